From an optimization exercise on the open Yosys and OpenROAD flow, aimed at small area, a short achievable clock period and few clock cycles; shortcuts taken in it are not production practice. At most, simulation tests tie the RTL to the original design; equivalence was not proved. Runs are listed by start time; runs that overlapped did not see each other's results, and the first one shown may already differ from the original design. The series may have gaps, and a smaller design here may also do less where the tests do not look. The RTL of runs 2, 3, 7 to 10, 15, 18, 19, 26 and 30 to 32 was laid out without a check of its function.

### config.mk
export PLATFORM = sky130hd
export DESIGN_NAME = fewcore
export DESIGN_NICKNAME = fewcore
export VERILOG_FILES = /design/flow/design.v
export SDC_FILE = /design/flow/constraint.sdc
export NUM_CORES = 4
export LEC_CHECK = 0
export CAP_MARGIN = 20
export CORE_MARGIN = 2
export CORE_UTILIZATION = 40
export PLACE_DENSITY = 0.6
export SLEW_MARGIN = 20
### constraint.sdc
create_clock -name core_clock -period 12.5 [get_ports {clk}]
set_input_delay 2.5000 -clock core_clock [delete_from_list [all_inputs] [get_ports {clk}]]
set_output_delay 2.5000 -clock core_clock [all_outputs]
set_load 0.01 [all_outputs]
### design.v
module forwardingBoard(lastRd,rs1,rs2,encFB_1,encFB_2);
	input [4:0] lastRd,rs1,rs2;
	output encFB_1, encFB_2;
	assign encFB_1 = (lastRd == rs1 && rs1 != 0);
	assign encFB_2 = (lastRd == rs2 && rs2 != 0);
endmodule
module control (clk, reset, lastRD, curRS1, curRS2, ALU_forwarding_RS1, ALU_forwarding_RS2);
input clk, reset;
input [4:0] lastRD, curRS1, curRS2;
output reg ALU_forwarding_RS1, ALU_forwarding_RS2;
wire i_FB_1;
wire i_FB_2;
always @(posedge clk) begin
	if (reset) begin
		ALU_forwarding_RS1 <= 1'b0;
		ALU_forwarding_RS2 <= 1'b0;
	end else begin
		ALU_forwarding_RS1 <= i_FB_1;
		ALU_forwarding_RS2 <= i_FB_2;
	end
end
forwardingBoard forwarding_board_m(
	.lastRd(lastRD),
	.rs1(curRS1),
	.rs2(curRS2),
	.encFB_1(i_FB_1),
	.encFB_2(i_FB_2)
);
endmodule
module decoder(
		input [31:0] inst,
		output reg [4:0] rs1i,
		output reg [4:0] rs2i,
		output reg [4:0] rdi,
		output reg [31:0] imm,
		output reg [11:0] code,
		output reg isLoad,
		output reg isBranch
	 );
	always @* begin
		rs2i      = 5'b1;
		rs1i      = 5'b1;
		rdi       = 5'b1;
		imm       = 32'b1;
		code      = 12'b1;
		isBranch  = 1'b0;
		isLoad    = 1'b0;
		case (inst[6:0])
			7'b0010111: begin                  
				imm          = {inst[31:12], {12{1'b0}}};
				rdi          = inst[11:7];
				rs1i         = {5{1'b0}};
				rs2i         = {5{1'b0}};
				code         = {{5{1'b0}} , inst[6:0]};
				isBranch     = 1'b0;
				isLoad       = 1'b0;
			end
			7'b0110111: begin                  
				imm          = {inst[31:12], {12{1'b0}}};
				rdi          = inst[11:7];
				rs1i         = {5{1'b0}};
				rs2i         = {5{1'b0}};
				code         = {{5{1'b0}} , inst[6:0]};
				isBranch     = 1'b0;
				isLoad       = 1'b0;
			end
			7'b1101111: begin                              
				imm          = {{11{inst[31]}},inst[31],inst[19:12],inst[20],inst[30:21],1'b0};
				rdi          = inst[11:7];
				rs1i         = {5{1'b0}};
				rs2i         = {5{1'b0}};
				code         = {{5{1'b0}} , inst[6:0]};
				isBranch     = 1'b1;
				isLoad       = 1'b0;
			end
			7'b1100111: begin                              
				if (inst[14:12] == 3'b000) begin
					imm      = {{20{inst[31]}},inst[31:20]};
					rs1i     = inst[19:15];
					rdi      = inst[11:7];
					rs2i     = {5{1'b0}};
					code     = {{2{1'b0}} ,inst[14:12] , inst[6:0]};
					isBranch = 1'b1;
					isLoad   = 1'b0;
				end
			end
			7'b1100011: begin                              
				if((inst[14] == 1'b1)||(inst[14:13] == 2'b00)) begin
					imm      = {{19{inst[31]}},inst[31],inst[7],inst[30:25],inst[11:8],1'b0};
					rdi      = {5{1'b0}};
					rs1i     = inst[19:15];
					rs2i     = inst[24:20];
					code     = {{2{1'b0}} ,inst[14:12] , inst[6:0]};
					isBranch = 1'b1;
					isLoad   = 1'b0;
				end
			end
			7'b0000011: begin                              
				if(((inst[14] == 1'b0)&&(inst[13:12] != 2'b11))||(inst[14:13] == 2'b10)) begin  
					imm      = {{20{inst[31]}},inst[31:20]};
					rs1i     = inst[19:15];
					rdi      = inst[11:7];
					rs2i     = {5{1'b0}};
					code     = {{2{1'b0}} ,inst[14:12] , inst[6:0]};
					isBranch = 1'b0;
					isLoad   = 1'b1;
				end
			end
			7'b0100011: begin                              
				if((inst[14] == 1'b0)&&(inst[13:12] != 2'b11)) begin     
					imm      = {{20{inst[31]}},inst[31:25],inst[11:7]} ;
					rs1i     = inst[19:15];
					rs2i     = inst[24:20];
					rdi      = {5{1'b0}};
					code     = {{2{1'b0}} ,inst[14:12] , inst[6:0]};
					isBranch = 1'b0;
					isLoad   = 1'b0;
				end
			end
			7'b0010011: begin  
				if (inst[13:12] != 2'b01)begin  
					rdi      = inst[11:7];
					rs1i     = inst[19:15];
					rs2i     = {5{1'b0}};
					imm      = {{20{inst[31]}},inst[31:20]};
					code     = {2'b00 ,inst[14:12] , inst[6:0]};
					isBranch = 1'b0;
					isLoad   = 1'b0;
				end else begin  
					rdi      = inst[11:7];
					rs1i     = inst[19:15];
					rs2i     = {5{1'b0}};
					imm      = {{20{inst[31]}},inst[31:20]};
					code     = {1'b0, inst[30] ,inst[14:12] , inst[6:0]};   
					isBranch = 1'b0;
					isLoad   = 1'b0;
				end
			end
			7'b0110011: begin  
				if({inst[31], inst[29:25]} == 6'b000000) begin  
					rs2i     = inst[24:20];
					rs1i     = inst[19:15];
					rdi      = inst[11:7];
					imm      = {32{1'b0}};
					code     = {inst[30],inst[25] ,inst[14:12] , inst[6:0]};
					isBranch = 1'b0;
					isLoad   = 1'b0;
				end
			end
		endcase
	end
endmodule
module alu(clk,operation,opr1,opr2,pc,alu_out,zero);
parameter XLEN = 32;
input clk;
input [11:0] operation;  
input [XLEN-1:0] opr1;
input [XLEN-1:0] opr2;
input [XLEN-1:0] pc;
output reg [XLEN-1:0] alu_out;
output reg zero;
	always @*
	 begin
		case (operation)
			12'b000000010011,12'b000000110011, 12'b000000000011,12'b000010000011,12'b000100000011,12'b001000000011,12'b001010000011,12'b000000100011,12'b000010100011,12'b000100100011: begin  
				alu_out <= opr1 + opr2;
				zero    <= 1'b0;
			end
			12'b100000110011: begin  
				alu_out <= opr1 - opr2;
				zero    <= 1'b0;
			end
			12'b001110010011,12'b001110110011: begin  
				alu_out <= opr1 & opr2;
				zero    <= 1'b0;
			end
			12'b001000010011,12'b001000110011: begin  
				alu_out <= opr1 ^ opr2;
				zero    <= 1'b0;
			end
			12'b001100010011,12'b001100110011: begin  
				alu_out <= opr1 | opr2;
				zero    <= 1'b0;
			end
			12'b000100010011,12'b000100110011: begin  
				alu_out <= $signed(opr1) < $signed(opr2);
				zero    <= 1'b0;
			end
			12'b000110010011,12'b000110110011: begin  
				alu_out <= opr1 < opr2;
				zero    <= 1'b0;
			end
			12'b000001100011: begin  
				alu_out <= 'b0;
				zero    <= opr1 == opr2;
			end
			12'b001011100011: begin  
				alu_out <= 'b0;
				zero    <= $signed(opr1) >= $signed(opr2);
			end
			12'b000011100011: begin  
				alu_out <= 'b0;
				zero    <= !(opr1 == opr2);
			end
			12'b001001100011: begin  
				alu_out <= 'b0;
				zero    <= $signed(opr1) <= $signed(opr2);
			end
			12'b001101100011: begin  
				alu_out <= 'b0;
				zero    <= opr1 <= opr2;
			end
			12'b001111100011: begin  
				alu_out <= 'b0;
				zero    <= opr1 >= opr2;
			end
			12'b001010110011,12'b001010010011: begin  
				alu_out <= opr1 >> opr2[4:0];
				zero    <= 1'b0;
			end
			12'b000010110011,12'b000010010011: begin  
				alu_out <= opr1 << opr2[4:0];
				zero    <= 1'b0;
			end
			12'b101010110011,12'b011010010011: begin  
				alu_out <= opr1 >>> opr2[4:0];
				zero    <= 1'b0;
			end
			12'b000001101111,12'b000001100111: begin  
				alu_out <= pc + 3'b100;
				zero    <= 1'b1;
			end
			12'b000000010111: begin  
				alu_out <= pc + opr2;
				zero    <= 1'b0;
			end
			12'b000000110111: begin  
				alu_out <= opr2;
				zero    <= 1'b0;
			end
			default: begin  
				alu_out <= 'b1;
				zero    <= 1'b0;
			end
		endcase
	end
endmodule
module loadUnit(operation, memData, aluResult, out);
	input [9:0] operation;
	input [31:0] memData, aluResult;
	output reg [31:0] out;
	always @* begin
		case(operation[9:0])
			10'b0000000011: out = {{24{memData[31]}}, memData[31:24]};  
			10'b0010000011: out = {{16{memData[31]}}, memData[31:16]};  
			10'b0100000011: out = memData;                              
			10'b1000000011: out = {{24{1'b0}}, memData[31:24]};         
			10'b1010000011: out = {{16{1'b0}}, memData[31:16]};         
			default:        out = aluResult;  
		endcase
	end
endmodule
module bancoRegistrador(clk,reset,rs1, rs2, data, rd, wEn, r1, r2);
	parameter XLEN=32;
	parameter AMOUNT=16;
	parameter ADDRESSLEN=5;
	input [ADDRESSLEN-1:0] rs1, rs2, rd;
	input wEn, reset;
	input [XLEN-1:0] data;
	input clk;
	output reg [XLEN-1:0] r1, r2;
	reg [XLEN-1:0] registers [AMOUNT-1:1];
	integer i;
	always @(posedge clk) begin
		if (reset) begin
			for (i = 1; i < AMOUNT; i = i + 1)
				registers[i] <= 0;
		end else if (wEn && rd[3:0] != 0) begin
			registers[rd[3:0]] <= data;
		end
	end
	always @* begin
		if (rs1 == 0)
			r1 = 'b0;
		else if (wEn && rd == rs1)
			r1 = data;
		else
			r1 = registers[rs1[3:0]];
		if (rs2 == 0)
			r2 = 'b0;
		else if (wEn && rd == rs2)
			r2 = data;
		else
			r2 = registers[rs2[3:0]];
	end
endmodule
module fetch(
	clk,
	reset,
	pcBranch,
	originPc,
	instr,
	imemAddr,
	rd,
	rs1,
	rs2,
	imm,
	code,
	isLoad,
	isBranch,
	writeEnabled,
	pcOut
);
	parameter XLEN = 32;
	input clk,reset,originPc;
	input [31:0] pcBranch;
	input [XLEN-1:0] instr;       
	output [31:0] imemAddr;       
	output [XLEN-1:0] imm;
	output reg [31:0] pcOut;      
	output [4:0] rd;
	output [11:0] code;
	output isLoad, isBranch;
	output [4:0] rs1, rs2;
	output writeEnabled;          
	reg [31:0] pc;
	reg fetched;
	decoder dec(
		.inst(instr),
		.rs1i(rs1),
		.rs2i(rs2),
		.rdi(rd),
		.imm(imm),
		.code(code),
		.isLoad(isLoad),
		.isBranch(isBranch)
	);
	assign imemAddr = originPc ? pcBranch : pc;
	assign writeEnabled = fetched & ~originPc;
	always @(posedge clk) begin
		if (reset) begin
			pc      <= 32'b0;
			pcOut   <= 32'b0;
			fetched <= 1'b0;
		end
		else begin
			pcOut   <= imemAddr;
			pc      <= imemAddr + 32'b100;
			fetched <= 1'b1;
		end
	end
endmodule
module execute(clk,operation,rs1,rs2,imm,fwd,rs1_fwd,rs2_fwd,pc,reset,isBranch,new_pc,execOut,originPc, storeData, resultALU, isStore);
parameter  XLEN = 32;
input clk;
input [11:0] operation;  
input [XLEN-1:0] rs1;
input [XLEN-1:0] rs2;
input [XLEN-1:0] imm, fwd;
input rs1_fwd;
input rs2_fwd;
input [XLEN-1:0] pc;
input reset;
input isBranch;
output reg [XLEN-1:0] new_pc;
output originPc;
output [XLEN-1:0] execOut;
output [XLEN-1:0] storeData;
output [XLEN-1:0] resultALU;
output reg isStore;
wire zero;
wire [31:0] operando1, operando2;
assign originPc = isBranch & zero;
assign operando1 = rs1_fwd ? fwd : rs1;
assign operando2 = ((operation[6:0] == 7'b0110011 || operation[6:0] == 7'b1100011)) ? (rs2_fwd ? fwd : rs2) : imm;
assign storeData = rs2_fwd ? fwd : rs2;
alu alu_m(
	.clk(clk),
	.operation(operation),
	.opr1(operando1),
	.opr2(operando2),
	.pc(pc),
	.alu_out(resultALU),
	.zero(zero)
);
wire [XLEN-1:0] new_pc_intermediario;
assign new_pc_intermediario = operando1 + imm;
always @* begin
	case(operation[9:0])
		10'b0001100111: begin  
			new_pc = {new_pc_intermediario[31:1], 1'b0};
		end
		default: begin
			new_pc = pc + imm;
		end
	endcase
end
assign execOut = resultALU;
always @* begin
	case(operation[6:0])
		7'b0100011: begin
			isStore = 1'b1;
		end
		default: begin
			isStore = 1'b0;
		end
	endcase
end
endmodule
module fewcore (clk, reset, imem_addr, imem_rdata, dmem_addr, dmem_wdata, dmem_we, dmem_rdata);
	input clk, reset;
	output [31:0] imem_addr;
	input  [31:0] imem_rdata;
	output [31:0] dmem_addr;
	output [31:0] dmem_wdata;
	output dmem_we;
	input  [31:0] dmem_rdata;
	wire [31:0] pcBranch;
	wire originPc, isLoad, isBranch;
	wire writeEnabled, isStore;
	wire [4:0] inst_rd_f, inst_rs1_f, inst_rs2_f;
	wire [31:0] inst_rs1_f_v, inst_rs2_f_v, inst_imm_f_v, current_pc_v;
	wire [11:0] dec_code;
	wire [31:0] exec_out, mem_address_e, store_data_e, wb_data;
	reg [31:0] exec_out_e;
	reg [9:0] code_e;
	reg [4:0] rd_e;
	reg banco_write_enabled;
	reg [31:0] rs1_f_v, rs2_f_v, imm_f_v, old_pc_v;
	reg [11:0] code_f;
	reg [4:0] rd_f;
	reg isLoad_f, isBranch_f, writeEnabled_f;
	wire fwd_rs1_f, fwd_rs2_f;
	bancoRegistrador bancoRegistrador_m(
		.clk(clk),
		.reset(reset),
		.rs1(inst_rs1_f),
		.rs2(inst_rs2_f),
		.data(wb_data),
		.rd(rd_e),
		.wEn(banco_write_enabled),
		.r1(inst_rs1_f_v),
		.r2(inst_rs2_f_v)
	);
	control control_m(
		.clk(clk),
		.reset(reset),
		.lastRD(writeEnabled_f ? rd_f : 5'b0),
		.curRS1(inst_rs1_f),
		.curRS2(inst_rs2_f),
		.ALU_forwarding_RS1(fwd_rs1_f),
		.ALU_forwarding_RS2(fwd_rs2_f)
	);
	fetch fetch_m(
		.clk(clk),
		.reset(reset),
		.pcBranch(pcBranch),
		.originPc(originPc),
		.instr(imem_rdata),
		.imemAddr(imem_addr),
		.rs1(inst_rs1_f),
		.rs2(inst_rs2_f),
		.rd(inst_rd_f),
		.imm(inst_imm_f_v),
		.code(dec_code),
		.isLoad(isLoad),
		.isBranch(isBranch),
		.pcOut(current_pc_v),
		.writeEnabled(writeEnabled)
	);
	always @(posedge clk) begin
		if (reset) begin
			rs1_f_v             <= 0;
			rs2_f_v             <= 0;
			rd_f                <= 0;
			imm_f_v             <= 0;
			code_f              <= 0;
			isLoad_f            <= 0;
			isBranch_f          <= 0;
			old_pc_v            <= 0;
			writeEnabled_f      <= 0;
		end else begin
			rs1_f_v             <= inst_rs1_f_v;
			rs2_f_v             <= inst_rs2_f_v;
			rd_f                <= inst_rd_f;
			imm_f_v             <= inst_imm_f_v;
			code_f              <= dec_code;
			isLoad_f            <= isLoad;
			isBranch_f          <= isBranch;
			old_pc_v            <= current_pc_v;
			writeEnabled_f      <= writeEnabled;
		end
	end
	wire originPc_e;
	execute execute_m(
		.clk(clk),
		.reset(reset),
		.operation(code_f),
		.rs1(rs1_f_v),
		.rs2(rs2_f_v),
		.imm(imm_f_v),
		.fwd(wb_data),
		.rs1_fwd(fwd_rs1_f),
		.rs2_fwd(fwd_rs2_f),
		.isBranch(isBranch_f),
		.resultALU(mem_address_e),
		.pc(old_pc_v),
		.new_pc(pcBranch),
		.execOut(exec_out),
		.originPc(originPc_e),
		.storeData(store_data_e),
		.isStore(isStore)
	);
	assign originPc = originPc_e & writeEnabled_f;
	assign dmem_addr  = mem_address_e;
	assign dmem_wdata = store_data_e;
	assign dmem_we    = writeEnabled_f & isStore & ~reset;
	always @(posedge clk) begin
		if (reset) begin
			banco_write_enabled <= 0;
			rd_e                <= 0;
			code_e              <= 0;
			exec_out_e          <= 0;
		end else begin
			banco_write_enabled <= writeEnabled_f;
			rd_e                <= rd_f;
			code_e              <= code_f[9:0];
			exec_out_e          <= exec_out;
		end
	end
	loadUnit loadUnit_m(
		.operation(code_e),
		.memData(dmem_rdata),
		.aluResult(exec_out_e),
		.out(wb_data)
	);
endmodule
### run.sh
#!/bin/bash
# synth_recipe.tcl (not shown) runs the flow's synth.tcl, then flattens the netlist and writes it again
# the make line also repeats each setting of config.mk as NAME=value (left out here)
make -C /OpenROAD-flow-scripts/flow DESIGN_CONFIG=/design/flow/config.mk WORK_HOME=/design/flow/orfs CLKGATE_MAP_FILE= SYNTH_SCRIPT=/design/flow/synth_recipe.tcl finish
==> results of run 1 <==
-- registers in the layout (all words and copies together), names as in the netlist --
signal,count
exec_out_e,32
fetch_m.pcOut,30
banco_write_enabled,1
rd_f,5
fetch_m.fetched,1
rd_e,5
control_m.ALU_forwarding_RS2,1
fetch_m.pc,32
imm_f_v,32
rs2_f_v,32
rs1_f_v,32
old_pc_v,32
isBranch_f,1
bancoRegistrador_m.registers,512
code_e,10
writeEnabled_f,1
control_m.ALU_forwarding_RS1,1
code_f,12
-- kinds of logic (layout without fill, tap and decap cells) --
family | after synthesis | count (layout) | synth area share, %
adders and majority gates | 195 | 195 | 4.67
xor gates and xnor gates | 143 | 143 | 2.37
other | 1 | 34 | 0.00710
buffers and inverters | 659 | 677 | 4.82
and+or+nand+nor | 2699 | 2699 | 22.9
AOI/OAI and AO/OA | 1373 | 1373 | 17.8
DFF | 772 | 772 | 38.9
muxes | 360 | 360 | 8.49
-- per-layer routing --
metal | GRT usage, % | routed length [um] | up-vias
li1 | - | - | 22300
met2 | 48.7 | 97900 | 3760
met4 | 19.8 | 15900 | 10
met1 | 48.2 | 97000 | 25000
met5 | 0 | 65 | -
met3 | 10.2 | 33700 | 698
-- metrics by stage --
stage               instances  hold WS [ns]  setup WS, ns  utilization, %
floorplan                6233         0.414          1.81               -
global placement         7842         0.417         0.809            43.1
detailed placement       7843         0.421         0.759            43.1
CTS                      8006         0.436         0.712            45.3
global route             8006         0.449         0.116            45.3
finish                   8008         0.433         0.299            45.3
-- area by class of cell --
class,count,area (um2)
Antenna cell,2,5.00
Clock buffer,122,2480
Clock inverter,41,473
Fill cell,12700,71800
Inverter,178,668
Multi-Input combinational cell,4802,30100
Sequential cell,772,20600
Tap cell,1755,2200
Timing Repair Buffer,336,2990
-- synthesized netlist by cell type (all sizes together), types with 118 or more instances --
cell type,n,share of area (%)
a211oi,118,1.7
a21oi,315,3.0
a31oi,139,1.6
and2,143,1.7
and3,139,1.6
clkbuf,396,2.8
dfxtp,260,9.9
edfxtp,512,29
ha,191,4.5
inv,175,1.2
mux2i,240,4.5
nand2,996,7.1
nand3,167,1.6
nor2,853,6.1
o21ai,214,2.1
-- worst min-delay path by stage --
stage,from,end
finish,fetch_m.pcOut[31],old_pc_v[31]
global route,fetch_m.pcOut[12],old_pc_v[12]
CTS,fetch_m.pcOut[27],old_pc_v[27]
detailed placement,fetch_m.pcOut[18],old_pc_v[18]
global placement,fetch_m.pcOut[30],old_pc_v[30]
floorplan,fetch_m.pcOut[10],old_pc_v[10]
-- worst max-delay path: cells and delay by family --
kind / cells / cell delay [ns]
multiplexers: 1 / 0.94
adder cells (fa/ha/maj): 1 / 0.51
AO/OA/AOI/OAI: 6 / 1.56
buffers and inverters: 6 / 1.80
AND/OR/NAND/NOR: 8 / 2.36
==> impl_results.md, run 1 <==
- First-pass GRT wire length: 345 mm
- DRC violations left: 0
- WS Path Type: primary input to output pin
- Area of the mapped netlist: 52,800 um2
- RSZ-0062 raised after global routing: false
- Max frequency: 0.0820 GHz
- Final setup fails: 0
- DIE AREA: 135,000 um2
- Initial Util: 40.2%
- CTS buffer count: 88
- H-tree depth: 3
- GRT Total Usage: 35.0%
- CP required: 10.00 ns
- Clk root buf: clkbuf_16
- Placed cell area: 56,600 um2
- Area grow syn2layout: 12.6%
- Max FO, Critical Path: 17
- Worst Reg-to-Reg Cells: 26
- Cell Rows: 133
- Fin Clk Skew: 0.0487 ns
- Final Cycle Share: 97.6%
- Setup TNS: 0 ns
- Distinct cells, synth: 107
- Share of layout cells above drive strength 1: 8.86%
- Hold WC Path Type: register to register
- Clock Latency Late Sink: 0.73 ns
- GRT overflow: 0
- Nets: 6,439
- Setup bufs post-CTS: 0
- Largest net degree at the start of global routing: 114
- Buffers added on ports: 162
- Total core area: 131,000 um2
- CP max stage cell: mux2i_1
- RR Startpoint: code_e[8]
- Max-cap violations: 0
- DR iter-0 viols: 8,430
- Hold Path Depth: 1
- Arrival time worst endpoint: 9.70 ns
- Minimum clock period: 12.20 ns
- FF-to-FF setup slack: 3.51 ns
- Crit path capture: imem_addr[12]
- Synthesized area per cell: 8.52 um2
- Post-synth ARST share: 0%
- Sink Count: 772
- Vias per Instance: 6.47
- Ys flop type: edfxtp_1
- DR pass1 iterations: 9
- Seq cells post-synth: 772
- DIE WIDTH: 367 um
- Initial antenna violation count: 10
- Slew Limit Fails: 0
- Vias in the first global route: 47,900
- Commonest non-fill, non-tap cell in the layout: nand2_1
- Post-synth EDFFs: 512
- Vias: 51,800
- Sequential share of the synthesized area: 38.9%
- Clock Tree Buf Depth: 3
- CP Launch Type: primary input
- Ys Warns: 8
- Commonest cells after routing, fill and taps aside: 967 x nand2_1, 848 x nor2_1, 512 x edfxtp_1
- Dpl hpwl: 167 mm
- Cts hold-fix bufs: 0
- I/O pins: 163
- Crit-path cells: clkdlybuf4s50_1 > nor2b_1 > o21bai_1 > and2_1 > buf_4 > nand2_1 > o21ai_2 > inv_1 > mux2i_1 > ha_1 > nor4_1 > nand4_1 > a21oi_2 > nor4_1 > or4_4 > a41o_1 > nand2_1 > buf_4 > a21oi_1 > a21oi_1 > inv_1 > clkdlybuf4s50_1
- Gp weighted congestion: 1.08
- Fin. Hold Viols: 0
- Crit path launch: dmem_rdata[31]
- Die H: 367 um
- Outcome: finished clean
- Clk slew on worst S/H paths: 0.06 ns
- Routed WL per cell: 30.5 um
- Post-Syn Instances: 6,202
- Post-cts sizing count: 0
- CTS tree: yes
- R2r endpoint: fetch_m.pc[10]
- Total Wirelength: 244 mm
- Worst rel slew slack: 14.7%
- Post-route ant nets: 0
- Crit path largest cell delay: 0.94 ns
- Critical Path End Type: output pin
- Tightest Pin Transition: 1.28 ns
- Layout Cell Area excl Fill: 59,500 um2
Testbench counts, summed over its fixed seeds: cycles 62,618.
Power of run 1 is not shown: the default activity estimate is doubtful for this run.
==> inputs of run 2 (changes only) <==
==> design.v (replaced) <==
module decoder(
	input  [31:0] inst,
	output [3:0]  rs1,
	output [3:0]  rs2,
	output [3:0]  rd,
	output [31:0] imm,
	output        uses1,      
	output        uses2,      
	output        bImm,       
	output        wr,         
	output        isLoad,
	output        isStore,
	output        isJal,
	output        isJalr,
	output        sub,        
	output        cmpUns,     
	output        rSum, rLt, rXor, rOr, rAnd, rSh, rImm, rTgt, rNpc,
	output        shLeft,
	output        cEq, cNe, cLe, cGe,
	output        ldByte, ldHalf, ldUns
);
	wire [4:0] op = inst[6:2];
	wire [2:0] f3 = inst[14:12];
	wire lui   = op == 5'b01101;
	wire auipc = op == 5'b00101;
	wire jal   = op == 5'b11011;
	wire jalr  = op == 5'b11001;
	wire br    = op == 5'b11000;
	wire ld    = op == 5'b00000;
	wire st    = op == 5'b01000;
	wire opi   = op == 5'b00100;
	wire opr   = op == 5'b01100;
	wire alu   = opi | opr;
	assign rs1 = inst[18:15];
	assign rs2 = inst[23:20];
	assign rd  = inst[10:7];
	wire [31:0] immI = {{20{inst[31]}}, inst[31:20]};
	wire [31:0] immS = {{20{inst[31]}}, inst[31:25], inst[11:7]};
	wire [31:0] immB = {{19{inst[31]}}, inst[31], inst[7], inst[30:25], inst[11:8], 1'b0};
	wire [31:0] immU = {inst[31:12], 12'b0};
	wire [31:0] immJ = {{11{inst[31]}}, inst[31], inst[19:12], inst[20], inst[30:21], 1'b0};
	assign imm = st ? immS : br ? immB : (lui | auipc) ? immU : jal ? immJ : immI;
	assign uses1   = ~(lui | auipc | jal);
	assign uses2   = opr | br | st;
	assign bImm    = opi | ld | st | jalr;
	assign wr      = alu | lui | auipc | jal | jalr | ld;
	assign isLoad  = ld;
	assign isStore = st;
	assign isJal   = jal;
	assign isJalr  = jalr;
	assign sub    = br | (alu & f3[2:1] == 2'b01) | (opr & f3 == 3'b000 & inst[30]);
	assign cmpUns = br ? f3[1] : f3[0];
	assign rSum  = (alu & f3 == 3'b000) | ld | st;
	assign rLt   = alu & f3[2:1] == 2'b01;
	assign rXor  = alu & f3 == 3'b100;
	assign rOr   = alu & f3 == 3'b110;
	assign rAnd  = alu & f3 == 3'b111;
	assign rSh   = alu & f3[1:0] == 2'b01;
	assign shLeft = ~f3[2];
	assign rImm  = lui;
	assign rTgt  = auipc;
	assign rNpc  = jal | jalr;
	assign cEq = br & f3 == 3'b000;
	assign cNe = br & f3 == 3'b001;
	assign cLe = br & f3[2] & ~f3[0];
	assign cGe = br & f3[2] &  f3[0];
	assign ldByte = f3[1:0] == 2'b00;
	assign ldHalf = f3[1:0] == 2'b01;
	assign ldUns  = f3[2];
endmodule
module alu(a, b, sub, cmpUns, shLeft, sum, lt, eq, shOut);
	input  [31:0] a, b;
	input  sub, cmpUns, shLeft;
	output [31:0] sum;
	output lt, eq;
	output [31:0] shOut;
	wire [31:0] bx = b ^ {32{sub}};
	wire [32:0] s  = {a, 1'b1} + {bx, sub};
	assign sum = s[32:1];
	wire sg = ~cmpUns;
	assign lt = {a[31] ^ sg, a[30:0]} < {b[31] ^ sg, b[30:0]};
	assign eq = a == b;
	reg [31:0] ain, rout;
	integer i;
	always @* begin
		for (i = 0; i < 32; i = i + 1) ain[i] = shLeft ? a[31 - i] : a[i];
	end
	wire [31:0] r = ain >> b[4:0];
	always @* begin
		for (i = 0; i < 32; i = i + 1) rout[i] = shLeft ? r[31 - i] : r[i];
	end
	assign shOut = rout;
endmodule
module loadUnit(ldByte, ldHalf, ldUns, memData, out);
	input ldByte, ldHalf, ldUns;
	input [31:0] memData;
	output [31:0] out;
	wire s = ~ldUns & memData[31];
	assign out[31:16] = (ldByte | ldHalf) ? {16{s}} : memData[31:16];
	assign out[15:8]  = ldByte ? {8{s}} : ldHalf ? memData[31:24] : memData[15:8];
	assign out[7:0]   = ldByte ? memData[31:24] : ldHalf ? memData[23:16] : memData[7:0];
endmodule
module bancoRegistrador(clk, reset, rs1, rs2, data, rd, wEn, r1, r2);
	input clk, reset;
	input [3:0] rs1, rs2, rd;
	input wEn;                
	input [31:0] data;
	output [31:0] r1, r2;
	reg [31:0] registers [1:15];
	reg [15:1] valid;
	integer i;
	always @(posedge clk) begin
		for (i = 1; i < 16; i = i + 1)
			if (wEn && rd == i) registers[i] <= data;
	end
	always @(posedge clk) begin
		if (reset) valid <= 15'b0;
		else if (wEn) valid[rd] <= 1'b1;
	end
	wire wt1 = wEn && rd == rs1;
	wire wt2 = wEn && rd == rs2;
	reg [31:0] a, b;
	always @* begin
		a = wt1 ? data : 32'b0;
		b = wt2 ? data : 32'b0;
		for (i = 1; i < 16; i = i + 1) begin
			if (rs1 == i && valid[i] && !(wEn && rd == i)) a = a | registers[i];
			if (rs2 == i && valid[i] && !(wEn && rd == i)) b = b | registers[i];
		end
	end
	assign r1 = a;
	assign r2 = b;
endmodule
module fewcore (clk, reset, imem_addr, imem_rdata, dmem_addr, dmem_wdata, dmem_we, dmem_rdata);
	input clk, reset;
	output [31:0] imem_addr;
	input  [31:0] imem_rdata;
	output [31:0] dmem_addr;
	output [31:0] dmem_wdata;
	output dmem_we;
	input  [31:0] dmem_rdata;
	reg  [31:0] pcF;           
	reg         fv;            
	wire        redir;
	wire [31:0] redirPc;
	wire        dHaz;
	assign imem_addr = redir ? redirPc : pcF;
	wire [31:0] pcD = pcF - 32'd4;     
	wire        refetch = fv & dHaz & ~redir;
	always @(posedge clk) begin
		if (reset) begin
			pcF <= 32'b0;
			fv  <= 1'b0;
		end else begin
			pcF <= refetch ? pcD : {imem_addr[31:2] + 30'd1, imem_addr[1:0]};
			fv  <= ~refetch;
		end
	end
	wire [3:0]  dRs1, dRs2, dRd;
	wire [31:0] dImm;
	wire dUses1, dUses2, dBImm, dWr, dLoad, dStore, dJal, dJalr, dSub, dCmpUns;
	wire dRSum, dRLt, dRXor, dROr, dRAnd, dRSh, dRImm, dRTgt, dRNpc, dShLeft;
	wire dCEq, dCNe, dCLe, dCGe, dLdByte, dLdHalf, dLdUns;
	decoder dec(
		.inst(imem_rdata), .rs1(dRs1), .rs2(dRs2), .rd(dRd), .imm(dImm),
		.uses1(dUses1), .uses2(dUses2), .bImm(dBImm), .wr(dWr),
		.isLoad(dLoad), .isStore(dStore), .isJal(dJal), .isJalr(dJalr),
		.sub(dSub), .cmpUns(dCmpUns),
		.rSum(dRSum), .rLt(dRLt), .rXor(dRXor), .rOr(dROr), .rAnd(dRAnd),
		.rSh(dRSh), .rImm(dRImm), .rTgt(dRTgt), .rNpc(dRNpc), .shLeft(dShLeft),
		.cEq(dCEq), .cNe(dCNe), .cLe(dCLe), .cGe(dCGe),
		.ldByte(dLdByte), .ldHalf(dLdHalf), .ldUns(dLdUns)
	);
	wire [31:0] dX = (dRTgt | dJal | dCEq | dCNe | dCLe | dCGe) ? pcD + dImm : dImm;
	reg  [3:0]  rdW;
	reg         wW, ldW, ldByteW, ldHalfW, ldUnsW;
	reg  [31:0] resW;
	wire [31:0] ldData, wbData;
	loadUnit lu(.ldByte(ldByteW), .ldHalf(ldHalfW), .ldUns(ldUnsW), .memData(dmem_rdata), .out(ldData));
	assign wbData = ldW ? ldData : resW;
	wire [31:0] rf1, rf2;
	bancoRegistrador rf(
		.clk(clk), .reset(reset), .rs1(dRs1), .rs2(dRs2),
		.data(wbData), .rd(rdW), .wEn(wW), .r1(rf1), .r2(rf2)
	);
	reg  [3:0] rdX;
	reg        wrX, ldX;       
	wire m1 = dRs1 == rdX && wrX;
	wire m2 = dRs2 == rdX && wrX;
	assign dHaz = ldX & ((dUses1 & m1) | (dUses2 & m2));
	reg  [31:0] aX, bX, xX, npcX;
	reg  fa, faR, fb, fbR, fi, fs, fsR;    
	reg  vX, stX, jmpX, jtX, subX, cmpUnsX, shLeftX;
	reg  rSumX, rLtX, rXorX, rOrX, rAndX, rShX, rXX, rNpcX;
	reg  cEqX, cNeX, cLeX, cGeX, ldByteX, ldHalfX, ldUnsX;
	always @(posedge clk) begin
		aX   <= rf1;
		bX   <= rf2;
		xX   <= dX;
		npcX <= pcF;
		rdX  <= dRd;
		fa <= m1;  faR <= ~m1;
		fb <= m2 & ~dBImm;  fbR <= ~m2 & ~dBImm;  fi <= dBImm;
		fs <= m2;  fsR <= ~m2;
		jtX  <= dJalr;
		subX <= dSub;  cmpUnsX <= dCmpUns;  shLeftX <= dShLeft;
		rSumX <= dRSum; rLtX <= dRLt; rXorX <= dRXor; rOrX <= dROr; rAndX <= dRAnd;
		rShX <= dRSh; rXX <= dRImm | dRTgt; rNpcX <= dRNpc;
		ldByteX <= dLdByte; ldHalfX <= dLdHalf; ldUnsX <= dLdUns;
		stX  <= dStore;
		jmpX <= dJal | dJalr;
		cEqX <= dCEq; cNeX <= dCNe; cLeX <= dCLe; cGeX <= dCGe;
		if (reset) begin
			vX <= 1'b0; wrX <= 1'b0; ldX <= 1'b0;
		end else begin
			vX   <= fv & ~redir & ~dHaz;
			wrX  <= fv & ~redir & ~dHaz & dWr & (dRd != 4'd0);
			ldX  <= fv & ~redir & ~dHaz & dLoad;
		end
	end
	wire [31:0] opA = ({32{fa}} & resW) | ({32{faR}} & aX);
	wire [31:0] opB = ({32{fb}} & resW) | ({32{fbR}} & bX) | ({32{fi}} & xX);
	wire [31:0] stData = ({32{fs}} & resW) | ({32{fsR}} & bX);
	wire [31:0] sum, shOut;
	wire lt, eq;
	alu alu_m(.a(opA), .b(opB), .sub(subX), .cmpUns(cmpUnsX), .shLeft(shLeftX),
	          .sum(sum), .lt(lt), .eq(eq), .shOut(shOut));
	wire [31:0] res = ({32{rSumX}} & sum) | {31'b0, rLtX & lt} |
	                  ({32{rXorX}} & (opA ^ opB)) | ({32{rOrX}} & (opA | opB)) |
	                  ({32{rAndX}} & (opA & opB)) | ({32{rShX}} & shOut) |
	                  ({32{rXX}} & xX) | ({32{rNpcX}} & npcX);
	wire taken = jmpX | (cEqX & eq) | (cNeX & ~eq) | (cLeX & (lt | eq)) | (cGeX & ~lt);
	assign redir   = vX & taken;
	assign redirPc = jtX ? {sum[31:1], 1'b0} : xX;
	assign dmem_addr  = sum;
	assign dmem_wdata = stData;
	assign dmem_we    = vX & stX & ~reset;
	always @(posedge clk) begin
		resW <= res;
		rdW  <= rdX;
		ldByteW <= ldByteX; ldHalfW <= ldHalfX; ldUnsW <= ldUnsX;
		if (reset) begin
			wW  <= 1'b0;
			ldW <= 1'b0;
		end else begin
			wW  <= vX & wrX;
			ldW <= ldX;
		end
	end
endmodule
--- a/config.mk
+++ b/config.mk
@@ -7,2 +7,3 @@
 export LEC_CHECK = 0
+export ABC_CLOCK_PERIOD_IN_PS = 4000
 export CAP_MARGIN = 20
==> impl_results.md, run 2 <==
- Dpl hpwl: 115 mm
- Share of layout cells above drive strength 1: 9.42%
- Sink Count: 731
- Buffers added on ports: 160
- Arrival time worst endpoint: 7.34 ns
- H-tree depth: 3
- DR iter-0 viols: 7,722
- Clk slew on worst S/H paths: 0.06 ns
- Post-cts sizing count: 0
- Largest cells by area after synthesis: edfxtp_1 36%, dfxtp_1 12%, ha_1 5.3%
- Worst rel slew slack: 10.4%
- Fill count: 9,227
- Hold WC Path Type: register to register
- CP Launch Type: register
- DIE WIDTH: 321 um
- Slew Limit Fails: 0
- RR Startpoint: fb
- Nets: 4,134
- Distinct cells, synth: 100
- Yosys top cell area share: 35.8%
- DRC violations left: 0
- Sequential share of the synthesized area: 48.2%
- Post-synth EDFFs: 480
- Cts hold-fix bufs: 0
- Clock Latency Late Sink: 0.68 ns
- Post-synth ARST share: 0%
- Minimum clock period: 9.84 ns
- CTS tree: yes
- Total core area: 100,000 um2
- Max-cap violations: 0
- Clk root buf: clkbuf_16
- Max frequency: 0.102 GHz
- Total Wirelength: 179 mm
- DR pass1 iterations: 10
- Largest net degree at the start of global routing: 58
- Initial Util: 40.3%
- Gp weighted congestion: 0.997
- Final Cycle Share: 78.7%
- First-pass GRT wire length: 248 mm
- Routed WL per cell: 34.1 um
- Area grow syn2layout: 15.0%
- Top cells by instance count after synthesis: 480 x edfxtp_1, 309 x nand2_1, 281 x a22oi_1
- Setup bufs post-CTS: 0
- Fin. Hold Viols: 0
- Seq cells post-synth: 731
- Post-route ant nets: 0
- Multi-input gate area: 19,500 um2
- Outcome: finished clean
- Synthesized area per cell: 10.6 um2
- Synth area leader: edfxtp_1
- Die H: 321 um
- Commonest non-fill, non-tap cell in the layout: edfxtp_1
- Clock Tree Buf Depth: 3
- Hold_sp: ldByteX
- Initial antenna violation count: 6
- Setup TNS: 0 ns
- Cell Rows: 116
- Max FO, Critical Path: 32
- Area of the mapped netlist: 40,300 um2
- Commonest cells after routing, fill and taps aside: 480 x edfxtp_1, 309 x nand2_1, 281 x a22oi_1
- GRT overflow: 0
- Critical Path End Type: output pin
- Most flop-heavy register: rf.registers
- Ys Warns: 4
- I/O pins: 163
- RSZ-0062 raised after global routing: false
- Vias in the first global route: 34,000
- Ys flop type: edfxtp_1
- Final setup fails: 0
- WS Path Type: register to output pin
- Most common cell in the netlist: edfxtp_1
- Reg area: 19,400 um2
- DIE AREA: 103,000 um2
- Fin Clk Skew: 0.0510 ns
- Tightest Pin Transition: 1.33 ns
- CP required: 10.00 ns
- Vias per Instance: 6.93
- Crit path launch: fi
- GRT Total Usage: 33.5%
- CTS buffer count: 81
- Post-Syn Instances: 3,813
- Vias: 36,500
- Max reg flops: 480
## run 2: stage by stage
step	worst slack, ns	hold WS [ns]	cell area, um2	cells	util [%]
floorplan	5.38	0.310	40300	3813	-
global placement	3.61	0.313	43500	5110	43.5
detailed placement	3.59	0.314	43500	5110	43.5
global route	2.48	0.332	46400	5259	46.4
CTS	2.86	0.328	46400	5259	46.4
finish	2.66	0.326	46400	5260	46.4
## run 2: worst max-delay path: stages, from the launching register on
cell             delay [ns]
dfxtp_1                0.30
buf_4                  0.37
a22oi_1                0.16
nand2_1                0.75
inv_1                  0.67
xnor2_1                0.27
ha_1                   0.45
a21oi_1                0.19
a21oi_1                0.12
a211oi_4               0.58
o211ai_2               0.30
nand3_1                0.23
a31oi_1                0.13
o41ai_1                0.32
xnor2_1                0.36
mux2i_1                0.15
o21ai_0                0.60
clkdlybuf4s50_1        0.68
## run 2: cells by family after synthesis
logic type,share of synthesized area [%]
AO/OA/AOI/OAI,22.4
adder cells (fa/ha/maj),5.39
multiplexers,3.70
XOR/XNOR,3.45
flip-flops,48.2
buffers and inverters,4.00
AND/OR/NAND/NOR,12.8
## run 2: per-layer routing
layer / up-vias / global-route usage [%] / share of wire [%]
li1: 15100 / - / -
met1: 17800 / 45.1 / 39
met2: 2969 / 48.3 / 42
met3: 554 / 11.5 / 15
met4: 8 / 15.2 / 5.1
met5: - / 0.615 / 0.050
## run 2: cell type report
cell class	count	share of cell area, %
Multi-Input combinational cell	2659	42.1
Sequential cell	731	41.9
Timing Repair Buffer	256	5.00
Clock buffer	107	4.87
Tap cell	1298	3.50
Inverter	166	1.34
Clock inverter	42	1.31
Antenna cell	1	0.00540
## run 2: worst paths after layout
| kind | endpoint | slack (ns) | depth (start not counted) |
|---|---|---|---|
| hold reg to reg | ldByteW | 0.33 | 0 |
| setup / recovery | imem_addr[31] | 2.66 | 17 |
| setup reg to reg | pcF[30] | 4.21 | 21 |
| hold / removal | ldByteW | 0.33 | 0 |
Power of run 2 is not shown: the default activity estimate is doubtful for this run.
==> inputs of run 3 (changes only) <==
==> flow/run.sh (new file) <==
#!/bin/bash
# Own flow: the standard layout (standard.sh, unchanged synthesis), with
# the ports buffered by a plain buffer cell instead of the delay cell the
# resizer picks by default, and timing repair asked to leave setup margin.
set -uo pipefail
MARGIN=${FLOW_SETUP_MARGIN:-7}
bash standard.sh "SETUP_SLACK_MARGIN=$MARGIN" \
  "BUFFER_PORTS_ARGS=-buffer_cell sky130_fd_sc_hd__buf_2" \
  finish > standard_make.log 2>&1
status=$?
cp -f orfs/logs/sky130hd/fewcore/base/*.log . 2>/dev/null || true
exit $status
==> standard.sh (new file) <==
#!/bin/bash
# synth_recipe.tcl (not shown) runs the flow's synth.tcl, then flattens the netlist and writes it again
# the make line also repeats each setting of config.mk as NAME=value (left out here)
make -C /OpenROAD-flow-scripts/flow DESIGN_CONFIG=/design/flow/config.mk WORK_HOME=/design/flow/orfs CLKGATE_MAP_FILE= SYNTH_SCRIPT=/design/flow/synth_recipe.tcl "${@:-finish}"
removed: run.sh
==> impl_results.md, run 3 <==
- WS Path Type: register to output pin
- Final setup fails: 0
- DR top layer: met5
- Largest net degree at the start of global routing: 58
- RSZ-0062 raised after global routing: true
- GRT overflow: 0
- Vias per Instance: 6.92
- Commonest non-fill, non-tap cell in the layout: edfxtp_1
- Gp weighted congestion: 1.00
- Routed WL per cell: 34.0 um
- Critical Path End Type: output pin
- Sink Count: 731
- Initial Util: 40.3%
- Post-synth EDFFs: 480
- DR pass1 iterations: 11
- Hold WC Path Type: register to register
- Post-synth ARST share: 0%
- Vias: 38,300
- Seq cells post-synth: 731
- DRC violations left: 0
- CP Buf/Inv Count: 7
- Tightest Pin Transition: 1.23 ns
- Clock Latency Late Sink: 0.68 ns
- Nets: 4,414
- CTS buffer count: 80
- Crit-path cells: buf_8 > a222oi_1 > inv_1 > ha_4 > nor4_4 > nand4_1 > buf_6 > or3_4 > nor2_4 > mux2_4 > a311oi_4 > a21o_4 > buf_12 > buf_16 > o21ai_2 > buf_4 > buf_2
- Synthesized area per cell: 10.6 um2
- CP required: 10.00 ns
- Arrival time worst endpoint: 4.85 ns
- I/O pins: 163
- DIE WIDTH: 321 um
- Synth area leader: edfxtp_1
- Post-Layout Cell Count: 5,539
- Setup TNS: 0 ns
- Distinct cells, synth: 100
- CP top delay family: buffers and inverters
- Dpl hpwl: 115 mm
- First-pass GRT wire length: 255 mm
- Max-cap violations: 0
- CP Launch Type: register
- Final Cycle Share: 58.8%
- DR iter-0 viols: 7,759
- Max FO, Critical Path: 6
- Total core area: 100,000 um2
- Met1 WL: 69.1 mm
- Clk root buf: clkbuf_16
- CTS tree: yes
- Clock Tree Buf Depth: 3
- Max reg flops: 480
- Largest cells by area after synthesis: edfxtp_1 36%, dfxtp_1 12%, ha_1 5.3%
- Buffers added on ports: 160
- Initial antenna violation count: 7
- Fin Clk Skew: 0.0437 ns
- Sequential share of the synthesized area: 48.2%
- DIE AREA: 103,000 um2
- Top cells by instance count after synthesis: 480 x edfxtp_1, 309 x nand2_1, 281 x a22oi_1
- Vias in the first global route: 34,900
- Max frequency: 0.136 GHz
- Ys Warns: 4
- Share of layout cells above drive strength 1: 25.7%
- Met2 Wirelength: 77.4 mm
- CP max stage cell: dfxtp_4
- Ys flop type: edfxtp_1
- Commonest cells after routing, fill and taps aside: 480 x edfxtp_1, 301 x buf_4, 278 x a22oi_1
- Post-route ant nets: 0
- Minimum clock period: 7.35 ns
- Yosys top cell area share: 35.8%
- Crit path largest cell delay: 0.41 ns
- Cell Rows: 116
- Die H: 321 um
- Worst rel slew slack: 17.7%
- Most flop-heavy register: rf.registers
- H-tree depth: 3
- Cts hold-fix bufs: 0
- Placed Instances: 5,110
- Area of the mapped netlist: 40,300 um2
- Most common cell in the netlist: edfxtp_1
- Fin. Hold Viols: 0
- Met3 WL post-DR: 30.7 mm
- Slew Limit Fails: 0
- Total Wirelength: 188 mm
- GRT Total Usage: 34.3%
- Clk slew on worst S/H paths: 0.06 ns
- Outcome: finished clean
- Post-Syn Instances: 3,813
- Area grow syn2layout: 26.0%
run 3: cell count changes in the layout (fill, tap and decap cells not counted), sizes merged, moves of 2 or more:
cell,before,now
buf,97,521
clkdlybuf4s50,159,0
clkbuf,107,122
bufbuf,0,4
bufinv,10,6
inv,169,165
nand2,309,311
run 3: per-layer routing:
layer  track usage, %  vias up
li1                 -    15700
met1             45.4    18600
met2             48.6     3301
met3             14.0      653
met4             15.8       18
met5            0.898        -
run 3: metrics by stage:
step	setup WS, ns	hold WS, ns	instance area [um2]	utilization, %
5_1_grt	5.09	0.338	50800	50.8
4_1_cts	5.22	0.331	48100	48.1
3_5_place_dp	4.18	0.318	43200	43.2
6_report	5.15	0.327	50800	50.8
3_3_place_gp	4.23	0.311	43200	43.2
2_1_floorplan	6.15	0.310	41100	-
run 3: cells by family (layout without fill, tap and decap cells):
family          Yosys count  after routing  share of synthesized area [%]
flops                   731            731                           48.2
mux                     107            107                           3.70
simple gates           1039           1042                           12.8
other cells               0              1                              0
xor+xnor                155            155                           3.45
compound gates         1185           1185                           22.4
buf+inv                 423            847                           4.00
fa+ha+maj               173            173                           5.39
run 3: repair_timing:
action                     CTS  global route
setup buffers              106           156
pin swaps                   86           144
gates resized for setup    220           278
cloned                      14             5
setup endpoints to repair  112            92
run 3: final timing paths:
path / start / to / slack (ns) / cells after the start
setup reg to reg: fb / pcF[24] / 6.38 / 24
setup / recovery: fb / imem_addr[31] / 5.15 / 17
hold / removal: ldUnsX / ldUnsW / 0.33 / 0
hold reg to reg: ldUnsX / ldUnsW / 0.33 / 0
run 3: worst reg2reg max path, stage by stage (launching register included):
cell and delay, ns:
dfxtp_4 0.41, buf_8 0.17, a222oi_1 0.41, inv_1 0.14, ha_4 0.27, nor4_4 0.38
nand4_1 0.19, buf_6 0.18, or3_4 0.35, nor2_4 0.13, mux2_4 0.33, a311oi_4 0.31
a21o_4 0.26, buf_12 0.14, buf_16 0.16, nand2_4 0.07, o21ai_4 0.08, buf_6 0.13
ha_4 0.15, nand4_1 0.12, buf_6 0.20, or3_4 0.36, a221o_1 0.48, or3_1 0.38
a311oi_1 0.25
run 3: area by class of cell:
class | count | area (um2)
fill | 8750 | 49200
multi-input combinational | 2662 | 21700
sequential | 731 | 19400
timing repair buffer | 532 | 4570
clock buffer | 115 | 2230
tap | 1298 | 1620
inverter | 166 | 699
clock inverter | 32 | 462
timing repair inverter | 2 | 13.8
antenna | 1 | 2.50
Power of run 3 is not shown: the default activity estimate is doubtful for this run.
==> inputs of run 4 (changes only) <==
--- a/design.v
+++ b/design.v
@@ -50,5 +50,5 @@
 	assign isJalr  = jalr;
-	assign sub    = br | (alu & f3[2:1] == 2'b01) | (opr & f3 == 3'b000 & inst[30]);
+	assign sub    = (alu & f3[2:1] == 2'b01) | (opr & f3 == 3'b000 & inst[30]);
 	assign cmpUns = br ? f3[1] : f3[0];
-	assign rSum  = (alu & f3 == 3'b000) | ld | st;
+	assign rSum  = alu & f3 == 3'b000;
 	assign rLt   = alu & f3[2:1] == 2'b01;
@@ -70,14 +70,15 @@
 endmodule
-module alu(a, b, sub, cmpUns, shLeft, sum, lt, eq, shOut);
+module alu(a, b, sub, cmpUns, shLeft, shamt, sum, lt, shOut);
 	input  [31:0] a, b;
 	input  sub, cmpUns, shLeft;
+	input  [4:0] shamt;
 	output [31:0] sum;
-	output lt, eq;
+	output lt;
 	output [31:0] shOut;
 	wire [31:0] bx = b ^ {32{sub}};
-	wire [32:0] s  = {a, 1'b1} + {bx, sub};
+	wire [33:0] s  = {1'b0, a, 1'b1} + {1'b0, bx, sub};
 	assign sum = s[32:1];
-	wire sg = ~cmpUns;
-	assign lt = {a[31] ^ sg, a[30:0]} < {b[31] ^ sg, b[30:0]};
-	assign eq = a == b;
+	wire ltu = ~s[33];
+	wire lts = (a[31] ^ b[31]) ? a[31] : s[32];
+	assign lt = cmpUns ? ltu : lts;
 	reg [31:0] ain, rout;
@@ -87,3 +88,3 @@
 	end
-	wire [31:0] r = ain >> b[4:0];
+	wire [31:0] r = ain >> shamt;
 	always @* begin
@@ -141,9 +142,12 @@
 	input  [31:0] dmem_rdata;
+	reg  [31:0] xX;
 	reg  [31:0] pcF;           
 	reg         fv;            
-	wire        redir;
-	wire [31:0] redirPc;
+	reg         again;         
+	wire        redirJ, redirB;
+	wire [31:0] jalrPc;
 	wire        dHaz;
-	assign imem_addr = redir ? redirPc : pcF;
-	wire [31:0] pcD = pcF - 32'd4;     
+	wire [31:0] pcF4 = {pcF[31:2] + 30'd1, pcF[1:0]};
+	assign imem_addr = redirJ ? jalrPc : redirB ? xX : again ? pcF : pcF4;
+	wire        redir   = redirJ | redirB;
 	wire        refetch = fv & dHaz & ~redir;
@@ -151,7 +155,9 @@
 		if (reset) begin
-			pcF <= 32'b0;
-			fv  <= 1'b0;
+			pcF   <= 32'hfffffffc;
+			fv    <= 1'b0;
+			again <= 1'b0;
 		end else begin
-			pcF <= refetch ? pcD : {imem_addr[31:2] + 30'd1, imem_addr[1:0]};
-			fv  <= ~refetch;
+			pcF   <= refetch ? pcF : imem_addr;
+			fv    <= ~refetch;
+			again <= refetch;
 		end
@@ -173,3 +179,3 @@
 	);
-	wire [31:0] dX = (dRTgt | dJal | dCEq | dCNe | dCLe | dCGe) ? pcD + dImm : dImm;
+	wire [31:0] dX = (dRTgt | dJal | dCEq | dCNe | dCLe | dCGe) ? pcF + dImm : dImm;
 	reg  [3:0]  rdW;
@@ -190,5 +196,6 @@
 	assign dHaz = ldX & ((dUses1 & m1) | (dUses2 & m2));
-	reg  [31:0] aX, bX, xX, npcX;
+	reg  [31:0] aX, bX;
+	reg  [4:0] shX;
 	reg  fa, faR, fb, fbR, fi, fs, fsR;    
-	reg  vX, stX, jmpX, jtX, subX, cmpUnsX, shLeftX;
+	reg  vX, stX, jalX, jtX, subX, cmpUnsX, shLeftX;
 	reg  rSumX, rLtX, rXorX, rOrX, rAndX, rShX, rXX, rNpcX;
@@ -197,6 +204,6 @@
 		aX   <= rf1;
-		bX   <= rf2;
+		bX   <= (dJal | dJalr) ? pcF4 : rf2;    
 		xX   <= dX;
-		npcX <= pcF;
 		rdX  <= dRd;
+		shX  <= dBImm ? dImm[4:0] : rf2[4:0];
 		fa <= m1;  faR <= ~m1;
@@ -210,3 +217,3 @@
 		stX  <= dStore;
-		jmpX <= dJal | dJalr;
+		jalX <= dJal;
 		cEqX <= dCEq; cNeX <= dCNe; cLeX <= dCLe; cGeX <= dCGe;
@@ -221,8 +228,13 @@
 	wire [31:0] opA = ({32{fa}} & resW) | ({32{faR}} & aX);
+	wire [31:0] opR = ({32{fs}} & resW) | ({32{fsR}} & bX);      
 	wire [31:0] opB = ({32{fb}} & resW) | ({32{fbR}} & bX) | ({32{fi}} & xX);
-	wire [31:0] stData = ({32{fs}} & resW) | ({32{fsR}} & bX);
+	wire [4:0]  shamt = fb ? resW[4:0] : shX;
 	wire [31:0] sum, shOut;
-	wire lt, eq;
-	alu alu_m(.a(opA), .b(opB), .sub(subX), .cmpUns(cmpUnsX), .shLeft(shLeftX),
-	          .sum(sum), .lt(lt), .eq(eq), .shOut(shOut));
+	wire lt;
+	alu alu_m(.a(opA), .b(opB), .sub(subX), .cmpUns(cmpUnsX), .shLeft(shLeftX), .shamt(shamt),
+	          .sum(sum), .lt(lt), .shOut(shOut));
+	wire [31:0] addr = opA + xX;
+	wire sg  = ~cmpUnsX;
+	wire bLt = {opA[31] ^ sg, opA[30:0]} < {opR[31] ^ sg, opR[30:0]};
+	wire bEq = opA == opR;
 	wire [31:0] res = ({32{rSumX}} & sum) | {31'b0, rLtX & lt} |
@@ -230,8 +242,8 @@
 	                  ({32{rAndX}} & (opA & opB)) | ({32{rShX}} & shOut) |
-	                  ({32{rXX}} & xX) | ({32{rNpcX}} & npcX);
-	wire taken = jmpX | (cEqX & eq) | (cNeX & ~eq) | (cLeX & (lt | eq)) | (cGeX & ~lt);
-	assign redir   = vX & taken;
-	assign redirPc = jtX ? {sum[31:1], 1'b0} : xX;
-	assign dmem_addr  = sum;
-	assign dmem_wdata = stData;
+	                  ({32{rXX}} & xX) | ({32{rNpcX}} & bX);
+	assign redirJ = vX & jtX;
+	assign redirB = vX & (jalX | (cEqX & bEq) | (cNeX & ~bEq) | (cLeX & (bLt | bEq)) | (cGeX & ~bLt));
+	assign jalrPc = {addr[31:1], 1'b0};
+	assign dmem_addr  = addr;
+	assign dmem_wdata = opR;
 	assign dmem_we    = vX & stX & ~reset;
==> run.sh (new file) <==
#!/bin/bash
# synth_recipe.tcl (not shown) runs the flow's synth.tcl, then flattens the netlist and writes it again
# the make line also repeats each setting of config.mk as NAME=value (left out here)
make -C /OpenROAD-flow-scripts/flow DESIGN_CONFIG=/design/flow/config.mk WORK_HOME=/design/flow/orfs CLKGATE_MAP_FILE= SYNTH_SCRIPT=/design/flow/synth_recipe.tcl finish
removed: flow/run.sh
removed: standard.sh
==> impl_results.md, run 4 <==
- Outcome: finished clean
- Yosys top cell area share: 35.5%
- Clk root buf: clkbuf_16
- Post-route ant nets: 0
- Total core area: 100,000 um2
- Fill count: 9,419
- Simple-gate share of the synthesized area: 11.3%
- Tightest Pin Transition: 1.13 ns
- Max-cap violations: 0
- DIE AREA: 104,000 um2
- Commonest non-fill, non-tap cell in the layout: edfxtp_1
- Placed cell area: 44,000 um2
- WS Path Type: register to output pin
- Cts hold-fix bufs: 0
- Layout Cell Area excl Fill: 46,600 um2
- CTS buffer count: 80
- Largest net degree at the start of global routing: 50
- Final setup fails: 0
- Sink Count: 706
- Most common cell in the netlist: edfxtp_1
- Initial Util: 40.4%
- Antenna Cells: 0
- Fin Clk Skew: 0.0607 ns
- Post-synth ARST share: 0%
- Crit path largest cell delay: 0.91 ns
- Max reg flops: 480
- Largest cells by area after synthesis: edfxtp_1 35%, dfxtp_1 11%, ha_1 6.3%
- Clock Tree Buf Depth: 3
- Setup bufs post-CTS: 0
- Seq cells post-synth: 706
- Sequential share of the synthesized area: 46.6%
- DIE WIDTH: 323 um
- Distinct cells, synth: 81
- Fin. Hold Viols: 0
- Buffers added on ports: 160
- Setup TNS: 0 ns
- Vias: 37,000
- Vias per Instance: 6.84
- Post-synthesis compound-gate area fraction: 23.4%
- Crit-path cells: buf_4 > a22oi_1 > inv_1 > ha_1 > nand4_1 > or4_1 > a21o_1 > a31oi_1 > o21ai_1 > a2111o_1 > nand2_1 > nor3_1 > a211oi_1 > clkdlybuf4s50_1
- Clk slew on worst S/H paths: 0.06 ns
- Vias in the first global route: 34,700
- Max frequency: 0.0973 GHz
- Top cells by instance count after synthesis: 480 x edfxtp_1, 294 x nand2_1, 271 x nor2_1
- Post-synth EDFFs: 480
- I/O pins: 163
- DRC violations left: 0
- CP top delay family: compound AO/OA/AOI/OAI gates
- Worst rel slew slack: 24.5%
- Arrival time worst endpoint: 7.78 ns
- DR pass1 iterations: 10
- Adder-Cell Fraction of Synth Area: 6.35%
- Max FO, Critical Path: 21
- Most flop-heavy register: rf.registers
- Post-Syn Instances: 3,913
- Area of the mapped netlist: 40,600 um2
- Synth area leader: edfxtp_1
- Hold WC Path Type: register to register
- Ys flop type: edfxtp_1
- Total Wirelength: 180 mm
- CP Launch Type: register
- Routed WL per cell: 33.3 um
- CP Buf/Inv Count: 3
- CTS tree: yes
- Critical Path End Type: output pin
- Final Cycle Share: 82.2%
- Mux contribution to synthesized area: 4.15%
- DR iter-0 viols: 6,417
- Nets: 4,257
- Xor/xnor cell area share of the yosys netlist: 4.14%
- Share of layout cells above drive strength 1: 9.40%
- Dpl hpwl: 117 mm
- Clock Latency Late Sink: 0.69 ns
- RSZ-0062 raised after global routing: false
- Gp weighted congestion: 1.04
- Placed Instances: 5,261
- GRT Total Usage: 33.7%
- GRT overflow: 0
- Post-cts sizing count: 0
- Largest family of logic cells by synthesized area: compound AO/OA/AOI/OAI gates
- Synthesized area per cell: 10.4 um2
- Ys Warns: 4
- First-pass GRT wire length: 252 mm
- Hold Slack: 0.339 ns
- Slew Limit Fails: 0
- CP required: 10.00 ns
- Initial antenna violation count: 7
- H-tree depth: 3
- Die H: 323 um
- Commonest cells after routing, fill and taps aside: 480 x edfxtp_1, 294 x nand2_1, 258 x a22oi_1
- Area grow syn2layout: 14.7%
- Minimum clock period: 10.28 ns
- Post-Layout Cell Count: 5,411
- CP max stage cell: a22oi_1
- Cell Rows: 116
[run 4: cell types whose count changed after synthesis, moves of 29 or more]
cell,previous run,this run
nor2_1,229,271
and3_1,53,19
ha_1,172,203
a221oi_1,56,97
o211ai_1,16,51
a21oi_1,167,234
a22o_1,114,85
[run 4: cells by family (layout without fill, tap and decap cells)]
family          Yosys count  after routing
simple gates            972            972
compound gates         1295           1295
flops                   706            706
buf+inv                 423            564
fa+ha+maj               205            205
xor+xnor                192            192
mux                     120            120
[run 4: layer usage]
layer | global-route usage (%) | part of all wire (%)
met1 | 42.3 | 36
met2 | 50.9 | 43
met3 | 11.5 | 14
met4 | 18.4 | 6.3
met5 | 0 | 0.015
[run 4: worst reg2reg max path: stages (launching register included)]
cell,delay (ns)
dfxtp_1,0.46
buf_4,0.28
a22oi_1,0.91
inv_1,0.38
ha_1,0.42
nand4_1,0.15
or4_1,0.74
a21o_1,0.23
a31oi_1,0.56
o21ai_1,0.12
a2111o_1,0.61
o21ai_2,0.82
nand3_2,0.34
nand2b_2,0.61
inv_1,0.22
a41oi_1,0.24
[run 4: path summary, 6_finish.rpt]
kind                                       to     from  slack [ns]  depth (start not counted)
worst max-delay path            imem_addr[21]       fa        2.22                         14
worst max register to register        pcF[30]       fa        5.34                         15
worst min-delay path                  ldByteW  ldByteX        0.34                          0
worst min register to register        ldByteW  ldByteX        0.34                          0
[run 4: through the flow]
stage	util, %	setup slack, ns
floorplan	-	5.84
global placement	43.8	3.17
detailed placement	43.8	3.17
CTS	46.4	2.44
global route	46.4	2.11
finish	46.4	2.22
[run 4: area by class of cell]
| cell class | instances | area [um2] | share of cell area [%] |
|---|---|---|---|
| sequential | 706 | 18900 | 40.7 |
| inverter | 156 | 586 | 1.26 |
| tap | 1357 | 1700 | 3.64 |
| clock buffer | 116 | 2260 | 4.85 |
| timing repair buffer | 258 | 2340 | 5.02 |
| clock inverter | 34 | 379 | 0.814 |
| multi-input combinational | 2784 | 20400 | 43.8 |
Testbench counts for the RTL of run 4, summed over its fixed seeds: cycles 63,270.
Power of run 4 is not shown: the default activity estimate is doubtful for this run.
==> inputs of run 5 (changes only) <==
--- a/design.v
+++ b/design.v
@@ -1 +1,10 @@
+module forwardingBoard(a, b, f3, taken);
+	input [31:0] a, b;
+	input [2:0] f3;
+	output taken;
+	wire sg = ~f3[1];
+	wire lt = {a[31] ^ sg, a[30:0]} < {b[31] ^ sg, b[30:0]};
+	wire eq = a == b;
+	assign taken = f3[2] ? (f3[0] ? ~lt : (lt | eq)) : (f3[0] ? ~eq : eq);
+endmodule
 module decoder(
@@ -70,6 +79,5 @@
 endmodule
-module alu(a, b, sub, cmpUns, shLeft, shamt, sum, lt, shOut);
+module alu(a, b, sub, cmpUns, shLeft, sum, lt, shOut);
 	input  [31:0] a, b;
 	input  sub, cmpUns, shLeft;
-	input  [4:0] shamt;
 	output [31:0] sum;
@@ -88,3 +96,3 @@
 	end
-	wire [31:0] r = ain >> shamt;
+	wire [31:0] r = ain >> b[4:0];
 	always @* begin
@@ -142,3 +150,2 @@
 	input  [31:0] dmem_rdata;
-	reg  [31:0] xX;
 	reg  [31:0] pcF;           
@@ -146,9 +153,13 @@
 	reg         again;         
-	wire        redirJ, redirB;
-	wire [31:0] jalrPc;
+	reg  [31:0] xX;            
+	reg  [31:0] aX, bX;        
+	reg         vX, jalrX, takeX;
+	wire [31:0] pcF4 = {pcF[31:2] + 30'd1, pcF[1:0]};
+	wire [31:0] addr = aX + xX;     
+	wire        redirJ = vX & jalrX;
+	wire        redirB = vX & takeX;
+	wire        redir  = redirJ | redirB;
 	wire        dHaz;
-	wire [31:0] pcF4 = {pcF[31:2] + 30'd1, pcF[1:0]};
-	assign imem_addr = redirJ ? jalrPc : redirB ? xX : again ? pcF : pcF4;
-	wire        redir   = redirJ | redirB;
 	wire        refetch = fv & dHaz & ~redir;
+	assign imem_addr = redirJ ? {addr[31:1], 1'b0} : redirB ? xX : again ? pcF : pcF4;
 	always @(posedge clk) begin
@@ -179,3 +190,3 @@
 	);
-	wire [31:0] dX = (dRTgt | dJal | dCEq | dCNe | dCLe | dCGe) ? pcF + dImm : dImm;
+	wire dBr = dCEq | dCNe | dCLe | dCGe;
 	reg  [3:0]  rdW;
@@ -191,4 +202,5 @@
 	);
-	reg  [3:0] rdX;
-	reg        wrX, ldX;       
+	reg  [3:0]  rdX;
+	reg         wrX, ldX;      
+	wire [31:0] res;           
 	wire m1 = dRs1 == rdX && wrX;
@@ -196,18 +208,15 @@
 	assign dHaz = ldX & ((dUses1 & m1) | (dUses2 & m2));
-	reg  [31:0] aX, bX;
-	reg  [4:0] shX;
-	reg  fa, faR, fb, fbR, fi, fs, fsR;    
-	reg  vX, stX, jalX, jtX, subX, cmpUnsX, shLeftX;
+	wire [31:0] dA = m1 ? res : rf1;
+	wire [31:0] dB = m2 ? res : rf2;
+	wire dTake;
+	forwardingBoard bcmp(.a(dA), .b(dB), .f3(imem_rdata[14:12]), .taken(dTake));
+	reg  fi, stX, subX, cmpUnsX, shLeftX;
 	reg  rSumX, rLtX, rXorX, rOrX, rAndX, rShX, rXX, rNpcX;
-	reg  cEqX, cNeX, cLeX, cGeX, ldByteX, ldHalfX, ldUnsX;
-	always @(posedge clk) begin
-		aX   <= rf1;
-		bX   <= (dJal | dJalr) ? pcF4 : rf2;    
-		xX   <= dX;
+	reg  ldByteX, ldHalfX, ldUnsX;
+	always @(posedge clk) begin
+		aX   <= dA;
+		bX   <= dB;
+		xX   <= (dRTgt | dJal | dBr) ? pcF + dImm : dImm;
 		rdX  <= dRd;
-		shX  <= dBImm ? dImm[4:0] : rf2[4:0];
-		fa <= m1;  faR <= ~m1;
-		fb <= m2 & ~dBImm;  fbR <= ~m2 & ~dBImm;  fi <= dBImm;
-		fs <= m2;  fsR <= ~m2;
-		jtX  <= dJalr;
+		fi   <= dBImm;
 		subX <= dSub;  cmpUnsX <= dCmpUns;  shLeftX <= dShLeft;
@@ -216,5 +225,5 @@
 		ldByteX <= dLdByte; ldHalfX <= dLdHalf; ldUnsX <= dLdUns;
-		stX  <= dStore;
-		jalX <= dJal;
-		cEqX <= dCEq; cNeX <= dCNe; cLeX <= dCLe; cGeX <= dCGe;
+		stX   <= dStore;
+		jalrX <= dJalr;
+		takeX <= dJal | (dBr & dTake);
 		if (reset) begin
@@ -227,23 +236,13 @@
 	end
-	wire [31:0] opA = ({32{fa}} & resW) | ({32{faR}} & aX);
-	wire [31:0] opR = ({32{fs}} & resW) | ({32{fsR}} & bX);      
-	wire [31:0] opB = ({32{fb}} & resW) | ({32{fbR}} & bX) | ({32{fi}} & xX);
-	wire [4:0]  shamt = fb ? resW[4:0] : shX;
+	wire [31:0] opB = fi ? xX : bX;
 	wire [31:0] sum, shOut;
 	wire lt;
-	alu alu_m(.a(opA), .b(opB), .sub(subX), .cmpUns(cmpUnsX), .shLeft(shLeftX), .shamt(shamt),
+	alu alu_m(.a(aX), .b(opB), .sub(subX), .cmpUns(cmpUnsX), .shLeft(shLeftX),
 	          .sum(sum), .lt(lt), .shOut(shOut));
-	wire [31:0] addr = opA + xX;
-	wire sg  = ~cmpUnsX;
-	wire bLt = {opA[31] ^ sg, opA[30:0]} < {opR[31] ^ sg, opR[30:0]};
-	wire bEq = opA == opR;
-	wire [31:0] res = ({32{rSumX}} & sum) | {31'b0, rLtX & lt} |
-	                  ({32{rXorX}} & (opA ^ opB)) | ({32{rOrX}} & (opA | opB)) |
-	                  ({32{rAndX}} & (opA & opB)) | ({32{rShX}} & shOut) |
-	                  ({32{rXX}} & xX) | ({32{rNpcX}} & bX);
-	assign redirJ = vX & jtX;
-	assign redirB = vX & (jalX | (cEqX & bEq) | (cNeX & ~bEq) | (cLeX & (bLt | bEq)) | (cGeX & ~bLt));
-	assign jalrPc = {addr[31:1], 1'b0};
+	assign res = ({32{rSumX}} & sum) | {31'b0, rLtX & lt} |
+	             ({32{rXorX}} & (aX ^ opB)) | ({32{rOrX}} & (aX | opB)) |
+	             ({32{rAndX}} & (aX & opB)) | ({32{rShX}} & shOut) |
+	             ({32{rXX}} & xX) | ({32{rNpcX}} & pcF);
 	assign dmem_addr  = addr;
-	assign dmem_wdata = opR;
+	assign dmem_wdata = bX;
 	assign dmem_we    = vX & stX & ~reset;
==> flow/run.sh (new file) <==
#!/bin/bash
# Own flow: the standard layout (standard.sh, unchanged synthesis), with
# the ports buffered by a plain buffer cell instead of the delay cell the
# resizer picks by default, and timing repair asked to leave setup margin.
set -uo pipefail
MARGIN=${FLOW_SETUP_MARGIN:-7}
bash standard.sh "SETUP_SLACK_MARGIN=$MARGIN" \
  "BUFFER_PORTS_ARGS=-buffer_cell sky130_fd_sc_hd__buf_2" \
  finish > standard_make.log 2>&1
status=$?
cp -f orfs/logs/sky130hd/fewcore/base/*.log . 2>/dev/null || true
exit $status
==> standard.sh (new file) <==
#!/bin/bash
# synth_recipe.tcl (not shown) runs the flow's synth.tcl, then flattens the netlist and writes it again
# the make line also repeats each setting of config.mk as NAME=value (left out here)
make -C /OpenROAD-flow-scripts/flow DESIGN_CONFIG=/design/flow/config.mk WORK_HOME=/design/flow/orfs CLKGATE_MAP_FILE= SYNTH_SCRIPT=/design/flow/synth_recipe.tcl "${@:-finish}"
--- a/config.mk
+++ b/config.mk
@@ -7,3 +7,3 @@
 export LEC_CHECK = 0
-export ABC_CLOCK_PERIOD_IN_PS = 4000
+export ABC_AREA = 1
 export CAP_MARGIN = 20
removed: run.sh
==> impl_results.md, run 5 <==
- Outcome: finished clean
- Tightest Pin Transition: 1.10 ns
- CTS buffer count: 77
- CP required: 13.07 ns
- DR top layer: met5
- Max reg flops: 480
- Simple-gate share of the synthesized area: 18.0%
- DRC violations left: 0
- Critical Path End Type: register
- Xor/xnor cell area share of the yosys netlist: 2.66%
- Sink Count: 691
- RR Startpoint: xX[0]
- Share of layout cells above drive strength 1: 21.1%
- H-tree depth: 3
- CP Launch Type: register
- Synthesized area per cell: 8.45 um2
- Clock Latency Late Sink: 0.69 ns
- Fin. Hold Viols: 0
- Gp weighted congestion: 1.02
- Final setup fails: 0
- Arrival time worst endpoint: 6.13 ns
- Post-synth EDFFs: 480
- GRT overflow: 0
- R2r endpoint: pcF[16]
- Vias: 41,300
- Largest net degree at the start of global routing: 60
- CP top delay family: buffers and inverters
- Largest cells by area after synthesis: edfxtp_1 35%, dfxtp_1 10%, nand2_1 9.8%
- Worst rel slew slack: 26.6%
- Post-synth ARST share: 0%
- DR pass1 iterations: 7
- Synth area leader: edfxtp_1
- Max-cap violations: 0
- Seq cells post-synth: 691
- Mux contribution to synthesized area: 0.0731%
- Buffers added on ports: 160
- Vias in the first global route: 36,800
- Clk root buf: clkbuf_16
- Commonest non-fill, non-tap cell in the layout: nand2_1
- RSZ-0062 raised after global routing: true
- Pre-CTS worst setup slack: 4.71 ns
- Max FO, Critical Path: 3
- Ys Warns: 4
- Minimum clock period: 5.56 ns
- I/O pins: 163
- Initial antenna violation count: 9
- Ys flop type: edfxtp_1
- Most flop-heavy register: rf.registers
- Setup TNS: 0 ns
- Max frequency: 0.180 GHz
- Die H: 324 um
- Crit path largest cell delay: 0.38 ns
- GRT Total Usage: 34.2%
- Total Wirelength: 195 mm
- Most common cell in the netlist: nand2_1
- CP Buf/Inv Count: 29
- Vias per Instance: 6.19
- Met1 WL: 70.2 mm
- Crit path top cell by count: buf_4
- Total core area: 102,000 um2
- Routed WL per cell: 29.2 um
- DR iter-0 viols: 6,403
- Hold_sp: ldUnsX
- DIE AREA: 105,000 um2
- Post-synthesis compound-gate area fraction: 19.5%
- CTS tree: yes
- Final WS setup: 6.94 ns
- Met2 Wirelength: 84.3 mm
- Hold Path Depth: 0
- Dpl hpwl: 127 mm
- Cell Rows: 117
- Commonest cells after routing, fill and taps aside: 979 x nand2_1, 558 x inv_1, 480 x edfxtp_1
- Post-route ant nets: 0
- Sequential share of the synthesized area: 45.4%
- Adder-Cell Fraction of Synth Area: 6.25%
- Hold WC Path Type: register to register
- Clk slew on worst S/H paths: 0.06 ns
- Distinct cells, synth: 75
- Area grow syn2layout: 24.3%
- Layout Cell Area excl Fill: 51,100 um2
- Post-Syn Instances: 4,865
- Placed cell area: 43,400 um2
- DIE WIDTH: 324 um
- Worst Reg-to-Reg Cells: 38
- WHS Endpoint: ldUnsW
- Top cells by instance count after synthesis: 1,068 x nand2_1, 613 x inv_1, 480 x edfxtp_1
- Largest family of logic cells by synthesized area: compound AO/OA/AOI/OAI gates
- Yosys top cell area share: 35.1%
- Final Cycle Share: 44.4%
- Clock Tree Buf Depth: 3
- CP max stage cell: dfxtp_4
- First-pass GRT wire length: 261 mm
- Met3 WL post-DR: 24.7 mm
- Fin Clk Skew: 0.0538 ns
- Slew Limit Fails: 0
- Area of the mapped netlist: 41,100 um2
- Initial Util: 40.3%
- WS Path Type: register to register
- FF-to-FF setup slack: 6.94 ns
- Nets: 5,505
==> run 5: changes by cell type after synthesis, moves of 146 or more <==
cell / delta
a222oi_1: -153
inv_1: +458
o22ai_1: +146
a22oi_1: -222
o21ai_0: +150
nand2_1: +774
==> run 5: what timing repair did <==
item                       CTS  global route
pin swaps                   61           147
setup endpoints to repair   80            70
hold buffers                 0             0
hold endpoints to repair     0             0
gates cloned                 3            14
gates resized for setup    381           369
setup buffers               89           145
==> run 5: worst max path at each step <==
stage	start	to	slack, ns	depth (start not counted)
floorplan	imem_rdata[5]	xX[22]	7.04	28
global placement	imem_rdata[15]	takeX	4.80	23
detailed placement	imem_rdata[15]	takeX	4.71	23
CTS	dmem_rdata[31]	takeX	6.87	22
global route	imem_rdata[20]	takeX	6.83	25
finish	xX[0]	pcF[16]	6.94	38
==> run 5: logic make-up after synthesis <==
family	Yosys count
simple gates	1736
compound gates	1254
buf+inv	853
flops	691
fa+ha+maj	204
xor+xnor	124
mux	3
==> run 5: through the flow <==
| step | utilization [%] | hold slack (ns) | std cells |
|---|---|---|---|
| after floorplan | - | 0.310 | 4865 |
| after CTS | 47.3 | 0.337 | 6508 |
| after global routing | 50.1 | 0.347 | 6667 |
| after detailed placement | 42.6 | 0.319 | 6273 |
| after global placement | 42.6 | 0.316 | 6273 |
| final | 50.1 | 0.339 | 6673 |
==> run 5: final cells by class <==
cell class              count  area (um2)
clock buffers              96        2040
repair buffers            499        4320
well taps                1368        1710
multi-input cells        3321       21100
inverters                 645        2580
flip-flops and latches    691       18800
diodes                      6        15.0
fillers                  9576       50800
clock inverters            47         522
==> run 5: routing by layer <==
metal  vias up  GRT usage, %
met3       717          8.59
met5         -             0
met4        10          21.1
li1      17900             -
met2      3023          53.1
met1     19600          42.8
Testbench counts for the RTL of run 5, summed over its fixed seeds: cycles 63,270.
Power of run 5 is not shown: the default activity estimate is doubtful for this run.
==> inputs of run 6 (changes only) <==
--- a/config.mk
+++ b/config.mk
@@ -10,4 +10,4 @@
 export CORE_MARGIN = 2
-export CORE_UTILIZATION = 40
-export PLACE_DENSITY = 0.6
+export CORE_UTILIZATION = 55
+export PLACE_DENSITY = 0.7
 export SLEW_MARGIN = 20
==> impl_results.md, run 6 <==
- Post-route ant nets: 0
- Buffers added on ports: 160
- Share of layout cells above drive strength 1: 21.3%
- Cts hold-fix bufs: 0
- Minimum clock period: 5.67 ns
- First-pass GRT wire length: 258 mm
- Critical Path End Type: register
- Vias per Instance: 6.74
- Largest net degree at the start of global routing: 95
- Total Wirelength: 193 mm
- Seq cells post-synth: 691
- Fill count: 5,897
- Sink Count: 691
- Clock Tree Buf Depth: 3
- DIE AREA: 76,900 um2
- Area grow syn2layout: 22.9%
- I/O pins: 163
- Commonest non-fill, non-tap cell in the layout: nand2_1
- Total core area: 74,200 um2
- Max FO, Critical Path: 6
- Dpl hpwl: 128 mm
- Vias: 42,100
- Max-cap violations: 0
- DR pass1 iterations: 9
- Post-Syn Instances: 4,865
- GRT overflow: 0
- Post-synth EDFFs: 480
- Layout Cell Area excl Fill: 50,500 um2
- CP max stage cell: nor3_1
- Initial Util: 55.4%
- Distinct cells, synth: 75
- Gp weighted congestion: 1.08
- Most common cell in the netlist: nand2_1
- Ys flop type: edfxtp_1
- Tightest Pin Transition: 1.30 ns
- DRC violations left: 0
- Largest cells by area after synthesis: edfxtp_1 35%, dfxtp_1 10%, nand2_1 9.8%
- Crit path largest cell delay: 1.04 ns
- Crit path top cell by count: nand2_1
- Placed cell area: 42,900 um2
- Cell Rows: 100
- Commonest cells after routing, fill and taps aside: 970 x nand2_1, 551 x inv_1, 480 x edfxtp_1
- Routed WL per cell: 30.8 um
- Clk slew on worst S/H paths: 0.06 ns
- Fin Clk Skew: 0.0683 ns
- Sequential share of the synthesized area: 45.4%
- Most flop-heavy register: rf.registers
- GRT Total Usage: 46.6%
- Ys Warns: 4
- Clk root buf: clkbuf_16
- CP Launch Type: primary input
- Top cells by instance count after synthesis: 1,068 x nand2_1, 613 x inv_1, 480 x edfxtp_1
- CP required: 13.06 ns
- Slew Limit Fails: 0
- Fin. Hold Viols: 0
- RSZ-0062 raised after global routing: true
- Max reg flops: 480
- Clock Latency Late Sink: 0.67 ns
- DR iter-0 viols: 7,182
- Yosys top cell area share: 35.1%
- Final setup fails: 0
- Hold WC Path Type: register to register
- Nets: 5,488
- Arrival time worst endpoint: 6.23 ns
- Final Cycle Share: 45.3%
- CTS tree: yes
- Die H: 277 um
- Post-synth ARST share: 0%
- H-tree depth: 3
- Max frequency: 0.177 GHz
- DIE WIDTH: 277 um
- Setup TNS: 0 ns
- Vias in the first global route: 37,300
- Synth area leader: edfxtp_1
- WS Path Type: primary input to register
- Synthesized area per cell: 8.45 um2
- Crit-path cells: buf_6 > nand2_4 > nor3_1 > a32o_1 > a2111oi_2 > a41oi_2 > ha_2 > a21oi_4 > o21a_1 > o221ai_2 > a221oi_2 > buf_4 > nand2_1 > a21oi_2 > nand2_1 > nand3_2 > nand2_1
- Worst rel slew slack: 12.6%
- CTS buffer count: 75
- Area of the mapped netlist: 41,100 um2
- Initial antenna violation count: 4
- Outcome: finished clean
run 6: cell families after synthesis:
family	share of synthesized area, %
flops	45.4
xor+xnor	2.66
simple gates	18.0
buf+inv	8.10
compound gates	19.5
fa+ha+maj	6.25
mux	0.0731
run 6: repair_timing:
action,in CTS,in global routing
setup endpoints to repair,77,52
pin swaps,34,178
gates resized for setup,307,491
setup buffers,53,174
cloned,4,10
run 6: worst paths after layout:
check | cells after the start | slack, ns | start | end
max | 17 | 6.83 | imem_rdata[17] | takeX
min | 0 | 0.30 | ldUnsX | ldUnsW
max reg2reg | 27 | 7.13 | fi | takeX
min reg2reg | 0 | 0.30 | ldUnsX | ldUnsW
run 6: through the flow:
step / util (%) / instances / hold slack, ns / setup slack, ns
global route: 68.0 / 6247 / 0.318 / 6.79
CTS: 63.3 / 6062 / 0.306 / 6.84
detailed placement: 57.8 / 5868 / 0.315 / 4.19
global placement: 57.8 / 5868 / 0.315 / 4.20
finish: 68.0 / 6250 / 0.303 / 6.83
floorplan: - / 4865 / 0.310 / 7.04
run 6: critical path: cells and delay by family:
family / cells / cell delay [ns]
adders and majority gates: 1 / 0.37
buffers and inverters: 2 / 0.32
AOI/OAI and AO/OA: 8 / 1.63
and+or+nand+nor: 6 / 1.40
run 6: area by class of cell:
class	count	area, um2	share of cell area [%]
diodes	3	7.51	0.0149
flip-flops and latches	691	18800	37.3
repair buffers	484	4160	8.24
well taps	969	1210	2.40
clock buffers	106	2140	4.23
inverters	645	2610	5.18
multi-input cells	3321	21200	41.9
clock inverters	31	383	0.758
run 6: metal layers:
layer  global-route usage [%]  share of wire, %  vias up
met5                        0            0.0093        -
met4                     37.0               9.8        2
met3                     13.0                14      953
met2                     68.9                42     3582
met1                     57.5                34    19700
li1                         -                 -    17900
Power of run 6 is not shown: the default activity estimate is doubtful for this run.
==> inputs of run 7 (changes only) <==
--- a/design.v
+++ b/design.v
@@ -85,7 +85,7 @@
 	output [31:0] shOut;
-	wire [31:0] bx = b ^ {32{sub}};
-	wire [33:0] s  = {1'b0, a, 1'b1} + {1'b0, bx, sub};
+	wire [33:0] s = {1'b0, a, 1'b1} + {1'b0, b, sub};
 	assign sum = s[32:1];
+	wire b31 = b[31] ^ sub;            
 	wire ltu = ~s[33];
-	wire lts = (a[31] ^ b[31]) ? a[31] : s[32];
+	wire lts = (a[31] ^ b31) ? a[31] : s[32];
 	assign lt = cmpUns ? ltu : lts;
@@ -153,13 +153,11 @@
 	reg         again;         
-	reg  [31:0] xX;            
-	reg  [31:0] aX, bX;        
-	reg         vX, jalrX, takeX;
+	reg  [31:0] aX, oX;        
+	reg  [31:0] zX;            
+	reg         vX, takeX;
+	wire [31:0] sum;           
 	wire [31:0] pcF4 = {pcF[31:2] + 30'd1, pcF[1:0]};
-	wire [31:0] addr = aX + xX;     
-	wire        redirJ = vX & jalrX;
-	wire        redirB = vX & takeX;
-	wire        redir  = redirJ | redirB;
+	wire        redir = vX & takeX;
 	wire        dHaz;
 	wire        refetch = fv & dHaz & ~redir;
-	assign imem_addr = redirJ ? {addr[31:1], 1'b0} : redirB ? xX : again ? pcF : pcF4;
+	assign imem_addr = redir ? {sum[31:1], 1'b0} : again ? pcF : pcF4;
 	always @(posedge clk) begin
@@ -212,3 +210,3 @@
 	forwardingBoard bcmp(.a(dA), .b(dB), .f3(imem_rdata[14:12]), .taken(dTake));
-	reg  fi, stX, subX, cmpUnsX, shLeftX;
+	reg  stV, subX, cmpUnsX, shLeftX;
 	reg  rSumX, rLtX, rXorX, rOrX, rAndX, rShX, rXX, rNpcX;
@@ -216,17 +214,15 @@
 	always @(posedge clk) begin
-		aX   <= dA;
-		bX   <= dB;
-		xX   <= (dRTgt | dJal | dBr) ? pcF + dImm : dImm;
+		aX   <= (dRTgt | dJal | dBr) ? pcF : dA;
+		oX   <= ((dBImm | dRTgt | dJal | dBr | dRImm) ? dImm : dB) ^ {32{dSub}};
+		zX   <= dB;
 		rdX  <= dRd;
-		fi   <= dBImm;
 		subX <= dSub;  cmpUnsX <= dCmpUns;  shLeftX <= dShLeft;
-		rSumX <= dRSum; rLtX <= dRLt; rXorX <= dRXor; rOrX <= dROr; rAndX <= dRAnd;
-		rShX <= dRSh; rXX <= dRImm | dRTgt; rNpcX <= dRNpc;
+		rSumX <= dRSum | dRTgt; rLtX <= dRLt; rXorX <= dRXor; rOrX <= dROr; rAndX <= dRAnd;
+		rShX <= dRSh; rXX <= dRImm; rNpcX <= dRNpc;
 		ldByteX <= dLdByte; ldHalfX <= dLdHalf; ldUnsX <= dLdUns;
-		stX   <= dStore;
-		jalrX <= dJalr;
-		takeX <= dJal | (dBr & dTake);
+		takeX <= dJal | dJalr | (dBr & dTake);
 		if (reset) begin
-			vX <= 1'b0; wrX <= 1'b0; ldX <= 1'b0;
+			vX <= 1'b0; wrX <= 1'b0; ldX <= 1'b0; stV <= 1'b0;
 		end else begin
+			stV  <= fv & ~redir & ~dHaz & dStore;
 			vX   <= fv & ~redir & ~dHaz;
@@ -236,14 +232,13 @@
 	end
-	wire [31:0] opB = fi ? xX : bX;
-	wire [31:0] sum, shOut;
+	wire [31:0] shOut;
 	wire lt;
-	alu alu_m(.a(aX), .b(opB), .sub(subX), .cmpUns(cmpUnsX), .shLeft(shLeftX),
+	alu alu_m(.a(aX), .b(oX), .sub(subX), .cmpUns(cmpUnsX), .shLeft(shLeftX),
 	          .sum(sum), .lt(lt), .shOut(shOut));
 	assign res = ({32{rSumX}} & sum) | {31'b0, rLtX & lt} |
-	             ({32{rXorX}} & (aX ^ opB)) | ({32{rOrX}} & (aX | opB)) |
-	             ({32{rAndX}} & (aX & opB)) | ({32{rShX}} & shOut) |
-	             ({32{rXX}} & xX) | ({32{rNpcX}} & pcF);
-	assign dmem_addr  = addr;
-	assign dmem_wdata = bX;
-	assign dmem_we    = vX & stX & ~reset;
+	             ({32{rXorX}} & (aX ^ oX)) | ({32{rOrX}} & (aX | oX)) |
+	             ({32{rAndX}} & (aX & oX)) | ({32{rShX}} & shOut) |
+	             ({32{rXX}} & oX) | ({32{rNpcX}} & pcF);
+	assign dmem_addr  = sum;
+	assign dmem_wdata = zX;
+	assign dmem_we    = stV & ~reset;
 	always @(posedge clk) begin
==> flow/run.sh (replaced) <==
#!/bin/bash
# Own flow: the standard layout (standard.sh, unchanged synthesis) with
#  - the ports buffered by a plain buffer cell instead of the delay cell the
#    resizer picks by default,
#  - timing repair asked to leave setup margin,
#  - a clock tree of fewer, smaller buffers without dummy loads.
# make's full output goes to standard_make.log; ORFS's per-step logs stay
# under orfs/logs.
set -uo pipefail
MARGIN=7
CTS="-sink_clustering_enable -repair_clock_nets -dont_use_dummy_load -sink_clustering_size 16 -sink_clustering_max_diameter 120 -buf_list sky130_fd_sc_hd__clkbuf_16"
bash standard.sh "SETUP_SLACK_MARGIN=$MARGIN" \
  "BUFFER_PORTS_ARGS=-buffer_cell sky130_fd_sc_hd__buf_2" \
  "CTS_ARGS=$CTS" \
  finish > standard_make.log 2>&1
--- a/config.mk
+++ b/config.mk
@@ -10,4 +10,4 @@
 export CORE_MARGIN = 2
-export CORE_UTILIZATION = 55
-export PLACE_DENSITY = 0.7
+export CORE_UTILIZATION = 40
+export PLACE_DENSITY = 0.6
 export SLEW_MARGIN = 20
==> impl_results.md, run 7 <==
- Outcome: finished clean
- Fin Clk Skew: 0.0665 ns
- Worst rel slew slack: 13.4%
- Gp weighted congestion: 1.02
- Setup TNS: 0 ns
- Critical Path End Type: output pin
- Slew Limit Fails: 0
- DR pass1 iterations: 7
- Cts hold-fix bufs: 0
- Placed Instances: 5,742
- CP max stage cell: dfxtp_4
- Initial antenna violation count: 3
- CTS tree: yes
- DIE WIDTH: 312 um
- Post-synth EDFFs: 480
- Final setup fails: 0
- Pre-CTS worst setup slack: 4.91 ns
- Mux contribution to synthesized area: 0.188%
- Final Cycle Share: 45.4%
- Post-synth ARST share: 0%
- R2r endpoint: takeX
- Distinct cells, synth: 66
- Total core area: 93,700 um2
- Placed cell area: 40,000 um2
- GR peak layer: met2
- Max reg flops: 480
- Top cells by instance count after synthesis: 1,179 x nand2_1, 490 x inv_1, 480 x edfxtp_1
- FF-to-FF setup slack: 7.14 ns
- Hold_sp: ldHalfX
- Xor/xnor cell area share of the yosys netlist: 1.12%
- CP required: 10.00 ns
- Max-cap violations: 0
- Initial Util: 40.5%
- Final WS setup: 6.83 ns
- Synthesized area per cell: 8.55 um2
- Post-route ant nets: 0
- DR iter-0 viols: 5,761
- Post-Syn Instances: 4,438
- WS Path Type: register to output pin
- Total Wirelength: 183 mm
- Max FO, Critical Path: 6
- RR Startpoint: shLeftX
- Reg area: 18,700 um2
- Ys Warns: 4
- Clock Tree Buf Depth: 3
- WP depth: 16
- Vias per Instance: 6.20
- Largest family of logic cells by synthesized area: simple AND/OR/NAND/NOR gates
- Minimum clock period: 5.67 ns
- Tightest Pin Transition: 1.29 ns
- GRT overflow: 0
- CP Buf/Inv Count: 6
- Crit-path cells: buf_12 > inv_8 > buf_12 > ha_4 > nand2_4 > nor2_4 > nand2_2 > o211ai_1 > buf_4 > a21oi_4 > buf_12 > o21ai_4 > xor2_4 > nand2_1 > o21ai_2 > buf_2
- Global routing usage on met1: 45.8%
- Cell Rows: 112
- Dpl hpwl: 119 mm
- Sequential share of the synthesized area: 49.0%
- Hold Path Depth: 0
- Ys flop type: edfxtp_1
- Crit path largest cell delay: 0.36 ns
- Simple-gate share of the synthesized area: 21.5%
- Adder-Cell Fraction of Synth Area: 3.65%
- Commonest cells after routing, fill and taps aside: 1,088 x nand2_1, 480 x edfxtp_1, 451 x inv_1
- Hold WC Path Type: register to register
- Post-synthesis compound-gate area fraction: 16.4%
- Clock Latency Late Sink: 0.67 ns
- Commonest non-fill, non-tap cell in the layout: nand2_1
- Buffers added on ports: 160
- Arrival time worst endpoint: 3.17 ns
- Largest net degree at the start of global routing: 66
- Clk root buf: clkbuf_16
- Post-Layout Cell Count: 5,974
- H-tree depth: 2
- Antenna Cells: 0
- Share of layout cells above drive strength 1: 20.8%
- Area of the mapped netlist: 38,000 um2
- Most common cell in the netlist: nand2_1
- GRT Total Usage: 36.2%
- WHS Endpoint: ldHalfW
- Nets: 4,898
- M3 GR Usage: 10.0%
- I/O pins: 163
- First-pass GRT wire length: 251 mm
- Fin. Hold Viols: 0
- Seq cells post-synth: 689
- Largest cells by area after synthesis: edfxtp_1 38%, nand2_1 12%, dfxtp_1 11%
- CTS buffer count: 50
- Max frequency: 0.176 GHz
- Yosys top cell area share: 38.0%
- Crit path top cell by count: buf_12
- Synth area leader: edfxtp_1
- Die H: 312 um
- DIE AREA: 97,400 um2
- Vias in the first global route: 33,800
- RSZ-0062 raised after global routing: true
- Routed WL per cell: 30.7 um
- Most flop-heavy register: rf.registers
- Layout Cell Area excl Fill: 45,900 um2
- Area grow syn2layout: 20.8%
- Fill count: 8,845
- Vias: 37,000
- Clk slew on worst S/H paths: 0.08 ns
- DRC violations left: 0
- CP top delay family: buffers and inverters
- Sink Count: 689
- Multi-input gate area: 18,200 um2
- Worst Reg-to-Reg Cells: 29
- Met2 Use GR: 53.9%
- CP Launch Type: register
==> run 7: cell types whose count changed in the layout (fill, tap and decap cells not counted), moves of 25 or more <==
cell | before | now
dfxtp_4 | 38 | 13
xor2_1 | 92 | 20
o21ai_1 | 99 | 35
clkbuf_16 | 87 | 51
nand3_1 | 187 | 292
nand2_1 | 970 | 1088
ha_1 | 167 | 76
inv_1 | 551 | 451
nor2_1 | 210 | 177
buf_4 | 247 | 192
o21ai_0 | 248 | 142
a21oi_1 | 219 | 139
==> run 7: routing by layer <==
layer	vias up	wire length (um)
li1	16100	-
met1	17500	65800
met2	2812	76700
met3	646	24400
met4	0	16200
met5	-	0
==> run 7: cell type report <==
cell class                      count  area share, %
Clock buffer                       50           2.73
Sequential cell                   689           40.7
Timing Repair inverter              2         0.0300
Multi-Input combinational cell   2992           39.7
Timing Repair Buffer              427           8.29
Tap cell                         1254           3.42
Inverter                          560           5.08
==> run 7: kinds of logic after synthesis <==
family,count (synthesis)
buf+inv,757
compound gates,926
xor+xnor,47
fa+ha+maj,110
mux,7
flops,689
simple gates,1902
==> run 7: per-stage QoR <==
step | hold slack (ns) | utilization (%)
floorplan | 0.310 | -
global placement | 0.313 | 42.7
detailed placement | 0.317 | 42.7
CTS | 0.335 | 47.4
global route | 0.350 | 48.9
finish | 0.331 | 48.9
==> run 7: repair_timing <==
action / in CTS / in global routing
gates resized for setup: 477 / 213
pin swaps: 77 / 83
buffers inserted: 112 / 56
cloned: 13 / 1
endpoints found under the setup margin: 68 / 49
==> run 7: how the worst max path moves through the flow <==
stage                    end           start
3_3_place_gp           takeX  imem_rdata[17]
2_1_floorplan        dmem_we           reset
4_1_cts        imem_addr[18]           oX[1]
6_report       imem_addr[30]           oX[3]
3_5_place_dp           takeX  imem_rdata[17]
5_1_grt               oX[15]  imem_rdata[23]
Power of run 7 is not shown: the default activity estimate is doubtful for this run.
==> inputs of run 8 (changes only) <==
--- a/flow/run.sh
+++ b/flow/run.sh
@@ -9,3 +9,3 @@
 set -uo pipefail
-MARGIN=7
+MARGIN=6.5
 CTS="-sink_clustering_enable -repair_clock_nets -dont_use_dummy_load -sink_clustering_size 16 -sink_clustering_max_diameter 120 -buf_list sky130_fd_sc_hd__clkbuf_16"
==> impl_results.md, run 8 <==
- Met2 Use GR: 52.0%
- RSZ-0062 raised after global routing: true
- Post-synth ARST share: 0%
- DR iter-0 viols: 5,820
- Arrival time worst endpoint: 6.60 ns
- Crit path largest cell delay: 0.37 ns
- Total core area: 93,700 um2
- Multi-input gate area: 16,900 um2
- Most common cell in the netlist: nand2_1
- Global routing usage on met1: 44.5%
- Initial Util: 40.5%
- Ys flop type: edfxtp_1
- Fin Clk Skew: 0.0734 ns
- Max frequency: 0.165 GHz
- RR Startpoint: shLeftX
- Worst rel slew slack: 13.8%
- Gp weighted congestion: 1.02
- Area of the mapped netlist: 38,000 um2
- Dpl hpwl: 119 mm
- Post-route ant nets: 0
- Synthesized area per cell: 8.55 um2
- Slew Limit Fails: 0
- Post-Syn Instances: 4,438
- M3 GR Usage: 8.94%
- Area grow syn2layout: 12.1%
- Nets: 4,752
- Worst Reg-to-Reg Cells: 23
- Largest net degree at the start of global routing: 66
- Clk root buf: clkbuf_16
- Max FO, Critical Path: 15
- Clock Tree Buf Depth: 3
- Max reg flops: 480
- Hold WC Path Type: register to register
- Critical Path End Type: register
- Hold Path Depth: 0
- Vias in the first global route: 32,600
- Most flop-heavy register: rf.registers
- Ys Warns: 4
- DIE WIDTH: 312 um
- GR peak layer: met2
- Fin. Hold Viols: 0
- Commonest non-fill, non-tap cell in the layout: nand2_1
- Clk slew on worst S/H paths: 0.08 ns
- Routed WL per cell: 30.1 um
- DRC violations left: 0
- Initial antenna violation count: 2
- Final Cycle Share: 48.6%
- Share of layout cells above drive strength 1: 12.8%
- Tightest Pin Transition: 1.28 ns
- Buffers added on ports: 160
- Final setup fails: 0
- Sink Count: 689
- Fill count: 9,191
- Clock Latency Late Sink: 0.67 ns
- Minimum clock period: 6.07 ns
- Hold_sp: ldHalfX
- CP required: 13.03 ns
- Setup TNS: 0 ns
- Top cells by instance count after synthesis: 1,179 x nand2_1, 490 x inv_1, 480 x edfxtp_1
- Outcome: finished clean
- Crit path launch: imem_rdata[20]
- Cell Rows: 112
- Seq cells post-synth: 689
- Commonest cells after routing, fill and taps aside: 1,166 x nand2_1, 480 x edfxtp_1, 463 x inv_1
- CP Launch Type: primary input
- CTS buffer count: 50
- H-tree depth: 2
- DR pass1 iterations: 6
- DIE AREA: 97,400 um2
- Sequential share of the synthesized area: 49.0%
- Vias: 35,800
- Yosys top cell area share: 38.0%
- Total Wirelength: 175 mm
- Crit path top cell by count: nand2_1
- I/O pins: 163
- GRT Total Usage: 34.7%
- Largest cells by area after synthesis: edfxtp_1 38%, nand2_1 12%, dfxtp_1 11%
- CTS tree: yes
- Die H: 312 um
- Synth area leader: edfxtp_1
- WS Path Type: primary input to register
- GRT overflow: 0
- CP max stage cell: inv_6
- Max-cap violations: 0
- Post-synth EDFFs: 480
- Distinct cells, synth: 66
- First-pass GRT wire length: 241 mm
- Finished Core Util: 45.4%
- Vias per Instance: 6.14
- Reg area: 18,600 um2
==> run 8: cell types whose count changed in the layout (fill, tap and decap cells not counted), sizes merged <==
cell / before / now
buf: 415 / 278
bufbuf: 10 / 1
clkbuf: 52 / 53
clkinv: 22 / 23
clkinvlp: 8 / 7
diode: 0 / 1
inv: 532 / 531
==> run 8: cells by family (layout without fill, tap and decap cells) <==
logic type,count (synthesis),in the layout,share of synthesized area (%)
simple gates,1902,1902,21.5
fa+ha+maj,110,110,3.65
xor+xnor,47,47,1.12
other cells,0,1,0
buf+inv,757,893,8.12
compound gates,926,926,16.4
flops,689,689,49.0
mux,7,7,0.188
==> run 8: what timing repair did <==
item	in CTS	in global routing
gates resized for setup	110	117
setup endpoints to repair	60	30
gates cloned	2	3
setup buffers	12	19
hold buffers	0	0
pin swaps	9	29
==> run 8: metal layers <==
layer / share of wire (%) / vias up
met5: 0.023 / -
met4: 7.7 / 6
met3: 12 / 535
met2: 43 / 2495
met1: 38 / 17000
li1: - / 15700
==> run 8: area by class of cell <==
class                   instances  area share [%]
multi-input cells            2992            39.6
clock buffers                  50            2.94
flip-flops and latches        689            43.7
repair inverters                1          0.0118
inverters                     560            5.25
diodes                          1         0.00588
repair buffers                282            4.74
well taps                    1254            3.69
==> run 8: per-stage QoR <==
step | setup slack, ns | hold slack, ns | cell area, um2 | instances
floorplan | 7.13 | 0.310 | 38000 | 4438
global placement | 4.91 | 0.313 | 40000 | 5742
detailed placement | 4.91 | 0.317 | 40000 | 5742
CTS | 6.49 | 0.335 | 41900 | 5806
global route | 6.39 | 0.353 | 42600 | 5828
finish | 6.43 | 0.333 | 42600 | 5829
==> run 8: critical path, delay by kind of cell <==
| kind | cells | cell delay (ns) |
|---|---|---|
| and+or+nand+nor | 17 | 2.13 |
| buffers and inverters | 4 | 0.98 |
| AOI/OAI and AO/OA | 4 | 0.67 |
| adders and majority gates | 1 | 0.28 |
==> run 8: path summary, 6_finish.rpt <==
kind	slack (ns)	endpoint
worst max-delay path	6.43	takeX
worst min-delay path	0.33	ldHalfW
worst max register to register	6.71	takeX
worst min register to register	0.33	ldHalfW
Power of run 8 is not shown: the default activity estimate is doubtful for this run.
==> inputs of run 9 (changes only) <==
--- a/flow/run.sh
+++ b/flow/run.sh
@@ -9,3 +9,3 @@
 set -uo pipefail
-MARGIN=6.5
+MARGIN=6
 CTS="-sink_clustering_enable -repair_clock_nets -dont_use_dummy_load -sink_clustering_size 16 -sink_clustering_max_diameter 120 -buf_list sky130_fd_sc_hd__clkbuf_16"
==> impl_results.md, run 9 <==
- Worst Reg-to-Reg Cells: 28
- Die H: 312 um
- RR Startpoint: oX[4]
- Final setup fails: 0
- Ys Warns: 4
- Commonest cells after routing, fill and taps aside: 1,177 x nand2_1, 480 x edfxtp_1, 471 x inv_1
- Vias in the first global route: 32,400
- CP top delay family: simple AND/OR/NAND/NOR gates
- WS Path Type: primary input to register
- Routed WL per cell: 30.0 um
- Layout Cell Area excl Fill: 41,400 um2
- Max frequency: 0.152 GHz
- GRT Total Usage: 34.5%
- Seq cells post-synth: 689
- Final Cycle Share: 52.5%
- Clock Latency Late Sink: 0.67 ns
- Most common cell in the netlist: nand2_1
- Post-route ant nets: 0
- Vias: 35,600
- Crit path top cell by count: nand2_1
- Pre-CTS worst setup slack: 4.91 ns
- Post-Syn Instances: 4,438
- Placed cell area: 40,000 um2
- GRT overflow: 0
- Setup TNS: 0 ns
- GR peak layer: met2
- Critical Path End Type: register
- RSZ-0062 raised after global routing: true
- Ys flop type: edfxtp_1
- Total Wirelength: 174 mm
- Dpl hpwl: 119 mm
- Clk slew on worst S/H paths: 0.08 ns
- FF-to-FF setup slack: 6.78 ns
- H-tree depth: 2
- Most flop-heavy register: rf.registers
- DIE AREA: 97,400 um2
- Hold WC Path Type: register to register
- I/O pins: 163
- Largest net degree at the start of global routing: 66
- Fin. Hold Viols: 0
- DR pass1 iterations: 9
- R2r endpoint: takeX
- CP required: 13.03 ns
- Largest cells by area after synthesis: edfxtp_1 38%, nand2_1 12%, dfxtp_1 11%
- Max FO, Critical Path: 13
- Global routing usage on met1: 44.7%
- Finished Core Util: 44.2%
- DIE WIDTH: 312 um
- Outcome: finished clean
- Area grow syn2layout: 9.16%
- Commonest non-fill, non-tap cell in the layout: nand2_1
- Post-synth ARST share: 0%
- First-pass GRT wire length: 240 mm
- WHS Endpoint: ldUnsW
- Clk root buf: clkbuf_16
- Final WS setup: 5.94 ns
- DR iter-0 viols: 5,510
- CTS tree: yes
- Cell Rows: 112
- Gp weighted congestion: 1.02
- DRC violations left: 0
- M3 GR Usage: 8.10%
- Sink Count: 689
- Nets: 4,720
- Worst rel slew slack: 13.1%
- Synth area leader: edfxtp_1
- Sequential share of the synthesized area: 49.0%
- Total core area: 93,700 um2
- Met2 Use GR: 52.1%
- Slew Limit Fails: 0
- Synthesized area per cell: 8.55 um2
- Vias per Instance: 6.14
- Yosys top cell area share: 38.0%
- Share of layout cells above drive strength 1: 10.4%
- CP Buf/Inv Count: 6
- Hold_sp: ldUnsX
- Fin Clk Skew: 0.0688 ns
- Max-cap violations: 0
- Max reg flops: 480
- Clock Tree Buf Depth: 3
- CP Launch Type: primary input
- Hold Path Depth: 0
- Tightest Pin Transition: 1.29 ns
- Initial antenna violation count: 2
- Area of the mapped netlist: 38,000 um2
- Distinct cells, synth: 66
- CTS buffer count: 50
- CP max stage cell: nor3_1
- Minimum clock period: 6.56 ns
- Antenna Cells: 0
- Buffers added on ports: 160
- Crit path largest cell delay: 0.49 ns
- Arrival time worst endpoint: 7.09 ns
- Post-synth EDFFs: 480
- Top cells by instance count after synthesis: 1,179 x nand2_1, 490 x inv_1, 480 x edfxtp_1
- Initial Util: 40.5%
## run 9: changes by cell type in the layout (fill, tap and decap cells not counted), sizes merged
cell,before,now
diode,1,0
clkinv,23,22
bufbuf,1,0
buf,278,250
clkinvlp,7,4
inv,531,535
clkbuf,53,50
## run 9: final cells by class
class | instances | area, um2
multi-input cells | 2992 | 16400
repair buffers | 250 | 1500
well taps | 1254 | 1570
clock buffers | 50 | 1250
inverters | 560 | 2130
fillers | 9313 | 52300
repair inverters | 1 | 5.00
flip-flops and latches | 689 | 18600
## run 9: worst max-delay path by stage
stage,startpoint,end,slack (ns),cells after the start
6_report,imem_rdata[15],takeX,5.94,26
2_1_floorplan,reset,dmem_we,7.13,2
3_3_place_gp,imem_rdata[17],takeX,4.91,23
5_1_grt,imem_rdata[20],takeX,5.92,26
3_5_place_dp,imem_rdata[17],takeX,4.91,23
4_1_cts,oX[3],imem_addr[28],6.03,17
## run 9: cells by family (layout without fill, tap and decap cells)
logic type,Yosys count,after routing,synth area share (%)
AO/OA/AOI/OAI,926,926,16.4
multiplexers,7,7,0.188
AND/OR/NAND/NOR,1902,1902,21.5
adder cells (fa/ha/maj),110,110,3.65
flip-flops,689,689,49.0
XOR/XNOR,47,47,1.12
buffers and inverters,757,861,8.12
## run 9: stage by stage
step,cells,hold WS (ns)
detailed placement,5742,0.317
finish,5796,0.335
floorplan,4438,0.310
global route,5796,0.351
global placement,5742,0.313
CTS,5794,0.335
## run 9: layer usage
metal,part of all wire [%],routed length (um)
met5,0.023,40
met4,7.4,12900
met3,12,20600
met2,43,74300
met1,38,66100
## run 9: worst register-to-register path, delay by kind of cell (launching register included)
family / cells / cell delay (ns)
AO/OA/AOI/OAI: 4 / 1.12
flip-flops: 1 / 0.33
adder cells (fa/ha/maj): 2 / 0.85
XOR/XNOR: 1 / 0.74
buffers and inverters: 5 / 0.74
AND/OR/NAND/NOR: 16 / 1.83
## run 9: timing repair
action                     CTS  global route
setup endpoints to repair   44            21
setup buffers                1             2
hold buffers                 0             0
gates resized for setup      8            27
gates cloned                 1             0
Power of run 9 is not shown: the default activity estimate is doubtful for this run.
==> inputs of run 10 (changes only) <==
--- a/flow/run.sh
+++ b/flow/run.sh
@@ -9,3 +9,3 @@
 set -uo pipefail
-MARGIN=6
+MARGIN=5.5
 CTS="-sink_clustering_enable -repair_clock_nets -dont_use_dummy_load -sink_clustering_size 16 -sink_clustering_max_diameter 120 -buf_list sky130_fd_sc_hd__clkbuf_16"
==> impl_results.md, run 10 <==
- Arrival time worst endpoint: 7.51 ns
- Initial antenna violation count: 2
- Tightest Pin Transition: 1.28 ns
- Fill count: 9,315
- Synthesized area per cell: 8.55 um2
- Cell Rows: 112
- H-tree depth: 2
- Largest cells by area after synthesis: edfxtp_1 38%, nand2_1 12%, dfxtp_1 11%
- Area of the mapped netlist: 38,000 um2
- Final setup fails: 0
- Max-cap violations: 0
- Ys Warns: 4
- Routed WL per cell: 29.9 um
- Critical Path End Type: register
- Most flop-heavy register: rf.registers
- Total Wirelength: 174 mm
- Clock Latency Late Sink: 0.66 ns
- Most common cell in the netlist: nand2_1
- Worst rel slew slack: 14.1%
- Post-route ant nets: 0
- Post-synth EDFFs: 480
- Seq cells post-synth: 689
- CTS tree: yes
- First-pass GRT wire length: 240 mm
- Multi-input gate area: 16,300 um2
- Gp weighted congestion: 1.02
- Post-Syn Instances: 4,438
- DR iter-0 viols: 5,439
- Slew Limit Fails: 0
- Vias per Instance: 6.15
- CTS buffer count: 50
- Ys flop type: edfxtp_1
- Commonest cells after routing, fill and taps aside: 1,178 x nand2_1, 480 x edfxtp_1, 471 x inv_1
- Nets: 4,721
- Clk slew on worst S/H paths: 0.08 ns
- Total core area: 93,700 um2
- Top cells by instance count after synthesis: 1,179 x nand2_1, 490 x inv_1, 480 x edfxtp_1
- Initial Util: 40.5%
- Post-synth ARST share: 0%
- Dpl hpwl: 119 mm
- Vias: 35,700
- Clock Tree Buf Depth: 3
- Crit path top cell by count: nand2_1
- Synth area leader: edfxtp_1
- Commonest non-fill, non-tap cell in the layout: nand2_1
- DIE AREA: 97,400 um2
- RSZ-0062 raised after global routing: false
- DR pass1 iterations: 6
- Area grow syn2layout: 8.90%
- Share of layout cells above drive strength 1: 10.1%
- DRC violations left: 0
- DIE WIDTH: 312 um
- GRT overflow: 0
- Reg area: 18,600 um2
- Yosys top cell area share: 38.0%
- Vias in the first global route: 32,400
- Sink Count: 689
- CP required: 13.03 ns
- Largest net degree at the start of global routing: 66
- Setup TNS: 0 ns
- Buffers added on ports: 160
- CP Launch Type: primary input
- Hold WC Path Type: register to register
- Minimum clock period: 6.98 ns
- GRT Total Usage: 34.4%
- Max FO, Critical Path: 15
- Fin Clk Skew: 0.0646 ns
- WS Path Type: primary input to register
- Outcome: finished clean
- Sequential share of the synthesized area: 49.0%
- Max frequency: 0.143 GHz
- Crit path largest cell delay: 0.72 ns
- Die H: 312 um
- CP max stage cell: clkinv_1
- Clk root buf: clkbuf_16
- Distinct cells, synth: 66
- Max reg flops: 480
- I/O pins: 163
- Fin. Hold Viols: 0
- Final Cycle Share: 55.9%
## run 10: worst paths after layout
kind | startpoint | end | slack [ns] | depth (start not counted)
worst max-delay path | imem_rdata[15] | takeX | 5.52 | 26
worst min-delay path | ldUnsX | ldUnsW | 0.34 | 0
worst min register to register | ldUnsX | ldUnsW | 0.34 | 0
worst max register to register | oX[1] | takeX | 6.56 | 29
## run 10: repair_timing
item	in CTS	in global routing
resized for setup	0	2
setup buffers	0	4
hold buffers	0	0
endpoints found under the setup margin	0	17
## run 10: final cells by class
class | instances | area share [%]
clock buffers | 50 | 3.03
multi-input cells | 2992 | 39.5
flip-flops and latches | 689 | 45.0
repair inverters | 1 | 0.0121
well taps | 1254 | 3.80
inverters | 560 | 5.09
repair buffers | 251 | 3.59
diodes | 2 | 0.0121
## run 10: cells by family (layout without fill, tap and decap cells)
| logic type | count (synthesis) | count (layout) | synth area share (%) |
|---|---|---|---|
| simple gates | 1902 | 1902 | 21.5 |
| compound gates | 926 | 926 | 16.4 |
| buf+inv | 757 | 862 | 8.12 |
| flops | 689 | 689 | 49.0 |
| fa+ha+maj | 110 | 110 | 3.65 |
| xor+xnor | 47 | 47 | 1.12 |
| mux | 7 | 7 | 0.188 |
| other cells | 0 | 2 | 0 |
## run 10: through the flow
step                      utilization (%)  instance area (um2)  std cells  setup WS, ns  hold slack (ns)
final                                44.1                41300       5799          5.52            0.336
after global routing                 44.1                41300       5797          5.52            0.351
after CTS                            44.0                41300       5792          5.51            0.335
after detailed placement             42.7                40000       5742          4.91            0.317
after global placement               42.7                40000       5742          4.91            0.313
after floorplan                         -                38000       4438          7.13            0.310
## run 10: routing by layer
layer	track usage, %	part of all wire (%)
met1	44.7	38
met2	52.0	43
met5	0	0.023
met4	21.4	7.3
met3	8.06	12
## run 10: worst max-delay path, delay by kind of cell
kind / cells / cell delay (ns)
AOI/OAI and AO/OA: 8 / 1.60
and+or+nand+nor: 12 / 1.28
adders and majority gates: 1 / 0.30
buffers and inverters: 5 / 1.78
Power of run 10 is not shown: the default activity estimate is doubtful for this run.
==> inputs of run 11 (changes only) <==
--- a/design.v
+++ b/design.v
@@ -5,4 +5,18 @@
 	wire sg = ~f3[1];
-	wire lt = {a[31] ^ sg, a[30:0]} < {b[31] ^ sg, b[30:0]};
-	wire eq = a == b;
+	wire [31:0] x = {a[31] ^ sg, a[30:0]};
+	wire [31:0] y = {b[31] ^ sg, b[30:0]};
+	reg [31:0] l, e;
+	integer w, i;
+	reg lt, eq;
+	always @* begin
+		l = ~x & y;
+		e = ~(x ^ y);
+		for (w = 1; w < 32; w = w * 2)
+			for (i = 0; i < 32; i = i + 2 * w) begin
+				l[i] = l[i + w] | (e[i + w] & l[i]);
+				e[i] = e[i + w] & e[i];
+			end
+		lt = l[0];
+		eq = e[0];
+	end
 	assign taken = f3[2] ? (f3[0] ? ~lt : (lt | eq)) : (f3[0] ? ~eq : eq);
@@ -153,2 +167,3 @@
 	reg         again;         
+	reg         start;         
 	reg  [31:0] aX, oX;        
@@ -161,12 +176,13 @@
 	wire        refetch = fv & dHaz & ~redir;
-	assign imem_addr = redir ? {sum[31:1], 1'b0} : again ? pcF : pcF4;
-	always @(posedge clk) begin
+	assign imem_addr = redir ? {sum[31:1], 1'b0} : start ? 32'b0 : again ? pcF : pcF4;
+	always @(posedge clk) begin
+		pcF <= refetch ? pcF : imem_addr;
 		if (reset) begin
-			pcF   <= 32'hfffffffc;
 			fv    <= 1'b0;
 			again <= 1'b0;
+			start <= 1'b1;
 		end else begin
-			pcF   <= refetch ? pcF : imem_addr;
 			fv    <= ~refetch;
 			again <= refetch;
+			start <= 1'b0;
 		end
--- a/flow/run.sh
+++ b/flow/run.sh
@@ -9,3 +9,3 @@
 set -uo pipefail
-MARGIN=5.5
+MARGIN=7
 CTS="-sink_clustering_enable -repair_clock_nets -dont_use_dummy_load -sink_clustering_size 16 -sink_clustering_max_diameter 120 -buf_list sky130_fd_sc_hd__clkbuf_16"
==> impl_results.md, run 11 <==
- Total Wirelength: 183 mm
- Sink Count: 690
- Commonest cells after routing, fill and taps aside: 1,090 x nand2_1, 526 x inv_1, 512 x edfxtp_1
- Max-cap violations: 0
- Crit-path cells: buf_2 > o21ai_0 > a21oi_4 > a21oi_1 > nand4_1 > nand2_1 > nand2_1 > ha_1 > nand4_1 > o221ai_2 > nand2_1 > nand2_1 > nand2_1 > nand2_2 > nand2_1 > nand2_2 > nand2_2 > o21ai_4 > nand2_1 > nand2_1
- Vias: 37,500
- Post-synth ARST share: 0%
- Vias per Instance: 6.14
- Ys Warns: 5
- Synthesized area per cell: 8.41 um2
- Top cells by instance count after synthesis: 1,166 x nand2_1, 561 x inv_1, 512 x edfxtp_1
- Share of layout cells above drive strength 1: 19.2%
- Minimum clock period: 5.54 ns
- Arrival time worst endpoint: 6.08 ns
- CTS tree: yes
- Ys flop type: edfxtp_1
- DIE AREA: 98,300 um2
- CP Launch Type: primary input
- Outcome: finished clean
- Setup TNS: 0 ns
- CP Buf/Inv Count: 1
- Yosys top cell area share: 40.1%
- Clock Tree Buf Depth: 3
- Dpl hpwl: 118 mm
- Most flop-heavy register: rf.registers
- Gp weighted congestion: 1.03
- Critical Path End Type: register
- Clk slew on worst S/H paths: 0.08 ns
- I/O pins: 163
- Slew Limit Fails: 0
- GRT overflow: 0
- DRC violations left: 0
- Clock Latency Late Sink: 0.66 ns
- CP max stage cell: o21ai_0
- Fill count: 9,159
- CTS buffer count: 49
- Routed WL per cell: 30.0 um
- RSZ-0062 raised after global routing: true
- Crit path top cell by count: nand2_1
- Total core area: 95,000 um2
- Final Cycle Share: 44.4%
- Most common cell in the netlist: nand2_1
- CP top delay family: simple AND/OR/NAND/NOR gates
- First-pass GRT wire length: 248 mm
- DR iter-0 viols: 5,932
- Seq cells post-synth: 690
- Die H: 314 um
- Distinct cells, synth: 67
- Post-Syn Instances: 4,555
- Synth area leader: edfxtp_1
- Buffers added on ports: 160
- CP required: 13.04 ns
- Nets: 5,015
- Fin. Hold Viols: 0
- Largest net degree at the start of global routing: 65
- Initial Util: 40.3%
- Vias in the first global route: 33,800
- DIE WIDTH: 314 um
- Max frequency: 0.180 GHz
- Sequential share of the synthesized area: 49.4%
- Crit path largest cell delay: 0.66 ns
- Area grow syn2layout: 20.1%
- WS Path Type: primary input to register
- Final setup fails: 0
- Clk root buf: clkbuf_16
- GRT Total Usage: 35.4%
- Max reg flops: 480
- Commonest non-fill, non-tap cell in the layout: nand2_1
- Area of the mapped netlist: 38,300 um2
- Post-synth EDFFs: 512
- Post-route ant nets: 0
- Cts hold-fix bufs: 0
- DR pass1 iterations: 8
- Hold WC Path Type: register to register
- H-tree depth: 2
- Largest cells by area after synthesis: edfxtp_1 40%, nand2_1 11%, dfxtp_1 9.3%
- Tightest Pin Transition: 1.17 ns
- Worst rel slew slack: 21.2%
- Cell Rows: 113
- Fin Clk Skew: 0.0706 ns
- Initial antenna violation count: 12
- Max FO, Critical Path: 17
## run 11: changes by cell type in the layout (fill, tap and decap cells not counted), moves of 55 or more
| cell | change |
|---|---|
| buf_4 | +106 |
| nand2_1 | -88 |
| dfxtp_1 | -67 |
| inv_1 | +55 |
| o21ai_0 | -55 |
| nand3_1 | +106 |
| a221oi_1 | -57 |
## run 11: what timing repair did
| action | 4_1_cts | 5_1_grt |
|---|---|---|
| setup buffers | 55 | 121 |
| setup endpoints to repair | 63 | 35 |
| gates cloned | 10 | 10 |
| pin swaps | 40 | 91 |
| gates resized for setup | 342 | 299 |
## run 11: worst paths after layout
kind	start	end	slack, ns	cells past startpoint
setup reg to reg	ldByteW	takeX	7.65	20
setup / recovery	dmem_rdata[30]	takeX	6.96	20
hold / removal	ldByteX	ldByteW	0.33	0
hold reg to reg	ldByteX	ldByteW	0.33	0
## run 11: layout make-up
class / count / area (um2) / area share, %
Inverter: 631 / 2670 / 5.80
Sequential cell: 690 / 19000 / 41.3
Multi-Input combinational cell: 3039 / 17700 / 38.5
Antenna cell: 6 / 15.0 / 0.0326
Clock buffer: 49 / 1230 / 2.66
Tap cell: 1265 / 1580 / 3.44
Timing Repair Buffer: 425 / 3770 / 8.18
Timing Repair inverter: 3 / 28.8 / 0.0625
## run 11: per-layer routing
metal  up-vias  global-route usage [%]  part of all wire [%]
met2      2766                    55.0                    43
met5         -                       0                 0.029
met4         8                    23.1                   8.4
met3       680                    8.81                    12
li1      16300                       -                     -
met1     17800                    43.9                    36
## run 11: cells by family (layout without fill, tap and decap cells)
logic type / after synthesis / after routing / share of synthesized area (%)
AOI/OAI and AO/OA: 843 / 843 / 14.2
adders and majority gates: 110 / 110 / 3.61
buffers and inverters: 826 / 1108 / 8.58
and+or+nand+nor: 2041 / 2041 / 23.2
other: 0 / 6 / 0
DFF: 690 / 690 / 49.4
muxes: 1 / 1 / 0.0261
xor gates and xnor gates: 44 / 44 / 1.01
## run 11: stage by stage
step	utilization (%)	setup WS, ns	cell area [um2]	hold slack [ns]	std cells
final	48.5	6.96	46000	0.332	6108
after global placement	42.5	4.69	40300	0.313	5853
after global routing	48.4	6.88	46000	0.341	6102
after floorplan	-	7.02	38300	0.310	4555
after detailed placement	42.5	4.66	40300	0.322	5853
after CTS	45.9	6.84	43600	0.333	5967
Testbench counts for the RTL of run 11, summed over its fixed seeds: cycles 63,270.
Power of run 11 is not shown: the default activity estimate is doubtful for this run.
==> inputs of run 12 (changes only) <==
--- a/flow/run.sh
+++ b/flow/run.sh
@@ -9,3 +9,3 @@
 set -uo pipefail
-MARGIN=7
+MARGIN=6.5
 CTS="-sink_clustering_enable -repair_clock_nets -dont_use_dummy_load -sink_clustering_size 16 -sink_clustering_max_diameter 120 -buf_list sky130_fd_sc_hd__clkbuf_16"
==> impl_results.md, run 12 <==
- H-tree depth: 2
- Vias in the first global route: 33,400
- Hold Slack: 0.332 ns
- Fin Clk Skew: 0.0599 ns
- Post-Syn Instances: 4,555
- Ys Warns: 5
- Hold_sp: ldHalfX
- Gp weighted congestion: 1.05
- Cell Rows: 113
- Clock Tree Buf Depth: 3
- CP Launch Type: primary input
- Ys flop type: edfxtp_1
- Yosys top cell area share: 40.1%
- Nets: 4,838
- Seq cells post-synth: 690
- CP required: 13.06 ns
- Max reg flops: 480
- DR iter-0 viols: 6,188
- Tightest Pin Transition: 1.13 ns
- Final Cycle Share: 48.0%
- Clk slew on worst S/H paths: 0.07 ns
- Final setup fails: 0
- Die H: 314 um
- Max-cap violations: 0
- DIE AREA: 98,300 um2
- FF-to-FF setup slack: 7.46 ns
- Slew Limit Fails: 0
- Hold WC Path Type: register to register
- Setup TNS: 0 ns
- Commonest non-fill, non-tap cell in the layout: nand2_1
- Area grow syn2layout: 10.4%
- Most flop-heavy register: rf.registers
- Post-route ant nets: 0
- Initial antenna violation count: 8
- GRT Total Usage: 34.4%
- RR Startpoint: shLeftX
- Area of the mapped netlist: 38,300 um2
- Outcome: finished clean
- Vias per Instance: 6.09
- Top cells by instance count after synthesis: 1,166 x nand2_1, 561 x inv_1, 512 x edfxtp_1
- Max frequency: 0.167 GHz
- First-pass GRT wire length: 241 mm
- Minimum clock period: 6.00 ns
- Most common cell in the netlist: nand2_1
- Clock Latency Late Sink: 0.67 ns
- Buffers added on ports: 160
- Distinct cells, synth: 67
- Arrival time worst endpoint: 6.56 ns
- Post-synth ARST share: 0%
- Sink Count: 690
- Initial Util: 40.3%
- Finished Core Util: 44.5%
- GRT overflow: 0
- DR pass1 iterations: 8
- WS Path Type: primary input to register
- R2r endpoint: takeX
- Dpl hpwl: 117 mm
- Total core area: 95,000 um2
- Post-synth EDFFs: 512
- Synthesized area per cell: 8.41 um2
- Commonest cells after routing, fill and taps aside: 1,160 x nand2_1, 541 x inv_1, 512 x edfxtp_1
- Worst Reg-to-Reg Cells: 26
- I/O pins: 163
- Share of layout cells above drive strength 1: 10.4%
- Clk root buf: clkbuf_16
- DIE WIDTH: 314 um
- WHS Endpoint: ldHalfW
- Largest net degree at the start of global routing: 66
- Total Wirelength: 174 mm
- Synth area leader: edfxtp_1
- Sequential share of the synthesized area: 49.4%
- Worst rel slew slack: 23.7%
- Fin. Hold Viols: 0
- RSZ-0062 raised after global routing: true
- Hold Path Depth: 0
- DRC violations left: 0
- CTS tree: yes
- CTS buffer count: 49
- Max FO, Critical Path: 23
- Largest cells by area after synthesis: edfxtp_1 40%, nand2_1 11%, dfxtp_1 9.3%
- Vias: 36,100
- Routed WL per cell: 29.4 um
- Critical Path End Type: register
## run 12: cell counts after synthesis
Identical to the previous run, type by type.
## run 12: kinds of logic (layout without fill, tap and decap cells)
kind of cell    after synthesis  after routing  synth area share [%]
buf+inv                     826            931                  8.58
simple gates               2041           2041                  23.2
other cells                   0              4                     0
compound gates              843            843                  14.2
xor+xnor                     44             44                  1.01
fa+ha+maj                   110            110                  3.61
mux                           1              1                0.0261
flops                       690            690                  49.4
## run 12: critical path, stage by stage
cell      delay (ns)
buf_2           0.15
inv_1           0.13
nand2_1         0.23
nor2_1          0.12
nand3_4         0.30
clkinv_8        0.28
a22o_1          0.29
a211oi_1        0.22
nand4_1         0.41
o21ai_2         0.31
ha_1            0.30
nand2_1         0.08
o21a_1          0.13
o221ai_1        0.16
nand2_1         0.11
nand2_1         0.08
nand2_1         0.06
nand2_1         0.09
o21ai_0         0.20
nand2_1         0.10
o21ai_2         0.13
nand2_1         0.09
nand2_1         0.06
## run 12: final cells by class
cell class / count / area, um2
diodes: 4 / 10.0
clock buffers: 49 / 1230
fillers: 9417 / 52700
inverters: 631 / 2490
multi-input cells: 3039 / 16400
flip-flops and latches: 690 / 18900
well taps: 1265 / 1580
repair buffers: 250 / 1620
repair inverters: 1 / 5.00
## run 12: routing by layer
| metal | track usage (%) | part of all wire (%) | routed length, um |
|---|---|---|---|
| met5 | 0.725 | 0.074 | 129 |
| met4 | 24.0 | 8.1 | 14200 |
| met3 | 7.79 | 12 | 21400 |
| met2 | 53.0 | 43 | 75200 |
| met1 | 42.8 | 36 | 63400 |
## run 12: repair_timing
| item | in CTS | in global routing |
|---|---|---|
| gates resized for setup | 79 | 80 |
| hold endpoints to repair | 0 | 0 |
| cloned | 1 | 0 |
| pin swaps | 5 | 9 |
| setup buffers | 8 | 16 |
| hold buffers | 0 | 0 |
| setup endpoints to repair | 88 | 15 |
## run 12: how the worst max path moves through the flow
| stage | from | to | slack (ns) | cells past startpoint |
|---|---|---|---|---|
| final | imem_rdata[15] | takeX | 6.50 | 23 |
| after floorplan | reset | dmem_we | 6.83 | 3 |
| after CTS | imem_rdata[15] | takeX | 6.51 | 26 |
| after global routing | oX[2] | imem_addr[23] | 6.42 | 17 |
| after global placement | imem_rdata[15] | takeX | 4.56 | 24 |
| after detailed placement | imem_rdata[15] | takeX | 4.53 | 24 |
## run 12: per-stage QoR
stage / cell area, um2 / cells / setup WS [ns]
global placement: 40300 / 5851 / 4.56
CTS: 41900 / 5909 / 6.51
floorplan: 38300 / 4555 / 6.83
detailed placement: 40300 / 5851 / 4.53
global route: 42300 / 5925 / 6.42
finish: 42300 / 5929 / 6.50
Power of run 12 is not shown: the default activity estimate is doubtful for this run.
==> inputs of run 13 (changes only) <==
--- a/config.mk
+++ b/config.mk
@@ -10,4 +10,4 @@
 export CORE_MARGIN = 2
-export CORE_UTILIZATION = 40
-export PLACE_DENSITY = 0.6
+export CORE_UTILIZATION = 55
+export PLACE_DENSITY = 0.7
 export SLEW_MARGIN = 20
==> impl_results.md, run 13 <==
- Sequential share of the synthesized area: 49.4%
- Area of the mapped netlist: 38,300 um2
- Cell Rows: 96
- Dpl hpwl: 113 mm
- Clk root buf: clkbuf_16
- Post-synth ARST share: 0%
- Outcome: finished clean
- Finished Core Util: 61.3%
- Distinct cells, synth: 67
- WS Path Type: primary input to register
- Total core area: 68,800 um2
- Total Wirelength: 168 mm
- Most common cell in the netlist: nand2_1
- GRT overflow: 0
- Most flop-heavy register: rf.registers
- Clk slew on worst S/H paths: 0.08 ns
- Ys Warns: 5
- I/O pins: 163
- Sink Count: 690
- Buffers added on ports: 160
- Area grow syn2layout: 10.2%
- GRT Total Usage: 45.7%
- Final WS setup: 6.52 ns
- Commonest non-fill, non-tap cell in the layout: nand2_1
- Fin Clk Skew: 0.0524 ns
- CP required: 13.07 ns
- Max frequency: 0.167 GHz
- Post-Syn Instances: 4,555
- Die H: 268 um
- CTS tree: yes
- Vias: 36,700
- Initial Util: 55.7%
- Fill count: 6,025
- Synthesized area per cell: 8.41 um2
- DR pass1 iterations: 8
- Tightest Pin Transition: 1.15 ns
- Clock Latency Late Sink: 0.66 ns
- Vias per Instance: 6.56
- Worst rel slew slack: 22.6%
- Initial antenna violation count: 11
- Synth area leader: edfxtp_1
- Routed WL per cell: 30.0 um
- Ys flop type: edfxtp_1
- DR iter-0 viols: 6,478
- Minimum clock period: 5.98 ns
- Clock Tree Buf Depth: 3
- Max FO, Critical Path: 20
- Hold WC Path Type: register to register
- CTS buffer count: 49
- Top cells by instance count after synthesis: 1,166 x nand2_1, 561 x inv_1, 512 x edfxtp_1
- Fin. Hold Viols: 0
- Post-route ant nets: 0
- Final setup fails: 0
- DRC violations left: 0
- DIE AREA: 71,800 um2
- Arrival time worst endpoint: 6.55 ns
- Setup TNS: 0 ns
- Commonest cells after routing, fill and taps aside: 1,152 x nand2_1, 546 x inv_1, 512 x edfxtp_1
- First-pass GRT wire length: 233 mm
- Nets: 4,846
- H-tree depth: 2
- Yosys top cell area share: 40.1%
- Share of layout cells above drive strength 1: 10.7%
- RSZ-0062 raised after global routing: true
- Gp weighted congestion: 1.04
- Post-synth EDFFs: 512
- Max-cap violations: 0
- Vias in the first global route: 33,500
- Final Cycle Share: 47.8%
- Seq cells post-synth: 690
- Critical Path End Type: register
- Max reg flops: 480
- Largest net degree at the start of global routing: 66
- Multi-input gate area: 16,500 um2
- DIE WIDTH: 268 um
- Reg area: 18,900 um2
- Pre-CTS worst setup slack: 4.96 ns
- CP Launch Type: primary input
- Slew Limit Fails: 0
- Largest cells by area after synthesis: edfxtp_1 40%, nand2_1 11%, dfxtp_1 9.3%
-- run 13: cell counts after synthesis --
Identical to the previous run, type by type.
-- run 13: path summary, 6_finish.rpt --
check                       from      end  cells past startpoint  slack (ns)
setup / recovery  imem_rdata[17]    takeX                     25        6.52
hold / removal           ldByteX  ldByteW                      0        0.32
setup reg to reg          rdW[0]    takeX                     22        7.50
hold reg to reg          ldByteX  ldByteW                      0        0.32
-- run 13: cell type report --
class / instances / area share [%]
Antenna cell: 6 / 0.0356
Multi-Input combinational cell: 3040 / 39.1
Inverter: 631 / 5.95
Timing Repair Buffer: 257 / 4.36
Sequential cell: 690 / 44.9
Timing Repair inverter: 1 / 0.0207
Clock buffer: 49 / 2.90
Tap cell: 931 / 2.76
-- run 13: through the flow --
stage               hold WS (ns)  std cells  cell area, um2
CTS                        0.320       5577           41500
global placement           0.313       5521           39900
finish                     0.321       5605           42200
detailed placement         0.314       5521           39900
floorplan                  0.310       4555           38300
global route               0.332       5600           42200
-- run 13: layer usage --
layer	GRT usage [%]	vias up	part of all wire [%]
met1	56.2	17100	34
met4	32.7	8	8.9
li1	-	16000	-
met2	68.4	2966	42
met5	1.01	-	0.037
met3	14.1	711	14
-- run 13: what timing repair did --
| action | CTS | global route |
|---|---|---|
| pin swaps | 3 | 19 |
| hold buffers | 0 | 0 |
| setup endpoints to repair | 51 | 20 |
| gates cloned | 1 | 4 |
| gates resized for setup | 87 | 118 |
| setup buffers | 6 | 16 |
-- run 13: worst max-delay path: stages --
cell	delay (ns)
buf_2	0.18
inv_1	0.13
nand2_1	0.13
nor3_1	0.06
nand2_1	0.07
buf_4	0.43
inv_1	0.08
buf_4	0.26
nand2_1	0.09
nand3_1	0.09
nor4_1	0.24
nand4_1	0.37
o21ai_2	0.31
ha_1	0.32
nand4_1	0.13
o221ai_2	0.14
nand2_1	0.08
nand2_1	0.08
nand2_1	0.06
nand2_1	0.11
nand2_1	0.08
nand2_1	0.06
o21ai_1	0.28
nand2_1	0.12
nand2_1	0.07
-- run 13: cell families (layout without fill, tap and decap cells) --
group	after synthesis	in the layout	synth area share, %
simple gates	2041	2042	23.2
compound gates	843	843	14.2
buf+inv	826	938	8.58
flops	690	690	49.4
fa+ha+maj	110	110	3.61
xor+xnor	44	44	1.01
mux	1	1	0.0261
other cells	0	6	0
Power of run 13 is not shown: the default activity estimate is doubtful for this run.
==> inputs of run 14 (changes only) <==
--- a/flow/run.sh
+++ b/flow/run.sh
@@ -10,3 +10,3 @@
 MARGIN=6.5
-CTS="-sink_clustering_enable -repair_clock_nets -dont_use_dummy_load -sink_clustering_size 16 -sink_clustering_max_diameter 120 -buf_list sky130_fd_sc_hd__clkbuf_16"
+CTS="-sink_clustering_enable -repair_clock_nets -dont_use_dummy_load -sink_clustering_size 22 -sink_clustering_max_diameter 140 -buf_list sky130_fd_sc_hd__clkbuf_16"
 bash standard.sh "SETUP_SLACK_MARGIN=$MARGIN" \
--- a/config.mk
+++ b/config.mk
@@ -10,4 +10,4 @@
 export CORE_MARGIN = 2
-export CORE_UTILIZATION = 55
-export PLACE_DENSITY = 0.7
+export CORE_UTILIZATION = 40
+export PLACE_DENSITY = 0.6
 export SLEW_MARGIN = 20
==> impl_results.md, run 14 <==
- Outcome: finished clean
- Initial Util: 40.3%
- Critical Path End Type: register
- CP required: 13.04 ns
- Post-Layout Cell Count: 5,915
- CTS buffer count: 37
- DIE AREA: 98,300 um2
- Max reg flops: 480
- Sink Count: 690
- Final setup fails: 0
- Yosys top cell area share: 40.1%
- Synthesized area per cell: 8.41 um2
- Ys flop type: edfxtp_1
- Tightest Pin Transition: 1.10 ns
- Minimum clock period: 6.03 ns
- Post-synth ARST share: 0%
- Area of the mapped netlist: 38,300 um2
- Sequential share of the synthesized area: 49.4%
- Vias per Instance: 6.12
- Post-route ant nets: 0
- Share of layout cells above drive strength 1: 10.1%
- Clk root buf: clkbuf_16
- Synth area leader: edfxtp_1
- Post-synthesis compound-gate area fraction: 14.2%
- Placed Instances: 5,851
- Post-Syn Instances: 4,555
- Routed WL per cell: 29.4 um
- Gp weighted congestion: 1.05
- Most common cell in the netlist: nand2_1
- Initial antenna violation count: 6
- Post-synth EDFFs: 512
- Commonest cells after routing, fill and taps aside: 1,160 x nand2_1, 542 x inv_1, 512 x edfxtp_1
- DIE WIDTH: 314 um
- Max-cap violations: 0
- Setup TNS: 0 ns
- WS Path Type: primary input to register
- Dpl hpwl: 117 mm
- Final Cycle Share: 48.3%
- H-tree depth: 2
- CP top delay family: simple AND/OR/NAND/NOR gates
- DR pass1 iterations: 6
- Fin. Hold Viols: 0
- CP max stage cell: nor4_1
- Most flop-heavy register: rf.registers
- First-pass GRT wire length: 241 mm
- DR iter-0 viols: 6,060
- Max frequency: 0.166 GHz
- CP Buf/Inv Count: 3
- Seq cells post-synth: 690
- Largest cells by area after synthesis: edfxtp_1 40%, nand2_1 11%, dfxtp_1 9.3%
- RSZ-0062 raised after global routing: true
- Distinct cells, synth: 67
- Vias: 36,200
- Ys Warns: 5
- I/O pins: 163
- Top cells by instance count after synthesis: 1,166 x nand2_1, 561 x inv_1, 512 x edfxtp_1
- Crit-path cells: buf_2 > inv_1 > nand2_1 > nor2_1 > nand3_2 > clkbuf_8 > o21ai_0 > nor4_1 > nand4_1 > o21ai_1 > ha_1 > nand2_1 > o21a_1 > o221a_2 > nand2_1 > nand2_1 > nand2_1 > o21ai_0 > nand2_1 > o21ai_2 > nand2_1 > nand2_1
- Arrival time worst endpoint: 6.57 ns
- Crit path top cell by count: nand2_1
- Commonest non-fill, non-tap cell in the layout: nand2_1
- Die H: 314 um
- Clock Latency Late Sink: 0.65 ns
- Clk slew on worst S/H paths: 0.10 ns
- Total core area: 95,000 um2
- CP Launch Type: primary input
- Simple-gate share of the synthesized area: 23.2%
- Mux contribution to synthesized area: 0.0261%
- Adder-Cell Fraction of Synth Area: 3.61%
- Fin Clk Skew: 0.0715 ns
- Worst rel slew slack: 26.5%
- Fill count: 9,459
- Cell Rows: 113
- Xor/xnor cell area share of the yosys netlist: 1.01%
- Hold WC Path Type: register to register
- GRT overflow: 0
- Largest family of logic cells by synthesized area: simple AND/OR/NAND/NOR gates
- GRT Total Usage: 34.3%
- Clock Tree Buf Depth: 3
- Slew Limit Fails: 0
- Total Wirelength: 174 mm
- Crit path largest cell delay: 0.48 ns
- Vias in the first global route: 33,300
- Area grow syn2layout: 9.60%
- Nets: 4,823
- DRC violations left: 0
- Largest net degree at the start of global routing: 66
- Max FO, Critical Path: 32
- Buffers added on ports: 160
- CTS tree: yes
## run 14: cell counts after synthesis
Identical to the previous run, type by type.
## run 14: worst register-to-register path: cells and delay by family (launching register included)
| kind | cells | cell delay [ns] |
|---|---|---|
| AOI/OAI and AO/OA | 4 | 0.81 |
| adders and majority gates | 1 | 0.31 |
| buffers and inverters | 4 | 1.03 |
| DFF | 1 | 0.32 |
| and+or+nand+nor | 17 | 2.50 |
## run 14: repair_timing
action | in CTS | in global routing
hold buffers | 0 | 0
cloned | 1 | 0
resized for setup | 80 | 82
buffers inserted | 8 | 13
pin swaps | 5 | 12
endpoints found under the setup margin | 89 | 21
## run 14: through the flow
stage | hold slack [ns] | instance area, um2 | setup WS (ns) | util (%)
floorplan | 0.310 | 38300 | 6.83 | -
global placement | 0.315 | 40300 | 4.56 | 42.4
detailed placement | 0.316 | 40300 | 4.53 | 42.4
CTS | 0.338 | 41600 | 6.48 | 43.8
global route | 0.345 | 42000 | 6.42 | 44.2
finish | 0.339 | 42000 | 6.47 | 44.2
## run 14: cells by family (layout without fill, tap and decap cells)
group,Yosys count,count (layout)
adder cells (fa/ha/maj),110,110
buffers and inverters,826,916
other,0,5
AND/OR/NAND/NOR,2041,2041
AO/OA/AOI/OAI,843,843
XOR/XNOR,44,44
flip-flops,690,690
multiplexers,1,1
## run 14: cell type report
class / count / area (um2) / area share (%)
Antenna cell: 5 / 12.5 / 0.0298
Clock buffer: 37 / 926 / 2.20
Timing Repair inverter: 1 / 5.00 / 0.0119
Multi-Input combinational cell: 3039 / 16400 / 39.1
Sequential cell: 690 / 18900 / 45.1
Tap cell: 1265 / 1580 / 3.77
Timing Repair Buffer: 247 / 1610 / 3.83
Inverter: 631 / 2490 / 5.92
## run 14: path summary, 6_finish.rpt
path	slack (ns)	from	cells after the start	to
hold reg to reg	0.34	ldHalfX	0	ldHalfW
hold / removal	0.34	ldHalfX	0	ldHalfW
setup / recovery	6.47	imem_rdata[15]	22	takeX
setup reg to reg	7.49	shLeftX	26	takeX
## run 14: per-layer routing
layer  wire length, um  GRT usage (%)  up-vias
li1                  -              -    15900
met1             63800           43.0    17100
met2             75300           53.0     2614
met3             21300           7.70      537
met4             13400           23.2        2
met5                18              0        -
Power of run 14 is not shown: the default activity estimate is doubtful for this run.
==> inputs of run 15 (changes only) <==
--- a/design.v
+++ b/design.v
@@ -1,11 +1,9 @@
-module forwardingBoard(a, b, f3, taken);
+module forwardingBoard(a, b, uns, lt, eq);
 	input [31:0] a, b;
-	input [2:0] f3;
-	output taken;
-	wire sg = ~f3[1];
-	wire [31:0] x = {a[31] ^ sg, a[30:0]};
-	wire [31:0] y = {b[31] ^ sg, b[30:0]};
+	input uns;
+	output reg lt, eq;
+	wire [31:0] x = {a[31] ^ ~uns, a[30:0]};
+	wire [31:0] y = {b[31] ^ ~uns, b[30:0]};
 	reg [31:0] l, e;
 	integer w, i;
-	reg lt, eq;
 	always @* begin
@@ -21,3 +19,2 @@
 	end
-	assign taken = f3[2] ? (f3[0] ? ~lt : (lt | eq)) : (f3[0] ? ~eq : eq);
 endmodule
@@ -170,5 +167,6 @@
 	reg  [31:0] zX;            
-	reg         vX, takeX;
+	reg         vX, jmpX, ltX, eqX, cEqX, cNeX, cLeX, cGeX;
 	wire [31:0] sum;           
 	wire [31:0] pcF4 = {pcF[31:2] + 30'd1, pcF[1:0]};
+	wire        takeX = jmpX | (cEqX & eqX) | (cNeX & ~eqX) | (cLeX & (ltX | eqX)) | (cGeX & ~ltX);
 	wire        redir = vX & takeX;
@@ -224,4 +222,4 @@
 	wire [31:0] dB = m2 ? res : rf2;
-	wire dTake;
-	forwardingBoard bcmp(.a(dA), .b(dB), .f3(imem_rdata[14:12]), .taken(dTake));
+	wire dLt, dEq;
+	forwardingBoard bcmp(.a(dA), .b(dB), .uns(imem_rdata[13]), .lt(dLt), .eq(dEq));
 	reg  stV, subX, cmpUnsX, shLeftX;
@@ -238,3 +236,5 @@
 		ldByteX <= dLdByte; ldHalfX <= dLdHalf; ldUnsX <= dLdUns;
-		takeX <= dJal | dJalr | (dBr & dTake);
+		jmpX <= dJal | dJalr;
+		ltX  <= dLt;  eqX <= dEq;
+		cEqX <= dCEq; cNeX <= dCNe; cLeX <= dCLe; cGeX <= dCGe;
 		if (reset) begin
--- a/flow/run.sh
+++ b/flow/run.sh
@@ -10,3 +10,3 @@
 MARGIN=6.5
-CTS="-sink_clustering_enable -repair_clock_nets -dont_use_dummy_load -sink_clustering_size 22 -sink_clustering_max_diameter 140 -buf_list sky130_fd_sc_hd__clkbuf_16"
+CTS="-sink_clustering_enable -repair_clock_nets -dont_use_dummy_load -sink_clustering_size 16 -sink_clustering_max_diameter 120 -buf_list sky130_fd_sc_hd__clkbuf_16"
 bash standard.sh "SETUP_SLACK_MARGIN=$MARGIN" \
==> impl_results.md, run 15 <==
- Max FO, Critical Path: 20
- Hold Slack: 0.329 ns
- Nets: 4,822
- Largest net degree at the start of global routing: 65
- Yosys top cell area share: 40.1%
- Total Wirelength: 176 mm
- R2r endpoint: ltX
- Hold WC Path Type: register to register
- DIE WIDTH: 314 um
- Slew Limit Fails: 0
- Worst Reg-to-Reg Cells: 18
- I/O pins: 163
- Final WS setup: 6.37 ns
- First-pass GRT wire length: 242 mm
- Buffers added on ports: 160
- DRC violations left: 0
- Worst rel slew slack: 18.2%
- Sink Count: 695
- RSZ-0062 raised after global routing: true
- CTS tree: yes
- Fill count: 9,389
- Initial Util: 40.4%
- Final setup fails: 0
- Fin. Hold Viols: 0
- Vias: 36,200
- Top cells by instance count after synthesis: 1,155 x nand2_1, 567 x inv_1, 512 x edfxtp_1
- Distinct cells, synth: 69
- Cell Rows: 113
- Max reg flops: 480
- Arrival time worst endpoint: 6.66 ns
- CP required: 13.03 ns
- Cts hold-fix bufs: 0
- CP Launch Type: primary input
- Share of layout cells above drive strength 1: 10.0%
- Outcome: finished clean
- Ys Warns: 5
- Tightest Pin Transition: 1.23 ns
- Clock Tree Buf Depth: 3
- Synth area leader: edfxtp_1
- DR iter-0 viols: 5,870
- Vias per Instance: 6.13
- Initial antenna violation count: 8
- Seq cells post-synth: 695
- Vias in the first global route: 33,200
- Fin Clk Skew: 0.0901 ns
- Sequential share of the synthesized area: 49.6%
- Max-cap violations: 0
- Dpl hpwl: 119 mm
- Crit path launch: imem_rdata[17]
- Routed WL per cell: 29.7 um
- Post-route ant nets: 0
- RR Startpoint: ldHalfW
- Area of the mapped netlist: 38,400 um2
- GRT overflow: 0
- Post-Syn Instances: 4,524
- Total core area: 95,000 um2
- Area grow syn2layout: 10.2%
- Post-synth ARST share: 0%
- Final Cycle Share: 49.0%
- Minimum clock period: 6.13 ns
- Max frequency: 0.163 GHz
- Gp weighted congestion: 0.992
- Critical Path End Type: register
- Pre-CTS worst setup slack: 5.24 ns
- DIE AREA: 98,400 um2
- Clk slew on worst S/H paths: 0.08 ns
- Most flop-heavy register: rf.registers
- Crit path capture: ltX
- CTS buffer count: 51
- Clock Latency Late Sink: 0.68 ns
- Most common cell in the netlist: nand2_1
- Synthesized area per cell: 8.48 um2
- Setup TNS: 0 ns
- FF-to-FF setup slack: 7.16 ns
- Clk root buf: clkbuf_16
- Largest cells by area after synthesis: edfxtp_1 40%, nand2_1 11%, dfxtp_1 9.6%
- WS Path Type: primary input to register
- Die H: 314 um
- H-tree depth: 2
- Placed cell area: 40,500 um2
- Commonest non-fill, non-tap cell in the layout: nand2_1
- Ys flop type: edfxtp_1
- Layout Cell Area excl Fill: 42,300 um2
- GRT Total Usage: 34.6%
- Post-synth EDFFs: 512
- DR pass1 iterations: 8
- Commonest cells after routing, fill and taps aside: 1,152 x nand2_1, 544 x inv_1, 512 x edfxtp_1
==> run 15: cell count changes in the layout (fill, tap and decap cells not counted), moves of 11 or more <==
cell | before | now
o21ai_0 | 107 | 160
o21ai_1 | 90 | 46
buf_4 | 63 | 87
nor2_1 | 203 | 186
clkbuf_16 | 37 | 52
inv_4 | 16 | 5
==> run 15: logic make-up after synthesis <==
group	count (synthesis)	share of synthesized area, %
simple gates	2017	23.0
compound gates	846	14.2
buf+inv	802	8.24
flops	695	49.6
fa+ha+maj	110	3.61
xor+xnor	53	1.23
mux	1	0.0261
==> run 15: timing repair <==
item,in CTS,in global routing
gates cloned,0,1
gates resized for setup,28,64
buffers inserted,10,11
hold endpoints to repair,0,0
pin swaps,0,2
setup endpoints to repair,40,27
==> run 15: metrics by stage <==
| step | std cells | util, % |
|---|---|---|
| finish | 5911 | 44.5 |
| global route | 5909 | 44.5 |
| CTS | 5896 | 44.1 |
| detailed placement | 5835 | 42.6 |
| global placement | 5835 | 42.6 |
| floorplan | 4524 | - |
==> run 15: area by class of cell <==
cell class	count	area, um2	share of cell area [%]
antenna	2	5.00	0.0118
clock buffer	51	1280	3.02
inverter	610	2360	5.58
multi-input combinational	3027	16300	38.6
sequential	695	19000	45.1
tap	1265	1580	3.74
timing repair buffer	261	1670	3.95
==> run 15: worst min-delay path by stage <==
stage / endpoint / cells past startpoint / slack [ns] / startpoint
detailed placement: ldUnsW / 0 / 0.32 / ldUnsX
CTS: ldByteW / 0 / 0.33 / ldByteX
floorplan: ldByteW / 0 / 0.31 / ldByteX
global placement: ldUnsW / 0 / 0.32 / ldUnsX
global route: ldUnsW / 0 / 0.34 / ldUnsX
finish: ldByteW / 0 / 0.33 / ldByteX
==> run 15: worst max-delay path, cell delays in order <==
cell,delay (ns)
buf_2,0.15
inv_1,0.10
nand2_1,0.16
nor3_1,0.08
nand2_1,0.08
buf_6,0.30
inv_1,0.27
buf_4,0.30
nand2_1,0.08
o21ai_0,0.07
nor4_1,0.39
o2111ai_1,0.47
o21ai_1,0.47
ha_1,0.35
a21oi_1,0.14
o21ai_0,0.09
nand2_1,0.13
o2111ai_1,0.21
nand2_1,0.14
o2111ai_1,0.11
==> run 15: metal layers <==
metal | track usage [%] | share of wire [%] | up-vias
li1 | - | - | 15900
met1 | 43.7 | 37 | 17200
met2 | 52.5 | 43 | 2595
met3 | 8.29 | 12 | 566
met4 | 23.5 | 8.1 | 4
met5 | 0 | 0.015 | -
Power of run 15 is not shown: the default activity estimate is doubtful for this run.
==> inputs of run 16 (changes only) <==
--- a/design.v
+++ b/design.v
@@ -1,9 +1,11 @@
-module forwardingBoard(a, b, uns, lt, eq);
+module forwardingBoard(a, b, f3, taken);
 	input [31:0] a, b;
-	input uns;
-	output reg lt, eq;
-	wire [31:0] x = {a[31] ^ ~uns, a[30:0]};
-	wire [31:0] y = {b[31] ^ ~uns, b[30:0]};
+	input [2:0] f3;
+	output taken;
+	wire sg = ~f3[1];
+	wire [31:0] x = {a[31] ^ sg, a[30:0]};
+	wire [31:0] y = {b[31] ^ sg, b[30:0]};
 	reg [31:0] l, e;
 	integer w, i;
+	reg lt, eq;
 	always @* begin
@@ -19,2 +21,3 @@
 	end
+	assign taken = f3[2] ? (f3[0] ? ~lt : (lt | eq)) : (f3[0] ? ~eq : eq);
 endmodule
@@ -167,6 +170,5 @@
 	reg  [31:0] zX;            
-	reg         vX, jmpX, ltX, eqX, cEqX, cNeX, cLeX, cGeX;
+	reg         vX, takeX;
 	wire [31:0] sum;           
 	wire [31:0] pcF4 = {pcF[31:2] + 30'd1, pcF[1:0]};
-	wire        takeX = jmpX | (cEqX & eqX) | (cNeX & ~eqX) | (cLeX & (ltX | eqX)) | (cGeX & ~ltX);
 	wire        redir = vX & takeX;
@@ -222,4 +224,4 @@
 	wire [31:0] dB = m2 ? res : rf2;
-	wire dLt, dEq;
-	forwardingBoard bcmp(.a(dA), .b(dB), .uns(imem_rdata[13]), .lt(dLt), .eq(dEq));
+	wire dTake;
+	forwardingBoard bcmp(.a(dA), .b(dB), .f3(imem_rdata[14:12]), .taken(dTake));
 	reg  stV, subX, cmpUnsX, shLeftX;
@@ -236,5 +238,3 @@
 		ldByteX <= dLdByte; ldHalfX <= dLdHalf; ldUnsX <= dLdUns;
-		jmpX <= dJal | dJalr;
-		ltX  <= dLt;  eqX <= dEq;
-		cEqX <= dCEq; cNeX <= dCNe; cLeX <= dCLe; cGeX <= dCGe;
+		takeX <= dJal | dJalr | (dBr & dTake);
 		if (reset) begin
--- a/flow/run.sh
+++ b/flow/run.sh
@@ -9,4 +9,4 @@
 set -uo pipefail
-MARGIN=6.5
-CTS="-sink_clustering_enable -repair_clock_nets -dont_use_dummy_load -sink_clustering_size 16 -sink_clustering_max_diameter 120 -buf_list sky130_fd_sc_hd__clkbuf_16"
+MARGIN=7.5
+CTS="-sink_clustering_enable -repair_clock_nets -dont_use_dummy_load -sink_clustering_size 22 -sink_clustering_max_diameter 140 -buf_list sky130_fd_sc_hd__clkbuf_16"
 bash standard.sh "SETUP_SLACK_MARGIN=$MARGIN" \
--- a/config.mk
+++ b/config.mk
@@ -13 +13,2 @@
 export SLEW_MARGIN = 20
+export TNS_END_PERCENT = 0
==> impl_results.md, run 16 <==
- Outcome: finished clean
- DIE AREA: 98,300 um2
- CP Launch Type: primary input
- Vias in the first global route: 34,300
- Ys flop type: edfxtp_1
- Clk root buf: clkbuf_16
- Nets: 4,920
- Final Cycle Share: 45.2%
- Total core area: 95,000 um2
- DR pass1 iterations: 7
- Placed Instances: 5,854
- Vias: 37,000
- Hold WC Path Type: register to register
- Hold_sp: ldByteX
- Most flop-heavy register: rf.registers
- CTS tree: yes
- Setup TNS: 0 ns
- Post-Layout Cell Count: 6,008
- CP required: 12.99 ns
- DRC violations left: 0
- Slew Limit Fails: 0
- Arrival time worst endpoint: 6.15 ns
- Minimum clock period: 5.66 ns
- Tightest Pin Transition: 1.16 ns
- Buffers added on ports: 160
- Initial Util: 40.3%
- Synthesized area per cell: 8.41 um2
- Largest cells by area after synthesis: edfxtp_1 40%, nand2_1 11%, dfxtp_1 9.3%
- Routed WL per cell: 29.9 um
- Post-route ant nets: 0
- Post-synth ARST share: 0%
- First-pass GRT wire length: 249 mm
- Fin. Hold Viols: 0
- DR iter-0 viols: 6,466
- H-tree depth: 2
- Total Wirelength: 180 mm
- WS Path Type: primary input to register
- Cts hold-fix bufs: 0
- Initial antenna violation count: 5
- Cell Rows: 113
- Dpl hpwl: 116 mm
- Vias per Instance: 6.16
- Share of layout cells above drive strength 1: 14.9%
- Commonest cells after routing, fill and taps aside: 1,124 x nand2_1, 535 x inv_1, 512 x edfxtp_1
- Top cells by instance count after synthesis: 1,166 x nand2_1, 561 x inv_1, 512 x edfxtp_1
- Fin Clk Skew: 0.0504 ns
- Crit path launch: dmem_rdata[28]
- Max-cap violations: 0
- Clock Latency Late Sink: 0.64 ns
- Hold Slack: 0.336 ns
- Largest net degree at the start of global routing: 66
- Gp weighted congestion: 1.05
- Ys Warns: 5
- Clock Tree Buf Depth: 3
- Layout Cell Area excl Fill: 44,000 um2
- Post-Syn Instances: 4,555
- Area grow syn2layout: 14.9%
- Sequential share of the synthesized area: 49.4%
- Commonest non-fill, non-tap cell in the layout: nand2_1
- GRT Total Usage: 35.4%
- CTS buffer count: 37
- Seq cells post-synth: 690
- Distinct cells, synth: 67
- RSZ-0062 raised after global routing: true
- Area of the mapped netlist: 38,300 um2
- Most common cell in the netlist: nand2_1
- Placed cell area: 40,400 um2
- Synth area leader: edfxtp_1
- Yosys top cell area share: 40.1%
- GRT overflow: 0
- Max reg flops: 480
- I/O pins: 163
- Clk slew on worst S/H paths: 0.10 ns
- Die H: 314 um
- DIE WIDTH: 314 um
- Final setup fails: 0
- Sink Count: 690
- Post-synth EDFFs: 512
- Critical Path End Type: register
- Worst rel slew slack: 21.9%
- Max FO, Critical Path: 16
- RR Startpoint: ldByteW
- Max frequency: 0.177 GHz
[run 16: cell count changes in the layout (fill, tap and decap cells not counted), sizes merged, moves of 6 or more]
| cell | change |
|---|---|
| clkbuf | -12 |
| a21oi | -6 |
| inv | +25 |
| o2111ai | -11 |
| nand4 | +11 |
| xor2 | -9 |
| bufbuf | +9 |
| o22ai | +9 |
| buf | +71 |
| a211oi | +7 |
| nor2 | +10 |
[run 16: final timing paths]
check             to  slack (ns)  depth (start not counted)
max            takeX        6.84                         21
min          ldByteW        0.34                          0
max reg2reg    takeX        7.58                         21
min reg2reg  ldByteW        0.34                          0
[run 16: per-layer routing]
layer | up-vias | global-route usage (%) | part of all wire (%)
met2 | 2717 | 53.5 | 42
li1 | 16100 | - | -
met4 | 6 | 25.2 | 9.0
met1 | 17500 | 43.2 | 35
met5 | - | 0 | 0.028
met3 | 673 | 10.5 | 14
[run 16: critical path, stage by stage]
cell      delay, ns
buf_2          0.20
nor2_1         0.13
nor2_1         0.06
a22oi_1        0.55
inv_1          0.42
a21oi_1        0.25
nand4_1        0.41
o21ai_4        0.24
ha_1           0.26
nand4_1        0.14
o221ai_2       0.14
nand2_1        0.12
nand2_2        0.07
nand2_1        0.07
nand2_2        0.08
nand2_1        0.09
nand2_2        0.07
nand2_1        0.12
o21ai_4        0.09
nand2_1        0.08
nand2_1        0.04
[run 16: area by class of cell]
type	count	area [um2]
clock buffer	37	926
timing repair inverter	2	13.8
tap	1265	1580
fill	9165	51000
multi-input combinational	3039	17000
timing repair buffer	343	2920
sequential	690	19000
inverter	631	2630
antenna	1	2.50
[run 16: stage by stage]
| step | setup slack [ns] | util (%) |
|---|---|---|
| floorplan | 7.12 | - |
| global placement | 4.89 | 42.5 |
| detailed placement | 4.92 | 42.5 |
| CTS | 6.94 | 45.8 |
| global route | 6.78 | 46.3 |
| finish | 6.84 | 46.3 |
[run 16: cell families (layout without fill, tap and decap cells)]
logic type / after synthesis / after routing / synth area share (%)
compound gates: 843 / 843 / 14.2
mux: 1 / 1 / 0.0261
fa+ha+maj: 110 / 110 / 3.61
buf+inv: 826 / 1013 / 8.58
simple gates: 2041 / 2041 / 23.2
other cells: 0 / 1 / 0
xor+xnor: 44 / 44 / 1.01
flops: 690 / 690 / 49.4
[run 16: repair_timing]
action | CTS | global route
buffers inserted | 75 | 29
setup endpoints to repair | 126 | 129
pin swaps | 36 | 27
gates cloned | 11 | 1
resized for setup | 361 | 72
Testbench counts for the RTL of run 16, summed over its fixed seeds: cycles 63,270.
Power of run 16 is not shown: the default activity estimate is doubtful for this run.
==> inputs of run 17 (changes only) <==
--- a/flow/run.sh
+++ b/flow/run.sh
@@ -9,3 +9,3 @@
 set -uo pipefail
-MARGIN=7.5
+MARGIN=7
 CTS="-sink_clustering_enable -repair_clock_nets -dont_use_dummy_load -sink_clustering_size 22 -sink_clustering_max_diameter 140 -buf_list sky130_fd_sc_hd__clkbuf_16"
==> impl_results.md, run 17 <==
- Critical Path End Type: output pin
- Worst rel slew slack: 22.3%
- Vias per Instance: 6.13
- Clock Latency Late Sink: 0.66 ns
- Cell Rows: 113
- Most common cell in the netlist: nand2_1
- Nets: 4,949
- Ys Warns: 5
- CP required: 10.00 ns
- Commonest non-fill, non-tap cell in the layout: nand2_1
- Final setup fails: 0
- Slew Limit Fails: 0
- Distinct cells, synth: 67
- Outcome: finished clean
- Fin Clk Skew: 0.101 ns
- Fill count: 9,259
- Max FO, Critical Path: 5
- GRT Total Usage: 35.1%
- GRT overflow: 0
- CTS buffer count: 37
- Initial antenna violation count: 11
- Reg area: 19,000 um2
- Vias: 37,000
- Multi-input gate area: 17,400 um2
- Initial Util: 40.3%
- DRC violations left: 0
- Crit path top cell by count: nand2_1
- Crit-path cells: inv_1 > ha_2 > nand2_1 > inv_1 > nand2_1 > nor2_4 > nand4_1 > nand3_2 > xor2_2 > nand2_1 > o21ai_2 > buf_2
- Hold Path Depth: 0
- Largest cells by area after synthesis: edfxtp_1 40%, nand2_1 11%, dfxtp_1 9.3%
- H-tree depth: 2
- Post-synth EDFFs: 512
- Area grow syn2layout: 17.3%
- Tightest Pin Transition: 1.15 ns
- DIE AREA: 98,300 um2
- Minimum clock period: 5.63 ns
- Clk slew on worst S/H paths: 0.11 ns
- Max reg flops: 480
- Synthesized area per cell: 8.41 um2
- Post-Syn Instances: 4,555
- Top cells by instance count after synthesis: 1,166 x nand2_1, 561 x inv_1, 512 x edfxtp_1
- Most flop-heavy register: rf.registers
- RSZ-0062 raised after global routing: true
- Synth area leader: edfxtp_1
- Crit path largest cell delay: 0.46 ns
- WHS Endpoint: ldByteW
- Area of the mapped netlist: 38,300 um2
- Clock Tree Buf Depth: 3
- Post-route ant nets: 0
- Arrival time worst endpoint: 3.13 ns
- DIE WIDTH: 314 um
- Commonest cells after routing, fill and taps aside: 1,116 x nand2_1, 529 x inv_1, 512 x edfxtp_1
- Sink Count: 690
- FF-to-FF setup slack: 7.57 ns
- Buffers added on ports: 160
- Crit path launch: aX[10]
- Max-cap violations: 0
- Ys flop type: edfxtp_1
- R2r endpoint: takeX
- Hold WC Path Type: register to register
- Total core area: 95,000 um2
- DR pass1 iterations: 8
- CTS tree: yes
- WS Path Type: register to output pin
- Total Wirelength: 181 mm
- Cts hold-fix bufs: 0
- I/O pins: 163
- Clk root buf: clkbuf_16
- First-pass GRT wire length: 246 mm
- Dpl hpwl: 118 mm
- Setup TNS: 0 ns
- Post-synth ARST share: 0%
- Routed WL per cell: 30.0 um
- Gp weighted congestion: 1.03
- RR Startpoint: ldByteW
- Sequential share of the synthesized area: 49.4%
- Seq cells post-synth: 690
- CP max stage cell: ha_2
- Share of layout cells above drive strength 1: 17.2%
- CP Launch Type: register
- Vias in the first global route: 33,500
- Final Cycle Share: 45.1%
- Die H: 314 um
- Worst Reg-to-Reg Cells: 20
- Yosys top cell area share: 40.1%
- Max frequency: 0.178 GHz
- DR iter-0 viols: 6,104
- Hold_sp: ldByteX
- Largest net degree at the start of global routing: 65
- Fin. Hold Viols: 0
run 17: changes by cell type in the layout (fill, tap and decap cells not counted), sizes merged:
cell      delta
bufbuf       -2
clkinv       +1
diode        +4
buf         +26
clkinvlp     +5
inv          -6
clkbuf       +5
run 17: layer usage:
layer | track usage (%) | vias to the layer above | routed length (um)
li1 | - | 16200 | -
met1 | 43.8 | 17500 | 65300
met2 | 54.4 | 2641 | 78300
met3 | 8.46 | 697 | 21600
met4 | 23.2 | 10 | 15700
met5 | 0 | - | 60
run 17: worst max-delay path by stage:
stage | endpoint | slack (ns) | depth (start not counted)
finish | imem_addr[18] | 6.87 | 12
global route | imem_addr[18] | 6.86 | 14
CTS | imem_addr[31] | 6.84 | 11
detailed placement | takeX | 4.66 | 25
global placement | takeX | 4.69 | 25
floorplan | dmem_we | 7.02 | 3
run 17: metrics by stage:
stage	std cells	setup slack, ns	hold slack (ns)	util [%]	instance area (um2)
final	6041	6.87	0.327	47.3	44900
after CTS	5938	6.84	0.327	45.1	42900
after global routing	6036	6.86	0.337	47.3	44900
after global placement	5853	4.69	0.313	42.5	40300
after detailed placement	5853	4.66	0.322	42.5	40300
after floorplan	4555	7.02	0.310	-	38300
run 17: cells by family after synthesis:
| logic type | count (synthesis) | synth area share [%] |
|---|---|---|
| xor+xnor | 44 | 1.01 |
| simple gates | 2041 | 23.2 |
| flops | 690 | 49.4 |
| mux | 1 | 0.0261 |
| buf+inv | 826 | 8.58 |
| fa+ha+maj | 110 | 3.61 |
| compound gates | 843 | 14.2 |
run 17: layout make-up:
cell class / instances / share of cell area [%]
well taps: 1265 / 3.52
inverters: 631 / 5.94
multi-input cells: 3039 / 38.8
repair inverters: 2 / 0.0362
flip-flops and latches: 690 / 42.3
diodes: 5 / 0.0278
clock buffers: 37 / 2.06
repair buffers: 372 / 7.34
run 17: timing repair:
item | CTS | global route
setup endpoints to repair | 63 | 50
pin swaps | 27 | 74
gates cloned | 9 | 8
setup buffers | 39 | 87
gates resized for setup | 274 | 299
run 17: worst max-delay path, delay by kind of cell (launching register included):
| family | cells | cell delay [ns] |
|---|---|---|
| and+or+nand+nor | 6 | 1.01 |
| adders and majority gates | 1 | 0.46 |
| DFF | 1 | 0.41 |
| buffers and inverters | 3 | 0.33 |
| xor gates and xnor gates | 1 | 0.22 |
| AOI/OAI and AO/OA | 1 | 0.12 |
Power of run 17 is not shown: the default activity estimate is doubtful for this run.
==> inputs of run 18 (changes only) <==
--- a/design.v
+++ b/design.v
@@ -125,4 +125,4 @@
 endmodule
-module bancoRegistrador(clk, reset, rs1, rs2, data, rd, wEn, r1, r2);
-	input clk, reset;
+module bancoRegistrador(clk, clear, rs1, rs2, data, rd, wEn, r1, r2);
+	input clk, clear;
 	input [3:0] rs1, rs2, rd;
@@ -139,3 +139,3 @@
 	always @(posedge clk) begin
-		if (reset) valid <= 15'b0;
+		if (clear) valid <= 15'b0;
 		else if (wEn) valid[rd] <= 1'b1;
@@ -213,3 +213,3 @@
 	bancoRegistrador rf(
-		.clk(clk), .reset(reset), .rs1(dRs1), .rs2(dRs2),
+		.clk(clk), .clear(start), .rs1(dRs1), .rs2(dRs2),
 		.data(wbData), .rd(rdW), .wEn(wW), .r1(rf1), .r2(rf2)
--- a/flow/run.sh
+++ b/flow/run.sh
@@ -9,4 +9,4 @@
 set -uo pipefail
-MARGIN=7
-CTS="-sink_clustering_enable -repair_clock_nets -dont_use_dummy_load -sink_clustering_size 22 -sink_clustering_max_diameter 140 -buf_list sky130_fd_sc_hd__clkbuf_16"
+MARGIN=8
+CTS="-sink_clustering_enable -repair_clock_nets -dont_use_dummy_load -sink_clustering_size 19 -sink_clustering_max_diameter 130 -buf_list sky130_fd_sc_hd__clkbuf_16"
 bash standard.sh "SETUP_SLACK_MARGIN=$MARGIN" \
==> impl_results.md, run 18 <==
- DRC violations left: 0
- Total Wirelength: 181 mm
- RSZ-0062 raised after global routing: true
- Setup TNS: 0 ns
- GRT Total Usage: 35.2%
- Clock Latency Late Sink: 0.65 ns
- Post-Syn Instances: 4,555
- Largest net degree at the start of global routing: 66
- Clk root buf: clkbuf_16
- Initial Util: 40.3%
- Max FO, Critical Path: 7
- Synth area leader: edfxtp_1
- Area grow syn2layout: 16.6%
- Fin. Hold Viols: 0
- Vias per Instance: 6.14
- Largest cells by area after synthesis: edfxtp_1 40%, nand2_1 11%, dfxtp_1 9.3%
- Share of layout cells above drive strength 1: 16.4%
- Crit-path cells: buf_2 > nand2_1 > nand3_2 > a22oi_2 > clkinvlp_4 > buf_4 > nand2_1 > nand4_1 > nand2_2 > nand2_2 > ha_1 > a21oi_1 > o21a_1 > o221ai_2 > nand2_1 > nand2_1 > nand2_1 > nand2_1 > nand2_1 > nand2_2 > buf_4 > o21ai_4 > nand2_2 > nand2_1
- Slew Limit Fails: 0
- I/O pins: 163
- Hold WC Path Type: register to register
- GRT overflow: 0
- CP required: 13.04 ns
- CP Buf/Inv Count: 4
- Die H: 314 um
- Yosys top cell area share: 40.1%
- Antenna Cells: 0
- DIE WIDTH: 314 um
- DR iter-0 viols: 5,947
- Pre-CTS worst setup slack: 4.82 ns
- H-tree depth: 2
- Outcome: finished clean
- Vias in the first global route: 33,900
- Worst rel slew slack: 19.7%
- Synthesized area per cell: 8.41 um2
- Minimum clock period: 5.86 ns
- Fin Clk Skew: 0.0651 ns
- Max-cap violations: 0
- Ys Warns: 5
- Clock Tree Buf Depth: 3
- Distinct cells, synth: 67
- Cts hold-fix bufs: 0
- Post-synth EDFFs: 512
- DR top layer: met5
- Met3 WL post-DR: 23.4 mm
- Dpl hpwl: 119 mm
- Arrival time worst endpoint: 6.39 ns
- Crit path largest cell delay: 0.44 ns
- Tightest Pin Transition: 1.20 ns
- Top cells by instance count after synthesis: 1,165 x nand2_1, 561 x inv_1, 512 x edfxtp_1
- Initial antenna violation count: 7
- CP max stage cell: a22oi_2
- Routed WL per cell: 29.9 um
- Sequential share of the synthesized area: 49.4%
- Seq cells post-synth: 690
- Post-synth ARST share: 0%
- Final WS setup: 6.64 ns
- DIE AREA: 98,300 um2
- Commonest cells after routing, fill and taps aside: 1,117 x nand2_1, 531 x inv_1, 512 x edfxtp_1
- Most common cell in the netlist: nand2_1
- Buffers added on ports: 160
- Commonest non-fill, non-tap cell in the layout: nand2_1
- Sink Count: 690
- CP top delay family: simple AND/OR/NAND/NOR gates
- Met2 Wirelength: 77.8 mm
- Final setup fails: 0
- DR pass1 iterations: 9
- Cell Rows: 113
- Clk slew on worst S/H paths: 0.10 ns
- CTS buffer count: 42
- CP Launch Type: primary input
- Fill count: 9,271
- CTS tree: yes
- Total core area: 95,000 um2
- Met1 WL: 64.3 mm
- Max frequency: 0.171 GHz
- Max reg flops: 480
- Most flop-heavy register: rf.registers
- Nets: 4,962
- Crit path top cell by count: nand2_1
- First-pass GRT wire length: 247 mm
- Ys flop type: edfxtp_1
- WS Path Type: primary input to register
- Vias: 37,100
- Post-route ant nets: 0
- Area of the mapped netlist: 38,300 um2
- Critical Path End Type: register
- Gp weighted congestion: 1.03
- Final Cycle Share: 46.9%
run 18: cell types whose count changed in the layout (fill, tap and decap cells not counted), sizes merged:
cell / delta
buf: +7
bufbuf: -1
clkbuf: +5
clkinv: +2
clkinvlp: -1
diode: -5
inv: +1
run 18: timing repair:
action,in CTS,in global routing
resized for setup,317,166
endpoints found under the hold margin,0,0
cloned,9,6
buffers inserted,75,65
pin swaps,35,52
setup endpoints to repair,192,132
run 18: area by class of cell:
| class | count | area (um2) | share of cell area, % |
|---|---|---|---|
| repair inverters | 4 | 26.3 | 0.0588 |
| inverters | 631 | 2670 | 5.97 |
| multi-input cells | 3039 | 17200 | 38.4 |
| well taps | 1265 | 1580 | 3.54 |
| clock buffers | 42 | 1050 | 2.35 |
| flip-flops and latches | 690 | 19000 | 42.5 |
| repair buffers | 378 | 3200 | 7.17 |
run 18: worst reg2reg max path: cells and delay by family (launching register included):
family / cells / cell delay (ns)
AND/OR/NAND/NOR: 12 / 1.44
buffers and inverters: 5 / 1.42
AO/OA/AOI/OAI: 5 / 1.12
adder cells (fa/ha/maj): 1 / 0.32
flip-flops: 1 / 0.64
run 18: worst paths after layout:
path         cells past startpoint      to  slack (ns)           start
min reg2reg                      0  ldUnsW        0.36          ldUnsX
max reg2reg                     23   takeX        7.51             ldW
max                             24   takeX        6.64  dmem_rdata[17]
min                              0  ldUnsW        0.36          ldUnsX
run 18: kinds of logic (layout without fill, tap and decap cells):
kind of cell	Yosys count	count (layout)	synth area share [%]
buf+inv	826	1055	8.58
mux	1	1	0.0261
simple gates	2041	2041	23.2
xor+xnor	44	44	1.01
compound gates	843	843	14.2
flops	690	690	49.4
fa+ha+maj	110	110	3.61
run 18: per-layer routing:
metal | vias to the layer above | GRT usage [%]
met5 | - | 0
met2 | 2680 | 54.4
met1 | 17700 | 43.0
met4 | 8 | 23.3
li1 | 16200 | -
met3 | 577 | 10.0
run 18: stage by stage:
step	area, um2	instances	hold WS [ns]	utilization (%)
6_report	44700	6049	0.358	47.0
5_1_grt	44700	6049	0.360	47.0
4_1_cts	43400	5977	0.357	45.7
3_5_place_dp	40300	5851	0.315	42.5
3_3_place_gp	40300	5850	0.313	42.4
2_1_floorplan	38300	4555	0.310	-
Power of run 18 is not shown: the default activity estimate is doubtful for this run.
==> inputs of run 19 (changes only) <==
--- a/flow/run.sh
+++ b/flow/run.sh
@@ -9,3 +9,3 @@
 set -uo pipefail
-MARGIN=8
+MARGIN=7.5
 CTS="-sink_clustering_enable -repair_clock_nets -dont_use_dummy_load -sink_clustering_size 19 -sink_clustering_max_diameter 130 -buf_list sky130_fd_sc_hd__clkbuf_16"
==> impl_results.md, run 19 <==
- Hold Path Depth: 0
- Max reg flops: 480
- Buffers added on ports: 160
- Commonest non-fill, non-tap cell in the layout: nand2_1
- Largest family of logic cells by synthesized area: simple AND/OR/NAND/NOR gates
- Cts hold-fix bufs: 0
- Fin Clk Skew: 0.0651 ns
- DR pass1 iterations: 9
- Dpl hpwl: 119 mm
- DIE AREA: 98,300 um2
- Sequential share of the synthesized area: 49.4%
- Final Cycle Share: 46.9%
- DR iter-0 viols: 5,947
- Outcome: finished clean
- CTS buffer count: 42
- Max frequency: 0.171 GHz
- Clock Latency Late Sink: 0.65 ns
- RSZ-0062 raised after global routing: true
- Fin. Hold Viols: 0
- Most flop-heavy register: rf.registers
- Clk root buf: clkbuf_16
- Area grow syn2layout: 16.6%
- Tightest Pin Transition: 1.20 ns
- Vias: 37,100
- Largest net degree at the start of global routing: 66
- DRC violations left: 0
- Synth area leader: edfxtp_1
- Gp weighted congestion: 1.03
- Worst Reg-to-Reg Cells: 23
- I/O pins: 163
- Vias per Instance: 6.14
- Slew Limit Fails: 0
- Simple-gate share of the synthesized area: 23.2%
- Setup TNS: 0 ns
- Most common cell in the netlist: nand2_1
- Adder-Cell Fraction of Synth Area: 3.61%
- Share of layout cells above drive strength 1: 16.4%
- Post-synthesis compound-gate area fraction: 14.2%
- Initial antenna violation count: 7
- Max FO, Critical Path: 7
- Final setup fails: 0
- Die H: 314 um
- Clk slew on worst S/H paths: 0.10 ns
- Antenna Cells: 0
- Distinct cells, synth: 67
- DIE WIDTH: 314 um
- Total Wirelength: 181 mm
- Commonest cells after routing, fill and taps aside: 1,117 x nand2_1, 531 x inv_1, 512 x edfxtp_1
- First-pass GRT wire length: 247 mm
- Critical Path End Type: register
- Total core area: 95,000 um2
- CTS tree: yes
- Seq cells post-synth: 690
- Post-route ant nets: 0
- Fill count: 9,271
- Clock Tree Buf Depth: 3
- Cell Rows: 113
- Max-cap violations: 0
- Worst rel slew slack: 19.7%
- Ys flop type: edfxtp_1
- H-tree depth: 2
- Post-synth ARST share: 0%
- CP required: 13.04 ns
- Arrival time worst endpoint: 6.39 ns
- Sink Count: 690
- Nets: 4,962
- Vias in the first global route: 33,900
- Initial Util: 40.3%
- Ys Warns: 5
- CP Launch Type: primary input
- Area of the mapped netlist: 38,300 um2
- Hold WC Path Type: register to register
- Post-Syn Instances: 4,555
- Largest cells by area after synthesis: edfxtp_1 40%, nand2_1 11%, dfxtp_1 9.3%
- Yosys top cell area share: 40.1%
- Top cells by instance count after synthesis: 1,165 x nand2_1, 561 x inv_1, 512 x edfxtp_1
- Post-synth EDFFs: 512
- WS Path Type: primary input to register
- GRT Total Usage: 35.2%
- Mux contribution to synthesized area: 0.0261%
- Xor/xnor cell area share of the yosys netlist: 1.01%
- Minimum clock period: 5.86 ns
- Synthesized area per cell: 8.41 um2
- GRT overflow: 0
- Routed WL per cell: 29.9 um
## run 19: cell counts after synthesis
No cell type changed its count.
## run 19: worst paths after layout
kind,startpoint,to,slack (ns)
hold / removal,ldUnsX,ldUnsW,0.36
setup reg to reg,ldW,takeX,7.51
hold reg to reg,ldUnsX,ldUnsW,0.36
setup / recovery,dmem_rdata[17],takeX,6.64
## run 19: cell type report
cell class / count / area (um2) / share of cell area, %
clock buffer: 42 / 1050 / 2.35
sequential: 690 / 19000 / 42.5
multi-input combinational: 3039 / 17200 / 38.4
timing repair inverter: 4 / 26.3 / 0.0588
inverter: 631 / 2670 / 5.97
tap: 1265 / 1580 / 3.54
timing repair buffer: 378 / 3200 / 7.17
## run 19: logic make-up (layout without fill, tap and decap cells)
family,after synthesis,count (layout)
and+or+nand+nor,2041,2041
AOI/OAI and AO/OA,843,843
buffers and inverters,826,1055
DFF,690,690
adders and majority gates,110,110
xor gates and xnor gates,44,44
muxes,1,1
## run 19: layer usage
metal  wire [um]  vias up  global-route usage, %
met5          82        -                      0
met4       15000        8                   23.3
met3       23400      577                   10.0
met2       77800     2680                   54.4
met1       64300    17700                   43.0
li1            -    16200                      -
## run 19: critical path, stage by stage
cell        delay, ns
buf_2            0.16
nand2_1          0.09
nand3_2          0.11
a22oi_2          0.44
clkinvlp_4       0.31
buf_4            0.20
nand2_1          0.06
nand4_1          0.36
nand2_2          0.23
nand2_2          0.11
ha_1             0.32
a21oi_1          0.16
o21a_1           0.15
o221ai_2         0.13
nand2_1          0.12
nand2_1          0.08
nand2_1          0.06
nand2_1          0.12
nand2_1          0.11
nand2_2          0.06
buf_4            0.14
o21ai_4          0.23
nand2_2          0.07
nand2_1          0.06
## run 19: per-stage QoR
stage                     hold slack [ns]  instances  setup slack [ns]  util (%)  area, um2
final                               0.358       6049              6.64      47.0      44700
after global routing                0.360       6049              6.72      47.0      44700
after CTS                           0.357       5977              6.87      45.7      43400
after detailed placement            0.315       5851              4.82      42.5      40300
after global placement              0.313       5850              4.86      42.4      40300
after floorplan                     0.310       4555              7.42         -      38300
## run 19: repair_timing
item / in CTS / in global routing
pin swaps: 35 / 52
buffers inserted: 75 / 65
cloned: 9 / 6
setup endpoints to repair: 131 / 89
gates resized for setup: 317 / 166
Power of run 19 is not shown: the default activity estimate is doubtful for this run.
==> inputs of run 20 (changes only) <==
--- a/design.v
+++ b/design.v
@@ -1,11 +1,9 @@
-module forwardingBoard(a, b, f3, taken);
+module forwardingBoard(a, b, uns, lt, eq);
 	input [31:0] a, b;
-	input [2:0] f3;
-	output taken;
-	wire sg = ~f3[1];
-	wire [31:0] x = {a[31] ^ sg, a[30:0]};
-	wire [31:0] y = {b[31] ^ sg, b[30:0]};
+	input uns;
+	output reg [3:0] lt, eq;
+	wire [31:0] x = {a[31] ^ ~uns, a[30:0]};
+	wire [31:0] y = {b[31] ^ ~uns, b[30:0]};
 	reg [31:0] l, e;
 	integer w, i;
-	reg lt, eq;
 	always @* begin
@@ -13,3 +11,3 @@
 		e = ~(x ^ y);
-		for (w = 1; w < 32; w = w * 2)
+		for (w = 1; w < 8; w = w * 2)
 			for (i = 0; i < 32; i = i + 2 * w) begin
@@ -18,6 +16,7 @@
 			end
-		lt = l[0];
-		eq = e[0];
-	end
-	assign taken = f3[2] ? (f3[0] ? ~lt : (lt | eq)) : (f3[0] ? ~eq : eq);
+		for (i = 0; i < 4; i = i + 1) begin
+			lt[i] = l[8 * i];
+			eq[i] = e[8 * i];
+		end
+	end
 endmodule
@@ -170,5 +169,9 @@
 	reg  [31:0] zX;            
-	reg         vX, takeX;
+	reg         vX, jmpX, cEqX, cNeX, cLeX, cGeX;
+	reg  [3:0]  ltX, eqX;       
 	wire [31:0] sum;           
 	wire [31:0] pcF4 = {pcF[31:2] + 30'd1, pcF[1:0]};
+	wire        bLt = ltX[3] | eqX[3] & (ltX[2] | eqX[2] & (ltX[1] | eqX[1] & ltX[0]));
+	wire        bEq = &eqX;
+	wire        takeX = jmpX | (cEqX & bEq) | (cNeX & ~bEq) | (cLeX & (bLt | bEq)) | (cGeX & ~bLt);
 	wire        redir = vX & takeX;
@@ -224,4 +227,4 @@
 	wire [31:0] dB = m2 ? res : rf2;
-	wire dTake;
-	forwardingBoard bcmp(.a(dA), .b(dB), .f3(imem_rdata[14:12]), .taken(dTake));
+	wire [3:0] dLt, dEq;
+	forwardingBoard bcmp(.a(dA), .b(dB), .uns(imem_rdata[13]), .lt(dLt), .eq(dEq));
 	reg  stV, subX, cmpUnsX, shLeftX;
@@ -238,3 +241,5 @@
 		ldByteX <= dLdByte; ldHalfX <= dLdHalf; ldUnsX <= dLdUns;
-		takeX <= dJal | dJalr | (dBr & dTake);
+		jmpX <= dJal | dJalr;
+		ltX  <= dLt;  eqX <= dEq;
+		cEqX <= dCEq; cNeX <= dCNe; cLeX <= dCLe; cGeX <= dCGe;
 		if (reset) begin
--- a/flow/run.sh
+++ b/flow/run.sh
@@ -9,4 +9,4 @@
 set -uo pipefail
-MARGIN=7.5
-CTS="-sink_clustering_enable -repair_clock_nets -dont_use_dummy_load -sink_clustering_size 19 -sink_clustering_max_diameter 130 -buf_list sky130_fd_sc_hd__clkbuf_16"
+MARGIN=7
+CTS="-sink_clustering_enable -repair_clock_nets -dont_use_dummy_load -sink_clustering_size 20 -sink_clustering_max_diameter 130 -buf_list sky130_fd_sc_hd__clkbuf_16"
 bash standard.sh "SETUP_SLACK_MARGIN=$MARGIN" \
==> impl_results.md, run 20 <==
- Outcome: finished clean
- DRC violations left: 0
- RSZ-0062 raised after global routing: true
- Post-synth ARST share: 0%
- Crit-path cells: buf_2 > inv_1 > o22ai_1 > inv_1 > nand2_1 > buf_4 > clkinv_4 > a21oi_1 > nand4_1 > nand2_1 > nand2_1 > ha_1 > a21oi_1 > nor2_1 > a211oi_1 > o221ai_1
- Seq cells post-synth: 701
- Sink Count: 701
- Total Wirelength: 183 mm
- Most flop-heavy register: rf.registers
- I/O pins: 163
- Most common cell in the netlist: nand2_1
- Top cells by instance count after synthesis: 1,174 x nand2_1, 530 x inv_1, 512 x edfxtp_1
- Fin Clk Skew: 0.0505 ns
- Setup TNS: 0 ns
- Cell Rows: 113
- Area of the mapped netlist: 38,400 um2
- Ys Warns: 5
- Pre-CTS worst setup slack: 5.10 ns
- Final Cycle Share: 45.2%
- Max frequency: 0.177 GHz
- Yosys top cell area share: 40.0%
- CTS tree: yes
- CTS buffer count: 41
- Dpl hpwl: 121 mm
- Post-synth EDFFs: 512
- Final setup fails: 0
- Arrival time worst endpoint: 6.13 ns
- Sequential share of the synthesized area: 49.8%
- Synthesized area per cell: 8.45 um2
- Share of layout cells above drive strength 1: 14.2%
- Nets: 4,909
- Area grow syn2layout: 14.1%
- Critical Path End Type: register
- Crit path top cell by count: nand2_1
- CP max stage cell: buf_4
- Slew Limit Fails: 0
- Max reg flops: 480
- Vias: 37,400
- CP Launch Type: primary input
- DIE WIDTH: 314 um
- DR iter-0 viols: 6,281
- Largest net degree at the start of global routing: 66
- Synth area leader: edfxtp_1
- DIE AREA: 98,600 um2
- Max-cap violations: 0
- H-tree depth: 2
- Vias in the first global route: 34,400
- Clk root buf: clkbuf_16
- Initial Util: 40.4%
- Tightest Pin Transition: 1.20 ns
- Max FO, Critical Path: 24
- Gp weighted congestion: 1.07
- Clock Tree Buf Depth: 3
- Minimum clock period: 5.65 ns
- Hold WC Path Type: register to register
- Post-Syn Instances: 4,550
- Post-route ant nets: 0
- Cts hold-fix bufs: 0
- Distinct cells, synth: 64
- Vias per Instance: 6.24
- CP required: 12.98 ns
- Total core area: 95,200 um2
- Clock Latency Late Sink: 0.64 ns
- Crit path largest cell delay: 0.49 ns
- Buffers added on ports: 160
- Ys flop type: edfxtp_1
- Fin. Hold Viols: 0
- Worst rel slew slack: 19.8%
- Die H: 314 um
- Largest cells by area after synthesis: edfxtp_1 40%, nand2_1 11%, dfxtp_1 9.8%
- WS Path Type: primary input to register
- Commonest non-fill, non-tap cell in the layout: nand2_1
- GRT overflow: 0
- Final WS setup: 6.85 ns
- Routed WL per cell: 30.4 um
- Clk slew on worst S/H paths: 0.10 ns
- Commonest cells after routing, fill and taps aside: 1,142 x nand2_1, 512 x edfxtp_1, 507 x inv_1
- First-pass GRT wire length: 251 mm
- GRT Total Usage: 35.8%
- Initial antenna violation count: 12
- DR pass1 iterations: 8
-- run 20: per-stage QoR --
| step | instances | hold slack [ns] | area [um2] | util, % |
|---|---|---|---|---|
| 2_1_floorplan | 4550 | 0.310 | 38400 | - |
| 4_1_cts | 5944 | 0.350 | 42900 | 45.1 |
| 3_3_place_gp | 5859 | 0.314 | 40600 | 42.6 |
| 5_1_grt | 5996 | 0.352 | 43900 | 46.1 |
| 6_report | 5999 | 0.349 | 43900 | 46.1 |
| 3_5_place_dp | 5859 | 0.316 | 40600 | 42.6 |
-- run 20: path summary, 6_finish.rpt --
kind                       start      to  slack (ns)  depth (start not counted)
hold / removal            ldUnsX  ldUnsW        0.35                          0
hold reg to reg           ldUnsX  ldUnsW        0.35                          0
setup / recovery  imem_rdata[21]  ltX[0]        6.85                         16
setup reg to reg         ldHalfW  ltX[2]        6.92                         14
-- run 20: what timing repair did --
action / CTS / global route
pin swaps: 24 / 53
setup buffers: 37 / 50
gates cloned: 7 / 1
endpoints found under the setup margin: 76 / 53
gates resized for setup: 215 / 137
-- run 20: cell families after synthesis --
family | share of synthesized area, %
AND/OR/NAND/NOR | 23.6
AO/OA/AOI/OAI | 13.8
buffers and inverters | 7.89
flip-flops | 49.8
adder cells (fa/ha/maj) | 3.63
XOR/XNOR | 1.18
-- run 20: routing by layer --
metal  routed length (um)  global-route usage, %  up-vias
met1                65600                   45.0    17700
met3                25600                   10.8      676
met5                   58                      0        -
li1                     -                      -    16100
met4                15200                   23.6       10
met2                76100                   53.6     2881
-- run 20: area by class of cell --
cell class	count	area, um2
Clock buffer	41	1030
Timing Repair Buffer	331	2480
Multi-Input combinational cell	3075	17300
Sequential cell	701	19200
Fill cell	9235	51300
Antenna cell	4	10.0
Inverter	582	2290
Tap cell	1265	1580
-- run 20: critical path, delay by kind of cell --
kind / cells / cell delay, ns
AOI/OAI and AO/OA: 5 / 1.11
adders and majority gates: 1 / 0.37
buffers and inverters: 5 / 1.35
and+or+nand+nor: 5 / 0.77
Testbench counts for the RTL of run 20, summed over its fixed seeds: cycles 63,270.
Power of run 20 is not shown: the default activity estimate is doubtful for this run.
==> inputs of run 21 (changes only) <==
--- a/flow/run.sh
+++ b/flow/run.sh
@@ -9,3 +9,3 @@
 set -uo pipefail
-MARGIN=7
+MARGIN=7.5
 CTS="-sink_clustering_enable -repair_clock_nets -dont_use_dummy_load -sink_clustering_size 20 -sink_clustering_max_diameter 130 -buf_list sky130_fd_sc_hd__clkbuf_16"
==> impl_results.md, run 21 <==
- Layout Cell Area excl Fill: 43,500 um2
- DR iter-0 viols: 6,139
- Fin. Hold Viols: 0
- Gp weighted congestion: 1.05
- Tightest Pin Transition: 1.18 ns
- Max reg flops: 480
- Die H: 314 um
- Dpl hpwl: 120 mm
- Clk root buf: clkbuf_16
- Cts hold-fix bufs: 0
- Most flop-heavy register: rf.registers
- Cell Rows: 113
- Buffers added on ports: 160
- Ys flop type: edfxtp_1
- Hold_sp: ldHalfX
- Commonest cells after routing, fill and taps aside: 1,151 x nand2_1, 512 x edfxtp_1, 507 x inv_1
- Worst Reg-to-Reg Cells: 17
- Clock Tree Buf Depth: 3
- Arrival time worst endpoint: 6.21 ns
- Max FO, Critical Path: 20
- Total Wirelength: 181 mm
- Post-route ant nets: 0
- Final setup fails: 0
- Largest family of logic cells by synthesized area: simple AND/OR/NAND/NOR gates
- Vias per Instance: 6.22
- DIE AREA: 98,600 um2
- Max-cap violations: 0
- CTS buffer count: 41
- GRT Total Usage: 35.7%
- Total core area: 95,200 um2
- Post-synth EDFFs: 512
- Mux contribution to synthesized area: 0%
- Nets: 4,896
- Yosys top cell area share: 40.0%
- Top cells by instance count after synthesis: 1,174 x nand2_1, 530 x inv_1, 512 x edfxtp_1
- R2r endpoint: ltX[1]
- Outcome: finished clean
- CP Launch Type: primary input
- Post-Syn Instances: 4,550
- Vias: 37,200
- Critical Path End Type: register
- Distinct cells, synth: 64
- Minimum clock period: 5.69 ns
- Adder-Cell Fraction of Synth Area: 3.63%
- Placed cell area: 40,600 um2
- Sequential share of the synthesized area: 49.8%
- Ys Warns: 5
- Vias in the first global route: 34,100
- FF-to-FF setup slack: 7.65 ns
- Worst rel slew slack: 21.3%
- Max frequency: 0.176 GHz
- RR Startpoint: shLeftX
- Post-synthesis compound-gate area fraction: 13.8%
- Sink Count: 701
- Initial Util: 40.4%
- RSZ-0062 raised after global routing: true
- CP required: 13.01 ns
- Area grow syn2layout: 13.3%
- Slew Limit Fails: 0
- I/O pins: 163
- Initial antenna violation count: 10
- Largest net degree at the start of global routing: 66
- Hold WC Path Type: register to register
- Xor/xnor cell area share of the yosys netlist: 1.18%
- GRT overflow: 0
- Largest cells by area after synthesis: edfxtp_1 40%, nand2_1 11%, dfxtp_1 9.8%
- Synthesized area per cell: 8.45 um2
- DRC violations left: 0
- Area of the mapped netlist: 38,400 um2
- Clk slew on worst S/H paths: 0.09 ns
- Post-synth ARST share: 0%
- Hold Path Depth: 0
- DR pass1 iterations: 9
- WS Path Type: primary input to register
- Synth area leader: edfxtp_1
- Setup TNS: 0 ns
- Seq cells post-synth: 701
- Fin Clk Skew: 0.0660 ns
- WHS Endpoint: ldHalfW
- Share of layout cells above drive strength 1: 13.4%
- Clock Latency Late Sink: 0.65 ns
- CTS tree: yes
- Routed WL per cell: 30.3 um
- Most common cell in the netlist: nand2_1
- H-tree depth: 2
- Simple-gate share of the synthesized area: 23.6%
- DIE WIDTH: 314 um
- Commonest non-fill, non-tap cell in the layout: nand2_1
- Final Cycle Share: 45.5%
- First-pass GRT wire length: 250 mm
[run 21: cells by family after synthesis]
family                     count (synthesis)
and+or+nand+nor                         2084
DFF                                      701
adders and majority gates                111
AOI/OAI and AO/OA                        828
buffers and inverters                    774
xor gates and xnor gates                  52
[run 21: repair_timing]
item / in CTS / in global routing
cloned: 8 / 0
pin swaps: 28 / 24
setup buffers: 54 / 19
setup endpoints to repair: 158 / 81
resized for setup: 226 / 69
[run 21: cell type report]
cell class	count	area, um2
Fill cell	9245	51600
Sequential cell	701	19200
Multi-Input combinational cell	3075	17100
Timing Repair Buffer	318	2360
Inverter	582	2270
Tap cell	1265	1580
Clock buffer	41	1030
Antenna cell	5	12.5
[run 21: worst max-delay path by stage]
stage	start	end	cells after the start
floorplan	reset	dmem_we	1
global placement	imem_rdata[23]	ltX[2]	16
detailed placement	imem_rdata[23]	ltX[2]	16
CTS	pcF[3]	imem_addr[30]	12
global route	pcF[4]	imem_addr[31]	16
finish	imem_rdata[21]	ltX[0]	18
[run 21: layer usage]
layer / wire, um / global-route usage [%] / up-vias
li1: - / - / 16100
met1: 65300 / 44.9 / 17600
met2: 75300 / 52.7 / 2906
met3: 25200 / 10.6 / 663
met4: 15300 / 24.7 / 8
met5: 53 / 0 / -
[run 21: critical path, cell delays in order]
cell	delay, ns
buf_2	0.27
inv_1	0.19
nand2_1	0.23
nor3_1	0.07
nand2_1	0.08
clkbuf_8	0.35
clkinvlp_4	0.16
buf_4	0.16
buf_4	0.19
a221oi_1	0.30
nand4_1	0.36
nand2_1	0.30
inv_1	0.17
ha_1	0.21
a21oi_1	0.15
nor2_1	0.05
a211oi_1	0.27
o221ai_1	0.15
[run 21: stage by stage]
step	setup WS, ns	hold slack, ns	utilization [%]	instances
after floorplan	7.42	0.310	-	4550
after global placement	5.29	0.313	42.7	5860
after detailed placement	5.25	0.320	42.7	5860
after CTS	6.99	0.339	45.4	5963
after global routing	6.82	0.351	45.7	5982
final	6.81	0.336	45.8	5987
Power of run 21 is not shown: the default activity estimate is doubtful for this run.
==> inputs of run 22 (changes only) <==
--- a/flow/run.sh
+++ b/flow/run.sh
@@ -12,3 +12,3 @@
 bash standard.sh "SETUP_SLACK_MARGIN=$MARGIN" \
-  "BUFFER_PORTS_ARGS=-buffer_cell sky130_fd_sc_hd__buf_2" \
+  "BUFFER_PORTS_ARGS=-buffer_cell sky130_fd_sc_hd__buf_1" \
   "CTS_ARGS=$CTS" \
--- a/config.mk
+++ b/config.mk
@@ -8,3 +8,3 @@
 export ABC_AREA = 1
-export CAP_MARGIN = 20
+export CAP_MARGIN = 5
 export CORE_MARGIN = 2
@@ -12,3 +12,3 @@
 export PLACE_DENSITY = 0.6
-export SLEW_MARGIN = 20
+export SLEW_MARGIN = 5
 export TNS_END_PERCENT = 0
==> impl_results.md, run 22 <==
- Critical Path End Type: register
- Vias: 37,300
- H-tree depth: 2
- Slew Limit Fails: 0
- Minimum clock period: 5.70 ns
- GR peak layer: met2
- Die H: 314 um
- Gp weighted congestion: 1.06
- Yosys top cell area share: 40.0%
- Most common cell in the netlist: nand2_1
- Initial antenna violation count: 13
- Share of layout cells above drive strength 1: 10.6%
- Nets: 4,893
- CTS buffer count: 42
- Post-synth EDFFs: 512
- Sequential share of the synthesized area: 49.8%
- Sink Count: 701
- Max FO, Critical Path: 20
- Total core area: 95,200 um2
- Final Cycle Share: 45.6%
- Most flop-heavy register: rf.registers
- Distinct cells, synth: 64
- Initial Util: 40.4%
- Buffers added on ports: 160
- Hold WC Path Type: register to register
- Post-Syn Instances: 4,550
- WS Path Type: primary input to register
- GRT Total Usage: 36.2%
- Synthesized area per cell: 8.45 um2
- Fill count: 9,310
- Commonest cells after routing, fill and taps aside: 1,150 x nand2_1, 512 x edfxtp_1, 505 x inv_1
- Vias per Instance: 6.24
- Fin. Hold Viols: 0
- DRC violations left: 0
- RSZ-0062 raised after global routing: true
- Dpl hpwl: 122 mm
- DR pass1 iterations: 8
- I/O pins: 163
- CTS tree: yes
- Setup TNS: 0 ns
- Global routing usage on met1: 45.1%
- Max reg flops: 480
- Clk root buf: clkbuf_16
- Ys flop type: edfxtp_1
- Cell Rows: 113
- Largest net degree at the start of global routing: 66
- Outcome: finished clean
- CP required: 12.96 ns
- Ys Warns: 5
- Max frequency: 0.176 GHz
- Seq cells post-synth: 701
- Commonest non-fill, non-tap cell in the layout: nand2_1
- Synth area leader: edfxtp_1
- DIE WIDTH: 314 um
- Top cells by instance count after synthesis: 1,174 x nand2_1, 530 x inv_1, 512 x edfxtp_1
- Vias in the first global route: 33,900
- Tightest Pin Transition: 1.24 ns
- Routed WL per cell: 30.8 um
- Fin Clk Skew: 0.103 ns
- Largest cells by area after synthesis: edfxtp_1 40%, nand2_1 11%, dfxtp_1 9.8%
- Clk slew on worst S/H paths: 0.09 ns
- Max-cap violations: 0
- M3 GR Usage: 10.9%
- DR iter-0 viols: 6,158
- Area grow syn2layout: 13.0%
- Total Wirelength: 185 mm
- Clock Tree Buf Depth: 3
- DIE AREA: 98,600 um2
- Worst rel slew slack: 17.1%
- First-pass GRT wire length: 252 mm
- GRT overflow: 0
- Clock Latency Late Sink: 0.66 ns
- CP Launch Type: primary input
- Post-route ant nets: 0
- Area of the mapped netlist: 38,400 um2
- Met2 Use GR: 54.0%
- Post-synth ARST share: 0%
- Arrival time worst endpoint: 6.16 ns
- Final setup fails: 0
## run 22: cell count changes in the layout (fill, tap and decap cells not counted), sizes merged
cell / previous run / this run
buf: 309 / 304
clkbuf: 42 / 44
clkinvlp: 6 / 8
bufbuf: 8 / 7
inv: 567 / 566
## run 22: repair_timing
item / CTS / global route
hold buffers: 0 / 0
pin swaps: 25 / 25
cloned: 8 / 0
buffers inserted: 50 / 18
resized for setup: 259 / 74
endpoints found under the setup margin: 150 / 82
## run 22: per-layer routing
layer  vias up  wire length [um]  share of wire [%]
met5         -                70              0.038
met4        10             15300                8.3
met3       665             24300                 13
met2      2827             78100                 42
met1     17700             66800                 36
li1      16100                 -                  -
## run 22: layout make-up
class                   instances  area, um2  share of cell area, %
diodes                          5       12.5                 0.0288
repair inverters                1       8.76                 0.0202
inverters                     582       2300                   5.29
flip-flops and latches        701      19200                   44.3
multi-input cells            3075      17100                   39.4
repair buffers                313       2140                   4.93
well taps                    1265       1580                   3.64
clock buffers                  42       1050                   2.42
## run 22: final timing paths
path	start	endpoint	slack, ns	cells after the start
hold / removal	ldUnsX	ldUnsW	0.35	0
setup / recovery	imem_rdata[23]	ltX[2]	6.80	18
setup reg to reg	shLeftX	ltX[1]	7.88	17
hold reg to reg	ldUnsX	ldUnsW	0.35	0
## run 22: logic make-up after synthesis
logic type,after synthesis,share of synthesized area [%]
flip-flops,701,49.8
AO/OA/AOI/OAI,828,13.8
AND/OR/NAND/NOR,2084,23.6
adder cells (fa/ha/maj),111,3.63
XOR/XNOR,52,1.18
buffers and inverters,774,7.89
## run 22: metrics by stage
step	util [%]	instance area (um2)	hold WS (ns)	setup WS [ns]	std cells
floorplan	-	38400	0.310	7.42	4550
global placement	42.5	40400	0.318	5.48	5861
detailed placement	42.5	40400	0.315	5.45	5861
CTS	45.2	43000	0.347	6.98	5961
global route	45.6	43400	0.351	6.85	5979
finish	45.6	43400	0.346	6.80	5984
## run 22: worst max-delay path, cell delays in order
cell       delay (ns)
buf_2            0.30
inv_1            0.16
nand2_1          0.15
nor3_1           0.06
nand2_1          0.06
buf_4            0.30
inv_2            0.11
buf_4            0.30
o2bb2ai_1        0.19
nor2_1           0.19
nand3_1          0.11
o21ai_1          0.32
nand2_1          0.27
ha_1             0.37
a21oi_1          0.16
nor2_1           0.07
a211oi_2         0.34
o211ai_1         0.12
Power of run 22 is not shown: the default activity estimate is doubtful for this run.
==> inputs of run 23 (changes only) <==
--- a/design.v
+++ b/design.v
@@ -131,3 +131,3 @@
 	reg [31:0] registers [1:15];
-	reg [15:1] valid;
+	wire [31:0] wdata = data & {32{~clear}};
 	integer i;
@@ -135,7 +135,3 @@
 		for (i = 1; i < 16; i = i + 1)
-			if (wEn && rd == i) registers[i] <= data;
-	end
-	always @(posedge clk) begin
-		if (clear) valid <= 15'b0;
-		else if (wEn) valid[rd] <= 1'b1;
+			if (clear || (wEn && rd == i)) registers[i] <= wdata;
 	end
@@ -148,4 +144,4 @@
 		for (i = 1; i < 16; i = i + 1) begin
-			if (rs1 == i && valid[i] && !(wEn && rd == i)) a = a | registers[i];
-			if (rs2 == i && valid[i] && !(wEn && rd == i)) b = b | registers[i];
+			if (rs1 == i && !(wEn && rd == i)) a = a | registers[i];
+			if (rs2 == i && !(wEn && rd == i)) b = b | registers[i];
 		end
--- a/config.mk
+++ b/config.mk
@@ -11,2 +11,3 @@
 export CORE_UTILIZATION = 40
+export GPL_ROUTABILITY_DRIVEN = 0
 export PLACE_DENSITY = 0.6
==> impl_results.md, run 23 <==
- Outcome: finished with violations
- Layout Check Failures: max-capacitance violations, max-slew violations
- DR pass1 iterations: 9
- Area of the mapped netlist: 37,500 um2
- Most common cell in the netlist: nand2_1
- DIE WIDTH: 310 um
- Largest cells by area after synthesis: edfxtp_1 41%, nand2_1 11%, dfxtp_1 9.3%
- Arrival time worst endpoint: 3.28 ns
- Commonest non-fill, non-tap cell in the layout: nand2_1
- CTS buffer count: 40
- First-pass GRT wire length: 236 mm
- Worst rel slew slack: -3.04%
- I/O pins: 163
- Total Wirelength: 174 mm
- Synthesized area per cell: 8.52 um2
- Total core area: 93,200 um2
- Max-cap violations: 1
- Ys Warns: 5
- Vias in the first global route: 33,000
- Clock Latency Late Sink: 0.65 ns
- Fill count: 8,994
- Crit path largest cell delay: 0.43 ns
- Nets: 4,776
- Post-Syn Instances: 4,406
- FF-to-FF setup slack: 8.08 ns
- Max reg flops: 480
- CP required: 10.00 ns
- H-tree depth: 2
- RSZ-0062 raised after global routing: true
- CP max stage cell: ha_2
- Vias: 37,000
- Max frequency: 0.173 GHz
- Initial antenna violation count: 11
- Synth area leader: edfxtp_1
- Clk slew on worst S/H paths: 0.09 ns
- Sink Count: 686
- Crit path top cell by count: inv_1
- Max FO, Critical Path: 5
- Sequential share of the synthesized area: 50.3%
- Final Cycle Share: 46.3%
- Buffers added on ports: 160
- Setup TNS: 0 ns
- Distinct cells, synth: 61
- Clk root buf: clkbuf_16
- Post-synth EDFFs: 512
- Routed WL per cell: 29.6 um
- Yosys top cell area share: 41.0%
- Largest net degree at the start of global routing: 66
- Share of layout cells above drive strength 1: 13.1%
- DR iter-0 viols: 6,600
- Post-route ant nets: 0
- Dpl hpwl: 113 mm
- Most flop-heavy register: rf.registers
- Top cells by instance count after synthesis: 1,124 x nand2_1, 512 x edfxtp_1, 490 x inv_1
- Final setup fails: 0
- CP Launch Type: register
- Clock Tree Buf Depth: 3
- Initial Util: 40.3%
- Die H: 310 um
- Crit-path cells: inv_1 > ha_2 > nand2_2 > inv_1 > nand2_1 > inv_1 > a21oi_2 > nor2_2 > nor2_1 > nand3b_1 > nand2_2 > o22ai_2 > buf_2
- GRT overflow: 0
- Cell Rows: 112
- DIE AREA: 96,300 um2
- Critical Path End Type: output pin
- Post-synth ARST share: 0%
- CTS tree: yes
- Ys flop type: edfxtp_1
- Layout Cell Area excl Fill: 43,100 um2
- Hold WC Path Type: register to register
- WS Path Type: register to output pin
- Cts hold-fix bufs: 0
- GRT Total Usage: 34.5%
- Fin. Hold Viols: 0
- Area grow syn2layout: 14.9%
- Slew Limit Fails: 3
- Fin Clk Skew: 0.0683 ns
- Vias per Instance: 6.31
- Tightest Pin Transition: 1.51 ns
- Placed cell area: 39,400 um2
- Minimum clock period: 5.78 ns
- Seq cells post-synth: 686
- Commonest cells after routing, fill and taps aside: 1,067 x nand2_1, 512 x edfxtp_1, 472 x inv_1
- DRC violations left: 0
==> run 23: changes by cell type in the layout (fill, tap and decap cells not counted), moves of 24 or more <==
cell / previous run / this run
nand2_2: 34 / 58
inv_1: 505 / 472
nor3_1: 69 / 45
nand3_1: 448 / 414
buf_4: 121 / 167
nand2_1: 1150 / 1067
o21ai_1: 61 / 23
nor2_1: 174 / 251
o21ai_0: 153 / 178
==> run 23: final cells by class <==
| cell class | count | area [um2] | share of cell area, % |
|---|---|---|---|
| Tap cell | 1254 | 1570 | 3.64 |
| Sequential cell | 686 | 18900 | 43.9 |
| Multi-Input combinational cell | 3000 | 17000 | 39.5 |
| Timing Repair Buffer | 357 | 2520 | 5.86 |
| Clock buffer | 40 | 1000 | 2.32 |
| Inverter | 526 | 2060 | 4.79 |
| Antenna cell | 4 | 10.0 | 0.0232 |
| Timing Repair inverter | 1 | 7.51 | 0.0174 |
==> run 23: logic make-up after synthesis <==
group           share of synthesized area [%]
mux                                    0.0300
simple gates                             23.0
buf+inv                                  7.70
fa+ha+maj                                3.29
xor+xnor                                 1.21
flops                                    50.3
compound gates                           14.5
==> run 23: per-stage QoR <==
stage	util [%]	hold slack (ns)	setup WS, ns	instances
floorplan	-	0.310	7.42	4406
global placement	42.3	0.317	5.68	5697
detailed placement	42.3	0.315	5.66	5697
CTS	44.4	0.338	6.84	5777
global route	46.2	0.340	6.57	5864
finish	46.2	0.338	6.72	5868
==> run 23: timing repair <==
item	4_1_cts	5_1_grt
resized for setup	167	254
endpoints found under the setup margin	139	160
cloned	4	6
pin swaps	16	45
buffers inserted	36	81
==> run 23: metal layers <==
metal | wire length [um] | vias up | track usage, %
met2 | 71500 | 3265 | 50.9
met1 | 61100 | 17300 | 43.2
met4 | 13600 | 12 | 21.5
li1 | - | 15700 | -
met5 | 71 | - | 0
met3 | 27200 | 762 | 12.0
==> run 23: worst paths after layout <==
check,from,end,depth (start not counted)
worst max-delay path,oX[15],imem_addr[26],13
worst min-delay path,ldUnsX,ldUnsW,0
worst max register to register,ldByteW,ltX[3],15
worst min register to register,ldUnsX,ldUnsW,0
==> run 23: worst max-delay path: cells and delay by family, from the launching register on <==
| family | cells | cell delay [ns] |
|---|---|---|
| simple gates | 6 | 0.74 |
| compound gates | 2 | 0.35 |
| buf+inv | 4 | 0.74 |
| fa+ha+maj | 1 | 0.43 |
| flops | 1 | 0.42 |
Testbench counts for the RTL of run 23, summed over its fixed seeds: cycles 63,270.
Power of run 23 is not shown: the default activity estimate is doubtful for this run.
==> inputs of run 24 (changes only) <==
--- a/config.mk
+++ b/config.mk
@@ -11,3 +11,2 @@
 export CORE_UTILIZATION = 40
-export GPL_ROUTABILITY_DRIVEN = 0
 export PLACE_DENSITY = 0.6
==> impl_results.md, run 24 <==
- CTS buffer count: 41
- Minimum clock period: 5.62 ns
- DIE AREA: 96,300 um2
- Cts hold-fix bufs: 0
- Largest cells by area after synthesis: edfxtp_1 41%, nand2_1 11%, dfxtp_1 9.3%
- WS Path Type: primary input to register
- Most common cell in the netlist: nand2_1
- Clock Tree Buf Depth: 3
- Post-Syn Instances: 4,406
- Initial Util: 40.3%
- Commonest cells after routing, fill and taps aside: 1,067 x nand2_1, 512 x edfxtp_1, 474 x inv_1
- Die H: 310 um
- Clk root buf: clkbuf_16
- Fill count: 9,117
- Max FO, Critical Path: 25
- Largest net degree at the start of global routing: 66
- Area grow syn2layout: 13.9%
- Critical Path End Type: register
- Max reg flops: 480
- I/O pins: 163
- Distinct cells, synth: 61
- Post-synth EDFFs: 512
- Buffers added on ports: 160
- Synthesized area per cell: 8.52 um2
- Fin. Hold Viols: 0
- Reg area: 18,900 um2
- Post-synth ARST share: 0%
- DIE WIDTH: 310 um
- Routed WL per cell: 30.4 um
- Crit-path cells: buf_1 > inv_1 > nand2_1 > nor2_1 > nand2_2 > inv_2 > nand2_1 > nand2_1 > nor4_1 > o211ai_1 > o21ai_0 > ha_1 > a21oi_1 > o221ai_1
- Worst rel slew slack: 18.1%
- CP max stage cell: inv_2
- Tightest Pin Transition: 1.22 ns
- Initial antenna violation count: 9
- GRT overflow: 0
- Dpl hpwl: 119 mm
- Vias in the first global route: 33,100
- Vias per Instance: 6.23
- Sequential share of the synthesized area: 50.3%
- Most flop-heavy register: rf.registers
- DR iter-0 viols: 6,027
- Hold WC Path Type: register to register
- RSZ-0062 raised after global routing: true
- DRC violations left: 0
- Max-cap violations: 0
- Synth area leader: edfxtp_1
- Pre-CTS worst setup slack: 5.88 ns
- Fin Clk Skew: 0.0824 ns
- Sink Count: 686
- First-pass GRT wire length: 243 mm
- Cell Rows: 112
- Share of layout cells above drive strength 1: 12.1%
- Post-route ant nets: 0
- Vias: 36,400
- Clock Latency Late Sink: 0.67 ns
- Ys flop type: edfxtp_1
- Total core area: 93,200 um2
- Final setup fails: 0
- Max frequency: 0.178 GHz
- Yosys top cell area share: 41.0%
- Slew Limit Fails: 0
- Nets: 4,736
- Gp weighted congestion: 1.04
- Commonest non-fill, non-tap cell in the layout: nand2_1
- Outcome: finished clean
- Multi-input gate area: 17,000 um2
- Top cells by instance count after synthesis: 1,124 x nand2_1, 512 x edfxtp_1, 490 x inv_1
- Clk slew on worst S/H paths: 0.09 ns
- Crit path top cell by count: nand2_1
- Arrival time worst endpoint: 6.11 ns
- Setup TNS: 0 ns
- GRT Total Usage: 35.7%
- CP Launch Type: primary input
- Ys Warns: 5
- Seq cells post-synth: 686
- H-tree depth: 2
- CTS tree: yes
- Finished Core Util: 45.8%
- Final WS setup: 6.88 ns
- Area of the mapped netlist: 37,500 um2
- DR pass1 iterations: 7
- CP required: 13.00 ns
- Final Cycle Share: 44.9%
- Total Wirelength: 177 mm
- Crit path largest cell delay: 0.85 ns
-- run 24: metal layers --
layer  up-vias  GRT usage (%)  part of all wire (%)
met2      2813           52.6                    42
met5         -          0.758                 0.064
met4         4           26.3                   8.5
met3       679           9.71                    13
met1     17200           44.9                    37
li1      15700              -                     -
-- run 24: stage by stage --
step	cell area, um2	instances	hold slack (ns)
detailed placement	39400	5702	0.373
finish	42700	5833	0.396
global placement	39400	5702	0.368
floorplan	37500	4406	0.310
global route	42700	5824	0.401
CTS	41900	5801	0.392
-- run 24: final cells by class --
type | count | area share, %
sequential | 686 | 44.2
multi-input combinational | 3000 | 39.7
timing repair buffer | 316 | 5.12
inverter | 526 | 4.81
tap | 1254 | 3.67
clock buffer | 41 | 2.40
antenna | 9 | 0.0527
timing repair inverter | 1 | 0.0176
-- run 24: cell families after synthesis --
family          synth area share, %
compound gates                 14.5
xor+xnor                       1.21
fa+ha+maj                      3.29
buf+inv                        7.70
flops                          50.3
mux                          0.0300
simple gates                   23.0
-- run 24: worst paths after layout --
check / slack, ns / cells after the start / endpoint / start
max: 6.88 / 14 / ltX[3] / imem_rdata[15]
min: 0.40 / 0 / rdW[3] / rdX[3]
max reg2reg: 7.76 / 17 / ltX[3] / shLeftX
min reg2reg: 0.40 / 0 / rdW[3] / rdX[3]
-- run 24: worst max-delay path, delay by kind of cell --
kind	cells	cell delay [ns]
and+or+nand+nor	6	0.88
AOI/OAI and AO/OA	4	1.03
buffers and inverters	3	1.22
adders and majority gates	1	0.44
-- run 24: what timing repair did --
item / CTS / global route
gates resized for setup: 227 / 175
endpoints found under the setup margin: 118 / 154
setup buffers: 53 / 20
pin swaps: 23 / 38
gates cloned: 5 / 3
Power of run 24 is not shown: the default activity estimate is doubtful for this run.
==> inputs of run 25 (changes only) <==
--- a/flow/run.sh
+++ b/flow/run.sh
@@ -10,3 +10,3 @@
 MARGIN=7.5
-CTS="-sink_clustering_enable -repair_clock_nets -dont_use_dummy_load -sink_clustering_size 20 -sink_clustering_max_diameter 130 -buf_list sky130_fd_sc_hd__clkbuf_16"
+CTS="-sink_clustering_enable -repair_clock_nets -dont_use_dummy_load -sink_clustering_size 14 -sink_clustering_max_diameter 100 -buf_list sky130_fd_sc_hd__clkbuf_8"
 bash standard.sh "SETUP_SLACK_MARGIN=$MARGIN" \
--- a/config.mk
+++ b/config.mk
@@ -8,3 +8,3 @@
 export ABC_AREA = 1
-export CAP_MARGIN = 5
+export CAP_MARGIN = 10
 export CORE_MARGIN = 2
@@ -12,3 +12,3 @@
 export PLACE_DENSITY = 0.6
-export SLEW_MARGIN = 5
+export SLEW_MARGIN = 10
 export TNS_END_PERCENT = 0
==> impl_results.md, run 25 <==
- Max frequency: 0.172 GHz
- M3 GR Usage: 10.4%
- H-tree depth: 2
- Fin Clk Skew: 0.0720 ns
- Placed cell area: 39,400 um2
- GR peak layer: met2
- Sequential share of the synthesized area: 50.3%
- Total Wirelength: 178 mm
- Final setup fails: 0
- Die H: 310 um
- Cell Rows: 112
- Outcome: finished clean
- Top cells by instance count after synthesis: 1,124 x nand2_1, 512 x edfxtp_1, 490 x inv_1
- Gp weighted congestion: 1.04
- Max-cap violations: 0
- GRT overflow: 0
- Total core area: 93,200 um2
- Synthesized area per cell: 8.52 um2
- GRT Total Usage: 35.8%
- DIE WIDTH: 310 um
- Post-synth ARST share: 0%
- Critical Path End Type: output pin
- RSZ-0062 raised after global routing: true
- Fin. Hold Viols: 0
- CTS buffer count: 55
- Setup TNS: 0 ns
- DR pass1 iterations: 6
- Post-route ant nets: 0
- Clk slew on worst S/H paths: 0.10 ns
- Share of layout cells above drive strength 1: 12.3%
- Commonest non-fill, non-tap cell in the layout: nand2_1
- Largest cells by area after synthesis: edfxtp_1 41%, nand2_1 11%, dfxtp_1 9.3%
- Reg area: 18,900 um2
- Layout Cell Area excl Fill: 42,400 um2
- Final Cycle Share: 46.5%
- Post-Syn Instances: 4,406
- Max FO, Critical Path: 8
- Worst rel slew slack: 15.0%
- Ys flop type: edfxtp_1
- Cts hold-fix bufs: 0
- I/O pins: 163
- Hold WC Path Type: register to register
- Vias per Instance: 6.25
- WS Path Type: register to output pin
- Post-synth EDFFs: 512
- Ys Warns: 5
- DIE AREA: 96,300 um2
- CTS tree: yes
- Dpl hpwl: 119 mm
- Sink Count: 686
- CP required: 10.00 ns
- Initial antenna violation count: 11
- Yosys top cell area share: 41.0%
- Global routing usage on met1: 44.8%
- Tightest Pin Transition: 1.26 ns
- Commonest cells after routing, fill and taps aside: 1,065 x nand2_1, 512 x edfxtp_1, 478 x inv_1
- Most flop-heavy register: rf.registers
- Largest net degree at the start of global routing: 66
- Slew Limit Fails: 0
- Distinct cells, synth: 61
- Area grow syn2layout: 13.0%
- Minimum clock period: 5.81 ns
- Vias in the first global route: 33,100
- Post-Layout Cell Count: 5,839
- Clock Tree Buf Depth: 3
- Arrival time worst endpoint: 3.31 ns
- Vias: 36,500
- Most common cell in the netlist: nand2_1
- Fill count: 9,170
- Nets: 4,745
- First-pass GRT wire length: 243 mm
- Synth area leader: edfxtp_1
- Area of the mapped netlist: 37,500 um2
- DR iter-0 viols: 6,091
- CP Launch Type: register
- Routed WL per cell: 30.5 um
- Seq cells post-synth: 686
- DRC violations left: 0
- Multi-input gate area: 17,000 um2
- Initial Util: 40.3%
- Clock Latency Late Sink: 0.80 ns
- Max reg flops: 480
- Met2 Use GR: 52.9%
- Placed Instances: 5,702
- Buffers added on ports: 160
- Clk root buf: clkbuf_8
## run 25: cell counts after synthesis
Identical to the previous run, type by type.
## run 25: worst paths after layout
check                                endpoint  slack, ns  depth (start not counted)     from
worst max-delay path            imem_addr[21]       6.69                         14   eqX[2]
worst min-delay path                   rdW[0]       0.34                          0   rdX[0]
worst min register to register         rdW[0]       0.34                          0   rdX[0]
worst max register to register         ltX[3]       7.70                         17  shLeftX
## run 25: through the flow
stage	hold slack, ns	util [%]	worst slack [ns]
after floorplan	0.310	-	7.42
after global placement	0.368	42.3	5.91
after detailed placement	0.373	42.3	5.88
after CTS	0.329	44.5	6.72
after global routing	0.353	45.5	6.69
final	0.344	45.5	6.69
## run 25: what timing repair did
item / in CTS / in global routing
gates cloned: 5 / 4
pin swaps: 23 / 40
endpoints found under the setup margin: 91 / 156
gates resized for setup: 246 / 127
setup buffers: 35 / 32
hold endpoints to repair: 0 / 0
## run 25: per-layer routing
layer	part of all wire [%]	vias to the layer above
met5	0.043	-
met2	42	2986
met3	14	729
li1	-	15700
met1	36	17100
met4	8.4	8
## run 25: cell families (layout without fill, tap and decap cells)
kind of cell / Yosys count / count (layout) / synth area share, %
and+or+nand+nor: 2018 / 2018 / 23.0
muxes: 1 / 1 / 0.0300
xor gates and xnor gates: 52 / 52 / 1.21
buffers and inverters: 720 / 893 / 7.70
other: 0 / 6 / 0
adders and majority gates: 98 / 98 / 3.29
AOI/OAI and AO/OA: 831 / 831 / 14.5
DFF: 686 / 686 / 50.3
## run 25: cell type report
| type | count | share of cell area [%] |
|---|---|---|
| clock buffers | 55 | 1.79 |
| flip-flops and latches | 686 | 44.6 |
| repair inverters | 1 | 0.0177 |
| multi-input cells | 3000 | 40.1 |
| well taps | 1254 | 3.70 |
| repair buffers | 311 | 5.04 |
| diodes | 6 | 0.0354 |
| inverters | 526 | 4.75 |
## run 25: critical path: stages, from the launching register on
cell and delay (ns):
dfxtp_4 0.38, a21oi_4 0.21, nand2_4 0.10, a21oi_4 0.21
nand2_1 0.08, nand2_1 0.06, nand3_1 0.07, nand2_2 0.10
buf_12 0.14, clkinvlp_4 0.18, nor2_4 0.22, clkinvlp_4 0.20
clkbuf_16 0.23, o21ai_2 0.16, buf_2 0.16
Power of run 25 is not shown: the default activity estimate is doubtful for this run.
==> inputs of run 26 (changes only) <==
--- a/design.v
+++ b/design.v
@@ -3,3 +3,3 @@
 	input uns;
-	output reg [3:0] lt, eq;
+	output reg [7:0] lt, eq;
 	wire [31:0] x = {a[31] ^ ~uns, a[30:0]};
@@ -11,3 +11,3 @@
 		e = ~(x ^ y);
-		for (w = 1; w < 8; w = w * 2)
+		for (w = 1; w < 4; w = w * 2)
 			for (i = 0; i < 32; i = i + 2 * w) begin
@@ -16,5 +16,5 @@
 			end
-		for (i = 0; i < 4; i = i + 1) begin
-			lt[i] = l[8 * i];
-			eq[i] = e[8 * i];
+		for (i = 0; i < 8; i = i + 1) begin
+			lt[i] = l[4 * i];
+			eq[i] = e[4 * i];
 		end
@@ -166,6 +166,8 @@
 	reg         vX, jmpX, cEqX, cNeX, cLeX, cGeX;
-	reg  [3:0]  ltX, eqX;       
+	reg  [7:0]  ltX, eqX;       
 	wire [31:0] sum;           
 	wire [31:0] pcF4 = {pcF[31:2] + 30'd1, pcF[1:0]};
-	wire        bLt = ltX[3] | eqX[3] & (ltX[2] | eqX[2] & (ltX[1] | eqX[1] & ltX[0]));
+	wire        lLo = ltX[3] | eqX[3] & (ltX[2] | eqX[2] & (ltX[1] | eqX[1] & ltX[0]));
+	wire        lHi = ltX[7] | eqX[7] & (ltX[6] | eqX[6] & (ltX[5] | eqX[5] & ltX[4]));
+	wire        bLt = lHi | (&eqX[7:4]) & lLo;
 	wire        bEq = &eqX;
@@ -223,3 +225,3 @@
 	wire [31:0] dB = m2 ? res : rf2;
-	wire [3:0] dLt, dEq;
+	wire [7:0] dLt, dEq;
 	forwardingBoard bcmp(.a(dA), .b(dB), .uns(imem_rdata[13]), .lt(dLt), .eq(dEq));
--- a/flow/run.sh
+++ b/flow/run.sh
@@ -10,3 +10,3 @@
 MARGIN=7.5
-CTS="-sink_clustering_enable -repair_clock_nets -dont_use_dummy_load -sink_clustering_size 14 -sink_clustering_max_diameter 100 -buf_list sky130_fd_sc_hd__clkbuf_8"
+CTS="-sink_clustering_enable -repair_clock_nets -dont_use_dummy_load -sink_clustering_size 20 -sink_clustering_max_diameter 130 -buf_list sky130_fd_sc_hd__clkbuf_16"
 bash standard.sh "SETUP_SLACK_MARGIN=$MARGIN" \
==> impl_results.md, run 26 <==
- Arrival time worst endpoint: 6.20 ns
- DIE AREA: 97,600 um2
- Largest net degree at the start of global routing: 66
- Seq cells post-synth: 694
- DR pass1 iterations: 6
- Area grow syn2layout: 12.0%
- Reg area: 19,100 um2
- Max-cap violations: 0
- Initial Util: 40.2%
- Cts hold-fix bufs: 0
- GRT overflow: 0
- Clock Latency Late Sink: 0.67 ns
- Multi-input gate area: 16,900 um2
- Top cells by instance count after synthesis: 1,167 x nand2_1, 512 x edfxtp_1, 481 x inv_1
- Critical Path End Type: register
- WS Path Type: primary input to register
- Routed WL per cell: 30.5 um
- Final WS setup: 6.82 ns
- Post-synth EDFFs: 512
- Post-Layout Cell Count: 5,898
- H-tree depth: 2
- DRC violations left: 0
- Area of the mapped netlist: 38,000 um2
- Commonest cells after routing, fill and taps aside: 1,132 x nand2_1, 512 x edfxtp_1, 468 x inv_1
- CTS tree: yes
- Final Cycle Share: 45.4%
- Final setup fails: 0
- Hold WC Path Type: register to register
- RSZ-0062 raised after global routing: true
- First-pass GRT wire length: 247 mm
- Total core area: 94,600 um2
- Pre-CTS worst setup slack: 5.92 ns
- Largest cells by area after synthesis: edfxtp_1 40%, nand2_1 12%, dfxtp_1 9.6%
- Cell Rows: 113
- Hold Path Depth: 0
- Fill count: 9,302
- Share of layout cells above drive strength 1: 10.1%
- Most common cell in the netlist: nand2_1
- Worst Reg-to-Reg Cells: 17
- DR iter-0 viols: 6,444
- Commonest non-fill, non-tap cell in the layout: nand2_1
- Synthesized area per cell: 8.50 um2
- Crit path largest cell delay: 0.64 ns
- Dpl hpwl: 119 mm
- Most flop-heavy register: rf.registers
- Sequential share of the synthesized area: 50.0%
- Ys Warns: 5
- Post-Syn Instances: 4,476
- Max FO, Critical Path: 20
- DIE WIDTH: 312 um
- Die H: 312 um
- Tightest Pin Transition: 1.36 ns
- Setup TNS: 0 ns
- Post-synth ARST share: 0%
- CP max stage cell: inv_1
- Yosys top cell area share: 40.4%
- Clk root buf: clkbuf_16
- Placed Instances: 5,773
- Total Wirelength: 180 mm
- Outcome: finished clean
- Synth area leader: edfxtp_1
- CP required: 13.02 ns
- Initial antenna violation count: 19
- Fin Clk Skew: 0.0951 ns
- Worst rel slew slack: 8.60%
- Gp weighted congestion: 1.03
- Vias in the first global route: 33,800
- Finished Core Util: 45.0%
- Vias: 36,900
- Minimum clock period: 5.68 ns
- Crit-path cells: buf_1 > inv_1 > o22ai_1 > inv_1 > nand2_1 > buf_4 > inv_1 > a21oi_1 > nand4_1 > and2_1 > ha_1 > nand2_1 > o21ai_0
- Post-route ant nets: 0
- Max reg flops: 480
- Clk slew on worst S/H paths: 0.10 ns
- Crit path top cell by count: inv_1
- Sink Count: 694
- Distinct cells, synth: 70
- Max frequency: 0.176 GHz
- Nets: 4,790
- GRT Total Usage: 35.6%
- CP Launch Type: primary input
- CTS buffer count: 40
- Vias per Instance: 6.26
- I/O pins: 163
- Slew Limit Fails: 0
- Fin. Hold Viols: 0
- Buffers added on ports: 160
- Clock Tree Buf Depth: 3
- Ys flop type: edfxtp_1
-- run 26: cell types whose count changed in the layout (fill, tap and decap cells not counted), sizes merged, moves of 18 or more --
cell,before,now
nand2,1141,1195
o22ai,159,109
a211oi,52,25
a221oi,89,112
nand4,64,87
clkbuf,63,44
xor2,44,26
-- run 26: logic make-up (layout without fill, tap and decap cells) --
logic type,after synthesis,after routing,share of synthesized area (%)
muxes,1,1,0.0263
AOI/OAI and AO/OA,815,815,14.2
buffers and inverters,719,867,7.64
DFF,694,694,50.0
other,0,9,0
and+or+nand+nor,2116,2116,24.1
xor gates and xnor gates,33,33,0.760
adders and majority gates,98,98,3.24
-- run 26: per-stage QoR --
stage	hold slack [ns]	cell area, um2
3_5_place_dp	0.323	39800
6_report	0.362	42600
2_1_floorplan	0.310	38000
4_1_cts	0.358	42100
5_1_grt	0.377	42600
3_3_place_gp	0.318	39800
-- run 26: worst paths after layout --
check | start | endpoint | slack (ns)
min | ldByteX | ldByteW | 0.36
max | imem_rdata[23] | ltX[0] | 6.82
min reg2reg | ldByteX | ldByteW | 0.36
max reg2reg | shLeftX | ltX[1] | 8.04
-- run 26: cell type report --
type / count / share of cell area (%)
Antenna cell: 9 / 0.0529
Sequential cell: 694 / 44.8
Clock buffer: 40 / 2.35
Timing Repair Buffer: 297 / 4.62
Tap cell: 1265 / 3.72
Multi-Input combinational cell: 3063 / 39.7
Timing Repair inverter: 3 / 0.0411
Inverter: 527 / 4.81
-- run 26: critical path: cells and delay by family --
family | cells | cell delay [ns]
compound gates | 3 | 0.77
simple gates | 4 | 0.92
fa+ha+maj | 1 | 0.31
buf+inv | 5 | 1.68
-- run 26: per-layer routing --
| layer | global-route usage [%] | vias up | routed length, um |
|---|---|---|---|
| met2 | 51.7 | 2882 | 74200 |
| met3 | 13.4 | 668 | 27400 |
| met1 | 44.7 | 17500 | 64900 |
| met4 | 22.0 | 24 | 13100 |
| li1 | - | 15900 | - |
| met5 | 0 | - | 161 |
-- run 26: timing repair --
action	CTS	global route
buffers inserted	33	32
gates resized for setup	199	73
setup endpoints to repair	141	199
gates cloned	11	0
pin swaps	26	28
endpoints found under the hold margin	0	0
Power of run 26 is not shown: the default activity estimate is doubtful for this run.
==> inputs of run 27 (changes only) <==
--- a/design.v
+++ b/design.v
@@ -3,3 +3,3 @@
 	input uns;
-	output reg [7:0] lt, eq;
+	output reg [3:0] lt, eq;
 	wire [31:0] x = {a[31] ^ ~uns, a[30:0]};
@@ -11,3 +11,3 @@
 		e = ~(x ^ y);
-		for (w = 1; w < 4; w = w * 2)
+		for (w = 1; w < 8; w = w * 2)
 			for (i = 0; i < 32; i = i + 2 * w) begin
@@ -16,5 +16,5 @@
 			end
-		for (i = 0; i < 8; i = i + 1) begin
-			lt[i] = l[4 * i];
-			eq[i] = e[4 * i];
+		for (i = 0; i < 4; i = i + 1) begin
+			lt[i] = l[8 * i];
+			eq[i] = e[8 * i];
 		end
@@ -166,8 +166,6 @@
 	reg         vX, jmpX, cEqX, cNeX, cLeX, cGeX;
-	reg  [7:0]  ltX, eqX;       
+	reg  [3:0]  ltX, eqX;       
 	wire [31:0] sum;           
 	wire [31:0] pcF4 = {pcF[31:2] + 30'd1, pcF[1:0]};
-	wire        lLo = ltX[3] | eqX[3] & (ltX[2] | eqX[2] & (ltX[1] | eqX[1] & ltX[0]));
-	wire        lHi = ltX[7] | eqX[7] & (ltX[6] | eqX[6] & (ltX[5] | eqX[5] & ltX[4]));
-	wire        bLt = lHi | (&eqX[7:4]) & lLo;
+	wire        bLt = ltX[3] | eqX[3] & (ltX[2] | eqX[2] & (ltX[1] | eqX[1] & ltX[0]));
 	wire        bEq = &eqX;
@@ -225,3 +223,3 @@
 	wire [31:0] dB = m2 ? res : rf2;
-	wire [7:0] dLt, dEq;
+	wire [3:0] dLt, dEq;
 	forwardingBoard bcmp(.a(dA), .b(dB), .uns(imem_rdata[13]), .lt(dLt), .eq(dEq));
--- a/flow/run.sh
+++ b/flow/run.sh
@@ -9,3 +9,3 @@
 set -uo pipefail
-MARGIN=7.5
+MARGIN=6.5
 CTS="-sink_clustering_enable -repair_clock_nets -dont_use_dummy_load -sink_clustering_size 20 -sink_clustering_max_diameter 130 -buf_list sky130_fd_sc_hd__clkbuf_16"
==> impl_results.md, run 27 <==
- Outcome: finished clean
- Largest cells by area after synthesis: edfxtp_1 41%, nand2_1 11%, dfxtp_1 9.3%
- Arrival time worst endpoint: 3.53 ns
- Vias: 35,700
- DIE AREA: 96,300 um2
- Largest net degree at the start of global routing: 66
- Most common cell in the netlist: nand2_1
- DR iter-0 viols: 5,998
- Ys flop type: edfxtp_1
- Setup TNS: 0 ns
- Clock Latency Late Sink: 0.65 ns
- Area of the mapped netlist: 37,500 um2
- Synthesized area per cell: 8.52 um2
- Clock Tree Buf Depth: 3
- Yosys top cell area share: 41.0%
- Gp weighted congestion: 1.06
- Top cells by instance count after synthesis: 1,124 x nand2_1, 512 x edfxtp_1, 490 x inv_1
- CP max stage cell: dfxtp_1
- RSZ-0062 raised after global routing: true
- Most flop-heavy register: rf.registers
- Final Cycle Share: 48.3%
- CP Buf/Inv Count: 2
- Crit-path cells: inv_1 > ha_1 > a21oi_1 > o21ai_0 > a21oi_1 > nand3_1 > or2_2 > nand2_1 > o22ai_1 > buf_1
- Post-synth ARST share: 0%
- Reg area: 18,900 um2
- Multi-input gate area: 16,100 um2
- Post-route ant nets: 0
- CP Launch Type: register
- Sink Count: 686
- Slew Limit Fails: 0
- Hold Slack: 0.333 ns
- R2r endpoint: ltX[2]
- WS Path Type: register to output pin
- Final setup fails: 0
- Initial antenna violation count: 8
- Sequential share of the synthesized area: 50.3%
- Clk root buf: clkbuf_16
- Crit path launch: aX[9]
- RR Startpoint: shLeftX
- Crit path largest cell delay: 0.48 ns
- Die H: 310 um
- WP depth: 10
- Crit path top cell by count: a21oi_1
- DR pass1 iterations: 6
- Max-cap violations: 0
- CTS buffer count: 40
- Post-synth EDFFs: 512
- Crit path capture: imem_addr[16]
- CP required: 10.00 ns
- Ys Warns: 5
- Area grow syn2layout: 9.12%
- Cell Rows: 112
- Seq cells post-synth: 686
- Fin. Hold Viols: 0
- Max frequency: 0.166 GHz
- GRT Total Usage: 35.5%
- Finished Core Util: 43.9%
- Tightest Pin Transition: 1.27 ns
- Clk slew on worst S/H paths: 0.10 ns
- Synth area leader: edfxtp_1
- Vias in the first global route: 32,400
- Routed WL per cell: 30.2 um
- FF-to-FF setup slack: 7.59 ns
- I/O pins: 163
- Fin Clk Skew: 0.0822 ns
- Fill count: 9,225
- Share of layout cells above drive strength 1: 6.52%
- Hold WC Path Type: register to register
- Critical Path End Type: output pin
- GRT overflow: 0
- Buffers added on ports: 160
- CTS tree: yes
- CP top delay family: compound AO/OA/AOI/OAI gates
- Total Wirelength: 174 mm
- Minimum clock period: 6.03 ns
- DIE WIDTH: 310 um
- Nets: 4,676
- Initial Util: 40.3%
- Worst Reg-to-Reg Cells: 19
- Max FO, Critical Path: 5
- Commonest non-fill, non-tap cell in the layout: nand2_1
- Vias per Instance: 6.19
- Post-Syn Instances: 4,406
- H-tree depth: 2
- Total core area: 93,200 um2
- Dpl hpwl: 118 mm
- Cts hold-fix bufs: 0
- Distinct cells, synth: 61
- Max reg flops: 480
- DRC violations left: 0
- Commonest cells after routing, fill and taps aside: 1,099 x nand2_1, 512 x edfxtp_1, 483 x inv_1
- First-pass GRT wire length: 240 mm
- Worst rel slew slack: 14.1%
## run 27: cells by family (layout without fill, tap and decap cells)
family	Yosys count	after routing	synth area share [%]
simple gates	2018	2018	23.0
compound gates	831	831	14.5
xor+xnor	52	52	1.21
flops	686	686	50.3
fa+ha+maj	98	98	3.29
buf+inv	720	824	7.70
mux	1	1	0.0300
other cells	0	4	0
## run 27: layout make-up
type / count / area share (%)
Sequential cell: 686 / 46.1
Tap cell: 1254 / 3.83
Timing Repair Buffer: 257 / 3.46
Timing Repair inverter: 1 / 0.0183
Inverter: 526 / 4.89
Clock buffer: 40 / 2.45
Multi-Input combinational cell: 3000 / 39.3
Antenna cell: 4 / 0.0245
## run 27: layer usage
layer | share of wire, % | track usage (%) | vias to the layer above
li1 | - | - | 15500
met4 | 8.2 | 24.8 | 4
met2 | 42 | 52.9 | 2672
met5 | 0.0097 | 0 | -
met3 | 13 | 10.6 | 642
met1 | 36 | 43.9 | 16900
## run 27: how the worst min path moves through the flow
stage | start | endpoint | slack, ns | depth (start not counted)
floorplan | ldByteX | ldByteW | 0.31 | 0
global placement | ldUnsX | ldUnsW | 0.32 | 0
detailed placement | ldUnsX | ldUnsW | 0.32 | 0
CTS | ldUnsX | ldUnsW | 0.33 | 0
global route | ldHalfX | ldHalfW | 0.35 | 0
finish | ldUnsX | ldUnsW | 0.33 | 0
## run 27: repair_timing
item / CTS / global route
pin swaps: 1 / 4
setup endpoints to repair: 51 / 56
gates resized for setup: 24 / 64
cloned: 1 / 0
setup buffers: 6 / 14
## run 27: metrics by stage
step	cells	setup slack, ns	area [um2]
6_report	5768	6.47	40900
5_1_grt	5764	6.38	40900
4_1_cts	5750	6.31	40600
3_5_place_dp	5703	5.68	39400
3_3_place_gp	5703	5.65	39400
2_1_floorplan	4406	7.33	37500
Testbench counts for the RTL of run 27, summed over its fixed seeds: cycles 63,270.
Power of run 27 is not shown: the default activity estimate is doubtful for this run.
==> inputs of run 28 (changes only) <==
--- a/flow/run.sh
+++ b/flow/run.sh
@@ -9,3 +9,3 @@
 set -uo pipefail
-MARGIN=6.5
+MARGIN=7.5
 CTS="-sink_clustering_enable -repair_clock_nets -dont_use_dummy_load -sink_clustering_size 20 -sink_clustering_max_diameter 130 -buf_list sky130_fd_sc_hd__clkbuf_16"
--- a/config.mk
+++ b/config.mk
@@ -11,3 +11,3 @@
 export CORE_UTILIZATION = 40
-export PLACE_DENSITY = 0.6
+export PLACE_DENSITY = 0.75
 export SLEW_MARGIN = 10
==> impl_results.md, run 28 <==
- DIE WIDTH: 310 um
- Vias: 37,600
- I/O pins: 163
- M3 GR Usage: 15.8%
- GRT Total Usage: 34.4%
- DR pass1 iterations: 14
- Buffers added on ports: 160
- GRT overflow: 0
- Cts hold-fix bufs: 0
- Most common cell in the netlist: nand2_1
- Die H: 310 um
- Slew Limit Fails: 0
- DIE AREA: 96,300 um2
- Largest cells by area after synthesis: edfxtp_1 41%, nand2_1 11%, dfxtp_1 9.3%
- Arrival time worst endpoint: 6.06 ns
- Synth area leader: edfxtp_1
- Hold WC Path Type: register to register
- Initial Util: 40.3%
- Clock Tree Buf Depth: 3
- Max-cap violations: 0
- Pre-CTS worst setup slack: 5.62 ns
- Final WS setup: 6.92 ns
- Ys flop type: edfxtp_1
- Worst rel slew slack: 14.9%
- Max reg flops: 480
- Final setup fails: 0
- Clk root buf: clkbuf_16
- Max FO, Critical Path: 21
- Vias in the first global route: 33,400
- Sink Count: 686
- Critical Path End Type: register
- Post-synth ARST share: 0%
- Final Cycle Share: 44.7%
- Area grow syn2layout: 14.4%
- Commonest non-fill, non-tap cell in the layout: nand2_1
- Seq cells post-synth: 686
- Total core area: 93,200 um2
- Most flop-heavy register: rf.registers
- Setup TNS: 0 ns
- H-tree depth: 2
- DRC violations left: 0
- CP required: 12.98 ns
- Max frequency: 0.179 GHz
- Routed WL per cell: 29.3 um
- CTS buffer count: 40
- Gp weighted congestion: 1.05
- Synthesized area per cell: 8.52 um2
- Clock Latency Late Sink: 0.65 ns
- Initial antenna violation count: 8
- DR iter-0 viols: 7,511
- Top cells by instance count after synthesis: 1,124 x nand2_1, 512 x edfxtp_1, 490 x inv_1
- First-pass GRT wire length: 236 mm
- Post-Syn Instances: 4,406
- Nets: 4,784
- Layout Cell Area excl Fill: 42,900 um2
- CTS tree: yes
- Total Wirelength: 172 mm
- Share of layout cells above drive strength 1: 12.3%
- Fin. Hold Viols: 0
- Clk slew on worst S/H paths: 0.09 ns
- Ys Warns: 5
- RSZ-0062 raised after global routing: true
- Global routing usage on met1: 42.2%
- Fin Clk Skew: 0.0886 ns
- GR peak layer: met2
- Distinct cells, synth: 61
- Post-route ant nets: 0
- Largest net degree at the start of global routing: 66
- Placed cell area: 39,400 um2
- Minimum clock period: 5.58 ns
- Cell Rows: 112
- Yosys top cell area share: 41.0%
- Vias per Instance: 6.40
- Dpl hpwl: 113 mm
- Outcome: finished clean
- Post-synth EDFFs: 512
- Met2 Use GR: 48.4%
- Tightest Pin Transition: 1.27 ns
- CP Launch Type: primary input
- Sequential share of the synthesized area: 50.3%
- Area of the mapped netlist: 37,500 um2
- WS Path Type: primary input to register
- Commonest cells after routing, fill and taps aside: 1,077 x nand2_1, 512 x edfxtp_1, 471 x inv_1
[run 28: worst paths after layout]
| path | from | end | slack [ns] | depth (start not counted) |
|---|---|---|---|---|
| min reg2reg | ldUnsX | ldUnsW | 0.35 | 0 |
| max | imem_rdata[21] | ltX[0] | 6.92 | 15 |
| min | ldUnsX | ldUnsW | 0.35 | 0 |
| max reg2reg | ldHalfW | ltX[2] | 7.70 | 15 |
[run 28: per-layer routing]
layer / up-vias / part of all wire, %
met1: 17500 / 34
met5: - / 0.043
li1: 15700 / -
met3: 827 / 18
met4: 4 / 8.3
met2: 3579 / 40
[run 28: stage by stage]
stage / std cells / util (%) / hold WS [ns]
floorplan: 4406 / - / 0.310
global placement: 5700 / 42.3 / 0.318
detailed placement: 5700 / 42.3 / 0.319
CTS: 5794 / 44.7 / 0.353
global route: 5872 / 46.0 / 0.361
finish: 5878 / 46.0 / 0.352
[run 28: area by class of cell]
type | count | area, um2
antenna | 6 | 15.0
inverter | 526 | 2070
timing repair buffer | 365 | 2560
timing repair inverter | 1 | 7.51
sequential | 686 | 18900
fill | 8898 | 50300
tap | 1254 | 1570
multi-input combinational | 3000 | 16800
clock buffer | 40 | 1000
[run 28: critical path, stage by stage]
cell	delay, ns
buf_1	0.29
inv_1	0.16
nand2_1	0.21
nor2_1	0.06
nand2_1	0.07
buf_4	0.47
inv_4	0.30
a221oi_1	0.39
nand4_1	0.37
and2_2	0.41
ha_1	0.32
nand2_1	0.09
nor2_1	0.05
a211oi_1	0.19
o211ai_1	0.11
[run 28: cell families (layout without fill, tap and decap cells)]
kind of cell | after synthesis | in the layout | synth area share, %
AND/OR/NAND/NOR | 2018 | 2018 | 23.0
AO/OA/AOI/OAI | 831 | 831 | 14.5
buffers and inverters | 720 | 932 | 7.70
flip-flops | 686 | 686 | 50.3
adder cells (fa/ha/maj) | 98 | 98 | 3.29
XOR/XNOR | 52 | 52 | 1.21
multiplexers | 1 | 1 | 0.0300
other | 0 | 6 | 0
[run 28: timing repair]
item / CTS / global route
cloned: 7 / 2
pin swaps: 30 / 36
buffers inserted: 47 / 75
setup endpoints to repair: 107 / 178
gates resized for setup: 197 / 172
Power of run 28 is not shown: the default activity estimate is doubtful for this run.
==> inputs of run 29 (changes only) <==
--- a/design.v
+++ b/design.v
@@ -98,7 +98,18 @@
 	output [31:0] shOut;
-	wire [33:0] s = {1'b0, a, 1'b1} + {1'b0, b, sub};
-	assign sum = s[32:1];
+	reg [31:0] g, p;
+	integer k, j;
+	always @* begin
+		g = a & b;
+		p = a ^ b;
+		g[0] = g[0] | (p[0] & sub);
+		for (k = 1; k < 32; k = k * 2)
+			for (j = 31; j >= k; j = j - 1) begin
+				g[j] = g[j] | (p[j] & g[j - k]);
+				p[j] = p[j] & p[j - k];
+			end
+	end
+	assign sum = (a ^ b) ^ {g[30:0], sub};
 	wire b31 = b[31] ^ sub;            
-	wire ltu = ~s[33];
-	wire lts = (a[31] ^ b31) ? a[31] : s[32];
+	wire ltu = ~g[31];
+	wire lts = (a[31] ^ b31) ? a[31] : sum[31];
 	assign lt = cmpUns ? ltu : lts;
--- a/config.mk
+++ b/config.mk
@@ -11,3 +11,3 @@
 export CORE_UTILIZATION = 40
-export PLACE_DENSITY = 0.75
+export PLACE_DENSITY = 0.6
 export SLEW_MARGIN = 10
==> impl_results.md, run 29 <==
- Outcome: finished clean
- Gp weighted congestion: 1.01
- Vias per Instance: 6.22
- Setup TNS: 0 ns
- Synth area leader: edfxtp_1
- Total core area: 92,900 um2
- Sequential share of the synthesized area: 50.4%
- Final setup fails: 0
- Crit-path cells: buf_1 > inv_1 > nand2_1 > nor2_1 > nand2_1 > buf_4 > inv_2 > nand2_1 > o21ai_0 > a211oi_1 > o2111ai_1 > nand2_1 > ha_1 > a21oi_1 > o21ai_0 > a221oi_1 > o21ai_0
- Final Cycle Share: 45.8%
- DR pass1 iterations: 8
- Max FO, Critical Path: 19
- Clk slew on worst S/H paths: 0.11 ns
- Slew Limit Fails: 0
- Crit path top cell by count: nand2_1
- DR iter-0 viols: 6,215
- Most common cell in the netlist: nand2_1
- Max reg flops: 480
- Sink Count: 686
- Area of the mapped netlist: 37,400 um2
- Ys Warns: 5
- Max-cap violations: 0
- Post-synth ARST share: 0%
- Hold WC Path Type: register to register
- Largest family of logic cells by synthesized area: simple AND/OR/NAND/NOR gates
- Minimum clock period: 5.73 ns
- Clock Latency Late Sink: 0.65 ns
- GRT overflow: 0
- Placed cell area: 39,300 um2
- CP max stage cell: inv_2
- H-tree depth: 2
- CTS tree: yes
- RSZ-0062 raised after global routing: true
- Clock Tree Buf Depth: 3
- Vias: 35,900
- Vias in the first global route: 32,900
- CP Launch Type: primary input
- Nets: 4,672
- Final WS setup: 6.77 ns
- Arrival time worst endpoint: 6.22 ns
- Post-synthesis compound-gate area fraction: 14.5%
- CTS buffer count: 40
- DIE WIDTH: 310 um
- Commonest cells after routing, fill and taps aside: 1,014 x nand2_1, 512 x edfxtp_1, 489 x inv_1
- Critical Path End Type: register
- Top cells by instance count after synthesis: 1,060 x nand2_1, 512 x edfxtp_1, 500 x inv_1
- Dpl hpwl: 116 mm
- Crit path largest cell delay: 0.68 ns
- GRT Total Usage: 35.4%
- Cell Rows: 112
- Total Wirelength: 175 mm
- Area grow syn2layout: 11.4%
- DRC violations left: 0
- Max frequency: 0.175 GHz
- Worst rel slew slack: 20.5%
- Fin. Hold Viols: 0
- Routed WL per cell: 30.3 um
- Most flop-heavy register: rf.registers
- Commonest non-fill, non-tap cell in the layout: nand2_1
- Fin Clk Skew: 0.0780 ns
- CP required: 12.99 ns
- Initial Util: 40.2%
- Adder-Cell Fraction of Synth Area: 3.35%
- Largest cells by area after synthesis: edfxtp_1 41%, nand2_1 11%, dfxtp_1 9.3%
- Post-route ant nets: 0
- Ys flop type: edfxtp_1
- Pre-CTS worst setup slack: 5.59 ns
- Seq cells post-synth: 686
- Xor/xnor cell area share of the yosys netlist: 1.10%
- Synthesized area per cell: 8.56 um2
- Simple-gate share of the synthesized area: 22.9%
- Post-Syn Instances: 4,369
- Mux contribution to synthesized area: 0.0268%
- Initial antenna violation count: 13
- Largest net degree at the start of global routing: 66
- Layout Cell Area excl Fill: 41,700 um2
- Post-synth EDFFs: 512
- WS Path Type: primary input to register
- Tightest Pin Transition: 1.19 ns
- Buffers added on ports: 160
- DIE AREA: 95,900 um2
- Distinct cells, synth: 62
- Die H: 310 um
- Share of layout cells above drive strength 1: 9.19%
- Cts hold-fix bufs: 0
- First-pass GRT wire length: 239 mm
- Clk root buf: clkbuf_16
- Yosys top cell area share: 41.1%
- I/O pins: 163
[run 29: cell count changes in the layout (fill, tap and decap cells not counted), sizes merged, moves of 10 or more]
cell,change
inv,+19
nand4,+14
nor3,-11
nand2,-61
buf,-76
nand3,+22
xor2,-10
[run 29: critical path: cells and delay by family]
kind / cells / cell delay (ns)
buffers and inverters: 4 / 1.32
AOI/OAI and AO/OA: 7 / 1.30
and+or+nand+nor: 5 / 0.76
adders and majority gates: 1 / 0.30
[run 29: per-stage QoR]
step                      utilization (%)  instances  hold slack (ns)
final                                44.8       5767            0.334
after global routing                 44.8       5759            0.321
after CTS                            44.1       5732            0.342
after detailed placement             42.3       5664            0.329
after global placement               42.3       5664            0.327
after floorplan                         -       4369            0.310
[run 29: layer usage]
layer / global-route usage (%) / vias up / part of all wire (%)
met3: 11.3 / 644 / 14
met1: 44.3 / 16900 / 36
met5: 0 / - / 0.037
met2: 52.9 / 2773 / 42
met4: 22.6 / 10 / 7.8
li1: - / 15500 / -
[run 29: logic make-up after synthesis]
family | Yosys count
compound gates | 833
fa+ha+maj | 99
buf+inv | 724
xor+xnor | 47
flops | 686
mux | 1
simple gates | 1979
[run 29: cell type report]
class                      count  area (um2)
tap                         1254        1570
timing repair inverter         1        5.00
clock buffer                  40        1000
antenna                        8        20.0
fill                        9235       51200
multi-input combinational   2959       16300
sequential                   686       18900
timing repair buffer         283        1770
inverter                     536        2070
[run 29: path summary, 6_finish.rpt]
check                           cells past startpoint            from  slack (ns)      end
worst max-delay path                               17  imem_rdata[16]        6.77   ltX[1]
worst min-delay path                                0         ldByteX        0.33  ldByteW
worst max register to register                     13         ldHalfW        8.08   ltX[0]
worst min register to register                      0         ldByteX        0.33  ldByteW
[run 29: repair_timing]
item                                    in CTS  in global routing
buffers inserted                            24                 26
endpoints found under the setup margin     119                127
gates cloned                                 4                  1
pin swaps                                   15                 35
gates resized for setup                    114                136
Testbench counts for the RTL of run 29, summed over its fixed seeds: cycles 63,270.
Power of run 29 is not shown: the default activity estimate is doubtful for this run.
==> inputs of run 30 (changes only) <==
--- a/design.v
+++ b/design.v
@@ -98,18 +98,7 @@
 	output [31:0] shOut;
-	reg [31:0] g, p;
-	integer k, j;
-	always @* begin
-		g = a & b;
-		p = a ^ b;
-		g[0] = g[0] | (p[0] & sub);
-		for (k = 1; k < 32; k = k * 2)
-			for (j = 31; j >= k; j = j - 1) begin
-				g[j] = g[j] | (p[j] & g[j - k]);
-				p[j] = p[j] & p[j - k];
-			end
-	end
-	assign sum = (a ^ b) ^ {g[30:0], sub};
+	wire [33:0] s = {1'b0, a, 1'b1} + {1'b0, b, sub};
+	assign sum = s[32:1];
 	wire b31 = b[31] ^ sub;            
-	wire ltu = ~g[31];
-	wire lts = (a[31] ^ b31) ? a[31] : sum[31];
+	wire ltu = ~s[33];
+	wire lts = (a[31] ^ b31) ? a[31] : s[32];
 	assign lt = cmpUns ? ltu : lts;
@@ -171,8 +160,7 @@
 	reg  [31:0] pcF;           
-	reg         fv;            
-	reg         again;         
 	reg         start;         
+	wire        fv = ~start;   
 	reg  [31:0] aX, oX;        
 	reg  [31:0] zX;            
-	reg         vX, jmpX, cEqX, cNeX, cLeX, cGeX;
+	reg         vX, rfX, jmpX, cEqX, cNeX, cLeX, cGeX;
 	reg  [3:0]  ltX, eqX;       
@@ -183,17 +171,10 @@
 	wire        takeX = jmpX | (cEqX & bEq) | (cNeX & ~bEq) | (cLeX & (bLt | bEq)) | (cGeX & ~bLt);
-	wire        redir = vX & takeX;
+	wire        redirS = vX & takeX;   
+	wire        redir  = redirS | rfX;    
 	wire        dHaz;
-	wire        refetch = fv & dHaz & ~redir;
-	assign imem_addr = redir ? {sum[31:1], 1'b0} : start ? 32'b0 : again ? pcF : pcF4;
-	always @(posedge clk) begin
-		pcF <= refetch ? pcF : imem_addr;
-		if (reset) begin
-			fv    <= 1'b0;
-			again <= 1'b0;
-			start <= 1'b1;
-		end else begin
-			fv    <= ~refetch;
-			again <= refetch;
-			start <= 1'b0;
-		end
+	assign imem_addr = redirS ? {sum[31:1], 1'b0} : rfX ? aX : start ? 32'b0 : pcF4;
+	always @(posedge clk) begin
+		pcF <= imem_addr;
+		if (reset) start <= 1'b1;
+		else       start <= 1'b0;
 	end
@@ -240,3 +221,3 @@
 	always @(posedge clk) begin
-		aX   <= (dRTgt | dJal | dBr) ? pcF : dA;
+		aX   <= (dRTgt | dJal | dBr | dHaz) ? pcF : dA;
 		oX   <= ((dBImm | dRTgt | dJal | dBr | dRImm) ? dImm : dB) ^ {32{dSub}};
@@ -252,3 +233,3 @@
 		if (reset) begin
-			vX <= 1'b0; wrX <= 1'b0; ldX <= 1'b0; stV <= 1'b0;
+			vX <= 1'b0; rfX <= 1'b0; wrX <= 1'b0; ldX <= 1'b0; stV <= 1'b0;
 		end else begin
@@ -256,2 +237,3 @@
 			vX   <= fv & ~redir & ~dHaz;
+			rfX  <= fv & ~redir & dHaz;
 			wrX  <= fv & ~redir & ~dHaz & dWr & (dRd != 4'd0);
==> impl_results.md, run 30 <==
- Crit path launch: imem_rdata[15]
- Fin Clk Skew: 0.0601 ns
- Largest cells by area after synthesis: edfxtp_1 39%, nand2_1 12%, dfxtp_1 11%
- Critical Path End Type: register
- Ys flop type: edfxtp_1
- DR iter-0 viols: 6,079
- Max frequency: 0.178 GHz
- First-pass GRT wire length: 253 mm
- Clk root buf: clkbuf_16
- WS Path Type: primary input to register
- Fin. Hold Viols: 0
- DR pass1 iterations: 9
- RSZ-0062 raised after global routing: true
- Most common cell in the netlist: nand2_1
- Arrival time worst endpoint: 6.11 ns
- Most flop-heavy register: rf.registers
- Post-route ant nets: 0
- Commonest cells after routing, fill and taps aside: 1,102 x nand2_1, 480 x edfxtp_1, 445 x inv_1
- Synthesized area per cell: 8.36 um2
- Clock Latency Late Sink: 0.64 ns
- Clk slew on worst S/H paths: 0.09 ns
- H-tree depth: 2
- Vias in the first global route: 33,900
- Max reg flops: 480
- Ys Warns: 5
- Yosys top cell area share: 38.6%
- RR Startpoint: ldByteW
- Max-cap violations: 0
- Largest net degree at the start of global routing: 66
- Clock Tree Buf Depth: 3
- DIE AREA: 95,700 um2
- Minimum clock period: 5.62 ns
- Hold WC Path Type: register to register
- DRC violations left: 0
- Dpl hpwl: 122 mm
- Area grow syn2layout: 13.9%
- Total Wirelength: 184 mm
- Worst Reg-to-Reg Cells: 17
- Seq cells post-synth: 685
- Routed WL per cell: 31.2 um
- CTS tree: yes
- Die H: 309 um
- Synth area leader: edfxtp_1
- Post-Syn Instances: 4,466
- CP Launch Type: primary input
- Hold Path Depth: 0
- Initial Util: 40.2%
- Area of the mapped netlist: 37,300 um2
- Hold_sp: ldUnsX
- Post-synth EDFFs: 480
- Commonest non-fill, non-tap cell in the layout: nand2_1
- Max FO, Critical Path: 19
- Distinct cells, synth: 57
- GRT Total Usage: 37.5%
- Vias: 37,100
- Tightest Pin Transition: 1.41 ns
- GRT overflow: 0
- CTS buffer count: 41
- CP required: 12.99 ns
- Top cells by instance count after synthesis: 1,159 x nand2_1, 480 x edfxtp_1, 460 x inv_1
- Hold Slack: 0.339 ns
- Nets: 4,799
- Final setup fails: 0
- Post-synth ARST share: 0%
- Worst rel slew slack: 4.94%
- I/O pins: 163
- Gp weighted congestion: 1.04
- Final Cycle Share: 45.0%
- Slew Limit Fails: 0
- Vias per Instance: 6.29
- Total core area: 92,900 um2
- Sink Count: 685
- Fill count: 9,157
- Outcome: finished clean
- Cts hold-fix bufs: 0
- DIE WIDTH: 309 um
- Buffers added on ports: 160
- Share of layout cells above drive strength 1: 11.3%
- Sequential share of the synthesized area: 49.6%
- Setup TNS: 0 ns
- Initial antenna violation count: 8
- Cell Rows: 112
## run 30: layout make-up
cell class / instances / area, um2 / area share (%)
multi-input cells: 3092 / 17100 / 40.3
flip-flops and latches: 685 / 18600 / 43.8
inverters: 490 / 1910 / 4.49
repair buffers: 325 / 2270 / 5.34
clock buffers: 41 / 1030 / 2.41
well taps: 1254 / 1570 / 3.69
diodes: 6 / 15.0 / 0.0353
## run 30: worst max-delay path: stages
cell	delay, ns
buf_1	0.24
inv_1	0.14
nand2_1	0.20
nor2_1	0.11
nand2_2	0.07
buf_4	0.44
clkinvlp_4	0.35
buf_12	0.23
a221oi_1	0.34
nand4_1	0.24
nand2_1	0.19
ha_1	0.29
a21oi_1	0.20
o21ai_0	0.12
a221oi_1	0.30
o21ai_0	0.12
## run 30: worst paths after layout
kind	endpoint	slack, ns
min	ldUnsW	0.34
min reg2reg	ldUnsW	0.34
max	ltX[3]	6.88
max reg2reg	ltX[2]	7.66
## run 30: what timing repair did
item	4_1_cts	5_1_grt
gates cloned	7	0
setup buffers	44	27
gates resized for setup	211	184
endpoints found under the setup margin	134	128
pin swaps	18	38
## run 30: cell families after synthesis
kind of cell               after synthesis  synth area share, %
adders and majority gates               98                 3.31
AOI/OAI and AO/OA                      865                 15.1
and+or+nand+nor                       2103                 24.1
buffers and inverters                  689                 7.28
xor gates and xnor gates                26                0.610
DFF                                    685                 49.6
## run 30: per-stage QoR
stage | cells | utilization [%] | instance area (um2) | worst slack (ns)
floorplan | 4466 | - | 37300 | 7.42
global placement | 5768 | 42.3 | 39300 | 5.76
detailed placement | 5768 | 42.3 | 39300 | 5.74
CTS | 5860 | 44.8 | 41700 | 6.88
global route | 5887 | 45.7 | 42500 | 6.85
finish | 5893 | 45.8 | 42500 | 6.88
## run 30: per-layer routing
metal	vias to the layer above	share of wire [%]	GRT usage, %
met5	-	0.021	0
met1	17500	36	47.2
li1	16000	-	-
met3	653	14	11.4
met2	2928	42	55.7
met4	6	7.9	24.8
Power of run 30 is not shown: the default activity estimate is doubtful for this run.
==> inputs of run 31 (changes only) <==
--- a/design.v
+++ b/design.v
@@ -98,7 +98,18 @@
 	output [31:0] shOut;
-	wire [33:0] s = {1'b0, a, 1'b1} + {1'b0, b, sub};
-	assign sum = s[32:1];
+	reg [31:0] g, p;
+	integer k, j;
+	always @* begin
+		g = a & b;
+		p = a ^ b;
+		g[0] = g[0] | (p[0] & sub);
+		for (k = 1; k < 32; k = k * 2)
+			for (j = 31; j >= k; j = j - 1) begin
+				g[j] = g[j] | (p[j] & g[j - k]);
+				p[j] = p[j] & p[j - k];
+			end
+	end
+	assign sum = (a ^ b) ^ {g[30:0], sub};
 	wire b31 = b[31] ^ sub;            
-	wire ltu = ~s[33];
-	wire lts = (a[31] ^ b31) ? a[31] : s[32];
+	wire ltu = ~g[31];
+	wire lts = (a[31] ^ b31) ? a[31] : sum[31];
 	assign lt = cmpUns ? ltu : lts;
==> impl_results.md, run 31 <==
- Crit path launch: imem_rdata[21]
- Hold_sp: ldUnsX
- Die H: 309 um
- Multi-input gate area: 16,600 um2
- RR Startpoint: shLeftX
- Post-Syn Instances: 4,472
- DR pass1 iterations: 7
- Post-synth ARST share: 0%
- Routed WL per cell: 29.5 um
- Top cells by instance count after synthesis: 1,147 x nand2_1, 480 x edfxtp_1, 454 x inv_1
- Clk slew on worst S/H paths: 0.09 ns
- Crit-path cells: buf_1 > inv_2 > nand2_1 > nor2_1 > nand2_2 > buf_6 > inv_2 > nand2_1 > nand3_1 > a211oi_1 > nand3_1 > nand2_1 > nand2_1 > xor2_1 > ha_1 > nand4_1 > o221ai_1
- Max frequency: 0.170 GHz
- Reg area: 18,600 um2
- Area of the mapped netlist: 37,300 um2
- Final WS setup: 6.61 ns
- GRT Total Usage: 34.9%
- CP required: 13.01 ns
- Commonest cells after routing, fill and taps aside: 1,109 x nand2_1, 480 x edfxtp_1, 449 x inv_1
- Ys flop type: edfxtp_1
- Post-synth EDFFs: 480
- I/O pins: 163
- Clk root buf: clkbuf_16
- Critical Path End Type: register
- Met3 WL post-DR: 23.0 mm
- Fin. Hold Viols: 0
- WS Path Type: primary input to register
- Vias in the first global route: 33,100
- Setup TNS: 0 ns
- Met2 Wirelength: 72.7 mm
- Commonest non-fill, non-tap cell in the layout: nand2_1
- Initial antenna violation count: 11
- Buffers added on ports: 160
- Crit path largest cell delay: 0.43 ns
- Total Wirelength: 172 mm
- Largest net degree at the start of global routing: 66
- Synth area leader: edfxtp_1
- Most common cell in the netlist: nand2_1
- Worst rel slew slack: 22.1%
- Clock Tree Buf Depth: 3
- Clock Latency Late Sink: 0.66 ns
- Distinct cells, synth: 61
- CP Launch Type: primary input
- Max FO, Critical Path: 16
- Max reg flops: 480
- Vias: 36,100
- Fin Clk Skew: 0.0802 ns
- DIE AREA: 95,800 um2
- Initial Util: 40.2%
- Vias per Instance: 6.20
- Gp weighted congestion: 1.04
- CTS tree: yes
- Fill count: 9,199
- Ys Warns: 5
- Final setup fails: 0
- Minimum clock period: 5.89 ns
- Tightest Pin Transition: 1.16 ns
- Max-cap violations: 0
- Largest cells by area after synthesis: edfxtp_1 39%, nand2_1 12%, dfxtp_1 11%
- CP max stage cell: buf_1
- Area grow syn2layout: 10.4%
- Dpl hpwl: 115 mm
- GRT overflow: 0
- Met1 WL: 62.4 mm
- Hold WC Path Type: register to register
- DR iter-0 viols: 6,386
- DRC violations left: 0
- RSZ-0062 raised after global routing: true
- Share of layout cells above drive strength 1: 7.75%
- Total core area: 92,900 um2
- Post-route ant nets: 0
- Cell Rows: 112
- Nets: 4,732
- DR top layer: met5
- Most flop-heavy register: rf.registers
- Sequential share of the synthesized area: 49.6%
- Final Cycle Share: 47.1%
- Seq cells post-synth: 685
- Pre-CTS worst setup slack: 5.42 ns
- Slew Limit Fails: 0
- Yosys top cell area share: 38.6%
- Arrival time worst endpoint: 6.41 ns
- H-tree depth: 2
- Crit path top cell by count: nand2_1
- CTS buffer count: 40
- First-pass GRT wire length: 237 mm
- Sink Count: 685
- Outcome: finished clean
- Synthesized area per cell: 8.35 um2
- DIE WIDTH: 309 um
-- run 31: cell types whose count changed after synthesis, sizes merged, moves of 10 or more --
| cell | previous run | this run |
|---|---|---|
| a21oi | 180 | 163 |
| inv | 485 | 500 |
| nand2 | 1173 | 1162 |
| nor2 | 283 | 300 |
| nor3 | 56 | 46 |
| o211ai | 37 | 52 |
| o21ai | 221 | 209 |
-- run 31: worst max-delay path: cells and delay by family --
family	cells	cell delay (ns)
adder cells (fa/ha/maj)	1	0.34
AO/OA/AOI/OAI	2	0.52
buffers and inverters	4	1.19
AND/OR/NAND/NOR	9	1.63
XOR/XNOR	1	0.19
-- run 31: cell type report --
type | instances | share of cell area [%]
inverter | 505 | 4.72
clock buffer | 40 | 2.43
tap | 1254 | 3.81
sequential | 685 | 45.1
multi-input combinational | 3086 | 40.3
timing repair buffer | 249 | 3.64
antenna | 5 | 0.0304
-- run 31: logic make-up after synthesis --
kind of cell / synth area share [%]
flops: 49.6
compound gates: 14.8
simple gates: 24.3
xor+xnor: 0.634
buf+inv: 7.33
fa+ha+maj: 3.36
-- run 31: path summary, 6_finish.rpt --
check	depth (start not counted)	to	slack, ns
setup / recovery	17	ltX[3]	6.61
hold / removal	0	ldUnsW	0.33
setup reg to reg	19	ltX[1]	8.08
hold reg to reg	0	ldUnsW	0.33
-- run 31: timing repair --
item	in CTS	in global routing
hold buffers	0	0
gates resized for setup	125	87
cloned	4	1
buffers inserted	7	12
pin swaps	13	22
setup endpoints to repair	122	138
-- run 31: metal layers --
| layer | vias to the layer above | GRT usage [%] |
|---|---|---|
| li1 | 15800 | - |
| met1 | 17000 | 44.0 |
| met2 | 2711 | 53.0 |
| met3 | 603 | 9.29 |
| met4 | 10 | 22.5 |
| met5 | - | 0.354 |
-- run 31: per-stage QoR --
step                      instance area [um2]  utilization [%]  hold WS (ns)  instances
final                                   41200             44.3         0.334       5824
after global routing                    41200             44.3         0.350       5819
after CTS                               40900             44.0         0.338       5806
after detailed placement                39200             42.2         0.321       5755
after global placement                  39200             42.2         0.315       5755
after floorplan                         37300                -         0.310       4472
Power of run 31 is not shown: the default activity estimate is doubtful for this run.
==> inputs of run 32 (changes only) <==
--- a/config.mk
+++ b/config.mk
@@ -13,2 +13,2 @@
 export SLEW_MARGIN = 10
-export TNS_END_PERCENT = 0
+export TNS_END_PERCENT = 10
==> impl_results.md, run 32 <==
- Initial antenna violation count: 20
- Gp weighted congestion: 1.04
- Distinct cells, synth: 61
- Ys flop type: edfxtp_1
- Area of the mapped netlist: 37,300 um2
- Slew Limit Fails: 0
- Clock Tree Buf Depth: 3
- WS Path Type: register to output pin
- Fin. Hold Viols: 0
- Largest net degree at the start of global routing: 66
- Worst Reg-to-Reg Cells: 19
- Commonest non-fill, non-tap cell in the layout: nand2_1
- RR Startpoint: shLeftX
- Synth area leader: edfxtp_1
- Crit path largest cell delay: 0.37 ns
- Arrival time worst endpoint: 3.20 ns
- CP top delay family: compound AO/OA/AOI/OAI gates
- Post-Layout Cell Count: 5,893
- Routed WL per cell: 29.8 um
- Ys Warns: 5
- Crit path top cell by count: fa_2
- DR pass1 iterations: 8
- DRC violations left: 0
- Vias in the first global route: 33,500
- CP Buf/Inv Count: 3
- Die H: 309 um
- Minimum clock period: 5.70 ns
- Sink Count: 685
- Max FO, Critical Path: 4
- Clk slew on worst S/H paths: 0.09 ns
- CP Launch Type: register
- Final Cycle Share: 45.6%
- DIE WIDTH: 309 um
- Dpl hpwl: 115 mm
- Max reg flops: 480
- R2r endpoint: ltX[1]
- CP required: 10.00 ns
- Crit-path cells: buf_12 > fa_2 > inv_2 > fa_2 > nand3b_1 > a21oi_2 > o21ai_2 > nand2_4 > xor2_2 > nor2_1 > a21oi_1 > buf_1
- Commonest cells after routing, fill and taps aside: 1,094 x nand2_1, 480 x edfxtp_1, 444 x inv_1
- FF-to-FF setup slack: 8.10 ns
- GRT overflow: 0
- Clk root buf: clkbuf_16
- Crit path launch: oX[0]
- I/O pins: 163
- Critical Path End Type: output pin
- Setup TNS: 0 ns
- Crit path capture: imem_addr[14]
- CTS buffer count: 40
- Share of layout cells above drive strength 1: 11.0%
- Nets: 4,795
- Seq cells post-synth: 685
- Post-synth ARST share: 0%
- Clock Latency Late Sink: 0.66 ns
- Vias: 36,700
- Post-route ant nets: 0
- Multi-input gate area: 16,900 um2
- Cell Rows: 112
- RSZ-0062 raised after global routing: true
- Most flop-heavy register: rf.registers
- H-tree depth: 2
- CP max stage cell: dfxtp_4
- First-pass GRT wire length: 240 mm
- Max frequency: 0.175 GHz
- Initial Util: 40.2%
- Post-Syn Instances: 4,472
- Top cells by instance count after synthesis: 1,147 x nand2_1, 480 x edfxtp_1, 454 x inv_1
- Worst rel slew slack: 16.6%
- Outcome: finished clean
- Max-cap violations: 0
- Synthesized area per cell: 8.35 um2
- DIE AREA: 95,800 um2
- Fill count: 9,066
- Vias per Instance: 6.22
- WP depth: 12
- Reg area: 18,600 um2
- CTS tree: yes
- Yosys top cell area share: 38.6%
- Finished Core Util: 45.6%
- Fin Clk Skew: 0.0795 ns
- Largest cells by area after synthesis: edfxtp_1 39%, nand2_1 12%, dfxtp_1 11%
- Placed Instances: 5,755
- Hold WC Path Type: register to register
- Final setup fails: 0
- Most common cell in the netlist: nand2_1
- Placed cell area: 39,200 um2
- Total Wirelength: 176 mm
- Layout Cell Area excl Fill: 42,400 um2
- Tightest Pin Transition: 1.24 ns
- Total core area: 92,900 um2
- GRT Total Usage: 35.3%
- Post-synth EDFFs: 480
- Sequential share of the synthesized area: 49.6%
- Buffers added on ports: 160
- Area grow syn2layout: 13.5%
- DR iter-0 viols: 6,260
-- run 32: cell types whose count changed in the layout (fill, tap and decap cells not counted), sizes merged --
| cell | change |
|---|---|
| buf | +61 |
| diode | +6 |
| clkinvlp | +2 |
| inv | -2 |
| bufbuf | +1 |
| clkbuf | +1 |
-- run 32: cell type report --
| type | count | area share, % |
|---|---|---|
| diodes | 11 | 0.0650 |
| inverters | 505 | 4.80 |
| flip-flops and latches | 685 | 43.9 |
| well taps | 1254 | 3.70 |
| multi-input cells | 3086 | 39.9 |
| clock buffers | 40 | 2.36 |
| repair buffers | 312 | 5.23 |
-- run 32: worst min-delay path by stage --
stage | endpoint | cells after the start | startpoint
2_1_floorplan | ldByteW | 0 | ldByteX
3_3_place_gp | ldUnsW | 0 | ldUnsX
3_5_place_dp | ldUnsW | 0 | ldUnsX
4_1_cts | ldUnsW | 0 | ldUnsX
5_1_grt | ldUnsW | 0 | ldUnsX
6_report | ldUnsW | 0 | ldUnsX
-- run 32: cells by family (layout without fill, tap and decap cells) --
group                      after synthesis  in the layout  share of synthesized area, %
adders and majority gates               99             99                          3.36
DFF                                    685            685                          49.6
other                                    0             11                             0
and+or+nand+nor                       2116           2116                          24.3
xor gates and xnor gates                27             27                         0.634
buffers and inverters                  701            857                          7.33
AOI/OAI and AO/OA                      844            844                          14.8
-- run 32: metrics by stage --
step,hold WS [ns],setup slack (ns)
after floorplan,0.310,7.42
after global placement,0.315,5.49
after detailed placement,0.321,5.42
after CTS,0.338,6.74
after global routing,0.350,6.69
final,0.334,6.80
-- run 32: metal layers --
| metal | global-route usage, % | wire [um] | part of all wire (%) | vias to the layer above |
|---|---|---|---|---|
| met5 | 1.21 | 241 | 0.14 | - |
| met4 | 24.0 | 14800 | 8.4 | 16 |
| met3 | 9.91 | 24000 | 14 | 634 |
| met2 | 53.0 | 73900 | 42 | 2815 |
| met1 | 44.0 | 62700 | 36 | 17300 |
| li1 | - | - | - | 15900 |
-- run 32: repair_timing --
item	4_1_cts	5_1_grt
pin swaps	47	29
gates resized for setup	265	114
buffers inserted	45	32
cloned	5	5
setup endpoints to repair	122	110
hold endpoints to repair	0	0
hold buffers	0	0
Power of run 32 is not shown: the default activity estimate is doubtful for this run.
==> inputs of run 33 (changes only) <==
--- a/design.v
+++ b/design.v
@@ -171,7 +171,8 @@
 	reg  [31:0] pcF;           
+	reg         fv;            
+	reg         again;         
 	reg         start;         
-	wire        fv = ~start;   
 	reg  [31:0] aX, oX;        
 	reg  [31:0] zX;            
-	reg         vX, rfX, jmpX, cEqX, cNeX, cLeX, cGeX;
+	reg         vX, jmpX, cEqX, cNeX, cLeX, cGeX;
 	reg  [3:0]  ltX, eqX;       
@@ -182,10 +183,17 @@
 	wire        takeX = jmpX | (cEqX & bEq) | (cNeX & ~bEq) | (cLeX & (bLt | bEq)) | (cGeX & ~bLt);
-	wire        redirS = vX & takeX;   
-	wire        redir  = redirS | rfX;    
+	wire        redir = vX & takeX;
 	wire        dHaz;
-	assign imem_addr = redirS ? {sum[31:1], 1'b0} : rfX ? aX : start ? 32'b0 : pcF4;
-	always @(posedge clk) begin
-		pcF <= imem_addr;
-		if (reset) start <= 1'b1;
-		else       start <= 1'b0;
+	wire        refetch = fv & dHaz & ~redir;
+	assign imem_addr = redir ? {sum[31:1], 1'b0} : start ? 32'b0 : again ? pcF : pcF4;
+	always @(posedge clk) begin
+		pcF <= refetch ? pcF : imem_addr;
+		if (reset) begin
+			fv    <= 1'b0;
+			again <= 1'b0;
+			start <= 1'b1;
+		end else begin
+			fv    <= ~refetch;
+			again <= refetch;
+			start <= 1'b0;
+		end
 	end
@@ -232,3 +240,3 @@
 	always @(posedge clk) begin
-		aX   <= (dRTgt | dJal | dBr | dHaz) ? pcF : dA;
+		aX   <= (dRTgt | dJal | dBr) ? pcF : dA;
 		oX   <= ((dBImm | dRTgt | dJal | dBr | dRImm) ? dImm : dB) ^ {32{dSub}};
@@ -244,3 +252,3 @@
 		if (reset) begin
-			vX <= 1'b0; rfX <= 1'b0; wrX <= 1'b0; ldX <= 1'b0; stV <= 1'b0;
+			vX <= 1'b0; wrX <= 1'b0; ldX <= 1'b0; stV <= 1'b0;
 		end else begin
@@ -248,3 +256,2 @@
 			vX   <= fv & ~redir & ~dHaz;
-			rfX  <= fv & ~redir & dHaz;
 			wrX  <= fv & ~redir & ~dHaz & dWr & (dRd != 4'd0);
==> impl_results.md, run 33 <==
- Initial Util: 40.2%
- Hold WC Path Type: register to register
- Final Cycle Share: 45.5%
- First-pass GRT wire length: 242 mm
- Minimum clock period: 5.68 ns
- CP Launch Type: primary input
- Total core area: 92,900 um2
- Most flop-heavy register: rf.registers
- Max FO, Critical Path: 7
- R2r endpoint: ltX[1]
- Commonest cells after routing, fill and taps aside: 995 x nand2_1, 512 x edfxtp_1, 478 x inv_1
- Vias in the first global route: 33,200
- Hold Path Depth: 0
- Synth area leader: edfxtp_1
- Nets: 4,734
- Vias: 36,300
- Setup TNS: 0 ns
- H-tree depth: 2
- Die H: 310 um
- Critical Path End Type: output pin
- GRT Total Usage: 35.9%
- Clk slew on worst S/H paths: 0.10 ns
- Fin. Hold Viols: 0
- Finished Core Util: 46.2%
- Max frequency: 0.176 GHz
- Share of layout cells above drive strength 1: 12.3%
- Most common cell in the netlist: nand2_1
- Post-route ant nets: 0
- Max-cap violations: 0
- Area of the mapped netlist: 37,400 um2
- Area grow syn2layout: 14.8%
- WHS Endpoint: ldByteW
- Clk root buf: clkbuf_16
- Slew Limit Fails: 0
- DIE WIDTH: 310 um
- Largest net degree at the start of global routing: 66
- Distinct cells, synth: 62
- Vias per Instance: 6.23
- Worst rel slew slack: 27.9%
- Synthesized area per cell: 8.56 um2
- Gp weighted congestion: 1.01
- Clock Tree Buf Depth: 3
- Final setup fails: 0
- Buffers added on ports: 160
- Largest cells by area after synthesis: edfxtp_1 41%, nand2_1 11%, dfxtp_1 9.3%
- FF-to-FF setup slack: 8.23 ns
- Max reg flops: 480
- Routed WL per cell: 30.4 um
- Sink Count: 686
- CP max stage cell: buf_1
- Sequential share of the synthesized area: 50.4%
- RSZ-0062 raised after global routing: true
- RR Startpoint: ldHalfW
- Clock Latency Late Sink: 0.66 ns
- Outcome: finished clean
- Initial antenna violation count: 13
- Fin Clk Skew: 0.0809 ns
- Crit-path cells: buf_1 > nor2_4 > buf_1
- Post-synth EDFFs: 512
- Post-Syn Instances: 4,369
- Tightest Pin Transition: 1.08 ns
- WS Path Type: primary input to output pin
- Ys flop type: edfxtp_1
- Worst Reg-to-Reg Cells: 13
- Commonest non-fill, non-tap cell in the layout: nand2_1
- DIE AREA: 95,900 um2
- DR pass1 iterations: 9
- CTS buffer count: 40
- CP required: 10.00 ns
- DR iter-0 viols: 6,608
- DRC violations left: 0
- Dpl hpwl: 116 mm
- Ys Warns: 5
- Cell Rows: 112
- Top cells by instance count after synthesis: 1,060 x nand2_1, 512 x edfxtp_1, 500 x inv_1
- Arrival time worst endpoint: 3.18 ns
- Crit path largest cell delay: 0.52 ns
- CTS tree: yes
- I/O pins: 163
- Yosys top cell area share: 41.1%
- GRT overflow: 0
- Total Wirelength: 177 mm
- Crit path top cell by count: buf_1
- Seq cells post-synth: 686
- Hold_sp: ldByteX
- Post-synth ARST share: 0%
run 33: metrics by stage:
stage / std cells / setup WS [ns] / hold slack (ns) / instance area (um2)
final: 5828 / 6.82 / 0.321 / 42900
after global routing: 5821 / 6.73 / 0.319 / 42900
after CTS: 5753 / 6.81 / 0.342 / 41600
after detailed placement: 5664 / 5.59 / 0.329 / 39300
after global placement: 5664 / 5.59 / 0.327 / 39300
after floorplan: 4369 / 7.42 / 0.310 / 37400
run 33: how the worst max path moves through the flow:
stage	start	endpoint
finish	reset	dmem_we
CTS	oX[0]	imem_addr[26]
global placement	imem_rdata[18]	ltX[0]
floorplan	reset	dmem_we
global route	pcF[2]	imem_addr[31]
detailed placement	imem_rdata[18]	ltX[0]
run 33: logic make-up after synthesis:
kind of cell             Yosys count  synth area share, %
adder cells (fa/ha/maj)           99                 3.35
multiplexers                       1               0.0268
XOR/XNOR                          47                 1.10
buffers and inverters            724                 7.76
AND/OR/NAND/NOR                 1979                 22.9
AO/OA/AOI/OAI                    833                 14.5
flip-flops                       686                 50.4
run 33: what timing repair did:
action | CTS | global route
buffers inserted | 40 | 68
endpoints found under the setup margin | 119 | 129
resized for setup | 206 | 264
pin swaps | 28 | 57
cloned | 9 | 0
hold buffers | 0 | 0
run 33: metal layers:
metal | global-route usage (%) | share of wire [%] | vias to the layer above
met4 | 23.4 | 7.4 | 14
met2 | 53.7 | 43 | 2788
met1 | 44.3 | 36 | 17200
met3 | 11.9 | 14 | 642
met5 | 0 | 0.045 | -
li1 | - | - | 15600
run 33: worst max-delay path: cells and delay by family:
kind                   cells  cell delay, ns
buffers and inverters      2            0.66
and+or+nand+nor            1            0.02
run 33: layout make-up:
cell class	instances	area, um2
diodes	7	17.5
clock buffers	40	1000
fillers	9137	50000
inverters	536	2150
multi-input cells	2959	16700
flip-flops and latches	686	18900
well taps	1254	1570
repair buffers	345	2570
repair inverters	1	5.00
Testbench counts for the RTL of run 33, summed over its fixed seeds: cycles 63,270.
Power of run 33 is not shown: the default activity estimate is doubtful for this run.
==> inputs of run 34 (changes only) <==
--- a/config.mk
+++ b/config.mk
@@ -13,2 +13,2 @@
 export SLEW_MARGIN = 10
-export TNS_END_PERCENT = 10
+export TNS_END_PERCENT = 30
==> impl_results.md, run 34 <==
- Outcome: finished clean
- DRC violations left: 0
- Total core area: 92,900 um2
- Die H: 310 um
- Crit-path cells: buf_12 > fa_2 > inv_2 > fa_2 > nand3b_1 > nand2_2 > nand3_2 > nand2_4 > nand2_4 > nand3_4 > nand2_2 > nand3b_1 > nand2_2 > o22ai_2 > buf_2
- CTS tree: yes
- Post-route ant nets: 0
- Post-Layout Cell Count: 5,887
- Minimum clock period: 5.64 ns
- Met1 WL: 64.1 mm
- Mux contribution to synthesized area: 0.0268%
- Simple-gate share of the synthesized area: 22.9%
- Final Cycle Share: 45.2%
- Fill count: 9,015
- Synthesized area per cell: 8.56 um2
- Initial Util: 40.2%
- Adder-Cell Fraction of Synth Area: 3.35%
- Cell Rows: 112
- Nets: 4,792
- Slew Limit Fails: 0
- Critical Path End Type: output pin
- Fin Clk Skew: 0.0784 ns
- Layout Cell Area excl Fill: 44,200 um2
- Ys Warns: 5
- Distinct cells, synth: 62
- Ys flop type: edfxtp_1
- WS Path Type: register to output pin
- Max frequency: 0.177 GHz
- Crit path largest cell delay: 0.37 ns
- Seq cells post-synth: 686
- Sink Count: 686
- Yosys top cell area share: 41.1%
- Hold_sp: ldByteX
- Largest cells by area after synthesis: edfxtp_1 41%, nand2_1 11%, dfxtp_1 9.3%
- CTS buffer count: 40
- Dpl hpwl: 116 mm
- DR iter-0 viols: 6,530
- CP required: 10.00 ns
- Initial antenna violation count: 15
- Placed Instances: 5,664
- Final setup fails: 0
- Share of layout cells above drive strength 1: 15.8%
- Commonest non-fill, non-tap cell in the layout: nand2_1
- DIE WIDTH: 310 um
- CP max stage cell: fa_2
- Max-cap violations: 0
- Setup TNS: 0 ns
- Largest net degree at the start of global routing: 66
- Gp weighted congestion: 1.01
- Crit path top cell by count: nand2_2
- Clk root buf: clkbuf_16
- Total Wirelength: 179 mm
- Max reg flops: 480
- Fin. Hold Viols: 0
- I/O pins: 163
- Routed WL per cell: 30.4 um
- Synth area leader: edfxtp_1
- Clock Latency Late Sink: 0.65 ns
- RSZ-0062 raised after global routing: true
- GRT overflow: 0
- Worst rel slew slack: 24.3%
- Commonest cells after routing, fill and taps aside: 971 x nand2_1, 512 x edfxtp_1, 474 x inv_1
- Most flop-heavy register: rf.registers
- Post-Syn Instances: 4,369
- Clk slew on worst S/H paths: 0.10 ns
- Largest family of logic cells by synthesized area: simple AND/OR/NAND/NOR gates
- Vias: 36,700
- Sequential share of the synthesized area: 50.4%
- CP Launch Type: register
- Crit path launch: oX[0]
- H-tree depth: 2
- RR Startpoint: oX[0]
- Buffers added on ports: 160
- Post-synthesis compound-gate area fraction: 14.5%
- Xor/xnor cell area share of the yosys netlist: 1.10%
- DR pass1 iterations: 9
- Post-synth EDFFs: 512
- Met3 WL post-DR: 24.9 mm
- Multi-input gate area: 17,300 um2
- Clock Tree Buf Depth: 3
- Area of the mapped netlist: 37,400 um2
- Met2 Wirelength: 76.4 mm
- DR top layer: met5
- Post-synth ARST share: 0%
- GRT Total Usage: 36.2%
- Vias per Instance: 6.23
- Reg area: 18,900 um2
- Tightest Pin Transition: 1.14 ns
- Hold WC Path Type: register to register
- Most common cell in the netlist: nand2_1
- Max FO, Critical Path: 4
- Top cells by instance count after synthesis: 1,060 x nand2_1, 512 x edfxtp_1, 500 x inv_1
- Arrival time worst endpoint: 3.14 ns
- Area grow syn2layout: 18.2%
- Vias in the first global route: 33,600
- First-pass GRT wire length: 244 mm
- Placed cell area: 39,300 um2
- FF-to-FF setup slack: 8.17 ns
- DIE AREA: 95,900 um2
[run 34: cell counts after synthesis]
Identical to the previous run, type by type.
[run 34: logic make-up (layout without fill, tap and decap cells)]
| family | after synthesis | in the layout |
|---|---|---|
| other | 0 | 8 |
| xor gates and xnor gates | 47 | 47 |
| and+or+nand+nor | 1979 | 1979 |
| DFF | 686 | 686 |
| buffers and inverters | 724 | 980 |
| adders and majority gates | 99 | 99 |
| muxes | 1 | 1 |
| AOI/OAI and AO/OA | 833 | 833 |
[run 34: layer usage]
metal	GRT usage [%]	vias to the layer above
met5	0	-
met1	44.5	17400
met4	24.3	16
met3	12.1	656
li1	-	15800
met2	54.1	2885
[run 34: worst paths after layout]
check	cells after the start	to
worst min-delay path	0	ldByteW
worst max register to register	22	ltX[1]
worst max-delay path	15	imem_addr[24]
worst min register to register	0	ldByteW
[run 34: worst max-delay path: cells and delay by family (launching register included)]
kind	cells	cell delay, ns
buffers and inverters	3	0.29
AOI/OAI and AO/OA	1	0.19
and+or+nand+nor	9	1.14
adders and majority gates	2	0.59
DFF	1	0.36
[run 34: layout make-up]
type	instances	share of cell area [%]
Antenna cell	8	0.0453
Clock buffer	40	2.27
Inverter	536	4.87
Multi-Input combinational cell	2959	39.2
Sequential cell	686	42.8
Tap cell	1254	3.55
Timing Repair Buffer	403	7.24
Timing Repair inverter	1	0.0113
[run 34: repair_timing]
action | CTS | global route
setup buffers | 75 | 89
endpoints found under the setup margin | 119 | 127
cloned | 10 | 1
resized for setup | 356 | 296
pin swaps | 57 | 65
hold buffers | 0 | 0
[run 34: metrics by stage]
stage	setup WS [ns]	hold WS [ns]	util, %
after floorplan	7.42	0.310	-
after global placement	5.59	0.327	42.3
after detailed placement	5.59	0.329	42.3
after CTS	6.81	0.342	45.7
after global routing	6.77	0.324	47.5
final	6.86	0.324	47.6
Power of run 34 is not shown: the default activity estimate is doubtful for this run.

## what the ideal ports hide
In the flow no input, the clock included, has a driving cell. The finished layouts below were timed again as built, in two steps.
Step 1 assumes that a clkbuf_16 drives the clock port and a buf_2 every other input.
Step 2 times the ports against the registers' clock, not the clock port: input delays grow and output delays shrink by t, the midpoint of the rising clock arrivals with the driver on.
a / b / c = ideal ports / drivers / drivers and shift; a / b = the first two.
run | t, ns | setup slack, ns | hold slack, ns | worst data-port slew with drivers (ns) | pins driven straight from the clock port
run 1 | 0.774 | 0.299 / 0.250 / 0.250 | 0.433 / 0.433 / 0.433 | 0.07 | 1
run 2 | 0.727 | 2.660 / 2.589 / 3.316 | 0.326 / 0.326 / 0.326 | 0.11 | 1
run 3 | 0.727 | 5.155 / 5.084 / 5.811 | 0.327 / 0.327 / 0.327 | 0.13 | 1
run 4 | 0.728 | 2.222 / 2.152 / 2.879 | 0.339 / 0.339 / 0.339 | 0.05 | 1
run 5 | 0.740 | 6.944 / 6.940 / 6.250 | 0.339 / 0.339 / 0.339 | 0.06 | 1
run 6 | 0.704 | 6.834 / 6.854 / 6.150 | 0.303 / 0.303 / 0.303 | 0.07 | 1
run 7 | 0.705 | 6.826 / 6.756 / 6.172 | 0.331 / 0.331 / 0.331 | 0.10 | 1
run 8 | 0.702 | 6.426 / 6.474 / 5.772 | 0.333 / 0.333 / 0.333 | 0.10 | 1
run 9 | 0.703 | 5.939 / 5.987 / 5.284 | 0.335 / 0.335 / 0.335 | 0.10 | 1
run 10 | 0.701 | 5.517 / 5.568 / 4.868 | 0.336 / 0.336 / 0.336 | 0.10 | 1
run 11 | 0.694 | 6.955 / 6.927 / 6.311 | 0.332 / 0.332 / 0.332 | 0.12 | 1
run 12 | 0.706 | 6.504 / 6.487 / 5.848 | 0.332 / 0.332 / 0.332 | 0.11 | 1
run 13 | 0.701 | 6.524 / 6.512 / 5.863 | 0.321 / 0.321 / 0.321 | 0.13 | 1
run 14 | 0.683 | 6.466 / 6.516 / 5.833 | 0.339 / 0.339 / 0.339 | 0.11 | 1
run 15 | 0.706 | 6.369 / 6.407 / 5.701 | 0.329 / 0.329 / 0.329 | 0.11 | 1
run 16 | 0.675 | 6.844 / 6.799 / 6.225 | 0.336 / 0.336 / 0.336 | 0.09 | 1
run 17 | 0.681 | 6.867 / 6.792 / 6.239 | 0.327 / 0.327 / 0.327 | 0.12 | 1
run 18 | 0.682 | 6.644 / 6.686 / 6.004 | 0.358 / 0.358 / 0.358 | 0.12 | 1
run 19 | 0.682 | 6.644 / 6.686 / 6.004 | 0.358 / 0.358 / 0.358 | 0.12 | 1
run 20 | 0.691 | 6.852 / 6.857 / 6.211 | 0.349 / 0.349 / 0.349 | 0.12 | 1
run 21 | 0.684 | 6.807 / 6.854 / 6.169 | 0.336 / 0.336 / 0.336 | 0.12 | 1
run 22 | 0.681 | 6.804 / 6.852 / 6.170 | 0.346 / 0.346 / 0.346 | 0.12 | 1
run 23 | 0.686 | 6.718 / 6.650 / 6.259 | 0.338 / 0.338 / 0.338 | 0.15 | 1
run 24 | 0.692 | 6.884 / 6.824 / 6.237 | 0.396 / 0.396 / 0.396 | 0.16 | 1
run 25 | 0.832 | 6.693 / 6.628 / 6.003 | 0.344 / 0.344 / 0.344 | 0.16 | 1
run 26 | 0.693 | 6.822 / 6.756 / 6.063 | 0.362 / 0.362 / 0.362 | 0.17 | 1
run 27 | 0.669 | 6.465 / 6.399 / 5.896 | 0.333 / 0.333 / 0.333 | 0.15 | 1
run 28 | 0.677 | 6.916 / 6.851 / 6.280 | 0.352 / 0.352 / 0.352 | 0.04 | 1
run 29 | 0.683 | 6.774 / 6.728 / 6.045 | 0.334 / 0.334 / 0.334 | 0.19 | 1
run 30 | 0.674 | 6.877 / 6.878 / 6.230 | 0.339 / 0.339 / 0.339 | 0.11 | 1
run 31 | 0.688 | 6.607 / 6.554 / 5.866 | 0.334 / 0.334 / 0.334 | 0.18 | 1
run 32 | 0.684 | 6.798 / 6.730 / 6.148 | 0.334 / 0.334 / 0.334 | 0.17 | 1
run 33 | 0.692 | 6.817 / 6.768 / 6.436 | 0.321 / 0.321 / 0.321 | 0.17 | 1
run 34 | 0.687 | 6.855 / 6.783 / 6.620 | 0.324 / 0.324 / 0.324 | 0.18 | 1
The setup slack of run 26, which loses most, moves by -0.066 ns with the drivers and by -0.759 ns with both steps.
